This design comes from an exercise in tuning for small area on the open sky130 flow, not from production work. At most, simulation tests tie the RTL to the original design; equivalence was not proved. Order is by start time. A run may have started before the one above it ended, and the first run may already hold edits. Some runs may be left out. An edit can pass the tests and still lose a function that they never use. For runs 4, 5 and 14, only the layout was checked, not whether the RTL still works. The clock port is modelled as an ideal driver; clocking choices that lean on that would not hold on a real chip. Power figures rest on the tool's default switching activity, not on a simulated workload.

`flow/config.mk`:
```
export PLATFORM = sky130hd
export DESIGN_NAME = top_stopwatch
export DESIGN_NICKNAME = top_stopwatch
export VERILOG_FILES = /design/flow/design.v
export SDC_FILE = /design/flow/constraint.sdc
export NUM_CORES = 4
export LEC_CHECK = 0
export ABC_AREA = 1
export CAP_MARGIN = 20
export CORE_MARGIN = 2
export CORE_UTILIZATION = 40
export SLEW_MARGIN = 20
```
`flow/constraint.sdc`:
```
create_clock -name core_clock -period 10.0 [get_ports {clk}]
set_input_delay 2.0000 -clock core_clock [delete_from_list [all_inputs] [get_ports {clk}]]
set_output_delay 2.0000 -clock core_clock [all_outputs]
set_load 0.01 [all_outputs]
```
`flow/design.v`:
```
module bcd_to_seg7 (
    input wire [3:0] bcd,
    output reg [6:0] seg7   
);
    always @(*) begin
        case (bcd)
            4'd0: seg7 = 7'b1000000;   
            4'd1: seg7 = 7'b1111001;   
            4'd2: seg7 = 7'b0100100;   
            4'd3: seg7 = 7'b0110000;   
            4'd4: seg7 = 7'b0011001;   
            4'd5: seg7 = 7'b0010010;   
            4'd6: seg7 = 7'b0000010;   
            4'd7: seg7 = 7'b1111000;   
            4'd8: seg7 = 7'b0000000;   
            4'd9: seg7 = 7'b0010000;   
            default: seg7 = 7'b1111111;   
        endcase
    end
endmodule
module top_stopwatch (
    input wire clk,
    input wire CLR,
    input wire PAUSE,
    input wire record_btn_raw,
    input wire browse_btn_raw,
    output wire [15:0] DATA,
    output wire [1:0] LED_TEST,
    output wire LED15,
    output wire LED14,
    output wire LED13,
    output wire LED12
);
    wire rst_n = CLR;
    reg [4:0] phase;
    wire tick_cnt  = (phase == 5'd9);
    wire tick_scan = (phase[1:0] == 2'd1);
    always @(posedge clk or negedge rst_n) begin
        if (!rst_n)
            phase <= 5'd0;
        else
            phase <= (phase == 5'd19) ? 5'd0 : phase + 5'd1;
    end
    reg rec_dly, brw_dly;
    wire rec_press = ~record_btn_raw & rec_dly;
    wire brw_press = ~browse_btn_raw & brw_dly;
    always @(posedge clk or negedge rst_n) begin
        if (!rst_n) begin
            rec_dly <= 1'b1;
            brw_dly <= 1'b1;
        end
        else begin
            rec_dly <= record_btn_raw;
            brw_dly <= browse_btn_raw;
        end
    end
    localparam [2:0] LIVE = 3'b010;
    localparam [2:0] ZERO = 3'b101;
    function [2:0] jnext;
        input [2:0] c;
        jnext = {c[1:0], ~c[2]};
    endfunction
    function [2:0] jpos;
        input [2:0] c;
        case (c)
            3'b000: jpos = 3'd0;
            3'b001: jpos = 3'd1;
            3'b011: jpos = 3'd2;
            3'b111: jpos = 3'd3;
            3'b110: jpos = 3'd4;
            3'b100: jpos = 3'd5;
            default: jpos = 3'd0;
        endcase
    endfunction
    reg [2:0] browse;
    reg [2:0] rec_idx;
    reg wrapped;
    wire browsing = (browse != LIVE);
    wire do_record = rec_press & ~browsing;
    always @(posedge clk or negedge rst_n) begin
        if (!rst_n) begin
            browse  <= LIVE;
            rec_idx <= 3'b000;
            wrapped <= 1'b0;
        end
        else begin
            if (browsing) begin
                if (rec_press)
                    browse <= jnext(browse);
                else if (brw_press)
                    browse <= LIVE;
            end
            else begin
                if (rec_press) begin
                    rec_idx <= jnext(rec_idx);
                    if (rec_idx == 3'b100)
                        wrapped <= 1'b1;
                end
                else if (brw_press)
                    browse <= 3'b000;
            end
        end
    end
    reg [6:0] centi;
    reg [5:0] sec;
    reg [5:0] min;
    wire en_c = tick_cnt & PAUSE & ~browsing;
    wire wrap_c = (centi == 7'd99);
    wire wrap_s = (sec == 6'd59);
    wire wrap_m = (min == 6'd59);
    always @(posedge clk or negedge rst_n) begin
        if (!rst_n) begin
            centi <= 7'd0;
            sec <= 6'd0;
            min <= 6'd0;
        end
        else if (en_c) begin
            centi <= wrap_c ? 7'd0 : centi + 7'd1;
            if (wrap_c) begin
                sec <= wrap_s ? 6'd0 : sec + 6'd1;
                if (wrap_s)
                    min <= wrap_m ? 6'd0 : min + 6'd1;
            end
        end
    end
    wire [18:0] live = {min, sec, centi};
    reg [18:0] slot0, slot1, slot2, slot3, slot4, slot5;
    always @(posedge clk) begin
        if (do_record && rec_idx == 3'b000) slot0 <= live;
        if (do_record && rec_idx == 3'b001) slot1 <= live;
        if (do_record && rec_idx == 3'b011) slot2 <= live;
        if (do_record && rec_idx == 3'b111) slot3 <= live;
        if (do_record && rec_idx == 3'b110) slot4 <= live;
        if (do_record && rec_idx == 3'b100) slot5 <= live;
    end
    wire browse_valid = wrapped | (jpos(browse) < jpos(rec_idx));
    reg [2:0] src;
    always @(posedge clk)
        src <= !browsing ? LIVE : (browse_valid ? browse : ZERO);
    reg [18:0] shown;
    always @(*) begin
        case (src)
            3'b000: shown = slot0;
            3'b001: shown = slot1;
            3'b011: shown = slot2;
            3'b111: shown = slot3;
            3'b110: shown = slot4;
            3'b100: shown = slot5;
            LIVE:   shown = live;
            default: shown = 19'd0;
        endcase
    end
    reg [2:0] scan;
    reg [3:0] digit;    
    wire [2:0] next_d = (scan == 3'd6) ? 3'd0 : scan;
    reg [6:0] field;
    always @(*) begin
        case (next_d[2:1])
            2'd0: field = {1'b0, shown[18:13]};
            2'd1: field = {1'b0, shown[12:7]};
            default: field = shown[6:0];
        endcase
    end
    wire [3:0] tens = field / 7'd10;
    wire [3:0] ones = field % 7'd10;
    always @(posedge clk or negedge rst_n) begin
        if (!rst_n) begin
            scan <= 3'd0;
            digit <= 4'd8;
        end
        else if (tick_scan) begin
            scan <= next_d + 3'd1;
            digit <= next_d[0] ? ones : tens;
        end
    end
    reg [7:0] sel;
    always @(*) begin
        case (scan)
            3'd1: sel = 8'b00000010;
            3'd2: sel = 8'b00000001;
            3'd3: sel = 8'b10000000;
            3'd4: sel = 8'b01000000;
            3'd5: sel = 8'b00100000;
            3'd6: sel = 8'b00010000;
            default: sel = 8'b00000000;
        endcase
    end
    wire [6:0] seg;
    bcd_to_seg7 u_seg (.bcd(digit), .seg7(seg));
    assign DATA = {sel, 1'b0, seg};
    assign LED_TEST = {brw_press, rec_press};
    assign LED15 = ~CLR;
    assign LED14 = ~PAUSE;
    assign LED13 = ~record_btn_raw;
    assign LED12 = ~browse_btn_raw;
endmodule
```
`flow/run.sh`:
```
#!/bin/bash
# synth_recipe.tcl (not shown) runs the flow's synth.tcl, then flattens the netlist and writes it again
# the make line also repeats each setting of config.mk as NAME=value (left out here)
make -C /OpenROAD-flow-scripts/flow DESIGN_CONFIG=/design/flow/config.mk WORK_HOME=/design/flow/orfs CLKGATE_MAP_FILE= SYNTH_SCRIPT=/design/flow/synth_recipe.tcl finish
```
==> impl_metrics.json, run 1 <==
{
  "grt_pass1_wl_um": 27600,
  "path_clk_slew_ns": 0.06,
  "hp-class": "reg2reg",
  "pre_cts_ws_ns": 4.76,
  "r2r_cells": 26,
  "ir_worst_vdd_uv": 136,
  "viasPerCell": 5.38,
  "grt_pass1_vias": 5136,
  "post-cts-setup-buffers": 0,
  "insertion_delay_ns": 0.42,
  "cp_max_fo": 4,
  "cts_tree": "built",
  "async_flop_share_pct": 25.5,
  "vias": 5280,
  "reg2reg_to": "digit[3]$_DFFE_PN1N_",
  "initial_core_util_pct": 40.9,
  "power_density_nw_per_um2": 277,
  "rrSetupSlack_ns": 6.21,
  "yosysWarnings": 2,
  "drive_gt1_share_pct": 11.6,
  "crit_chain": "clkdlybuf4s50_1 > inv_1 > nand2_1 > inv_1 > clkdlybuf4s50_1",
  "fin_crit_ns": 5.24,
  "holdBufCountCts": 0,
  "dp_hpwl_um": 11300,
  "grt_antenna_before_repair": 0,
  "ys_ff_latch": 157,
  "min_path_cells": 2,
  "p_leak_nw": 3.22,
  "drv_slew": 0,
  "status": "timing/DRC/antenna clean",
  "grt_start_max_net_pins": 42,
  "total_power_mw": 2.31,
  "tightest_slew_ns": 0.999,
  "fill_cells": 1622,
  "syn_inst": 708,
  "core_area_um2": 18000,
  "drt_pass1_iterations": 7,
  "cts.sinks": 157,
  "cts_resized": 0,
  "max_stage_delay_ns": 0.54,
  "max_slew_margin_pct": 33.3,
  "fin_crit_sh_pct": 52.4,
  "hold_violations": 0,
  "synth.distinct_cells": 51,
  "critPathKind": "in2out",
  "arrival_ns": 3.24,
  "end_kind": "output port",
  "fp.dieH_um": 140,
  "gp_congestion": 0.798,
  "syn_area_um2": 7340,
  "drt_iter0_markers": 437,
  "cts_max_level": 4,
  "cp.required_ns": 8.00,
  "yosysSeqAreaShare_pct": 61.1,
  "routedWlPerCell_um": 17.3,
  "finalWirelength_um": 17000,
  "grt_usage_pct": 18.3,
  "timing.rr.start": "src[2]$_SDFF_PN0_",
  "min_to": "wrapped$_DFFE_PN0P_",
  "crit_slowest_cell": "clkdlybuf4s50_1",
  "antenna_cells": 0,
  "skew_ns": 0.00546,
  "min-delay-start": "wrapped$_DFFE_PN0P_",
  "nets": 759,
  "final.setup.worst_slack_ns": 4.76,
  "core.rowCount": 49,
  "dp.cells": 950,
  "die_area_um2": 19500,
  "clock_path_buffers": 2,
  "tns_ns": 0,
  "ant_nets": 0,
  "ys.flop_type": "edfxtp_1",
  "synth_top_area_share_pct": 46.6,
  "setup_viol": 0,
  "finalNonFillerCells": 982,
  "dieWidth_um": 140,
  "synth_top_area_cell": "edfxtp_1",
  "portBuffers": 23,
  "synth_edf_count": 114,
  "max_cap_viol_count": 0,
  "syn2layout_area_growth_pct": 13.7,
  "syn_avg_cell_area_um2": 10.4,
  "synth_area_leaders": "edfxtp_1, dfrtp_1, nand2_1, inv_1, nor2_1",
  "drc": 0,
  "cts_buffers": 17,
  "gr-total-overflow": 0,
  "root_buffer": "clkbuf_16",
  "rsz0062_at_grt": "false",
  "pin_count": 27,
  "max_freq_ghz": 0.191,
  "startpoint_type": "input pin"
}
cell families after synthesis:
logic type	share of synthesized area (%)
adders and majority gates	2.39
xor gates and xnor gates	0.358
and+or+nand+nor	21.2
AOI/OAI and AO/OA	8.02
buffers and inverters	6.88
other	0.0511
DFF	61.1
flip-flops by register name, indices dropped and copies added, names as in the netlist:
register	flops
slot0	19
slot1	19
slot2	19
slot3	19
slot4	19
slot5	19
centi	7
min	6
sec	6
phase	5
digit	4
browse	3
rec_idx	3
scan	3
src	3
brw_dly	1
rec_dly	1
wrapped	1
metrics by stage:
stage	hold WS (ns)	instance area, µm²	util (%)
2_1_floorplan	0.422	7350	-
3_3_place_gp	0.461	7780	43.3
3_5_place_dp	0.473	7790	43.4
4_1_cts	0.489	8350	46.5
5_1_grt	0.516	8350	46.5
6_report	0.487	8350	46.5
final cells by class:
cell class                      instances  area (µm²)  area share, %
Clock inverter                         10         115           1.38
Multi-Input combinational cell        442        2380           28.5
Tap cell                              229         287           3.43
Timing Repair Buffer                   31         293           3.51
Clock buffer                           22         444           5.32
Sequential cell                       157        4490           53.8
Inverter                               91         344           4.12
report_power, final:
group | total [mW] | internal (mW) | switching, mW
clock network | 0.620 | 0.367 | 0.253
logic | 0.872 | 0.293 | 0.579
registers | 0.819 | 0.759 | 0.0593
total | 2.31 | 1.42 | 0.891
cell usage after synthesis (10+ instances only):
cell,n
ha_1,14
inv_1,81
a221oi_1,10
nor2_1,57
dfrtp_1,36
edfxtp_1,114
nand3_1,31
nand2_1,159
o21ai_0,32
a21oi_1,19
nor3_1,16
nand4_1,32
cells in the final DEF, fill, tap and decap left out, drive strengths merged, types with 9 or more instances in the layout:
| master | count |
|---|---|
| a21oi | 23 |
| a221oi | 10 |
| a22oi | 9 |
| buf | 9 |
| clkbuf | 22 |
| clkdlybuf4s50 | 22 |
| dfrtp | 36 |
| edfxtp | 114 |
| ha | 14 |
| inv | 91 |
| nand2 | 169 |
| nand3 | 37 |
| nand4 | 33 |
| nor2 | 65 |
| nor3 | 17 |
| o21ai | 36 |
per-layer routing:
| metal | part of all wire (%) | up-vias | global-route usage, % |
|---|---|---|---|
| met4 | 1.9 | 0 | 6.01 |
| met3 | 6.2 | 29 | 4.13 |
| li1 | - | 2511 | - |
| met5 | 0 | - | 0 |
| met2 | 48 | 183 | 29.3 |
| met1 | 44 | 2557 | 24.8 |
critical path: cells and delay by family:
family                 cells  cell delay [ns]
buffers and inverters      4             1.15
AND/OR/NAND/NOR            1             0.10
worst max-delay path by stage:
| stage | startpoint | end | slack, ns | depth (start not counted) |
|---|---|---|---|---|
| 3_5_place_dp | record_btn_raw | LED_TEST[0] | 4.76 | 5 |
| 3_3_place_gp | record_btn_raw | LED_TEST[0] | 4.79 | 5 |
| 5_1_grt | record_btn_raw | LED_TEST[0] | 4.68 | 5 |
| 4_1_cts | record_btn_raw | LED_TEST[0] | 4.76 | 5 |
| 2_1_floorplan | record_btn_raw | slot4[0]$_DFFE_PP_ | 5.00 | 7 |
| 6_report | record_btn_raw | LED_TEST[0] | 4.76 | 5 |
==> run 2, diff against run 1 <==
==> flow/flow/run.sh (new file) <==
#!/bin/bash
# Own layout flow: the standard flow (standard.sh), with three changes to how
# the layout is made:
#   * synthesis maps the combinational logic with an area-oriented ABC script
#     (flow/abc_area.script) instead of ORFS's abc_area.script; registers are
#     mapped by the unchanged standard synthesis before ABC runs;
#   * port buffers use sky130_fd_sc_hd__buf_1 (still one buffer per port);
#   * clock tree synthesis inserts no dummy loads.
# Each step's full output goes to a log file of its own in this folder.
set -euo pipefail
W=$(pwd)
rm -rf "$W/scripts_mod"
cp -r "$FLOW_HOME/scripts" "$W/scripts_mod"
cp "$W/flow/abc_area.script" "$W/scripts_mod/abc_area.script"
export SCRIPTS_DIR="$W/scripts_mod"
export BUFFER_PORTS_ARGS="-buffer_cell sky130_fd_sc_hd__buf_1"
export CTS_ARGS="-sink_clustering_enable -repair_clock_nets -dont_use_dummy_load ${CTS_EXTRA:-}"
bash standard.sh synth > "$W/log_synth.txt" 2>&1
bash standard.sh floorplan > "$W/log_floorplan.txt" 2>&1
bash standard.sh place > "$W/log_place.txt" 2>&1
bash standard.sh cts > "$W/log_cts.txt" 2>&1
bash standard.sh route > "$W/log_route.txt" 2>&1
bash standard.sh finish > "$W/log_finish.txt" 2>&1
test -f "$W/out/final.def"
==> flow/flow/abc_area.script (new file) <==
&get -n
&st
&dch -f
&nf -R 1000
&put
topo
==> flow/standard.sh (new file) <==
#!/bin/bash
# synth_recipe.tcl (not shown) runs the flow's synth.tcl, then flattens the netlist and writes it again
# the make line also repeats each setting of config.mk as NAME=value (left out here)
make -C /OpenROAD-flow-scripts/flow DESIGN_CONFIG=/design/flow/config.mk WORK_HOME=/design/flow/orfs CLKGATE_MAP_FILE= SYNTH_SCRIPT=/design/flow/synth_recipe.tcl "${@:-finish}"
removed: flow/run.sh
==> run 2 against run 1 <==
  * Still clean
  * Setup slack better by 0.16 ns
  * Final area down 10%
  * Flip-flop and latch count unchanged
  * Largest cell class unchanged
  * Largest power group is now sequential cells
==> impl_metrics.json, run 2 <==
{
  "status": "timing/DRC/antenna clean",
  "grt_pass1_wl_um": 23600,
  "core_area_um2": 16000,
  "synth_compound_area_share_pct": 14.3,
  "drt_pass1_iterations": 6,
  "drive_gt1_share_pct": 8.62,
  "max_freq_ghz": 0.197,
  "power_density_nw_per_um2": 269,
  "vias": 4292,
  "ys_ff_latch": 157,
  "p_leak_nw": 2.55,
  "tns_ns": 0,
  "skew_ns": 0.0114,
  "finalWirelength_um": 14500,
  "syn_avg_cell_area_um2": 13.3,
  "crit_family": "compound AO/OA/AOI/OAI gates",
  "routedWlPerCell_um": 19.0,
  "fp.dieH_um": 132,
  "rrSetupSlack_ns": 4.92,
  "startpoint_type": "flop",
  "total_power_mw": 2.02,
  "ant_nets": 0,
  "cp_max_fo": 13,
  "synth_top_area_share_pct": 51.9,
  "synth_top_area_cell": "edfxtp_1",
  "portBuffers": 23,
  "post-cts-setup-buffers": 0,
  "critical_path_depth": 23,
  "synth.distinct_cells": 45,
  "crit_buf_inv": 2,
  "synth_fa_ha_area_share_pct": 2.66,
  "cp.required_ns": 10.29,
  "dp_hpwl_um": 9080,
  "final_cell_mix": "edfxtp_1, nand2_1, dfrtp_1",
  "dieWidth_um": 132,
  "synth.area.mux_share_pct": 1.63,
  "cts.sinks": 157,
  "viasPerCell": 5.64,
  "synth.most_common_cell": "edfxtp_1",
  "ys_top_cells_by_count": "edfxtp_1, nand2_1, dfrtp_1",
  "gp_congestion": 0.800,
  "finalNonFillerCells": 761,
  "max_slew_margin_pct": 53.7,
  "cts_max_level": 4,
  "grt_antenna_before_repair": 0,
  "syn_inst": 494,
  "fin_crit_ns": 5.08,
  "path_clk_slew_ns": 0.06,
  "holdBufCountCts": 0,
  "syn2layout_area_growth_pct": 13.8,
  "yosysSeqAreaShare_pct": 68.1,
  "nets": 566,
  "max_stage_delay_ns": 0.56,
  "grt_start_max_net_pins": 42,
  "core.rowCount": 46,
  "cpMostUsedCell": "nand2_1",
  "crit_slowest_cell": "dfrtp_1",
  "ys.flop_type": "edfxtp_1",
  "drc": 0,
  "end_kind": "flop",
  "synth_area_leaders": "edfxtp_1, dfrtp_1, a22oi_1, ha_1, a222oi_1",
  "setup_viol": 0,
  "max_cap_viol_count": 0,
  "grt_pass1_vias": 4350,
  "grt_usage_pct": 17.5,
  "clock_path_buffers": 2,
  "gr-total-overflow": 0,
  "yosysWarnings": 2,
  "synth_edf_count": 114,
  "tightest_slew_ns": 0.689,
  "syn_area_um2": 6590,
  "crit_chain": "clkinv_1 > nand2_1 > nand2_1 > nand2_1 > a31oi_1 > o31a_1 > clkinv_1 > a21o_1 > nor2_1 > a21oi_1 > a21oi_1 > a31oi_1 > xnor2_1 > nand2_1 > a21o_1 > xor2_1 > ha_1 > nor2_1 > nor2_1 > mux2i_1 > nand2_1 > o21ai_0 > mux2_1",
  "fin_crit_sh_pct": 50.8,
  "cts_resized": 0,
  "ir_worst_vdd_uv": 147,
  "hold_violations": 0,
  "layout.cells.most_common": "edfxtp_1",
  "cts_tree": "built",
  "antenna_cells": 0,
  "drv_slew": 0,
  "initial_core_util_pct": 41.2,
  "hp-class": "reg2reg",
  "synthXorXnorAreaFrac_pct": 1.33,
  "insertion_delay_ns": 0.42,
  "drt_iter0_markers": 466,
  "rsz0062_at_grt": "false",
  "synth_top_family_by_area": "compound AO/OA/AOI/OAI gates",
  "dp.cells": 744,
  "arrival_ns": 5.37,
  "async_flop_share_pct": 25.5,
  "pin_count": 27,
  "min_path_cells": 1,
  "root_buffer": "clkbuf_16",
  "critPathKind": "reg2reg",
  "die_area_um2": 17500,
  "yosys.area_share.simple_pct": 10.2,
  "r2r_cells": 23,
  "cts_buffers": 17
}
==> run 2: changes by cell type after synthesis, sizes merged, moves of 13 or more <==
cell / delta
a222oi: +17
a22oi: +18
a31oi: +13
clkinv: +19
inv: -90
nand2: -128
nand3: -18
nand4: -30
nor2: -32
==> run 2: worst paths after layout <==
| check | startpoint | endpoint |
|---|---|---|
| worst max-delay path | scan[0]$_DFFE_PN0N_ | digit[2]$_DFFE_PN0N_ |
| worst min-delay path | phase[0]$_DFF_PN0_ | phase[0]$_DFF_PN0_ |
| worst max register to register | scan[0]$_DFFE_PN0N_ | digit[2]$_DFFE_PN0N_ |
| worst min register to register | phase[0]$_DFF_PN0_ | phase[0]$_DFF_PN0_ |
| max in group asynchronous | CLR | digit[3]$_DFFE_PN1N_ |
| min in group asynchronous | CLR | min[0]$_DFFE_PN0P_ |
==> run 2: cell families (layout without fill, tap and decap cells) <==
family,count (synthesis),in the layout
muxes,10,10
and+or+nand+nor,140,140
adders and majority gates,14,14
other,1,3
AOI/OAI and AO/OA,136,136
buffers and inverters,26,75
DFF,157,157
xor gates and xnor gates,10,10
==> run 2: through the flow <==
stage	util [%]	setup slack, ns	hold slack [ns]	cell area, µm²
2_1_floorplan	-	5.26	0.444	6600
4_1_cts	46.9	4.96	0.504	7500
5_1_grt	46.9	4.43	0.519	7500
6_report	46.9	4.92	0.504	7500
3_3_place_gp	44.2	5.12	0.482	7070
3_5_place_dp	44.2	5.00	0.476	7070
==> run 2: final cells by class <==
class                           count  area (µm²)
Clock buffer                       17         425
Fill cell                        1421        8500
Inverter                           20        75.1
Multi-Input combinational cell    313        2040
Sequential cell                   157        4490
Tap cell                          216         270
Timing Repair Buffer               38         200
==> run 2: routing by layer <==
layer / vias up / wire (µm) / GRT usage, %
met5: - / 0 / 0
li1: 2026 / - / -
met1: 2134 / 6250 / 22.2
met3: 19 / 775 / 4.65
met4: 0 / 204 / 5.68
met2: 113 / 7240 / 29.3
==> run 2: power by group <==
group | internal [mW] | switching, mW
clock network | 0.294 | 0.210
registers | 0.744 | 0.0567
logic | 0.279 | 0.436
==> run 3, diff against run 2 <==
==> flow/run.sh (new file) <==
#!/bin/bash
# synth_recipe.tcl (not shown) runs the flow's synth.tcl, then flattens the netlist and writes it again
# the make line also repeats each setting of config.mk as NAME=value (left out here)
make -C /OpenROAD-flow-scripts/flow DESIGN_CONFIG=/design/flow/config.mk WORK_HOME=/design/flow/orfs CLKGATE_MAP_FILE= SYNTH_SCRIPT=/design/flow/synth_recipe.tcl finish
--- a/flow/config.mk
+++ b/flow/config.mk
@@ -9,4 +9,5 @@
 export CAP_MARGIN = 20
 export CORE_MARGIN = 2
 export CORE_UTILIZATION = 40
+export CTS_BUF_LIST = sky130_fd_sc_hd__clkbuf_2 sky130_fd_sc_hd__clkbuf_4 sky130_fd_sc_hd__clkbuf_8
 export SLEW_MARGIN = 20
removed: flow/flow/run.sh
removed: flow/flow/abc_area.script
removed: flow/standard.sh
==> run 3 against run 2 <==
  * Still clean on timing, DRC and antenna
  * Synthesized area up 11%
  * Global-route usage up 0.71 points
  * Combinational power up 21%
  * Synthesized cell count up 43%
  * Setup slack worse by 0.16 ns
  * Critical path depth down 18
  * Core utilization down 1.3 points
  * Routed wire length up 17%
  * Final cell count up 29%
  * Fmax down 3.0%
  * Clock skew down 0.00084 ns
  * Highest routed layer unchanged
==> impl_metrics.json, run 3 <==
{
  "clock_path_buffers": 2,
  "fp.dieH_um": 140,
  "pin_count": 27,
  "ys_top_cells_by_count": "nand2_1, edfxtp_1, inv_1",
  "hold_violations": 0,
  "p_seq_share_pct": 38.0,
  "gp_congestion": 0.798,
  "cts_resized": 0,
  "critPathKind": "in2out",
  "holdBufCountCts": 0,
  "grt_usage_pct": 18.2,
  "skew_ns": 0.0105,
  "gr-total-overflow": 0,
  "initial_core_util_pct": 40.9,
  "tns_ns": 0,
  "status": "timing/DRC/antenna clean",
  "routedWlPerCell_um": 17.2,
  "power_density_nw_per_um2": 263,
  "syn_inst": 708,
  "synth_top_area_share_pct": 46.6,
  "cp.required_ns": 8.00,
  "synth_area_leaders": "edfxtp_1, dfrtp_1, nand2_1, inv_1, nor2_1",
  "p_clk_share_pct": 21.7,
  "cp_max_fo": 4,
  "synth_edf_count": 114,
  "ys_ff_latch": 157,
  "switching_share_pct": 40.3,
  "crit_chain": "clkdlybuf4s50_1 > inv_1 > nand2_1 > inv_1 > clkdlybuf4s50_1",
  "rsz0062_at_grt": "false",
  "fin_crit_sh_pct": 52.4,
  "yosysWarnings": 2,
  "grt_antenna_before_repair": 0,
  "max_cap_viol_count": 0,
  "cts.sinks": 157,
  "syn_avg_cell_area_um2": 10.4,
  "syn2layout_area_growth_pct": 11.4,
  "crit_family": "buffers and inverters",
  "hp-class": "reg2reg",
  "max_freq_ghz": 0.191,
  "synth.distinct_cells": 51,
  "grt_pass1_vias": 5123,
  "path_clk_slew_ns": 0.08,
  "crit_buf_inv": 4,
  "die_area_um2": 19500,
  "root_buffer": "clkbuf_8",
  "yosysSeqAreaShare_pct": 61.1,
  "synth.most_common_cell": "nand2_1",
  "grt_pass1_wl_um": 27400,
  "p_leak_nw": 3.15,
  "ys.flop_type": "edfxtp_1",
  "layout.cells.most_common": "nand2_1",
  "fin_crit_ns": 5.24,
  "hold_slack_ns": 0.491,
  "viasPerCell": 5.36,
  "final_cell_mix": "nand2_1, edfxtp_1, inv_1",
  "core_area_um2": 18000,
  "max_slew_margin_pct": 34.6,
  "dp_hpwl_um": 11300,
  "cts_buffers": 17,
  "comb_power_share_pct": 40.3,
  "syn_area_um2": 7340,
  "p_sw_uw": 868,
  "vias": 5264,
  "cts_max_level": 4,
  "drv_slew": 0,
  "crit_slowest_cell": "clkdlybuf4s50_1",
  "drt_iter0_markers": 484,
  "final.setup.worst_slack_ns": 4.76,
  "ir_worst_vdd_uv": 131,
  "core.rowCount": 49,
  "cts_tree": "built",
  "tightest_slew_ns": 0.980,
  "grt_start_max_net_pins": 42,
  "startpoint_type": "input pin",
  "end_kind": "output port",
  "dieWidth_um": 140,
  "synth_top_area_cell": "edfxtp_1",
  "drt_pass1_iterations": 5,
  "nets": 759,
  "post-cts-setup-buffers": 0,
  "finalWirelength_um": 16900,
  "drc": 0,
  "setup_viol": 0,
  "drive_gt1_share_pct": 12.2,
  "arrival_ns": 3.24,
  "ant_nets": 0,
  "insertion_delay_ns": 0.45,
  "pre_cts_ws_ns": 4.76,
  "portBuffers": 23,
  "async_flop_share_pct": 25.5,
  "max_stage_delay_ns": 0.54,
  "p_int_mw": 1.29
}
## run 3: layout make-up
cell class	instances	area, µm²
Clock inverter	10	115
Timing Repair Buffer	31	293
Sequential cell	157	4490
Inverter	91	344
Fill cell	1646	9780
Multi-Input combinational cell	442	2380
Tap cell	229	287
Antenna cell	1	2.50
Clock buffer	22	272
## run 3: final timing paths
| kind | slack (ns) | depth (start not counted) | start | endpoint |
|---|---|---|---|---|
| max | 4.76 | 5 | record_btn_raw | LED_TEST[0] |
| max in group asynchronous | 8.00 | 2 | CLR | digit[3]$_DFFE_PN1N_ |
| min in group asynchronous | 1.58 | 2 | CLR | min[3]$_DFFE_PN0P_ |
| max reg2reg | 6.20 | 27 | src[2]$_SDFF_PN0_ | digit[3]$_DFFE_PN1N_ |
| min reg2reg | 0.49 | 2 | wrapped$_DFFE_PN0P_ | wrapped$_DFFE_PN0P_ |
| min | 0.49 | 2 | wrapped$_DFFE_PN0P_ | wrapped$_DFFE_PN0P_ |
## run 3: per-layer routing
layer	GRT usage, %	vias to the layer above	part of all wire (%)
met5	0	-	0
met4	6.59	0	2.0
met3	3.96	29	6.1
met2	28.9	165	48
met1	24.8	2562	44
li1	-	2508	-
## run 3: metrics by stage
stage	util (%)	instance area [µm²]	instances	power (mW)
CTS	45.5	8180	982	2.16
global placement	43.3	7780	949	1.67
global route	45.5	8180	982	2.31
finish	45.5	8180	983	2.15
floorplan	-	7350	710	1.46
detailed placement	43.4	7790	950	1.70
## run 3: cells by family (layout without fill, tap and decap cells)
family	after synthesis	count (layout)	share of synthesized area [%]
buffers and inverters	111	154	6.88
and+or+nand+nor	330	330	21.2
adders and majority gates	14	14	2.39
AOI/OAI and AO/OA	92	92	8.02
other	1	4	0.0511
xor gates and xnor gates	3	3	0.358
DFF	157	157	61.1
## run 3: power groups by stage
stage / clock network [mW] / logic [mW] / registers (mW)
6_report: 0.468 / 0.868 / 0.817
5_1_grt: 0.504 / 0.979 / 0.825
2_1_floorplan: 0 / 0.653 / 0.810
3_5_place_dp: 0 / 0.867 / 0.831
4_1_cts: 0.471 / 0.870 / 0.816
3_3_place_gp: 0 / 0.838 / 0.827
## run 3: worst register-to-register path, delay by kind of cell (launching register included)
family | cells | cell delay (ns)
buf+inv | 4 | 0.57
compound gates | 1 | 0.12
fa+ha+maj | 1 | 0.17
simple gates | 21 | 2.12
flops | 1 | 0.74
==> run 4, diff against run 3 <==
--- a/flow/design.v
+++ b/flow/design.v
@@ -32,14 +32,30 @@
     output wire LED12
 );
     wire rst_n = CLR;
-    reg [4:0] phase;
-    wire tick_cnt  = (phase == 5'd9);
-    wire tick_scan = (phase[1:0] == 2'd1);
-    always @(posedge clk or negedge rst_n) begin
-        if (!rst_n)
-            phase <= 5'd0;
-        else
-            phase <= (phase == 5'd19) ? 5'd0 : phase + 5'd1;
+    reg [1:0] lo;
+    reg [2:0] hi;
+    reg [2:0] hi_next;
+    wire tick_scan = (lo == 2'b01);
+    wire tick_cnt  = tick_scan & (hi == 3'b011);
+    always @(*) begin
+        case (hi)
+            3'b000: hi_next = 3'b001;
+            3'b001: hi_next = 3'b011;
+            3'b011: hi_next = 3'b111;
+            3'b111: hi_next = 3'b110;
+            default: hi_next = 3'b000;
+        endcase
+    end
+    always @(posedge clk or negedge rst_n) begin
+        if (!rst_n) begin
+            lo <= 2'b00;
+            hi <= 3'b000;
+        end
+        else begin
+            lo <= {lo[0], ~lo[1]};
+            if (lo == 2'b10)
+                hi <= hi_next;
+        end
     end
     reg rec_dly, brw_dly;
     wire rec_press = ~record_btn_raw & rec_dly;
@@ -55,35 +71,23 @@
         end
     end
     localparam [2:0] LIVE = 3'b010;
-    localparam [2:0] ZERO = 3'b101;
     function [2:0] jnext;
         input [2:0] c;
         jnext = {c[1:0], ~c[2]};
     endfunction
-    function [2:0] jpos;
-        input [2:0] c;
-        case (c)
-            3'b000: jpos = 3'd0;
-            3'b001: jpos = 3'd1;
-            3'b011: jpos = 3'd2;
-            3'b111: jpos = 3'd3;
-            3'b110: jpos = 3'd4;
-            3'b100: jpos = 3'd5;
-            default: jpos = 3'd0;
-        endcase
-    endfunction
     reg [2:0] browse;
     reg [2:0] rec_idx;
-    reg wrapped;
+    reg clear;
     wire browsing = (browse != LIVE);
     wire do_record = rec_press & ~browsing;
     always @(posedge clk or negedge rst_n) begin
         if (!rst_n) begin
             browse  <= LIVE;
             rec_idx <= 3'b000;
-            wrapped <= 1'b0;
-        end
-        else begin
+            clear   <= 1'b1;
+        end
+        else begin
+            clear <= 1'b0;
             if (browsing) begin
                 if (rec_press)
                     browse <= jnext(browse);
@@ -91,11 +95,8 @@
                     browse <= LIVE;
             end
             else begin
-                if (rec_press) begin
+                if (rec_press)
                     rec_idx <= jnext(rec_idx);
-                    if (rec_idx == 3'b100)
-                        wrapped <= 1'b1;
-                end
                 else if (brw_press)
                     browse <= 3'b000;
             end
@@ -105,38 +106,49 @@
     reg [5:0] sec;
     reg [5:0] min;
     wire en_c = tick_cnt & PAUSE & ~browsing;
-    wire wrap_c = (centi == 7'd99);
-    wire wrap_s = (sec == 6'd59);
-    wire wrap_m = (min == 6'd59);
+    wire wrap_c = en_c & centi[6] & centi[5] & centi[1] & centi[0];
+    wire wrap_s = wrap_c & sec[5] & sec[4] & sec[3] & sec[1] & sec[0];
+    wire wrap_m = wrap_s & min[5] & min[4] & min[3] & min[1] & min[0];
+    wire [6:0] t_c;
+    wire [5:0] t_s, t_m;
+    assign t_c[0] = en_c;
+    assign t_s[0] = wrap_c;
+    assign t_m[0] = wrap_s;
+    genvar gi;
+    generate
+        for (gi = 1; gi < 7; gi = gi + 1) begin : g_c
+            assign t_c[gi] = t_c[gi-1] & centi[gi-1];
+        end
+        for (gi = 1; gi < 6; gi = gi + 1) begin : g_sm
+            assign t_s[gi] = t_s[gi-1] & sec[gi-1];
+            assign t_m[gi] = t_m[gi-1] & min[gi-1];
+        end
+    endgenerate
     always @(posedge clk or negedge rst_n) begin
         if (!rst_n) begin
             centi <= 7'd0;
             sec <= 6'd0;
             min <= 6'd0;
         end
-        else if (en_c) begin
-            centi <= wrap_c ? 7'd0 : centi + 7'd1;
-            if (wrap_c) begin
-                sec <= wrap_s ? 6'd0 : sec + 6'd1;
-                if (wrap_s)
-                    min <= wrap_m ? 6'd0 : min + 6'd1;
-            end
+        else begin
+            centi <= (centi ^ t_c) & ~({7{wrap_c}} & 7'b1100100);
+            sec <= (sec ^ t_s) & ~({6{wrap_s}} & 6'b111100);
+            min <= (min ^ t_m) & ~({6{wrap_m}} & 6'b111100);
         end
     end
     wire [18:0] live = {min, sec, centi};
     reg [18:0] slot0, slot1, slot2, slot3, slot4, slot5;
     always @(posedge clk) begin
-        if (do_record && rec_idx == 3'b000) slot0 <= live;
-        if (do_record && rec_idx == 3'b001) slot1 <= live;
-        if (do_record && rec_idx == 3'b011) slot2 <= live;
-        if (do_record && rec_idx == 3'b111) slot3 <= live;
-        if (do_record && rec_idx == 3'b110) slot4 <= live;
-        if (do_record && rec_idx == 3'b100) slot5 <= live;
-    end
-    wire browse_valid = wrapped | (jpos(browse) < jpos(rec_idx));
+        if (clear || (do_record && rec_idx == 3'b000)) slot0 <= live;
+        if (clear || (do_record && rec_idx == 3'b001)) slot1 <= live;
+        if (clear || (do_record && rec_idx == 3'b011)) slot2 <= live;
+        if (clear || (do_record && rec_idx == 3'b111)) slot3 <= live;
+        if (clear || (do_record && rec_idx == 3'b110)) slot4 <= live;
+        if (clear || (do_record && rec_idx == 3'b100)) slot5 <= live;
+    end
     reg [2:0] src;
     always @(posedge clk)
-        src <= !browsing ? LIVE : (browse_valid ? browse : ZERO);
+        src <= browse;
     reg [18:0] shown;
     always @(*) begin
         case (src)
==> flow/flow/run.sh (new file) <==
#!/bin/bash
# Own layout flow: the standard flow (standard.sh), with three changes to how
# the layout is made:
#   * synthesis maps the combinational logic with an area-oriented ABC script
#     (flow/abc_area.script) instead of ORFS's abc_area.script; registers are
#     mapped by the unchanged standard synthesis before ABC runs;
#   * port buffers use sky130_fd_sc_hd__buf_1 (still one buffer per port);
#   * clock tree synthesis uses clkbuf_8 buffers and inserts no dummy loads.
# Each step's full output goes to a log file of its own in this folder.
set -euo pipefail
W=$(pwd)
rm -rf "$W/scripts_mod"
cp -r "$FLOW_HOME/scripts" "$W/scripts_mod"
cp "$W/flow/abc_area.script" "$W/scripts_mod/abc_area.script"
export SCRIPTS_DIR="$W/scripts_mod"
export BUFFER_PORTS_ARGS="-buffer_cell sky130_fd_sc_hd__buf_1"
export CTS_ARGS="-sink_clustering_enable -repair_clock_nets -dont_use_dummy_load -buf_list sky130_fd_sc_hd__clkbuf_8 -root_buf sky130_fd_sc_hd__clkbuf_8"
bash standard.sh synth > "$W/log_synth.txt" 2>&1
bash standard.sh floorplan > "$W/log_floorplan.txt" 2>&1
bash standard.sh place > "$W/log_place.txt" 2>&1
bash standard.sh cts > "$W/log_cts.txt" 2>&1
bash standard.sh route > "$W/log_route.txt" 2>&1
bash standard.sh finish > "$W/log_finish.txt" 2>&1
test -f "$W/out/final.def"
==> flow/flow/abc_area.script (new file) <==
&get -n
&st
&dch -f
&nf -R 1000
&put
topo
==> flow/standard.sh (new file) <==
#!/bin/bash
# synth_recipe.tcl (not shown) runs the flow's synth.tcl, then flattens the netlist and writes it again
# the make line also repeats each setting of config.mk as NAME=value (left out here)
make -C /OpenROAD-flow-scripts/flow DESIGN_CONFIG=/design/flow/config.mk WORK_HOME=/design/flow/orfs CLKGATE_MAP_FILE= SYNTH_SCRIPT=/design/flow/synth_recipe.tcl "${@:-finish}"
--- a/flow/config.mk
+++ b/flow/config.mk
@@ -9,5 +9,4 @@
 export CAP_MARGIN = 20
 export CORE_MARGIN = 2
 export CORE_UTILIZATION = 40
-export CTS_BUF_LIST = sky130_fd_sc_hd__clkbuf_2 sky130_fd_sc_hd__clkbuf_4 sky130_fd_sc_hd__clkbuf_8
 export SLEW_MARGIN = 20
removed: flow/run.sh
==> run 4 against run 3 <==
  * Still clean
  * Count of clock-buffer cells in the layout down 5
  * Die area fell by 13%
  * Via count shrank 26%
  * Critical path type unchanged
  * Critical endpoint is now LED15
==> impl_metrics.json, run 4 <==
{
  "switching_share_pct": 30.9,
  "ff_latch_area_um2": 4490,
  "end_kind": "output port",
  "fin_crit_sh_pct": 48.3,
  "synth_area_leaders": "edfxtp_1, dfrtp_1, ha_1, a22oi_1, a222oi_1",
  "critPathKind": "in2out",
  "gp_congestion": 0.798,
  "fp.dieH_um": 130,
  "crit_slowest_cell": "buf_4",
  "skew_ns": 0.0201,
  "pre_cts_ws_ns": 5.10,
  "hold_slack_ns": 0.413,
  "yosysSeqAreaShare_pct": 70.4,
  "final_cell_mix": "edfxtp_1, nand2_1, dfrtp_1",
  "synth_top_area_cell": "edfxtp_1",
  "final.setup.worst_slack_ns": 5.17,
  "cts_resized": 0,
  "routedWlPerCell_um": 19.2,
  "cts_max_level": 4,
  "core_area_um2": 15700,
  "max_freq_ghz": 0.207,
  "drc": 0,
  "grt_pass1_wl_um": 21100,
  "max_cap_viol_count": 0,
  "async_flop_share_pct": 25.5,
  "holdBufCountCts": 0,
  "drt_pass1_iterations": 5,
  "setup_viol": 0,
  "comb_power_share_pct": 24.0,
  "clock_path_buffers": 2,
  "synth_edf_count": 114,
  "grt_pass1_vias": 3811,
  "power_density_nw_per_um2": 214,
  "gr-total-overflow": 0,
  "crit_chain": "clkbuf_2 > buf_4 > clkinv_1 > buf_1",
  "arrival_ns": 2.83,
  "grt_usage_pct": 17.2,
  "core.rowCount": 46,
  "dp_hpwl_um": 8060,
  "drive_gt1_share_pct": 7.84,
  "ys.flop_type": "edfxtp_1",
  "tns_ns": 0,
  "startpoint_type": "input pin",
  "tightest_slew_ns": 1.08,
  "yosysWarnings": 2,
  "max_stage_delay_ns": 0.47,
  "cts.sinks": 157,
  "die_area_um2": 17000,
  "pin_count": 27,
  "max_slew_margin_pct": 27.8,
  "portBuffers": 23,
  "p_leak_nw": 2.69,
  "p_sw_uw": 467,
  "cp.required_ns": 8.00,
  "path_clk_slew_ns": 0.07,
  "antenna_cells": 0,
  "insertion_delay_ns": 0.44,
  "fin_crit_ns": 4.83,
  "ir_worst_vdd_uv": 95.7,
  "initial_core_util_pct": 40.6,
  "rsz0062_at_grt": "false",
  "syn_avg_cell_area_um2": 14.6,
  "p_int_mw": 1.04,
  "cts_buffers": 17,
  "ant_nets": 0,
  "grt_antenna_before_repair": 0,
  "cts_tree": "built",
  "syn2layout_area_growth_pct": 10.4,
  "synth.distinct_cells": 42,
  "finalWirelength_um": 13400,
  "syn_inst": 437,
  "grt_start_max_net_pins": 42,
  "layout.cells.most_common": "edfxtp_1",
  "ys_ff_latch": 157,
  "synth_top_area_share_pct": 53.7,
  "viasPerCell": 5.54,
  "ys_top_cells_by_count": "edfxtp_1, nand2_1, dfrtp_1",
  "drt_iter0_markers": 371,
  "cp_max_fo": 41,
  "vias": 3886,
  "total_power_mw": 1.51,
  "dieWidth_um": 130,
  "status": "timing/DRC/antenna clean",
  "hold_violations": 0,
  "drv_slew": 0,
  "root_buffer": "clkbuf_8",
  "hp-class": "reg2reg",
  "p_clk_share_pct": 22.6,
  "syn_area_um2": 6380,
  "multi_input_area_um2": 1820,
  "fill_cells": 1408,
  "nets": 515,
  "p_seq_share_pct": 53.4,
  "post-cts-setup-buffers": 0,
  "synth.most_common_cell": "edfxtp_1"
}
[run 4: through the flow]
step,instances,area [µm²],utilization [%]
after floorplan,440,6390,-
after global placement,684,6810,43.3
after detailed placement,684,6810,43.3
after CTS,701,7040,44.8
after global routing,701,7040,44.8
final,701,7040,44.8
[run 4: worst max-delay path: cells and delay by family]
family	cells	cell delay [ns]
buffers and inverters	4	0.82
[run 4: kinds of logic after synthesis]
logic type,count (synthesis),synth area share [%]
adders and majority gates,23,4.51
other,1,0.0588
DFF,157,70.4
AOI/OAI and AO/OA,116,13.2
buffers and inverters,22,1.59
and+or+nand+nor,102,7.87
xor gates and xnor gates,11,1.51
muxes,5,0.824
[run 4: worst paths after layout]
check | startpoint | end | slack [ns] | cells past startpoint
max | CLR | LED15 | 5.17 | 4
min | lo[0]$_DFF_PN0_ | lo[1]$_DFF_PN0_ | 0.41 | 0
max reg2reg | src[0]$_DFF_P_ | digit[2]$_DFFE_PN0N_ | 5.47 | 22
min reg2reg | lo[0]$_DFF_PN0_ | lo[1]$_DFF_PN0_ | 0.41 | 0
max in group asynchronous | CLR | digit[3]$_DFFE_PN1N_ | 7.97 | 2
min in group asynchronous | CLR | min[2]$_DFF_PN0_ | 1.64 | 2
[run 4: per-layer routing]
| metal | global-route usage [%] | part of all wire (%) | vias up |
|---|---|---|---|
| li1 | - | - | 1805 |
| met5 | 0 | 0 | - |
| met2 | 27.9 | 48 | 114 |
| met1 | 22.9 | 45 | 1953 |
| met4 | 6.39 | 1.5 | 0 |
| met3 | 3.61 | 5.3 | 14 |
[run 4: power by group through the flow]
stage | logic, mW | registers (mW) | clock network (mW)
CTS | 0.365 | 0.807 | 0.349
floorplan | 0.251 | 0.805 | 0
finish | 0.362 | 0.807 | 0.342
global placement | 0.355 | 0.815 | 0
global route | 0.405 | 0.816 | 0.373
detailed placement | 0.363 | 0.820 | 0
[run 4: area by class of cell]
| cell class | count | area share, % |
|---|---|---|
| clock buffers | 17 | 3.32 |
| repair buffers | 34 | 2.42 |
| inverters | 16 | 0.853 |
| multi-input cells | 261 | 25.8 |
| flip-flops and latches | 157 | 63.8 |
| well taps | 216 | 3.84 |
==> run 5, diff against run 4 <==
--- a/flow/config.mk
+++ b/flow/config.mk
@@ -6,7 +6,7 @@
 export NUM_CORES = 4
 export LEC_CHECK = 0
 export ABC_AREA = 1
-export CAP_MARGIN = 20
+export CAP_MARGIN = 0
 export CORE_MARGIN = 2
 export CORE_UTILIZATION = 40
-export SLEW_MARGIN = 20
+export SLEW_MARGIN = 0
==> run 5 against run 4 <==
  * Via count did not move
  * Non-clock buffer count did not move
  * Sequential share of layout area stayed put
  * Critical path type unchanged
==> impl_metrics.json, run 5 <==
{
  "p_leak_nw": 2.69,
  "gp_congestion": 0.798,
  "startpoint_type": "input pin",
  "routedWlPerCell_um": 19.2,
  "synth_top_area_cell": "edfxtp_1",
  "arrival_ns": 2.83,
  "grt_pass1_wl_um": 21100,
  "synth_edf_count": 114,
  "cts_buffers": 17,
  "min_path_cells": 0,
  "cp_max_fo": 41,
  "vias": 3886,
  "yosysWarnings": 2,
  "cts_resized": 0,
  "async_flop_share_pct": 25.5,
  "grt_antenna_before_repair": 0,
  "core.rowCount": 46,
  "max_freq_ghz": 0.207,
  "synth.distinct_cells": 42,
  "portBuffers": 23,
  "syn2layout_area_growth_pct": 10.4,
  "grt_usage_pct": 17.2,
  "end_kind": "output port",
  "initial_core_util_pct": 40.6,
  "post-cts-setup-buffers": 0,
  "synth_top_area_share_pct": 53.7,
  "dp_hpwl_um": 8060,
  "yosysSeqAreaShare_pct": 70.4,
  "r2r_cells": 22,
  "nets": 515,
  "fin_crit_sh_pct": 48.3,
  "ant_nets": 0,
  "die_area_um2": 17000,
  "fp.dieH_um": 130,
  "final_cell_mix": "edfxtp_1, nand2_1, dfrtp_1",
  "tightest_slew_ns": 1.08,
  "gr-total-overflow": 0,
  "path_clk_slew_ns": 0.07,
  "synth.most_common_cell": "edfxtp_1",
  "dieWidth_um": 130,
  "syn_inst": 437,
  "skew_ns": 0.0201,
  "cts.sinks": 157,
  "layout.cells.most_common": "edfxtp_1",
  "synth_area_leaders": "edfxtp_1, dfrtp_1, ha_1, a22oi_1, a222oi_1",
  "insertion_delay_ns": 0.44,
  "root_buffer": "clkbuf_8",
  "tns_ns": 0,
  "hold_violations": 0,
  "grt_start_max_net_pins": 42,
  "drive_gt1_share_pct": 7.84,
  "power_density_nw_per_um2": 214,
  "core_area_um2": 15700,
  "max_cap_viol_count": 0,
  "ys.flop_type": "edfxtp_1",
  "holdBufCountCts": 0,
  "ys_top_cells_by_count": "edfxtp_1, nand2_1, dfrtp_1",
  "drc": 0,
  "finalWirelength_um": 13400,
  "max_slew_margin_pct": 27.8,
  "final_util_pct": 44.8,
  "drv_slew": 0,
  "clock_path_buffers": 2,
  "viasPerCell": 5.54,
  "syn_area_um2": 6380,
  "grt_pass1_vias": 3811,
  "pin_count": 27,
  "status": "timing/DRC/antenna clean",
  "cp.required_ns": 8.00,
  "ys_ff_latch": 157,
  "cts_tree": "built",
  "ir_worst_vdd_uv": 95.7,
  "hp-class": "reg2reg",
  "cts_max_level": 4,
  "fin_crit_ns": 4.83,
  "critPathKind": "in2out",
  "setup_viol": 0,
  "antenna_cells": 0,
  "drt_iter0_markers": 371,
  "drt_pass1_iterations": 5,
  "rsz0062_at_grt": "false",
  "syn_avg_cell_area_um2": 14.6
}
-- run 5: cell counts after synthesis --
No cell type changed its count.
-- run 5: cells by family after synthesis --
group	count (synthesis)	share of synthesized area (%)
flip-flops	157	70.4
AO/OA/AOI/OAI	116	13.2
AND/OR/NAND/NOR	102	7.87
adder cells (fa/ha/maj)	23	4.51
buffers and inverters	22	1.59
XOR/XNOR	11	1.51
multiplexers	5	0.824
other	1	0.0588
-- run 5: area by class of cell --
class / count / area [µm²]
Fill cell: 1408 / 8670
Inverter: 16 / 60.1
Sequential cell: 157 / 4490
Tap cell: 216 / 270
Multi-Input combinational cell: 261 / 1820
Clock buffer: 17 / 234
Timing Repair Buffer: 34 / 170
-- run 5: metrics by stage --
step	power, mW	hold WS (ns)	worst slack, ns	cell area [µm²]	instances
global route	1.59	0.425	5.01	7040	701
finish	1.51	0.413	5.17	7040	701
global placement	1.17	0.397	5.10	6810	684
floorplan	1.06	0.379	5.42	6390	440
detailed placement	1.18	0.396	5.10	6810	684
CTS	1.52	0.413	5.10	7040	701
-- run 5: final timing paths --
check	slack, ns	to	start
max	5.17	LED15	CLR
min	0.41	lo[1]$_DFF_PN0_	lo[0]$_DFF_PN0_
max reg2reg	5.47	digit[2]$_DFFE_PN0N_	src[0]$_DFF_P_
min reg2reg	0.41	lo[1]$_DFF_PN0_	lo[0]$_DFF_PN0_
max in group asynchronous	7.97	digit[3]$_DFFE_PN1N_	CLR
min in group asynchronous	1.64	min[2]$_DFF_PN0_	CLR
-- run 5: worst max-delay path, stage by stage --
cell,delay (ns)
clkbuf_2,0.07
buf_4,0.47
clkinv_1,0.13
buf_1,0.15
-- run 5: report_power, final --
part           internal, mW  switching, mW
Combinational         0.135          0.227
Sequential            0.759         0.0479
Clock                 0.150          0.192
-- run 5: per-layer routing --
metal  vias to the layer above  track usage, %  routed length [µm]
li1                       1805               -                   -
met1                      1953            22.9                6110
met2                       114            27.9                6420
met3                        14            3.61                 715
met4                         0            6.39                 198
met5                         -               0                   0
==> run 6, diff against run 5 <==
--- a/flow/design.v
+++ b/flow/design.v
@@ -76,18 +76,16 @@
         jnext = {c[1:0], ~c[2]};
     endfunction
     reg [2:0] browse;
+    reg [2:0] scan;
     reg [2:0] rec_idx;
-    reg clear;
     wire browsing = (browse != LIVE);
     wire do_record = rec_press & ~browsing;
     always @(posedge clk or negedge rst_n) begin
         if (!rst_n) begin
             browse  <= LIVE;
             rec_idx <= 3'b000;
-            clear   <= 1'b1;
-        end
-        else begin
-            clear <= 1'b0;
+        end
+        else begin
             if (browsing) begin
                 if (rec_press)
                     browse <= jnext(browse);
@@ -137,6 +135,7 @@
         end
     end
     wire [18:0] live = {min, sec, centi};
+    wire clear = (scan == 3'd0);
     reg [18:0] slot0, slot1, slot2, slot3, slot4, slot5;
     always @(posedge clk) begin
         if (clear || (do_record && rec_idx == 3'b000)) slot0 <= live;
@@ -162,7 +161,6 @@
             default: shown = 19'd0;
         endcase
     end
-    reg [2:0] scan;
     reg [3:0] digit;    
     wire [2:0] next_d = (scan == 3'd6) ? 3'd0 : scan;
     reg [6:0] field;
==> run 6 against run 5 <==
  * Flip-flop and latch count decreased by 1
  * First-iteration DRC count decreased by 4.9%
  * Clock power about the same
  * Die area decreased by 0.69%
  * Sequential share of layout area decreased by 0.62 points
  * Worst hold slack got worse by 0.012 ns
  * Combinational power increased by about 20%
  * Critical path type unchanged
  * Largest cell class unchanged
  * Largest power group unchanged
==> impl_metrics.json, run 6 <==
{
  "status": "timing/DRC/antenna clean",
  "core_area_um2": 15300,
  "grt_pass1_wl_um": 21200,
  "p_leak_nw": 2.64,
  "synth.distinct_cells": 41,
  "dp_hpwl_um": 8470,
  "hp-class": "reg2reg",
  "yosysWarnings": 2,
  "cp.required_ns": 8.00,
  "grt_antenna_before_repair": 0,
  "crit_buf_inv": 4,
  "crit_family": "buffers and inverters",
  "drt_pass1_iterations": 6,
  "crit_slowest_cell": "buf_4",
  "p_int_mw": 1.05,
  "dpl_cell_area_um2": 6840,
  "antenna_cells": 0,
  "async_flop_share_pct": 25.0,
  "max_stage_delay_ns": 0.45,
  "arrival_ns": 2.82,
  "fin_crit_sh_pct": 48.2,
  "syn_inst": 435,
  "fill_cells": 1341,
  "final_cell_mix": "edfxtp_1, nand2_1, dfrtp_1",
  "fin_crit_ns": 4.82,
  "root_buffer": "clkbuf_8",
  "final.setup.worst_slack_ns": 5.18,
  "max_freq_ghz": 0.208,
  "ys_ff_latch": 156,
  "drive_gt1_share_pct": 9.67,
  "portBuffers": 23,
  "post-cts-setup-buffers": 0,
  "synth.most_common_cell": "edfxtp_1",
  "max_slew_margin_pct": 53.3,
  "final_cell_area_um2": 7070,
  "grt_start_max_net_pins": 41,
  "tns_ns": 0,
  "total_power_mw": 1.56,
  "holdBufCountCts": 0,
  "ir_worst_vdd_uv": 114,
  "synth_area_leaders": "edfxtp_1, dfrtp_1, ha_1, a22oi_1, a222oi_1",
  "initial_core_util_pct": 41.4,
  "rsz0062_at_grt": "false",
  "hold_violations": 0,
  "core.rowCount": 45,
  "insertion_delay_ns": 0.44,
  "p_sw_uw": 510,
  "max_cap_viol_count": 0,
  "pre_cts_ws_ns": 5.14,
  "crit_chain": "clkbuf_2 > buf_4 > clkinv_1 > buf_1",
  "skew_ns": 0.0214,
  "ys_top_cells_by_count": "edfxtp_1, nand2_1, dfrtp_1",
  "p_clk_share_pct": 21.7,
  "drc": 0,
  "synth_edf_count": 114,
  "cts_max_level": 4,
  "gp_congestion": 0.781,
  "cts_resized": 0,
  "dp.cells": 680,
  "p_seq_share_pct": 50.6,
  "routedWlPerCell_um": 19.7,
  "cts_tree": "built",
  "synth_top_area_cell": "edfxtp_1",
  "syn2layout_area_growth_pct": 11.6,
  "drv_slew": 0,
  "vias": 3864,
  "dieWidth_um": 130,
  "cts_buffers": 17,
  "drt_iter0_markers": 353,
  "critPathKind": "in2out",
  "comb_power_share_pct": 27.7,
  "cts.sinks": 156,
  "nets": 516,
  "cp_max_fo": 40,
  "grt_usage_pct": 17.2,
  "viasPerCell": 5.54,
  "tightest_slew_ns": 0.701,
  "switching_share_pct": 32.6,
  "finalNonFillerCells": 697,
  "gr-total-overflow": 0,
  "ant_nets": 0,
  "end_kind": "output port",
  "final_util_pct": 46.2,
  "yosysSeqAreaShare_pct": 70.5,
  "die_area_um2": 16900,
  "clock_path_buffers": 2,
  "ys.flop_type": "edfxtp_1",
  "pin_count": 27,
  "synth_top_area_share_pct": 54.0,
  "power_density_nw_per_um2": 221,
  "finalWirelength_um": 13700,
  "path_clk_slew_ns": 0.06,
  "syn_avg_cell_area_um2": 14.6,
  "startpoint_type": "input pin",
  "fp.dieH_um": 130,
  "layout.cells.most_common": "edfxtp_1",
  "setup_viol": 0,
  "syn_area_um2": 6330,
  "hold_slack_ns": 0.401,
  "grt_pass1_vias": 3772
}
[run 6: changes by cell type in the layout (fill, tap and decap cells not counted), sizes merged, moves of 3 or more]
cell    before  now
a21o         4    1
and3         2    6
buf         33   37
clkinv      16   12
nand4        3    0
xor2         4    1
a31o         3    0
a22oi       27   30
xnor2        7   10
[run 6: cell type report]
class | instances | area (µm²) | area share (%)
timing repair buffer | 38 | 200 | 2.83
inverter | 12 | 45.0 | 0.637
tap | 211 | 264 | 3.73
sequential | 156 | 4460 | 63.1
multi-input combinational | 263 | 1860 | 26.3
clock buffer | 17 | 234 | 3.31
[run 6: power by group through the flow]
stage / Combinational (mW) / Sequential, mW / Clock, mW
finish: 0.434 / 0.792 / 0.339
global placement: 0.416 / 0.802 / 0
CTS: 0.436 / 0.792 / 0.348
global route: 0.486 / 0.800 / 0.377
detailed placement: 0.435 / 0.805 / 0
floorplan: 0.303 / 0.785 / 0
[run 6: metal layers]
layer / wire, µm / part of all wire (%) / vias to the layer above / GRT usage [%]
met2: 6650 / 49 / 115 / 28.0
met5: 0 / 0 / - / 0
met4: 76 / 0.55 / 0 / 3.80
met3: 716 / 5.2 / 5 / 4.47
li1: - / - / 1817 / -
met1: 6270 / 46 / 1927 / 23.5
[run 6: logic make-up (layout without fill, tap and decap cells)]
| group | after synthesis | count (layout) | synth area share, % |
|---|---|---|---|
| other | 1 | 3 | 0.0592 |
| xor gates and xnor gates | 11 | 11 | 1.52 |
| muxes | 5 | 5 | 0.830 |
| DFF | 156 | 156 | 70.5 |
| adders and majority gates | 23 | 23 | 4.54 |
| buffers and inverters | 18 | 67 | 1.36 |
| AOI/OAI and AO/OA | 115 | 115 | 13.1 |
| and+or+nand+nor | 106 | 106 | 8.12 |
[run 6: final timing paths]
path	startpoint	to	slack, ns	cells after the start
max in group asynchronous	CLR	digit[3]$_DFFE_PN1N_	7.96	2
max	CLR	LED15	5.18	4
min	lo[0]$_DFF_PN0_	lo[1]$_DFF_PN0_	0.40	0
min reg2reg	lo[0]$_DFF_PN0_	lo[1]$_DFF_PN0_	0.40	0
max reg2reg	src[0]$_DFF_P_	digit[2]$_DFFE_PN0N_	5.18	21
min in group asynchronous	CLR	sec[1]$_DFF_PN0_	1.63	2
==> run 7, diff against run 6 <==
--- a/flow/config.mk
+++ b/flow/config.mk
@@ -8,5 +8,6 @@
 export ABC_AREA = 1
 export CAP_MARGIN = 0
 export CORE_MARGIN = 2
-export CORE_UTILIZATION = 40
+export CORE_UTILIZATION = 65
+export PLACE_DENSITY = 0.75
 export SLEW_MARGIN = 0
==> run 7 against run 6 <==
  * Setup slack worse by 0.26 ns
  * Final cell count down 12%
  * Critical endpoint unchanged
  * Count of clock-buffer cells in the layout unchanged
  * Critical path type unchanged
  * Total power down 0.63%
  * Largest cell class unchanged
  * Non-clock buffer count down 4
  * Worst hold slack lost 0.012 ns
  * Clock power is 1% lower
==> impl_metrics.json, run 7 <==
{
  "syn_avg_cell_area_um2": 14.6,
  "grt_usage_pct": 25.8,
  "initial_core_util_pct": 66.0,
  "grt_antenna_before_repair": 0,
  "syn2layout_area_growth_pct": 9.52,
  "hp-class": "reg2reg",
  "layout.cells.most_common": "edfxtp_1",
  "antenna_cells": 0,
  "end_kind": "output port",
  "drv_slew": 0,
  "crit_family": "buffers and inverters",
  "cts_max_level": 4,
  "cts.sinks": 156,
  "dpl_cell_area_um2": 6700,
  "startpoint_type": "input pin",
  "timing.rr.start": "scan[0]$_DFFE_PN0N_",
  "final_cell_mix": "edfxtp_1, nand2_1, dfrtp_1",
  "dp_hpwl_um": 7640,
  "dp.cells": 598,
  "syn_inst": 435,
  "ir_worst_vdd_uv": 158,
  "fin_crit_ns": 5.07,
  "hold_slack_ns": 0.389,
  "setup_viol": 0,
  "synth.most_common_cell": "edfxtp_1",
  "synth_area_leaders": "edfxtp_1, dfrtp_1, ha_1, a22oi_1, a222oi_1",
  "min-delay-start": "lo[0]$_DFF_PN0_",
  "skew_ns": 0.0255,
  "crit_buf_inv": 3,
  "die_area_um2": 10500,
  "crit_slowest_cell": "clkbuf_2",
  "pre_cts_ws_ns": 4.85,
  "min_to": "lo[1]$_DFF_PN0_",
  "final_cell_area_um2": 6940,
  "holdBufCountCts": 0,
  "clock_path_buffers": 2,
  "fin_crit_sh_pct": 50.7,
  "dieWidth_um": 103,
  "cp_max_fo": 40,
  "cts_buffers": 17,
  "tightest_slew_ns": 1.21,
  "cts_tree": "built",
  "cts_resized": 0,
  "max_slew_margin_pct": 19.6,
  "viasPerCell": 6.34,
  "fp.dieH_um": 103,
  "pin_count": 27,
  "status": "timing/DRC/antenna clean",
  "ys_top_cells_by_count": "edfxtp_1, nand2_1, dfrtp_1",
  "cp.required_ns": 8.00,
  "worstSetupStartpoint": "CLR",
  "final_util_pct": 72.3,
  "portBuffers": 23,
  "gp_congestion": 0.839,
  "hold_violations": 0,
  "post-cts-setup-buffers": 0,
  "core_area_um2": 9590,
  "synth_edf_count": 114,
  "finalNonFillerCells": 615,
  "vias": 3900,
  "yosysWarnings": 2,
  "rrSetupSlack_ns": 5.16,
  "synth_top_area_share_pct": 54.0,
  "final.setup.worst_slack_ns": 4.93,
  "ys.flop_type": "edfxtp_1",
  "grt_pass1_wl_um": 19400,
  "max_stage_delay_ns": 0.74,
  "max_cap_viol_count": 0,
  "yosysSeqAreaShare_pct": 70.5,
  "power_density_nw_per_um2": 224,
  "max_freq_ghz": 0.197,
  "arrival_ns": 3.07,
  "drt_iter0_markers": 353,
  "routedWlPerCell_um": 20.3,
  "root_buffer": "clkbuf_8",
  "grt_start_max_net_pins": 41,
  "p_leak_nw": 2.62,
  "ys_ff_latch": 156,
  "crit_chain": "clkbuf_2 > clkinv_1 > buf_1",
  "gr-total-overflow": 0,
  "core.rowCount": 36,
  "min_path_cells": 0,
  "total_power_mw": 1.55,
  "insertion_delay_ns": 0.45,
  "critPathKind": "in2out",
  "synth.distinct_cells": 41,
  "syn_area_um2": 6330,
  "drt_pass1_iterations": 5,
  "r2r_cells": 21,
  "ant_nets": 0,
  "path_clk_slew_ns": 0.06,
  "tns_ns": 0,
  "finalWirelength_um": 12500,
  "grt_pass1_vias": 3678,
  "drc": 0,
  "drive_gt1_share_pct": 8.92,
  "reg2reg_to": "digit[2]$_DFFE_PN0N_",
  "synth_top_area_cell": "edfxtp_1",
  "async_flop_share_pct": 25.0,
  "nets": 512,
  "rsz0062_at_grt": "false"
}
[run 7: changes by cell type in the layout (fill, tap and decap cells not counted)]
cell / change
buf_4: -4
nor3b_2: +1
nor3b_4: -1
[run 7: logic make-up after synthesis]
family | synth area share, %
AND/OR/NAND/NOR | 8.12
multiplexers | 0.830
other | 0.0592
AO/OA/AOI/OAI | 13.1
buffers and inverters | 1.36
XOR/XNOR | 1.52
flip-flops | 70.5
adder cells (fa/ha/maj) | 4.54
[run 7: how the worst max path moves through the flow]
| stage | to | slack (ns) | depth (start not counted) |
|---|---|---|---|
| after floorplan | slot0[0]$_DFFE_PP_ | 5.12 | 5 |
| after global placement | LED15 | 4.88 | 3 |
| after detailed placement | LED15 | 4.85 | 3 |
| after CTS | LED15 | 4.86 | 3 |
| after global routing | LED15 | 4.66 | 3 |
| final | LED15 | 4.93 | 3 |
[run 7: layout make-up]
type | instances | area, µm²
tap | 133 | 166
timing repair buffer | 34 | 170
sequential | 156 | 4460
multi-input combinational | 263 | 1860
clock buffer | 17 | 234
fill | 630 | 2660
inverter | 12 | 45.0
[run 7: power breakdown]
group | total, mW | internal (mW) | switching, mW
combinational | 0.430 | 0.166 | 0.264
clock | 0.334 | 0.150 | 0.184
sequential | 0.790 | 0.737 | 0.0528
total | 1.55 | 1.05 | 0.501
[run 7: worst register-to-register path: stages (launching register included)]
cell and delay (ns):
dfrtp_1 0.63, clkinv_1 0.26, nand2_1 0.13, nand2_1 0.14, nand2_1 0.29, a31oi_1 0.08
o31a_1 0.32, nor2_1 0.11, nor2_1 0.08, xnor2_1 0.31, a21oi_1 0.12, nor2_1 0.34
xnor2_1 0.20, nand2_1 0.12, a21oi_1 0.30, xnor2_1 0.21, ha_1 0.25, nand2_1 0.07
a21oi_1 0.28, mux2i_1 0.25, a21oi_1 0.09, o21ai_0 0.17
[run 7: metal layers]
metal  wire (µm)  GRT usage [%]  part of all wire [%]
met1        5440           37.2                    44
met2        5840           36.9                    47
met3         843           6.78                   6.7
met4         370           13.1                   3.0
met5           0              0                     0
==> run 8, diff against run 7 <==
--- a/flow/flow/run.sh
+++ b/flow/flow/run.sh
@@ -5,7 +5,9 @@
 #     (flow/abc_area.script) instead of ORFS's abc_area.script; registers are
 #     mapped by the unchanged standard synthesis before ABC runs;
 #   * port buffers use sky130_fd_sc_hd__buf_1 (still one buffer per port);
-#   * clock tree synthesis uses clkbuf_8 buffers and inserts no dummy loads.
+#   * clock tree synthesis uses clkbuf_4 leaf buffers under a clkbuf_8 root and
+#     inserts no dummy loads; after it, flow/post_cts.tcl upsizes to clkbuf_8
+#     each leaf buffer whose estimated clock-pin slew is over 100 ps.
 # Each step's full output goes to a log file of its own in this folder.
 set -euo pipefail
 W=$(pwd)
@@ -14,7 +16,8 @@
 cp "$W/flow/abc_area.script" "$W/scripts_mod/abc_area.script"
 export SCRIPTS_DIR="$W/scripts_mod"
 export BUFFER_PORTS_ARGS="-buffer_cell sky130_fd_sc_hd__buf_1"
-export CTS_ARGS="-sink_clustering_enable -repair_clock_nets -dont_use_dummy_load -buf_list sky130_fd_sc_hd__clkbuf_8 -root_buf sky130_fd_sc_hd__clkbuf_8"
+export CTS_ARGS="-sink_clustering_enable -repair_clock_nets -dont_use_dummy_load -buf_list sky130_fd_sc_hd__clkbuf_4 -root_buf sky130_fd_sc_hd__clkbuf_8"
+export POST_CTS_TCL="$W/flow/post_cts.tcl"
 bash standard.sh synth > "$W/log_synth.txt" 2>&1
 bash standard.sh floorplan > "$W/log_floorplan.txt" 2>&1
 bash standard.sh place > "$W/log_place.txt" 2>&1
==> flow/flow/post_cts.tcl (new file) <==
# POST_CTS hook: upsize a clock-tree leaf buffer to clkbuf_8 when the estimated
# slew at any of its register clock pins is over 100 ps, then legalize.
estimate_parasitics -placement
set my_big [[ord::get_db] findMaster sky130_fd_sc_hd__clkbuf_8]
set my_n 0
foreach inst [[ord::get_db_block] getInsts] {
  if {[[$inst getMaster] getName] != "sky130_fd_sc_hd__clkbuf_4"} { continue }
  set onet [[$inst findITerm X] getNet]
  if {$onet == "NULL" || [$onet getSigType] != "CLOCK"} { continue }
  set worst 0.0
  foreach it [$onet getITerms] {
    if {[$it getInst] == $inst} { continue }
    set pin [get_pins [[$it getInst] getName]/[[$it getMTerm] getName]]
    set s [get_property $pin slew_max]
    if {$s > $worst} { set worst $s }
  }
  if {$worst > 0.100} {
    puts "post_cts: [$inst getName] sink slew [format %.3f $worst], upsized to clkbuf_8"
    $inst swapMaster $my_big
    incr my_n
  }
}
puts "post_cts: upsized $my_n clock buffers"
if {$my_n > 0} {
  detailed_placement
  check_placement -verbose
  estimate_parasitics -placement
}
--- a/flow/config.mk
+++ b/flow/config.mk
@@ -8,6 +8,5 @@
 export ABC_AREA = 1
 export CAP_MARGIN = 0
 export CORE_MARGIN = 2
-export CORE_UTILIZATION = 65
-export PLACE_DENSITY = 0.75
+export CORE_UTILIZATION = 40
 export SLEW_MARGIN = 0
==> run 8 against run 7 <==
  * Still clean
  * Routed wire length is 9.3% higher
  * Count of clock-buffer cells in the layout stayed put
  * Combinational power is 0.9% higher
  * Final area is 1.3% higher
  * Critical path depth is 1 higher
  * Critical endpoint unchanged
  * Largest cell class unchanged
==> impl_metrics.json, run 8 <==
{
  "hp-class": "reg2reg",
  "p_seq_share_pct": 51.7,
  "p_clk_share_pct": 19.8,
  "skew_ns": 0.0316,
  "yosysWarnings": 2,
  "drt_iter0_markers": 372,
  "finalWirelength_um": 13600,
  "fp.dieH_um": 130,
  "p_int_mw": 1.02,
  "max_freq_ghz": 0.208,
  "grt_start_max_net_pins": 41,
  "grt_usage_pct": 17.2,
  "final_util_pct": 45.9,
  "core_area_um2": 15300,
  "initial_core_util_pct": 41.4,
  "grt_pass1_wl_um": 21200,
  "insertion_delay_ns": 0.43,
  "cp.required_ns": 8.00,
  "rsz0062_at_grt": "false",
  "layout.cells.most_common": "edfxtp_1",
  "synth_top_area_share_pct": 54.0,
  "ant_nets": 0,
  "grt_pass1_vias": 3752,
  "antenna_cells": 0,
  "ys_top_cells_by_count": "edfxtp_1, nand2_1, dfrtp_1",
  "syn_avg_cell_area_um2": 14.6,
  "switching_share_pct": 33.0,
  "die_area_um2": 16900,
  "p_leak_nw": 2.62,
  "cts_tree": "built",
  "arrival_ns": 2.81,
  "startpoint_type": "input pin",
  "synth.most_common_cell": "edfxtp_1",
  "gp_congestion": 0.781,
  "max_slew_margin_pct": 53.8,
  "drc": 0,
  "async_flop_share_pct": 25.0,
  "syn2layout_area_growth_pct": 10.9,
  "reg2reg_to": "digit[2]$_DFFE_PN0N_",
  "total_power_mw": 1.53,
  "pin_count": 27,
  "hold_violations": 0,
  "routedWlPerCell_um": 19.6,
  "drv_slew": 0,
  "dp_hpwl_um": 8470,
  "end_kind": "output port",
  "final_cell_mix": "edfxtp_1, nand2_1, dfrtp_1",
  "p_sw_uw": 505,
  "syn_inst": 435,
  "gr-total-overflow": 0,
  "synth_top_area_cell": "edfxtp_1",
  "cts.sinks": 156,
  "path_clk_slew_ns": 0.09,
  "fin_crit_sh_pct": 48.1,
  "dieWidth_um": 130,
  "drt_pass1_iterations": 5,
  "fin_crit_ns": 4.81,
  "nets": 516,
  "min_to": "lo[1]$_DFF_PN0_",
  "viasPerCell": 5.52,
  "fill_cells": 1349,
  "rrSetupSlack_ns": 5.19,
  "cp_max_fo": 40,
  "tightest_slew_ns": 0.694,
  "synth_edf_count": 114,
  "timing.rr.start": "scan[0]$_DFFE_PN0N_",
  "status": "timing/DRC/antenna clean",
  "ir_worst_vdd_uv": 114,
  "grt_antenna_before_repair": 0,
  "ys.flop_type": "edfxtp_1",
  "max_cap_viol_count": 0,
  "setup_viol": 0,
  "comb_power_share_pct": 28.4,
  "min_path_cells": 0,
  "min-delay-start": "lo[0]$_DFF_PN0_",
  "core.rowCount": 45,
  "critPathKind": "in2out",
  "synth.distinct_cells": 41,
  "syn_area_um2": 6330,
  "synth_area_leaders": "edfxtp_1, dfrtp_1, ha_1, a22oi_1, a222oi_1",
  "power_density_nw_per_um2": 218,
  "drive_gt1_share_pct": 9.67,
  "ys_ff_latch": 156,
  "tns_ns": 0,
  "portBuffers": 23,
  "r2r_cells": 20,
  "yosysSeqAreaShare_pct": 70.5,
  "vias": 3848
}
[run 8: cell counts after synthesis]
No cell type changed its count.
[run 8: worst max path at each step]
stage	to	startpoint	depth (start not counted)	slack, ns
final	LED15	CLR	4	5.19
after global routing	digit[2]$_DFFE_PN0N_	scan[0]$_DFFE_PN0N_	20	4.69
after detailed placement	LED15	CLR	4	5.14
after global placement	LED15	CLR	4	5.15
after floorplan	slot0[0]$_DFFE_PP_	record_btn_raw	5	5.12
[run 8: final cells by class]
cell class | instances | area, µm² | area share, %
multi-input cells | 263 | 1860 | 26.5
clock buffers | 17 | 190 | 2.71
well taps | 211 | 264 | 3.76
repair buffers | 38 | 200 | 2.85
inverters | 12 | 45.0 | 0.641
flip-flops and latches | 156 | 4460 | 63.5
[run 8: logic make-up (layout without fill, tap and decap cells)]
group | count (synthesis) | after routing | synth area share, %
compound gates | 115 | 115 | 13.1
xor+xnor | 11 | 11 | 1.52
fa+ha+maj | 23 | 23 | 4.54
buf+inv | 18 | 67 | 1.36
flops | 156 | 156 | 70.5
mux | 5 | 5 | 0.830
other cells | 1 | 3 | 0.0592
simple gates | 106 | 106 | 8.12
[run 8: stage by stage]
| stage | hold slack [ns] | setup slack, ns | instance area (µm²) | instances |
|---|---|---|---|---|
| 5_1_grt | 0.437 | 4.69 | 7030 | 697 |
| 3_3_place_gp | 0.382 | 5.15 | 6840 | 680 |
| 3_5_place_dp | 0.389 | 5.14 | 6840 | 680 |
| 2_1_floorplan | 0.366 | 5.12 | 6340 | 437 |
| 6_report | 0.407 | 5.19 | 7030 | 697 |
[run 8: power groups by stage]
| stage | registers (mW) | logic [mW] | clock network, mW |
|---|---|---|---|
| after floorplan | 0.785 | 0.303 | 0 |
| after global placement | 0.802 | 0.416 | 0 |
| after detailed placement | 0.805 | 0.435 | 0 |
| after global routing | 0.800 | 0.486 | 0.343 |
| final | 0.791 | 0.434 | 0.303 |
[run 8: layer usage]
| metal | up-vias | GRT usage (%) | share of wire, % |
|---|---|---|---|
| met1 | 1902 | 23.5 | 45 |
| met2 | 116 | 27.9 | 48 |
| met4 | 0 | 4.36 | 0.78 |
| li1 | 1819 | - | - |
| met5 | - | 0 | 0 |
| met3 | 11 | 3.98 | 5.7 |
[run 8: critical path, cell delays in order]
cell and delay (ns):
clkbuf_2 0.07, buf_4 0.44, clkinv_1 0.12, buf_1 0.15
==> run 9, diff against run 8 <==
--- a/flow/config.mk
+++ b/flow/config.mk
@@ -8,5 +8,6 @@
 export ABC_AREA = 1
 export CAP_MARGIN = 0
 export CORE_MARGIN = 2
-export CORE_UTILIZATION = 40
+export CORE_UTILIZATION = 65
+export PLACE_DENSITY = 0.75
 export SLEW_MARGIN = 0
==> run 9 against run 8 <==
  * Critical path type unchanged
  * Still clean
  * Largest cell class unchanged
  * Total power down 1.8%
  * Clock power down 6%
  * Global-route usage increased by 8.3 points
  * Critical path depth down 1
  * Final area down 2.2%
  * Routed wire length is 9.5% lower
==> impl_metrics.json, run 9 <==
{
  "max_cap_viol_count": 0,
  "max_slew_margin_pct": 20.4,
  "multi_input_area_um2": 1860,
  "final_cell_mix": "edfxtp_1, nand2_1, dfrtp_1",
  "ant_nets": 0,
  "die_area_um2": 10500,
  "cts.sinks": 156,
  "initial_core_util_pct": 66.0,
  "rrSetupSlack_ns": 5.17,
  "fin_crit_ns": 5.07,
  "gp_congestion": 0.839,
  "gr-total-overflow": 0,
  "startpoint_type": "input pin",
  "pre_cts_ws_ns": 4.85,
  "hold_violations": 0,
  "tns_ns": 0,
  "total_power_mw": 1.50,
  "dpl_cell_area_um2": 6700,
  "hp-class": "reg2reg",
  "critPathKind": "in2out",
  "power_density_nw_per_um2": 218,
  "drt_pass1_iterations": 5,
  "cp_max_fo": 40,
  "grt_usage_pct": 25.5,
  "fill_cells": 647,
  "drv_slew": 0,
  "path_clk_slew_ns": 0.10,
  "synth.most_common_cell": "edfxtp_1",
  "synth.distinct_cells": 41,
  "synth_top_area_cell": "edfxtp_1",
  "nets": 512,
  "ff_latch_area_um2": 4460,
  "core.rowCount": 36,
  "p_leak_nw": 2.59,
  "portBuffers": 23,
  "async_flop_share_pct": 25.0,
  "synth_area_leaders": "edfxtp_1, dfrtp_1, ha_1, a22oi_1, a222oi_1",
  "vias": 3875,
  "arrival_ns": 3.07,
  "insertion_delay_ns": 0.42,
  "finalWirelength_um": 12400,
  "viasPerCell": 6.30,
  "final.setup.worst_slack_ns": 4.93,
  "grt_pass1_vias": 3694,
  "yosysWarnings": 2,
  "drc": 0,
  "cp.required_ns": 8.00,
  "synth_top_area_share_pct": 54.0,
  "pin_count": 27,
  "ys_top_cells_by_count": "edfxtp_1, nand2_1, dfrtp_1",
  "drive_gt1_share_pct": 8.92,
  "antenna_cells": 0,
  "rsz0062_at_grt": "false",
  "cts_tree": "built",
  "grt_antenna_before_repair": 0,
  "syn_avg_cell_area_um2": 14.6,
  "ir_worst_vdd_uv": 157,
  "max_freq_ghz": 0.197,
  "core_area_um2": 9590,
  "status": "timing/DRC/antenna clean",
  "skew_ns": 0.0311,
  "ys_ff_latch": 156,
  "crit_chain": "clkbuf_2 > clkinv_1 > buf_1",
  "fin_crit_sh_pct": 50.7,
  "end_kind": "output port",
  "yosysSeqAreaShare_pct": 70.5,
  "dp_hpwl_um": 7640,
  "drt_iter0_markers": 373,
  "grt_pass1_wl_um": 19200,
  "layout.cells.most_common": "edfxtp_1",
  "tightest_slew_ns": 1.19,
  "ys.flop_type": "edfxtp_1",
  "dieWidth_um": 103,
  "routedWlPerCell_um": 20.1,
  "synth_edf_count": 114,
  "crit_slowest_cell": "clkbuf_2",
  "setup_viol": 0,
  "max_stage_delay_ns": 0.74,
  "fp.dieH_um": 103,
  "syn_inst": 435,
  "final_cell_area_um2": 6870,
  "syn_area_um2": 6330,
  "grt_start_max_net_pins": 41,
  "syn2layout_area_growth_pct": 8.53
}
run 9: report_power, final:
part           switching (mW)  leakage [nW]  internal (mW)
clock                   0.175        0.0963          0.109
combinational           0.263         0.871          0.166
sequential             0.0529          1.62          0.737
run 9: path summary, 6_finish.rpt:
kind / from / endpoint / depth (start not counted)
max in group asynchronous: CLR / sec[3]$_DFF_PN0_ / 1
worst max-delay path: CLR / LED15 / 3
min in group asynchronous: CLR / scan[0]$_DFFE_PN0N_ / 1
worst min register to register: lo[0]$_DFF_PN0_ / lo[1]$_DFF_PN0_ / 0
worst min-delay path: lo[0]$_DFF_PN0_ / lo[1]$_DFF_PN0_ / 0
worst max register to register: scan[0]$_DFFE_PN0N_ / digit[2]$_DFFE_PN0N_ / 21
run 9: cells by family (layout without fill, tap and decap cells):
kind of cell | count (synthesis) | count (layout) | synth area share (%)
flops | 156 | 156 | 70.5
fa+ha+maj | 23 | 23 | 4.54
compound gates | 115 | 115 | 13.1
xor+xnor | 11 | 11 | 1.52
simple gates | 106 | 106 | 8.12
buf+inv | 18 | 63 | 1.36
mux | 5 | 5 | 0.830
other cells | 1 | 3 | 0.0592
run 9: cell type report:
class / instances / area share (%)
Timing Repair Buffer: 34 / 2.48
Sequential cell: 156 / 64.9
Multi-Input combinational cell: 263 / 27.0
Clock buffer: 17 / 2.49
Inverter: 12 / 0.655
Tap cell: 133 / 2.42
run 9: critical path, delay by kind of cell:
| kind | cells | cell delay, ns |
|---|---|---|
| buf+inv | 3 | 1.06 |
run 9: metal layers:
layer | global-route usage, % | part of all wire, % | routed length, µm
met1 | 36.6 | 43 | 5250
met2 | 37.3 | 48 | 5940
met3 | 6.58 | 7.5 | 925
met4 | 11.4 | 1.9 | 233
met5 | 0 | 0 | 0
run 9: through the flow:
step                cells  utilization (%)  hold WS, ns
floorplan             437                -        0.366
global placement      598             69.9        0.379
detailed placement    598             69.9        0.389
global route          615             71.6        0.402
finish                615             71.6        0.389
==> run 10, diff against run 9 <==
--- a/flow/flow/run.sh
+++ b/flow/flow/run.sh
@@ -18,6 +18,7 @@
 export BUFFER_PORTS_ARGS="-buffer_cell sky130_fd_sc_hd__buf_1"
 export CTS_ARGS="-sink_clustering_enable -repair_clock_nets -dont_use_dummy_load -buf_list sky130_fd_sc_hd__clkbuf_4 -root_buf sky130_fd_sc_hd__clkbuf_8"
 export POST_CTS_TCL="$W/flow/post_cts.tcl"
+export RECOVER_POWER=100
 bash standard.sh synth > "$W/log_synth.txt" 2>&1
 bash standard.sh floorplan > "$W/log_floorplan.txt" 2>&1
 bash standard.sh place > "$W/log_place.txt" 2>&1
--- a/flow/config.mk
+++ b/flow/config.mk
@@ -8,6 +8,5 @@
 export ABC_AREA = 1
 export CAP_MARGIN = 0
 export CORE_MARGIN = 2
-export CORE_UTILIZATION = 65
-export PLACE_DENSITY = 0.75
+export CORE_UTILIZATION = 40
 export SLEW_MARGIN = 0
==> run 10 against run 9 <==
  * The layout now fails its checks (capacitance limit, slew limit)
  * Total power up 1.5%
  * Sequential power about the same
  * Combinational power about the same
  * Critical path depth up 1
  * Synthesized cell count unchanged
  * Count of clock-buffer cells in the layout unchanged
  * Final cell count up 13%
  * Via count down 0.21%
  * Sequential share of layout area down 0.84 points
  * Largest cell class unchanged
==> impl_metrics.json, run 10 <==
{
  "status": "failed layout checks",
  "so_faults": "capacitance limit, slew limit",
  "reg2reg_to": "digit[2]$_DFFE_PN0N_",
  "pin_count": 27,
  "fin_crit_ns": 6.14,
  "synth_area_leaders": "edfxtp_1, dfrtp_1, ha_1, a22oi_1, a222oi_1",
  "rrSetupSlack_ns": 5.18,
  "tightest_slew_ns": 2.28,
  "ys.flop_type": "edfxtp_1",
  "hp-class": "reg2reg",
  "drv_slew": 51,
  "yosysSeqAreaShare_pct": 70.5,
  "routedWlPerCell_um": 19.7,
  "synthXorXnorAreaFrac_pct": 1.52,
  "grt_antenna_before_repair": 0,
  "async_flop_share_pct": 25.0,
  "max_slew_margin_pct": -51.8,
  "p_clk_share_pct": 20.0,
  "max_freq_ghz": 0.163,
  "startpoint_type": "input pin",
  "core_area_um2": 15300,
  "drc": 0,
  "ys_ff_latch": 156,
  "switching_share_pct": 32.9,
  "cp_max_fo": 40,
  "p_int_mw": 1.02,
  "p_sw_uw": 502,
  "grt_start_max_net_pins": 41,
  "critPathKind": "in2out",
  "tns_ns": 0,
  "drt_pass1_iterations": 5,
  "syn_avg_cell_area_um2": 14.6,
  "fin_crit_sh_pct": 61.4,
  "drt_iter0_markers": 392,
  "rsz0062_at_grt": "false",
  "synth_top_area_cell": "edfxtp_1",
  "ant_nets": 0,
  "synth_top_family_by_area": "compound AO/OA/AOI/OAI gates",
  "synth.most_common_cell": "edfxtp_1",
  "yosysWarnings": 2,
  "ys_top_cells_by_count": "edfxtp_1, nand2_1, dfrtp_1",
  "syn_area_um2": 6330,
  "syn2layout_area_growth_pct": 9.96,
  "yosys.area_share.simple_pct": 8.12,
  "cts_tree": "built",
  "arrival_ns": 4.14,
  "timing.rr.start": "src[0]$_DFF_P_",
  "portBuffers": 23,
  "core.rowCount": 45,
  "dp_hpwl_um": 8470,
  "drive_gt1_share_pct": 6.79,
  "synth_compound_area_share_pct": 13.1,
  "nets": 516,
  "cp-endpoint": "LED15",
  "comb_power_share_pct": 28.3,
  "gr-total-overflow": 0,
  "hold_violations": 0,
  "end_kind": "output port",
  "finalWirelength_um": 13700,
  "grt_pass1_vias": 3752,
  "r2r_cells": 21,
  "fp.dieH_um": 130,
  "setup_viol": 0,
  "synth_edf_count": 114,
  "power_density_nw_per_um2": 219,
  "grt_pass1_wl_um": 21200,
  "max_cap_viol_count": 2,
  "antenna_cells": 0,
  "vias": 3867,
  "synth.distinct_cells": 41,
  "syn_inst": 435,
  "fill_cells": 1365,
  "skew_ns": 0.0311,
  "initial_core_util_pct": 41.4,
  "final_cell_mix": "edfxtp_1, nand2_1, dfrtp_1",
  "synth_top_area_share_pct": 54.0,
  "worstSetupStartpoint": "CLR",
  "path_clk_slew_ns": 0.09,
  "layout.cells.most_common": "edfxtp_1",
  "die_area_um2": 16900,
  "viasPerCell": 5.55,
  "p_seq_share_pct": 51.7,
  "hold_slack_ns": 0.407,
  "dieWidth_um": 130,
  "grt_usage_pct": 17.2,
  "synth_fa_ha_area_share_pct": 4.54,
  "insertion_delay_ns": 0.43,
  "cp.required_ns": 8.00,
  "ir_worst_vdd_uv": 114,
  "synth.area.mux_share_pct": 0.830,
  "gp_congestion": 0.781,
  "cts.sinks": 156,
  "p_leak_nw": 2.57
}
## run 10: per-stage QoR
| step | cell area (µm²) | std cells | setup WS, ns | total power [mW] | utilization (%) |
|---|---|---|---|---|---|
| floorplan | 6340 | 437 | 5.12 | 1.09 | - |
| global placement | 6840 | 680 | 5.15 | 1.22 | 44.6 |
| detailed placement | 6840 | 680 | 5.14 | 1.24 | 44.6 |
| global route | 6960 | 697 | 3.36 | 1.62 | 45.5 |
| finish | 6960 | 697 | 3.86 | 1.52 | 45.5 |
## run 10: cell families after synthesis
logic type | Yosys count
DFF | 156
AOI/OAI and AO/OA | 115
and+or+nand+nor | 106
adders and majority gates | 23
buffers and inverters | 18
xor gates and xnor gates | 11
muxes | 5
other | 1
## run 10: worst min-delay path by stage
stage,start,end,slack (ns),depth (start not counted)
3_3_place_gp,lo[0]$_DFF_PN0_,lo[1]$_DFF_PN0_,0.38,0
2_1_floorplan,lo[0]$_DFF_PN0_,lo[1]$_DFF_PN0_,0.37,0
6_report,lo[0]$_DFF_PN0_,lo[1]$_DFF_PN0_,0.41,0
5_1_grt,lo[0]$_DFF_PN0_,lo[1]$_DFF_PN0_,0.44,0
3_5_place_dp,lo[0]$_DFF_PN0_,lo[1]$_DFF_PN0_,0.39,0
## run 10: routing by layer
layer / global-route usage, % / routed length, µm / up-vias / part of all wire (%)
met3: 3.98 / 608 / 11 / 4.4
met4: 4.36 / 106 / 0 / 0.77
met2: 27.9 / 6580 / 103 / 48
li1: - / - / 1822 / -
met5: 0 / 0 / - / 0
met1: 23.5 / 6420 / 1931 / 47
## run 10: final cells by class
| class | instances | area (µm²) | area share, % |
|---|---|---|---|
| clock buffers | 17 | 190 | 2.73 |
| inverters | 12 | 45.0 | 0.647 |
| multi-input cells | 263 | 1830 | 26.3 |
| flip-flops and latches | 156 | 4460 | 64.1 |
| well taps | 211 | 264 | 3.79 |
| repair buffers | 38 | 170 | 2.44 |
## run 10: critical path, stage by stage
cell	delay, ns
clkbuf_2	0.07
clkbuf_1	1.61
clkinv_1	0.22
buf_1	0.20
## run 10: power by group through the flow
stage               registers, mW  logic (mW)  clock network [mW]
global placement            0.802       0.416                   0
global route                0.797       0.483               0.343
floorplan                   0.785       0.303                   0
detailed placement          0.805       0.435                   0
finish                      0.789       0.431               0.305
==> run 11, diff against run 10 <==
--- a/flow/flow/run.sh
+++ b/flow/flow/run.sh
@@ -18,7 +18,6 @@
 export BUFFER_PORTS_ARGS="-buffer_cell sky130_fd_sc_hd__buf_1"
 export CTS_ARGS="-sink_clustering_enable -repair_clock_nets -dont_use_dummy_load -buf_list sky130_fd_sc_hd__clkbuf_4 -root_buf sky130_fd_sc_hd__clkbuf_8"
 export POST_CTS_TCL="$W/flow/post_cts.tcl"
-export RECOVER_POWER=100
 bash standard.sh synth > "$W/log_synth.txt" 2>&1
 bash standard.sh floorplan > "$W/log_floorplan.txt" 2>&1
 bash standard.sh place > "$W/log_place.txt" 2>&1
--- a/flow/config.mk
+++ b/flow/config.mk
@@ -8,5 +8,6 @@
 export ABC_AREA = 1
 export CAP_MARGIN = 0
 export CORE_MARGIN = 2
-export CORE_UTILIZATION = 40
+export CORE_UTILIZATION = 80
+export PLACE_DENSITY = 0.88
 export SLEW_MARGIN = 0
==> run 11 against run 10 <==
  * Now clean on timing, DRC and antenna
  * Sequential power up 0.8%
  * Non-clock buffer count down 3
  * Synthesized area unchanged
  * Critical path type is now reg2reg
  * Largest power group unchanged
  * Highest routed layer unchanged
==> impl_metrics.json, run 11 <==
{
  "status": "timing/DRC/antenna clean",
  "tightest_slew_ns": 1.16,
  "yosysSeqAreaShare_pct": 70.5,
  "die_area_um2": 8640,
  "p_leak_nw": 2.59,
  "cp_max_fo": 19,
  "synth_area_leaders": "edfxtp_1, dfrtp_1, ha_1, a22oi_1, a222oi_1",
  "dpl_cell_area_um2": 6670,
  "core_area_um2": 7690,
  "drv_slew": 0,
  "cts.sinks": 156,
  "r2r_cells": 21,
  "arrival_ns": 5.21,
  "drt_iter0_markers": 647,
  "routedWlPerCell_um": 24.2,
  "p_sw_uw": 514,
  "grt_pass1_wl_um": 21700,
  "gp_congestion": 0.816,
  "max_freq_ghz": 0.205,
  "grt_start_max_net_pins": 41,
  "grt_antenna_before_repair": 0,
  "hp-class": "reg2reg",
  "grt_usage_pct": 34.9,
  "power_density_nw_per_um2": 223,
  "synth.most_common_cell": "edfxtp_1",
  "async_flop_share_pct": 25.0,
  "gr-total-overflow": 0,
  "drc": 0,
  "path_clk_slew_ns": 0.09,
  "grt_pass1_vias": 4166,
  "antenna_cells": 0,
  "syn_inst": 435,
  "synth_top_area_cell": "edfxtp_1",
  "cts_tree": "built",
  "end_kind": "flop",
  "final_cell_mix": "edfxtp_1, nand2_1, dfrtp_1",
  "dp_hpwl_um": 8460,
  "drt_pass1_iterations": 8,
  "initial_core_util_pct": 82.4,
  "critPathKind": "reg2reg",
  "yosysWarnings": 2,
  "finalWirelength_um": 14100,
  "fin_crit_sh_pct": 48.8,
  "nets": 513,
  "ir_worst_vdd_uv": 167,
  "max_slew_margin_pct": 22.7,
  "startpoint_type": "flop",
  "setup_viol": 0,
  "switching_share_pct": 33.7,
  "ant_nets": 0,
  "min_path_cells": 0,
  "syn_avg_cell_area_um2": 14.6,
  "syn_area_um2": 6330,
  "synth.distinct_cells": 41,
  "core.rowCount": 32,
  "max_cap_viol_count": 0,
  "fin_crit_ns": 4.88,
  "skew_ns": 0.0294,
  "insertion_delay_ns": 0.43,
  "ys_top_cells_by_count": "edfxtp_1, nand2_1, dfrtp_1",
  "viasPerCell": 7.20,
  "syn2layout_area_growth_pct": 8.04,
  "p_seq_share_pct": 52.1,
  "layout.cells.most_common": "edfxtp_1",
  "p_int_mw": 1.01,
  "ys.flop_type": "edfxtp_1",
  "synth_edf_count": 114,
  "final_cell_area_um2": 6840,
  "portBuffers": 23,
  "drive_gt1_share_pct": 9.11,
  "dieWidth_um": 93.0,
  "cp.required_ns": 10.33,
  "pin_count": 27,
  "vias": 4211,
  "synth_top_area_share_pct": 54.0,
  "comb_power_share_pct": 28.9,
  "fill_cells": 312,
  "rsz0062_at_grt": "false",
  "fp.dieH_um": 93.0,
  "tns_ns": 0,
  "p_clk_share_pct": 19.0,
  "ys_ff_latch": 156,
  "hold_violations": 0
}
run 11: cell count changes in the layout (fill, tap and decap cells not counted), sizes merged:
cell	before	now
clkbuf	26	18
buf	29	34
run 11: worst max-delay path, cell delays in order, from the launching register on:
cell	delay [ns]
dfxtp_1	0.49
nor3b_2	0.09
buf_4	0.23
a222oi_1	0.40
nand3_1	0.19
a211oi_1	0.28
a21oi_1	0.09
nor2_1	0.13
nor2_1	0.07
xnor2_1	0.30
a21oi_1	0.12
nor2_1	0.39
xnor2_1	0.23
nand2_1	0.13
a21oi_1	0.31
xnor2_1	0.22
ha_1	0.25
nand2_1	0.07
a21oi_1	0.29
mux2i_1	0.22
a21oi_1	0.08
o21ai_0	0.18
run 11: worst paths after layout:
kind / slack [ns] / end / from
setup / recovery: 5.12 / digit[2]$_DFFE_PN0N_ / src[2]$_DFF_P_
hold / removal: 0.41 / lo[1]$_DFF_PN0_ / lo[0]$_DFF_PN0_
setup reg to reg: 5.12 / digit[2]$_DFFE_PN0N_ / src[2]$_DFF_P_
hold reg to reg: 0.41 / lo[1]$_DFF_PN0_ / lo[0]$_DFF_PN0_
max in group asynchronous: 7.96 / digit[3]$_DFFE_PN1N_ / CLR
min in group asynchronous: 1.63 / centi[3]$_DFF_PN0_ / CLR
run 11: logic make-up (layout without fill, tap and decap cells):
family | count (synthesis) | in the layout | synth area share [%]
adders and majority gates | 23 | 23 | 4.54
other | 1 | 3 | 0.0592
buffers and inverters | 18 | 64 | 1.36
xor gates and xnor gates | 11 | 11 | 1.52
AOI/OAI and AO/OA | 115 | 115 | 13.1
and+or+nand+nor | 106 | 106 | 8.12
muxes | 5 | 5 | 0.830
DFF | 156 | 156 | 70.5
run 11: power by group through the flow:
stage                     Combinational [mW]  Sequential [mW]  Clock (mW)
final                                  0.441            0.795       0.289
after global placement                 0.403            0.799           0
after detailed placement               0.425            0.806           0
after global routing                   0.478            0.801       0.310
after floorplan                        0.303            0.785           0
run 11: stage by stage:
step | cells | hold WS (ns) | util, % | power, mW | setup slack, ns
floorplan | 437 | 0.366 | - | 1.09 | 5.12
global placement | 568 | 0.380 | 86.8 | 1.20 | 5.18
detailed placement | 568 | 0.386 | 86.8 | 1.23 | 5.17
global route | 585 | 0.438 | 89.0 | 1.59 | 4.75
finish | 585 | 0.408 | 89.0 | 1.52 | 5.12
run 11: layer usage:
layer  routed length [µm]  track usage, %  part of all wire, %  vias up
met4                  687            18.5                  4.9        0
met5                    0               0                    0        -
met3                 1660            7.82                   12       79
met2                 6940            55.3                   49      307
met1                 4860            46.2                   34     2014
li1                     -               -                    -     1811
run 11: cell type report:
class / instances / area, µm² / share of cell area, %
Sequential cell: 156 / 4460 / 65.2
Multi-Input combinational cell: 263 / 1860 / 27.1
Timing Repair Buffer: 35 / 178 / 2.60
Clock buffer: 17 / 171 / 2.51
Tap cell: 102 / 128 / 1.87
Inverter: 12 / 45.0 / 0.658
==> run 12, diff against run 11 <==
--- a/flow/flow/run.sh
+++ b/flow/flow/run.sh
@@ -1,5 +1,5 @@
 #!/bin/bash
-# Own layout flow: the standard flow (standard.sh), with three changes to how
+# Own layout flow: the standard flow (standard.sh), with these changes to how
 # the layout is made:
 #   * synthesis maps the combinational logic with an area-oriented ABC script
 #     (flow/abc_area.script) instead of ORFS's abc_area.script; registers are
--- a/flow/config.mk
+++ b/flow/config.mk
@@ -8,6 +8,6 @@
 export ABC_AREA = 1
 export CAP_MARGIN = 0
 export CORE_MARGIN = 2
-export CORE_UTILIZATION = 80
-export PLACE_DENSITY = 0.88
+export CORE_UTILIZATION = 65
+export PLACE_DENSITY = 0.75
 export SLEW_MARGIN = 0
==> run 12 against run 11 <==
  * Largest cell class unchanged
  * Still clean on timing, DRC and antenna
  * Flip-flop and latch count is the same
  * Clock power shrank 2%
  * Critical endpoint is now LED15
  * Sequential power decreased by 0.8%
==> impl_metrics.json, run 12 <==
{
  "timing.rr.start": "scan[0]$_DFFE_PN0N_",
  "syn_avg_cell_area_um2": 14.6,
  "grt_pass1_wl_um": 19200,
  "ant_nets": 0,
  "synth_edf_count": 114,
  "status": "timing/DRC/antenna clean",
  "drt_pass1_iterations": 5,
  "finalWirelength_um": 12400,
  "gp_congestion": 0.839,
  "core_area_um2": 9590,
  "pin_count": 27,
  "synth_top_area_cell": "edfxtp_1",
  "layout.cells.most_common": "edfxtp_1",
  "path_clk_slew_ns": 0.10,
  "synth.most_common_cell": "edfxtp_1",
  "grt_start_max_net_pins": 41,
  "tightest_slew_ns": 1.19,
  "final_cell_mix": "edfxtp_1, nand2_1, dfrtp_1",
  "setup_viol": 0,
  "portBuffers": 23,
  "ys_top_cells_by_count": "edfxtp_1, nand2_1, dfrtp_1",
  "nets": 512,
  "drc": 0,
  "core.rowCount": 36,
  "fp.dieH_um": 103,
  "power_density_nw_per_um2": 218,
  "syn2layout_area_growth_pct": 8.53,
  "grt_usage_pct": 25.5,
  "worstSetupStartpoint": "CLR",
  "switching_share_pct": 32.7,
  "drv_slew": 0,
  "insertion_delay_ns": 0.42,
  "syn_inst": 435,
  "die_area_um2": 10500,
  "max_cap_viol_count": 0,
  "dieWidth_um": 103,
  "synth_top_area_share_pct": 54.0,
  "cts_tree": "built",
  "ys_ff_latch": 156,
  "hp-class": "reg2reg",
  "p_sw_uw": 490,
  "yosysSeqAreaShare_pct": 70.5,
  "synth_area_leaders": "edfxtp_1, dfrtp_1, ha_1, a22oi_1, a222oi_1",
  "ys.flop_type": "edfxtp_1",
  "skew_ns": 0.0311,
  "end_kind": "output port",
  "grt_pass1_vias": 3694,
  "yosysWarnings": 2,
  "p_clk_share_pct": 18.9,
  "hold_violations": 0,
  "critPathKind": "in2out",
  "vias": 3875,
  "comb_power_share_pct": 28.6,
  "drt_iter0_markers": 373,
  "arrival_ns": 3.07,
  "min-delay-start": "lo[0]$_DFF_PN0_",
  "grt_antenna_before_repair": 0,
  "fill_cells": 647,
  "startpoint_type": "input pin",
  "antenna_cells": 0,
  "ff_latch_area_um2": 4460,
  "async_flop_share_pct": 25.0,
  "rsz0062_at_grt": "false",
  "ir_worst_vdd_uv": 157,
  "fin_crit_ns": 5.07,
  "p_leak_nw": 2.59,
  "fin_crit_sh_pct": 50.7,
  "p_seq_share_pct": 52.6,
  "multi_input_area_um2": 1860,
  "viasPerCell": 6.30,
  "max_freq_ghz": 0.197,
  "gr-total-overflow": 0,
  "dp_hpwl_um": 7640,
  "drive_gt1_share_pct": 8.92,
  "cp.required_ns": 8.00,
  "initial_core_util_pct": 66.0,
  "syn_area_um2": 6330,
  "cp_max_fo": 40,
  "total_power_mw": 1.50,
  "p_int_mw": 1.01,
  "tns_ns": 0,
  "synth.distinct_cells": 41,
  "max_slew_margin_pct": 20.4,
  "cts.sinks": 156,
  "routedWlPerCell_um": 20.1
}
==> run 12: changes by cell type in the layout (fill, tap and decap cells not counted), sizes merged <==
cell  delta
buf      -1
==> run 12: routing by layer <==
| layer | vias up | wire length (µm) | track usage (%) |
|---|---|---|---|
| met1 | 1902 | 5250 | 36.6 |
| li1 | 1807 | - | - |
| met4 | 0 | 233 | 11.4 |
| met5 | - | 0 | 0 |
| met2 | 143 | 5940 | 37.3 |
| met3 | 23 | 925 | 6.58 |
==> run 12: power by group through the flow <==
| stage | Clock (mW) | Sequential (mW) | Combinational, mW |
|---|---|---|---|
| global route | 0.309 | 0.797 | 0.480 |
| floorplan | 0 | 0.785 | 0.303 |
| global placement | 0 | 0.799 | 0.407 |
| detailed placement | 0 | 0.802 | 0.425 |
| finish | 0.284 | 0.789 | 0.429 |
==> run 12: logic make-up (layout without fill, tap and decap cells) <==
kind of cell / Yosys count / after routing / synth area share (%)
compound gates: 115 / 115 / 13.1
xor+xnor: 11 / 11 / 1.52
fa+ha+maj: 23 / 23 / 4.54
buf+inv: 18 / 63 / 1.36
flops: 156 / 156 / 70.5
mux: 5 / 5 / 0.830
other cells: 1 / 3 / 0.0592
simple gates: 106 / 106 / 8.12
==> run 12: area by class of cell <==
cell class | instances | share of cell area, %
inverters | 12 | 0.655
well taps | 133 | 2.42
repair buffers | 34 | 2.48
clock buffers | 17 | 2.49
flip-flops and latches | 156 | 64.9
multi-input cells | 263 | 27.0
==> run 12: path summary, 6_finish.rpt <==
| path | end | slack, ns | cells after the start |
|---|---|---|---|
| min in group asynchronous | scan[0]$_DFFE_PN0N_ | 1.73 | 1 |
| max | LED15 | 4.93 | 3 |
| max reg2reg | digit[2]$_DFFE_PN0N_ | 5.17 | 21 |
| min | lo[1]$_DFF_PN0_ | 0.39 | 0 |
| min reg2reg | lo[1]$_DFF_PN0_ | 0.39 | 0 |
| max in group asynchronous | sec[3]$_DFF_PN0_ | 7.61 | 1 |
==> run 12: critical path, stage by stage <==
cell and delay [ns]:
clkbuf_2 0.74, clkinv_1 0.15, buf_1 0.17
==> run 12: per-stage QoR <==
step | std cells | area, µm² | setup WS, ns | hold WS, ns | util, %
2_1_floorplan | 437 | 6340 | 5.12 | 0.366 | -
3_3_place_gp | 598 | 6700 | 4.88 | 0.379 | 69.9
3_5_place_dp | 598 | 6700 | 4.85 | 0.389 | 69.9
5_1_grt | 615 | 6870 | 4.67 | 0.402 | 71.6
6_report | 615 | 6870 | 4.93 | 0.389 | 71.6
==> run 13, diff against run 12 <==
--- a/flow/config.mk
+++ b/flow/config.mk
@@ -9,5 +9,6 @@
 export CAP_MARGIN = 0
 export CORE_MARGIN = 2
 export CORE_UTILIZATION = 65
+export GPL_TIMING_DRIVEN = 0
 export PLACE_DENSITY = 0.75
 export SLEW_MARGIN = 0
==> run 13 against run 12 <==
  * Global-route usage grew 1.8 points
  * Highest routed layer unchanged
  * Synthesized cell count is the same
  * Final cell count grew 1.5%
  * Routed wire length grew 7.7%
  * Worst hold slack gained 0.035 ns
  * Combinational power grew 3%
  * Sequential power grew 0.5%
  * Count of clock-buffer cells in the layout is the same
  * Still clean
  * Critical path depth grew 16
==> impl_metrics.json, run 13 <==
{
  "status": "timing/DRC/antenna clean",
  "rrSetupSlack_ns": 4.86,
  "arrival_ns": 5.49,
  "p_clk_share_pct": 19.5,
  "p_int_mw": 1.03,
  "cp_max_fo": 19,
  "yosysWarnings": 2,
  "dieWidth_um": 103,
  "pre_cts_ws_ns": 4.94,
  "total_power_mw": 1.54,
  "synth_top_area_cell": "edfxtp_1",
  "vias": 4004,
  "ys_ff_latch": 156,
  "cp-endpoint": "digit[2]$_DFFE_PN0N_",
  "synth_area_leaders": "edfxtp_1, dfrtp_1, ha_1, a22oi_1, a222oi_1",
  "ir_worst_vdd_uv": 176,
  "synth.most_common_cell": "edfxtp_1",
  "drt_pass1_iterations": 8,
  "die_area_um2": 10500,
  "synth.area.mux_share_pct": 0.830,
  "crit_chain": "and3b_1 > a22oi_1 > a31oi_1 > o31a_1 > nor2_1 > nor2_1 > xnor2_1 > a21oi_1 > nor2_1 > xnor2_1 > nand2_1 > a21oi_1 > xnor2_1 > ha_1 > nand2_1 > a21oi_1 > mux2i_1 > a21oi_1 > o21ai_0",
  "gp_congestion": 0.755,
  "tightest_slew_ns": 0.951,
  "ys.flop_type": "edfxtp_1",
  "rsz0062_at_grt": "false",
  "fin_crit_sh_pct": 51.4,
  "end_kind": "flop",
  "drt_iter0_markers": 447,
  "drive_gt1_share_pct": 10.6,
  "initial_core_util_pct": 66.0,
  "drc": 0,
  "power_density_nw_per_um2": 218,
  "layout.cells.most_common": "edfxtp_1",
  "portBuffers": 23,
  "path_clk_slew_ns": 0.09,
  "skew_ns": 0.0265,
  "synth_fa_ha_area_share_pct": 4.54,
  "critPathKind": "reg2reg",
  "synth.distinct_cells": 41,
  "viasPerCell": 6.42,
  "cpMostUsedCell": "a21oi_1",
  "p_seq_share_pct": 51.6,
  "yosys.area_share.simple_pct": 8.12,
  "hp-class": "reg2reg",
  "fp.dieH_um": 103,
  "dp.cells": 607,
  "syn_avg_cell_area_um2": 14.6,
  "synth_top_family_by_area": "compound AO/OA/AOI/OAI gates",
  "syn_inst": 435,
  "grt_antenna_before_repair": 0,
  "crit_slowest_cell": "and3b_1",
  "p_leak_nw": 2.66,
  "comb_power_share_pct": 28.9,
  "synthXorXnorAreaFrac_pct": 1.52,
  "max_stage_delay_ns": 0.84,
  "yosysSeqAreaShare_pct": 70.5,
  "p_sw_uw": 504,
  "synth_edf_count": 114,
  "grt_usage_pct": 27.3,
  "synth_compound_area_share_pct": 13.1,
  "core.rowCount": 36,
  "nets": 521,
  "gr-total-overflow": 0,
  "setup_viol": 0,
  "dp_hpwl_um": 8870,
  "max_slew_margin_pct": 36.6,
  "r2r_cells": 19,
  "hold_violations": 0,
  "insertion_delay_ns": 0.43,
  "finalNonFillerCells": 624,
  "final.setup.worst_slack_ns": 4.86,
  "max_cap_viol_count": 0,
  "synth_top_area_share_pct": 54.0,
  "syn_area_um2": 6330,
  "syn2layout_area_growth_pct": 11.1,
  "switching_share_pct": 32.8,
  "async_flop_share_pct": 25.0,
  "pin_count": 27,
  "cts.sinks": 156,
  "max_freq_ghz": 0.195,
  "fin_crit_ns": 5.14,
  "ant_nets": 0,
  "grt_start_max_net_pins": 33,
  "startpoint_type": "flop",
  "cts_tree": "built",
  "ys_top_cells_by_count": "edfxtp_1, nand2_1, dfrtp_1",
  "tns_ns": 0,
  "routedWlPerCell_um": 21.3,
  "antenna_cells": 0,
  "final_util_pct": 73.3,
  "grt_pass1_vias": 3783,
  "final_cell_mix": "edfxtp_1, nand2_1, dfrtp_1",
  "reg2reg_to": "digit[2]$_DFFE_PN0N_",
  "grt_pass1_wl_um": 20300,
  "drv_slew": 0,
  "cp.required_ns": 10.35,
  "finalWirelength_um": 13300,
  "timing.rr.start": "src[2]$_DFF_P_",
  "worstSetupStartpoint": "src[2]$_DFF_P_",
  "core_area_um2": 9590
}
run 13: cell counts after synthesis:
Identical to the previous run, type by type.
run 13: per-stage QoR:
stage	hold WS [ns]	cell area, µm²
after floorplan	0.366	6340
after global placement	0.378	6590
after detailed placement	0.401	6850
after global routing	0.444	7040
final	0.424	7040
run 13: critical path, delay by kind of cell, from the launching register on:
kind                       cells  cell delay (ns)
and+or+nand+nor                6             1.66
DFF                            1             0.49
xor gates and xnor gates       3             0.65
AOI/OAI and AO/OA              8             1.76
adders and majority gates      1             0.24
muxes                          1             0.26
run 13: power by group through the flow:
stage / registers (mW) / clock network, mW / logic (mW)
floorplan: 0.785 / 0 / 0.303
global placement: 0.794 / 0 / 0.395
detailed placement: 0.804 / 0 / 0.440
global route: 0.798 / 0.334 / 0.498
finish: 0.793 / 0.300 / 0.444
run 13: metal layers:
layer / wire, µm / global-route usage [%]
met4: 189 / 10.4
met5: 0 / 0
met2: 6750 / 42.9
met1: 5400 / 37.4
met3: 955 / 7.05
run 13: final cells by class:
cell class                 instances  area, µm²
sequential                       156       4460
fill                             631       2560
multi-input combinational        263       1860
timing repair buffer              37        269
clock buffer                      17        190
tap                              133        166
inverter                          12       45.0
buffer                             6       41.3
run 13: kinds of logic (layout without fill, tap and decap cells):
kind of cell	after synthesis	count (layout)
flip-flops	156	156
AO/OA/AOI/OAI	115	115
AND/OR/NAND/NOR	106	106
adder cells (fa/ha/maj)	23	23
buffers and inverters	18	72
XOR/XNOR	11	11
multiplexers	5	5
other	1	3
run 13: how the worst min path moves through the flow:
stage	startpoint	to	slack [ns]	depth (start not counted)
3_3_place_gp	lo[0]$_DFF_PN0_	lo[1]$_DFF_PN0_	0.38	0
3_5_place_dp	lo[0]$_DFF_PN0_	lo[1]$_DFF_PN0_	0.40	0
2_1_floorplan	lo[0]$_DFF_PN0_	lo[1]$_DFF_PN0_	0.37	0
6_report	lo[0]$_DFF_PN0_	lo[1]$_DFF_PN0_	0.42	0
5_1_grt	lo[0]$_DFF_PN0_	lo[1]$_DFF_PN0_	0.44	0
==> run 14, diff against run 13 <==
--- a/flow/design.v
+++ b/flow/design.v
@@ -135,7 +135,7 @@
         end
     end
     wire [18:0] live = {min, sec, centi};
-    wire clear = (scan == 3'd0);
+    wire clear = (scan == 3'd2);
     reg [18:0] slot0, slot1, slot2, slot3, slot4, slot5;
     always @(posedge clk) begin
         if (clear || (do_record && rec_idx == 3'b000)) slot0 <= live;
@@ -162,10 +162,25 @@
         endcase
     end
     reg [3:0] digit;    
-    wire [2:0] next_d = (scan == 3'd6) ? 3'd0 : scan;
+    reg [2:0] scan_n;
+    reg [1:0] fsel;
+    reg dsel;
+    reg [7:0] sel;
+    always @(*) begin
+        case (scan)
+            3'd2: begin scan_n = 3'd0; fsel = 2'd0; dsel = 1'b0; sel = 8'b00000000; end
+            3'd0: begin scan_n = 3'd1; fsel = 2'd0; dsel = 1'b1; sel = 8'b00000010; end
+            3'd1: begin scan_n = 3'd3; fsel = 2'd1; dsel = 1'b0; sel = 8'b00000001; end
+            3'd3: begin scan_n = 3'd7; fsel = 2'd1; dsel = 1'b1; sel = 8'b10000000; end
+            3'd7: begin scan_n = 3'd6; fsel = 2'd2; dsel = 1'b0; sel = 8'b01000000; end
+            3'd6: begin scan_n = 3'd4; fsel = 2'd2; dsel = 1'b1; sel = 8'b00100000; end
+            3'd4: begin scan_n = 3'd0; fsel = 2'd0; dsel = 1'b0; sel = 8'b00010000; end
+            default: begin scan_n = 3'd0; fsel = 2'd0; dsel = 1'b0; sel = 8'b00000000; end
+        endcase
+    end
     reg [6:0] field;
     always @(*) begin
-        case (next_d[2:1])
+        case (fsel)
             2'd0: field = {1'b0, shown[18:13]};
             2'd1: field = {1'b0, shown[12:7]};
             default: field = shown[6:0];
@@ -175,25 +190,13 @@
     wire [3:0] ones = field % 7'd10;
     always @(posedge clk or negedge rst_n) begin
         if (!rst_n) begin
-            scan <= 3'd0;
+            scan <= 3'd2;
             digit <= 4'd8;
         end
         else if (tick_scan) begin
-            scan <= next_d + 3'd1;
-            digit <= next_d[0] ? ones : tens;
-        end
-    end
-    reg [7:0] sel;
-    always @(*) begin
-        case (scan)
-            3'd1: sel = 8'b00000010;
-            3'd2: sel = 8'b00000001;
-            3'd3: sel = 8'b10000000;
-            3'd4: sel = 8'b01000000;
-            3'd5: sel = 8'b00100000;
-            3'd6: sel = 8'b00010000;
-            default: sel = 8'b00000000;
-        endcase
+            scan <= scan_n;
+            digit <= dsel ? ones : tens;
+        end
     end
     wire [6:0] seg;
     bcd_to_seg7 u_seg (.bcd(digit), .seg7(seg));
--- a/flow/config.mk
+++ b/flow/config.mk
@@ -9,6 +9,5 @@
 export CAP_MARGIN = 0
 export CORE_MARGIN = 2
 export CORE_UTILIZATION = 65
-export GPL_TIMING_DRIVEN = 0
 export PLACE_DENSITY = 0.75
 export SLEW_MARGIN = 0
==> run 14 against run 13 <==
  * Still clean
  * Sequential power decreased by 2.6%
  * Final cell count down 2.2%
  * Combinational power fell by 4%
  * Critical endpoint unchanged
  * Synthesized area shrank 0.36%
  * Sequential share of layout area increased by 1.6 points
  * Critical path type unchanged
  * First-iteration DRC count is 8.7% lower
  * Final area shrank 2.4%
  * Worst hold slack got worse by 0.00069 ns
  * Clock power is 4% lower
  * Count of clock-buffer cells in the layout is the same
  * Setup slack better by 0.15 ns
  * Register-to-register slack improved by 0.15 ns
==> impl_metrics.json, run 14 <==
{
  "gr-total-overflow": 0,
  "hp-class": "reg2reg",
  "min_to": "lo[1]$_DFF_PN0_",
  "reg2reg_to": "digit[2]$_DFFE_PN0N_",
  "arrival_ns": 5.37,
  "crit_slowest_cell": "and3_1",
  "grt_usage_pct": 26.4,
  "final_cell_mix": "edfxtp_1, a22oi_1, dfrtp_1",
  "insertion_delay_ns": 0.43,
  "ant_nets": 0,
  "drv_slew": 0,
  "dr_wl_met3_um": 1080,
  "path_clk_slew_ns": 0.10,
  "r2r_cells": 20,
  "grt_pass1_wl_um": 19900,
  "setup_viol": 0,
  "async_flop_share_pct": 25.0,
  "syn_avg_cell_area_um2": 14.6,
  "synth.distinct_cells": 36,
  "hold_violations": 0,
  "rsz0062_at_grt": "false",
  "rrSetupSlack_ns": 5.01,
  "ys_top_cells_by_count": "edfxtp_1, a22oi_1, dfrtp_1",
  "drt_pass1_iterations": 6,
  "synth.area.mux_share_pct": 1.15,
  "p_leak_nw": 2.62,
  "yosysWarnings": 2,
  "worstSetupStartpoint": "src[0]$_DFF_P_",
  "wl_met1_um": 5270,
  "cts.sinks": 156,
  "drt_iter0_markers": 408,
  "vias": 3894,
  "skew_ns": 0.0341,
  "routedWlPerCell_um": 20.5,
  "crit_chain": "and3_1 > a22oi_1 > a31oi_1 > a21oi_1 > nand2_1 > o21ai_0 > a21oi_1 > xnor2_1 > nor2b_1 > o22a_1 > xnor2_1 > nand2_1 > a21oi_1 > xnor2_1 > ha_1 > a21oi_1 > nor2_1 > mux2i_1 > o21ai_0 > nand2_1",
  "finalWirelength_um": 12500,
  "synth_top_area_cell": "edfxtp_1",
  "total_power_mw": 1.49,
  "synth_top_family_by_area": "compound AO/OA/AOI/OAI gates",
  "fill_cells": 616,
  "fin_crit_ns": 4.99,
  "core.rowCount": 35,
  "synth_area_leaders": "edfxtp_1, dfrtp_1, ha_1, a22oi_1, a222oi_1",
  "max_slew_margin_pct": 22.0,
  "synthXorXnorAreaFrac_pct": 1.39,
  "ff_latch_area_um2": 4470,
  "dr_wl_met2_um": 5970,
  "synth_top_area_share_pct": 54.2,
  "cpMostUsedCell": "a21oi_1",
  "yosys.area_share.simple_pct": 7.28,
  "yosysSeqAreaShare_pct": 70.8,
  "die_area_um2": 10500,
  "max_cap_viol_count": 0,
  "portBuffers": 23,
  "startpoint_type": "flop",
  "layout.cells.most_common": "edfxtp_1",
  "critPathKind": "reg2reg",
  "status": "timing/DRC/antenna clean",
  "min_path_cells": 0,
  "multi_input_area_um2": 1830,
  "dp_hpwl_um": 7640,
  "ys_ff_latch": 156,
  "grt_start_max_net_pins": 41,
  "syn_area_um2": 6310,
  "synth_fa_ha_area_share_pct": 4.36,
  "timing.rr.start": "src[0]$_DFF_P_",
  "max_freq_ghz": 0.200,
  "nets": 510,
  "power_density_nw_per_um2": 216,
  "tightest_slew_ns": 1.17,
  "core_area_um2": 9330,
  "syn_inst": 432,
  "grt_antenna_before_repair": 0,
  "grt_pass1_vias": 3735,
  "fp.dieH_um": 103,
  "min-delay-start": "lo[0]$_DFF_PN0_",
  "pin_count": 27,
  "drive_gt1_share_pct": 9.36,
  "drc": 0,
  "initial_core_util_pct": 67.7,
  "fin_crit_sh_pct": 49.9,
  "dieWidth_um": 103,
  "end_kind": "flop",
  "cts_tree": "built",
  "antenna_cells": 0,
  "tns_ns": 0,
  "synth_compound_area_share_pct": 13.5,
  "cp.required_ns": 10.38,
  "synth.most_common_cell": "edfxtp_1",
  "cp_max_fo": 19,
  "synth_edf_count": 114,
  "ys.flop_type": "edfxtp_1",
  "syn2layout_area_growth_pct": 8.76,
  "ir_worst_vdd_uv": 135,
  "max_stage_delay_ns": 0.87,
  "viasPerCell": 6.38,
  "top_layer_used": "met4",
  "gp_congestion": 0.773
}
-- run 14: cell count changes in the layout (fill, tap and decap cells not counted), sizes merged, moves of 4 or more --
cell	change
a31oi	-4
buf	-9
a22oi	+6
o21ai	+5
nand2	-9
nand3	+6
-- run 14: layer usage --
layer	track usage (%)	vias to the layer above
li1	-	1804
met1	37.8	1899
met2	40.6	172
met3	7.32	19
met4	7.69	0
met5	0	-
-- run 14: kinds of logic after synthesis --
family,after synthesis
xor+xnor,10
compound gates,121
simple gates,95
flops,156
buf+inv,20
mux,7
fa+ha+maj,22
other cells,1
-- run 14: worst max-delay path by stage --
stage / to / slack (ns)
2_1_floorplan: slot0[0]$_DFFE_PP_ / 5.10
3_3_place_gp: LED15 / 5.20
3_5_place_dp: digit[2]$_DFFE_PN0N_ / 5.05
5_1_grt: digit[2]$_DFFE_PN0N_ / 4.69
6_report: digit[2]$_DFFE_PN0N_ / 5.01
-- run 14: worst max-delay path: cells and delay by family, from the launching register on --
family	cells	cell delay, ns
muxes	1	0.21
xor gates and xnor gates	3	0.70
adders and majority gates	1	0.26
DFF	1	0.50
AOI/OAI and AO/OA	9	1.73
and+or+nand+nor	6	1.55
-- run 14: metrics by stage --
stage	utilization, %	setup slack (ns)	instances	hold WS [ns]	cell area (µm²)
final	73.6	5.01	610	0.423	6860
after global routing	73.6	4.69	610	0.438	6860
after detailed placement	71.8	5.05	593	0.403	6690
after global placement	71.8	5.20	593	0.391	6690
after floorplan	-	5.10	434	0.379	6320
-- run 14: cell type report --
cell class | instances | share of cell area (%)
Clock buffer | 17 | 2.50
Timing Repair Buffer | 35 | 2.59
Sequential cell | 156 | 65.1
Inverter | 15 | 0.820
Tap cell | 129 | 2.35
Multi-Input combinational cell | 258 | 26.7
-- run 14: power by group --
part	total, mW	internal [mW]	switching [mW]
sequential	0.772	0.729	0.0423
clock	0.289	0.109	0.180
combinational	0.425	0.167	0.258
==> run 15, diff against run 14 <==
--- a/flow/design.v
+++ b/flow/design.v
@@ -135,7 +135,7 @@
         end
     end
     wire [18:0] live = {min, sec, centi};
-    wire clear = (scan == 3'd2);
+    wire clear = (scan == 3'd0);
     reg [18:0] slot0, slot1, slot2, slot3, slot4, slot5;
     always @(posedge clk) begin
         if (clear || (do_record && rec_idx == 3'b000)) slot0 <= live;
@@ -168,14 +168,14 @@
     reg [7:0] sel;
     always @(*) begin
         case (scan)
-            3'd2: begin scan_n = 3'd0; fsel = 2'd0; dsel = 1'b0; sel = 8'b00000000; end
-            3'd0: begin scan_n = 3'd1; fsel = 2'd0; dsel = 1'b1; sel = 8'b00000010; end
-            3'd1: begin scan_n = 3'd3; fsel = 2'd1; dsel = 1'b0; sel = 8'b00000001; end
-            3'd3: begin scan_n = 3'd7; fsel = 2'd1; dsel = 1'b1; sel = 8'b10000000; end
-            3'd7: begin scan_n = 3'd6; fsel = 2'd2; dsel = 1'b0; sel = 8'b01000000; end
-            3'd6: begin scan_n = 3'd4; fsel = 2'd2; dsel = 1'b1; sel = 8'b00100000; end
-            3'd4: begin scan_n = 3'd0; fsel = 2'd0; dsel = 1'b0; sel = 8'b00010000; end
-            default: begin scan_n = 3'd0; fsel = 2'd0; dsel = 1'b0; sel = 8'b00000000; end
+            3'd0: begin scan_n = 3'd4; fsel = 2'd0; dsel = 1'b0; sel = 8'b00000000; end
+            3'd4: begin scan_n = 3'd6; fsel = 2'd0; dsel = 1'b1; sel = 8'b00000010; end
+            3'd6: begin scan_n = 3'd7; fsel = 2'd1; dsel = 1'b0; sel = 8'b00000001; end
+            3'd7: begin scan_n = 3'd3; fsel = 2'd1; dsel = 1'b1; sel = 8'b10000000; end
+            3'd3: begin scan_n = 3'd1; fsel = 2'd2; dsel = 1'b0; sel = 8'b01000000; end
+            3'd1: begin scan_n = 3'd5; fsel = 2'd2; dsel = 1'b1; sel = 8'b00100000; end
+            3'd5: begin scan_n = 3'd4; fsel = 2'd0; dsel = 1'b0; sel = 8'b00010000; end
+            default: begin scan_n = 3'd4; fsel = 2'd0; dsel = 1'b0; sel = 8'b00000000; end
         endcase
     end
     reg [6:0] field;
@@ -190,7 +190,7 @@
     wire [3:0] ones = field % 7'd10;
     always @(posedge clk or negedge rst_n) begin
         if (!rst_n) begin
-            scan <= 3'd2;
+            scan <= 3'd0;
             digit <= 4'd8;
         end
         else if (tick_scan) begin
==> run 15 against run 14 <==
  * Still clean on timing, DRC and antenna
  * First-iteration DRC count rose by 17%
  * Sequential share of layout area grew 0.15 points
  * Count of clock-buffer cells in the layout is the same
  * Via count rose by 1.5%
  * Core utilization decreased by 0.19 points
  * Clock power increased by 3%
  * Clock skew is 0.0051 ns lower
  * Register-to-register slack lost 0.03 ns
  * Worst hold slack better by 0.0010 ns
  * Die area fell by 0.24%
  * Flip-flop and latch count unchanged
  * Global-route usage is 1.0 points higher
==> impl_metrics.json, run 15 <==
{
  "layout.cells.most_common": "edfxtp_1",
  "core_area_um2": 9330,
  "insertion_delay_ns": 0.43,
  "yosysSeqAreaShare_pct": 70.9,
  "fp.dieH_um": 102,
  "ir_worst_vdd_uv": 145,
  "nets": 509,
  "grt_usage_pct": 27.5,
  "dpl_cell_area_um2": 6660,
  "synth_top_area_share_pct": 54.4,
  "ys.flop_type": "edfxtp_1",
  "fill_cells": 611,
  "max_cap_viol_count": 0,
  "drive_gt1_share_pct": 8.96,
  "grt_pass1_vias": 3856,
  "vias": 3953,
  "fin_crit_sh_pct": 50.3,
  "ys_top_cells_by_count": "edfxtp_1, nand2_1, dfrtp_1",
  "tns_ns": 0,
  "drt_pass1_iterations": 6,
  "hp-class": "reg2reg",
  "p_leak_nw": 2.45,
  "antenna_cells": 0,
  "power_density_nw_per_um2": 221,
  "synth_area_leaders": "edfxtp_1, dfrtp_1, ha_1, a22oi_1, a222oi_1",
  "drc": 0,
  "min_path_cells": 0,
  "cp.required_ns": 10.28,
  "die_area_um2": 10500,
  "synth.distinct_cells": 36,
  "viasPerCell": 6.49,
  "dr_wl_met3_um": 1180,
  "drv_slew": 0,
  "final_cell_area_um2": 6850,
  "yosysWarnings": 2,
  "r2r_cells": 23,
  "pin_count": 27,
  "cts.sinks": 156,
  "max_slew_margin_pct": 22.0,
  "dieWidth_um": 102,
  "status": "timing/DRC/antenna clean",
  "synth.most_common_cell": "edfxtp_1",
  "syn_avg_cell_area_um2": 14.6,
  "critPathKind": "reg2reg",
  "syn2layout_area_growth_pct": 8.77,
  "initial_core_util_pct": 67.5,
  "grt_antenna_before_repair": 0,
  "grt_pass1_wl_um": 20700,
  "drt_iter0_markers": 476,
  "dr_wl_met2_um": 6550,
  "core.rowCount": 35,
  "synth_edf_count": 114,
  "cts_tree": "built",
  "arrival_ns": 5.31,
  "fin_crit_ns": 5.03,
  "gp_congestion": 0.786,
  "setup_viol": 0,
  "tightest_slew_ns": 1.17,
  "cp_max_fo": 9,
  "syn_area_um2": 6290,
  "skew_ns": 0.0290,
  "ant_nets": 0,
  "gr-total-overflow": 0,
  "portBuffers": 23,
  "startpoint_type": "flop",
  "grt_start_max_net_pins": 41,
  "end_kind": "flop",
  "ys_ff_latch": 156,
  "async_flop_share_pct": 25.0,
  "top_layer_used": "met4",
  "path_clk_slew_ns": 0.08,
  "routedWlPerCell_um": 21.8,
  "syn_inst": 432,
  "max_freq_ghz": 0.199,
  "final_cell_mix": "edfxtp_1, nand2_1, dfrtp_1",
  "rsz0062_at_grt": "false",
  "finalWirelength_um": 13300,
  "synth_top_area_cell": "edfxtp_1",
  "hold_violations": 0,
  "wl_met1_um": 5380,
  "dp_hpwl_um": 8100
}
## run 15: final timing paths
kind                                        from              endpoint  slack [ns]
setup / recovery             scan[0]$_DFFE_PN0N_  digit[1]$_DFFE_PN0N_        4.97
hold / removal             browse[1]$_DFFE_PN1P_        src[1]$_DFF_P_        0.42
setup reg to reg             scan[0]$_DFFE_PN0N_  digit[1]$_DFFE_PN0N_        4.97
hold reg to reg            browse[1]$_DFFE_PN1P_        src[1]$_DFF_P_        0.42
max in group asynchronous                    CLR  digit[3]$_DFFE_PN1N_        7.97
min in group asynchronous                    CLR      sec[4]$_DFF_PN0_        1.62
## run 15: cell type report
type / count / area, µm² / area share (%)
multi-input cells: 262 / 1830 / 26.7
repair buffers: 34 / 170 / 2.49
clock buffers: 17 / 184 / 2.69
inverters: 11 / 41.3 / 0.603
flip-flops and latches: 156 / 4460 / 65.2
well taps: 129 / 161 / 2.36
## run 15: report_power, final
| group | internal [mW] | switching [mW] | total (mW) | leakage, nW |
|---|---|---|---|---|
| combinational | 0.164 | 0.267 | 0.432 | 0.847 |
| clock | 0.117 | 0.182 | 0.299 | 0.102 |
| sequential | 0.733 | 0.0497 | 0.782 | 1.50 |
| total | 1.01 | 0.499 | 1.51 | 2.45 |
## run 15: per-layer routing
layer  vias up  global-route usage (%)
met4         0                    9.95
met3        15                    5.81
met2       193                    43.4
met5         -                       0
li1       1806                       -
met1      1939                    38.5
## run 15: logic make-up (layout without fill, tap and decap cells)
| kind of cell | Yosys count | in the layout | synth area share, % |
|---|---|---|---|
| mux | 5 | 5 | 0.815 |
| simple gates | 104 | 104 | 7.95 |
| fa+ha+maj | 22 | 22 | 4.37 |
| buf+inv | 16 | 62 | 1.25 |
| compound gates | 119 | 119 | 13.4 |
| other cells | 1 | 3 | 0.0596 |
| flops | 156 | 156 | 70.9 |
| xor+xnor | 9 | 9 | 1.25 |
## run 15: critical path: stages, from the launching register on
cell     delay [ns]
dfrtp_1        0.46
nor2b_1        0.18
nor2b_1        0.16
nor2_1         0.30
nand2_1        0.25
a31oi_1        0.22
nor3_1         0.07
a31oi_1        0.30
nor2_1         0.07
nor2_1         0.19
xnor2_1        0.23
a21oi_1        0.12
nor2_1         0.31
xnor2_1        0.18
and2_0         0.24
o21ai_0        0.34
xor2_1         0.27
ha_1           0.24
a21oi_1        0.07
nor2_1         0.25
xnor2_1        0.17
nor2_1         0.05
a21oi_1        0.13
o21ai_0        0.08
## run 15: through the flow
step	cells	hold WS (ns)	setup WS, ns	total power [mW]	util (%)
3_5_place_dp	592	0.401	5.03	1.22	71.4
6_report	609	0.424	4.97	1.51	73.4
2_1_floorplan	434	0.379	5.10	1.08	-
5_1_grt	609	0.431	4.48	1.60	73.4
3_3_place_gp	592	0.393	5.17	1.20	71.4
==> run 16, diff against run 15 <==
--- a/flow/flow/run.sh
+++ b/flow/flow/run.sh
@@ -7,7 +7,7 @@
 #   * port buffers use sky130_fd_sc_hd__buf_1 (still one buffer per port);
 #   * clock tree synthesis uses clkbuf_4 leaf buffers under a clkbuf_8 root and
 #     inserts no dummy loads; after it, flow/post_cts.tcl upsizes to clkbuf_8
-#     each leaf buffer whose estimated clock-pin slew is over 100 ps.
+#     each leaf buffer whose estimated clock-pin slew is over 110 ps.
 # Each step's full output goes to a log file of its own in this folder.
 set -euo pipefail
 W=$(pwd)
@@ -18,6 +18,7 @@
 export BUFFER_PORTS_ARGS="-buffer_cell sky130_fd_sc_hd__buf_1"
 export CTS_ARGS="-sink_clustering_enable -repair_clock_nets -dont_use_dummy_load -buf_list sky130_fd_sc_hd__clkbuf_4 -root_buf sky130_fd_sc_hd__clkbuf_8"
 export POST_CTS_TCL="$W/flow/post_cts.tcl"
+export REMOVE_ABC_BUFFERS=1
 bash standard.sh synth > "$W/log_synth.txt" 2>&1
 bash standard.sh floorplan > "$W/log_floorplan.txt" 2>&1
 bash standard.sh place > "$W/log_place.txt" 2>&1
--- a/flow/flow/post_cts.tcl
+++ b/flow/flow/post_cts.tcl
@@ -14,7 +14,7 @@
     set s [get_property $pin slew_max]
     if {$s > $worst} { set worst $s }
   }
-  if {$worst > 0.100} {
+  if {$worst > 0.110} {
     puts "post_cts: [$inst getName] sink slew [format %.3f $worst], upsized to clkbuf_8"
     $inst swapMaster $my_big
     incr my_n
--- a/flow/config.mk
+++ b/flow/config.mk
@@ -9,5 +9,6 @@
 export CAP_MARGIN = 0
 export CORE_MARGIN = 2
 export CORE_UTILIZATION = 65
+export GPL_TIMING_DRIVEN = 0
 export PLACE_DENSITY = 0.75
 export SLEW_MARGIN = 0
==> run 16 against run 15 <==
  * Still clean
  * Die area is the same
  * Synthesized area is the same
  * Fmax shrank 8.6%
  * Sequential power is essentially flat
==> impl_metrics.json, run 16 <==
{
  "fin_crit_sh_pct": 55.0,
  "cts.sinks": 156,
  "p_seq_share_pct": 52.3,
  "core.rowCount": 35,
  "drt_pass1_iterations": 5,
  "die_area_um2": 10500,
  "p_clk_share_pct": 17.8,
  "initial_core_util_pct": 67.5,
  "cpMostUsedCell": "nor2_1",
  "fin_crit_ns": 5.50,
  "status": "timing/DRC/antenna clean",
  "vias": 3909,
  "fill_cells": 620,
  "reg2reg_to": "digit[1]$_DFFE_PN0N_",
  "ant_nets": 0,
  "routedWlPerCell_um": 20.5,
  "cts_tree": "built",
  "syn2layout_area_growth_pct": 10.3,
  "rrSetupSlack_ns": 4.50,
  "tightest_slew_ns": 0.964,
  "dp_hpwl_um": 8880,
  "insertion_delay_ns": 0.41,
  "final_cell_mix": "edfxtp_1, nand2_1, dfrtp_1",
  "syn_avg_cell_area_um2": 14.6,
  "p_sw_uw": 492,
  "dieWidth_um": 102,
  "p_leak_nw": 2.48,
  "min_to": "src[1]$_DFF_P_",
  "grt_pass1_vias": 3776,
  "synth_top_area_cell": "edfxtp_1",
  "gr-total-overflow": 0,
  "async_flop_share_pct": 25.0,
  "startpoint_type": "flop",
  "layout.cells.most_common": "edfxtp_1",
  "cp.required_ns": 10.29,
  "pre_cts_ws_ns": 4.53,
  "ys.flop_type": "edfxtp_1",
  "final.setup.worst_slack_ns": 4.50,
  "syn_area_um2": 6290,
  "crit_chain": "nor3b_2 > buf_6 > a222oi_1 > a31oi_1 > nor3_1 > a31oi_1 > nor2_1 > nor2_1 > xnor2_1 > a21oi_1 > nor2_1 > xnor2_1 > and2_0 > o21ai_0 > xor2_1 > ha_1 > a21oi_1 > nor2_1 > xnor2_1 > nor2_1 > a21oi_1 > o21ai_0",
  "power_density_nw_per_um2": 216,
  "synth_edf_count": 114,
  "path_clk_slew_ns": 0.11,
  "switching_share_pct": 32.9,
  "portBuffers": 23,
  "grt_antenna_before_repair": 0,
  "antenna_cells": 0,
  "yosysSeqAreaShare_pct": 70.9,
  "ir_worst_vdd_uv": 133,
  "tns_ns": 0,
  "grt_start_max_net_pins": 30,
  "min-delay-start": "browse[1]$_DFFE_PN1P_",
  "grt_usage_pct": 26.5,
  "max_stage_delay_ns": 0.79,
  "synth.most_common_cell": "edfxtp_1",
  "gp_congestion": 0.764,
  "arrival_ns": 5.79,
  "crit_slowest_cell": "nor3b_2",
  "pin_count": 27,
  "drt_iter0_markers": 411,
  "end_kind": "flop",
  "grt_pass1_wl_um": 19900,
  "synth_area_leaders": "edfxtp_1, dfrtp_1, ha_1, a22oi_1, a222oi_1",
  "drive_gt1_share_pct": 10.1,
  "rsz0062_at_grt": "false",
  "dpl_cell_area_um2": 6790,
  "drv_slew": 0,
  "yosysWarnings": 2,
  "comb_power_share_pct": 29.9,
  "final_util_pct": 74.4,
  "timing.rr.start": "src[0]$_DFF_P_",
  "hold_violations": 0,
  "final_cell_area_um2": 6940,
  "critPathKind": "reg2reg",
  "setup_viol": 0,
  "cp_max_fo": 10,
  "skew_ns": 0.0310,
  "ys_top_cells_by_count": "edfxtp_1, nand2_1, dfrtp_1",
  "synth_top_area_share_pct": 54.4,
  "ys_ff_latch": 156,
  "core_area_um2": 9330,
  "p_int_mw": 1.00,
  "drc": 0,
  "min_path_cells": 0,
  "viasPerCell": 6.38,
  "synth.distinct_cells": 36,
  "max_cap_viol_count": 0,
  "max_freq_ghz": 0.182,
  "syn_inst": 432,
  "max_slew_margin_pct": 35.7,
  "r2r_cells": 22,
  "fp.dieH_um": 102,
  "finalWirelength_um": 12600,
  "nets": 513,
  "hp-class": "reg2reg",
  "total_power_mw": 1.50
}
run 16: final cells by class:
type / count / area, µm² / share of cell area (%)
clock buffer: 17 / 153 / 2.20
timing repair buffer: 38 / 293 / 4.22
tap: 129 / 161 / 2.32
inverter: 11 / 41.3 / 0.595
sequential: 156 / 4460 / 64.3
multi-input combinational: 262 / 1830 / 26.4
run 16: worst max path at each step:
stage | from | endpoint | slack [ns] | depth (start not counted)
2_1_floorplan | record_btn_raw | slot0[0]$_DFFE_PP_ | 5.07 | 5
3_3_place_gp | record_btn_raw | slot0[16]$_DFFE_PP_ | 3.08 | 6
3_5_place_dp | src[0]$_DFF_P_ | digit[1]$_DFFE_PN0N_ | 4.53 | 22
5_1_grt | src[0]$_DFF_P_ | digit[1]$_DFFE_PN0N_ | 3.99 | 22
6_report | src[0]$_DFF_P_ | digit[1]$_DFFE_PN0N_ | 4.50 | 22
run 16: cell families (layout without fill, tap and decap cells):
family	Yosys count	in the layout	synth area share, %
AO/OA/AOI/OAI	119	119	13.4
XOR/XNOR	9	9	1.25
adder cells (fa/ha/maj)	22	22	4.37
buffers and inverters	16	66	1.25
flip-flops	156	156	70.9
multiplexers	5	5	0.815
other	1	3	0.0596
AND/OR/NAND/NOR	104	104	7.95
run 16: power groups by stage:
stage / Sequential (mW) / Combinational, mW / Clock (mW)
final: 0.783 / 0.448 / 0.266
after global routing: 0.790 / 0.498 / 0.298
after detailed placement: 0.797 / 0.445 / 0
after global placement: 0.787 / 0.394 / 0
after floorplan: 0.779 / 0.303 / 0
run 16: per-stage QoR:
stage / hold WS (ns) / std cells
detailed placement: 0.409 / 596
floorplan: 0.379 / 429
global route: 0.443 / 613
global placement: 0.393 / 581
finish: 0.432 / 613
run 16: critical path, delay by kind of cell, from the launching register on:
family,cells,cell delay [ns]
simple gates,8,2.03
compound gates,8,1.50
xor+xnor,4,0.88
flops,1,0.48
buf+inv,1,0.26
fa+ha+maj,1,0.25
run 16: per-layer routing:
metal  GRT usage (%)  vias up  wire length (µm)
met5               0        -                 0
met4            7.59        0               107
met3            6.77       13               652
met2            43.7      141              6530
met1            35.5     1943              5290
li1                -     1812                 -
==> run 17, diff against run 16 <==
--- a/flow/flow/run.sh
+++ b/flow/flow/run.sh
@@ -18,7 +18,6 @@
 export BUFFER_PORTS_ARGS="-buffer_cell sky130_fd_sc_hd__buf_1"
 export CTS_ARGS="-sink_clustering_enable -repair_clock_nets -dont_use_dummy_load -buf_list sky130_fd_sc_hd__clkbuf_4 -root_buf sky130_fd_sc_hd__clkbuf_8"
 export POST_CTS_TCL="$W/flow/post_cts.tcl"
-export REMOVE_ABC_BUFFERS=1
 bash standard.sh synth > "$W/log_synth.txt" 2>&1
 bash standard.sh floorplan > "$W/log_floorplan.txt" 2>&1
 bash standard.sh place > "$W/log_place.txt" 2>&1
--- a/flow/config.mk
+++ b/flow/config.mk
@@ -9,6 +9,5 @@
 export CAP_MARGIN = 0
 export CORE_MARGIN = 2
 export CORE_UTILIZATION = 65
-export GPL_TIMING_DRIVEN = 0
 export PLACE_DENSITY = 0.75
 export SLEW_MARGIN = 0
==> run 17 against run 16 <==
  * Sequential power barely moved
  * Still clean on timing, DRC and antenna
  * Critical path depth is 1 higher
  * Highest routed layer unchanged
  * Register-to-register slack improved by 0.48 ns
  * Final area decreased by 1.7%
  * Via count is 1.3% higher
  * Largest power group unchanged
  * Critical endpoint unchanged
==> impl_metrics.json, run 17 <==
{
  "switching_share_pct": 33.3,
  "syn_inst": 432,
  "tightest_slew_ns": 1.18,
  "final_cell_area_um2": 6820,
  "rsz0062_at_grt": "false",
  "cp_max_fo": 9,
  "status": "timing/DRC/antenna clean",
  "startpoint_type": "flop",
  "hold_violations": 0,
  "syn_avg_cell_area_um2": 14.6,
  "p_leak_nw": 2.43,
  "insertion_delay_ns": 0.42,
  "tns_ns": 0,
  "grt_start_max_net_pins": 41,
  "dpl_cell_area_um2": 6660,
  "layout.cells.most_common": "edfxtp_1",
  "p_seq_share_pct": 52.3,
  "max_cap_viol_count": 0,
  "ys.flop_type": "edfxtp_1",
  "synth_top_family_by_area": "compound AO/OA/AOI/OAI gates",
  "max_freq_ghz": 0.199,
  "viasPerCell": 6.50,
  "synth.area.mux_share_pct": 0.815,
  "synthXorXnorAreaFrac_pct": 1.25,
  "fp.dieH_um": 102,
  "async_flop_share_pct": 25.0,
  "ys_top_cells_by_count": "edfxtp_1, nand2_1, dfrtp_1",
  "pin_count": 27,
  "cts_tree": "built",
  "core_area_um2": 9330,
  "comb_power_share_pct": 28.9,
  "gp_congestion": 0.786,
  "total_power_mw": 1.49,
  "drc": 0,
  "grt_pass1_vias": 3860,
  "power_density_nw_per_um2": 219,
  "hold_slack_ns": 0.429,
  "dieWidth_um": 102,
  "synth_fa_ha_area_share_pct": 4.37,
  "ant_nets": 0,
  "core.rowCount": 35,
  "hp-class": "reg2reg",
  "grt_antenna_before_repair": 0,
  "finalWirelength_um": 13300,
  "synth.distinct_cells": 36,
  "critPathKind": "reg2reg",
  "yosysSeqAreaShare_pct": 70.9,
  "ir_worst_vdd_uv": 151,
  "yosys.area_share.simple_pct": 7.95,
  "dp.cells": 592,
  "grt_usage_pct": 27.6,
  "drt_pass1_iterations": 6,
  "p_sw_uw": 497,
  "synth_area_leaders": "edfxtp_1, dfrtp_1, ha_1, a22oi_1, a222oi_1",
  "antenna_cells": 0,
  "dp_hpwl_um": 8100,
  "fin_crit_sh_pct": 50.2,
  "synth_compound_area_share_pct": 13.4,
  "portBuffers": 23,
  "initial_core_util_pct": 67.5,
  "nets": 509,
  "cp.required_ns": 10.31,
  "final_cell_mix": "edfxtp_1, nand2_1, dfrtp_1",
  "routedWlPerCell_um": 21.8,
  "grt_pass1_wl_um": 20700,
  "end_kind": "flop",
  "setup_viol": 0,
  "synth_top_area_cell": "edfxtp_1",
  "path_clk_slew_ns": 0.11,
  "cts.sinks": 156,
  "drv_slew": 0,
  "syn_area_um2": 6290,
  "p_int_uw": 997,
  "ys_ff_latch": 156,
  "gr-total-overflow": 0,
  "vias": 3961,
  "arrival_ns": 5.33,
  "max_slew_margin_pct": 21.1,
  "synth_edf_count": 114,
  "drive_gt1_share_pct": 8.96,
  "syn2layout_area_growth_pct": 8.37,
  "die_area_um2": 10500,
  "drt_iter0_markers": 482,
  "finalNonFillerCells": 609,
  "skew_ns": 0.0328,
  "yosysWarnings": 2,
  "synth.most_common_cell": "edfxtp_1",
  "fin_crit_ns": 5.02,
  "p_clk_share_pct": 18.8,
  "synth_top_area_share_pct": 54.4
}
[run 17: cell type report]
type	instances	area, µm²
Tap cell	129	161
Clock buffer	17	159
Multi-Input combinational cell	262	1830
Timing Repair Buffer	34	170
Sequential cell	156	4460
Inverter	11	41.3
Fill cell	614	2510
[run 17: stage by stage]
stage / utilization, % / setup slack (ns)
after floorplan: - / 5.10
after global placement: 71.4 / 5.17
after detailed placement: 71.4 / 5.03
after global routing: 73.1 / 4.52
final: 73.1 / 4.98
[run 17: worst paths after layout]
kind                                       startpoint              endpoint  slack (ns)  cells past startpoint
worst max-delay path              scan[0]$_DFFE_PN0N_  digit[1]$_DFFE_PN0N_        4.98                     23
min in group asynchronous                         CLR      min[1]$_DFF_PN0_        1.62                      2
worst min-delay path            browse[1]$_DFFE_PN1P_        src[1]$_DFF_P_        0.43                      0
max in group asynchronous                         CLR     hi[2]$_DFFE_PN0N_        7.98                      2
worst max register to register    scan[0]$_DFFE_PN0N_  digit[1]$_DFFE_PN0N_        4.98                     23
worst min register to register  browse[1]$_DFFE_PN1P_        src[1]$_DFF_P_        0.43                      0
[run 17: critical path, stage by stage (launching register included)]
cell and delay [ns]:
dfrtp_1 0.46, nor2b_1 0.18, nor2b_1 0.16, nor2_1 0.31
nand2_1 0.25, a31oi_1 0.23, nor3_1 0.07, a31oi_1 0.30
nor2_1 0.07, nor2_1 0.19, xnor2_1 0.23, a21oi_1 0.12
nor2_1 0.32, xnor2_1 0.18, and2_0 0.24, o21ai_0 0.35
xor2_1 0.27, ha_1 0.24, a21oi_1 0.07, nor2_1 0.25
xnor2_1 0.17, nor2_1 0.05, a21oi_1 0.13, o21ai_0 0.08
[run 17: kinds of logic after synthesis]
group                      Yosys count
buffers and inverters               16
AOI/OAI and AO/OA                  119
xor gates and xnor gates             9
muxes                                5
DFF                                156
other                                1
and+or+nand+nor                    104
adders and majority gates           22
[run 17: power groups by stage]
stage / clock network (mW) / registers [mW] / logic (mW)
after global placement: 0 / 0.793 / 0.408
after global routing: 0.305 / 0.790 / 0.482
after detailed placement: 0 / 0.796 / 0.426
final: 0.281 / 0.781 / 0.431
after floorplan: 0 / 0.779 / 0.304
[run 17: metal layers]
layer,routed length [µm],track usage [%],vias to the layer above
li1,-,-,1804
met1,5320,38.3,1957
met2,6610,43.4,184
met3,1180,6.43,16
met4,153,9.95,0
met5,0,0,-
==> run 18, diff against run 17 <==
--- a/flow/flow/post_cts.tcl
+++ b/flow/flow/post_cts.tcl
@@ -1,5 +1,5 @@
 # POST_CTS hook: upsize a clock-tree leaf buffer to clkbuf_8 when the estimated
-# slew at any of its register clock pins is over 100 ps, then legalize.
+# slew at any of its register clock pins is over 110 ps, then legalize.
 estimate_parasitics -placement
 set my_big [[ord::get_db] findMaster sky130_fd_sc_hd__clkbuf_8]
 set my_n 0
==> run 18 against run 17 <==
  * Largest power group unchanged
  * Clock power is essentially flat
  * Synthesized area did not move
  * Clock skew is the same
==> impl_metrics.json, run 18 <==
{
  "path_clk_slew_ns": 0.11,
  "viasPerCell": 6.50,
  "synth.area.mux_share_pct": 0.815,
  "max_cap_viol_count": 0,
  "cts.sinks": 156,
  "max_freq_ghz": 0.199,
  "tns_ns": 0,
  "cp.required_ns": 10.31,
  "drt_pass1_iterations": 6,
  "arrival_ns": 5.33,
  "synth_top_family_by_area": "compound AO/OA/AOI/OAI gates",
  "final_util_pct": 73.1,
  "p_int_uw": 997,
  "tightest_slew_ns": 1.18,
  "ys_top_cells_by_count": "edfxtp_1, nand2_1, dfrtp_1",
  "min_path_cells": 0,
  "synth_area_leaders": "edfxtp_1, dfrtp_1, ha_1, a22oi_1, a222oi_1",
  "max_stage_delay_ns": 0.46,
  "nets": 509,
  "routedWlPerCell_um": 21.8,
  "ys.flop_type": "edfxtp_1",
  "drv_slew": 0,
  "p_clk_share_pct": 18.8,
  "hold_slack_ns": 0.429,
  "syn_inst": 432,
  "grt_usage_pct": 27.6,
  "synth_top_area_share_pct": 54.4,
  "ys_ff_latch": 156,
  "power_density_nw_per_um2": 219,
  "syn_area_um2": 6290,
  "synthXorXnorAreaFrac_pct": 1.25,
  "critical_path_depth": 23,
  "final_cell_area_um2": 6820,
  "critPathKind": "reg2reg",
  "dieWidth_um": 102,
  "async_flop_share_pct": 25.0,
  "grt_start_max_net_pins": 41,
  "hp-class": "reg2reg",
  "layout.cells.most_common": "edfxtp_1",
  "switching_share_pct": 33.3,
  "finalWirelength_um": 13300,
  "skew_ns": 0.0328,
  "crit_chain": "nor2b_1 > nor2b_1 > nor2_1 > nand2_1 > a31oi_1 > nor3_1 > a31oi_1 > nor2_1 > nor2_1 > xnor2_1 > a21oi_1 > nor2_1 > xnor2_1 > and2_0 > o21ai_0 > xor2_1 > ha_1 > a21oi_1 > nor2_1 > xnor2_1 > nor2_1 > a21oi_1 > o21ai_0",
  "drive_gt1_share_pct": 8.96,
  "crit_buf_inv": 0,
  "crit_family": "simple AND/OR/NAND/NOR gates",
  "synth_edf_count": 114,
  "status": "timing/DRC/antenna clean",
  "fin_crit_ns": 5.02,
  "synth.most_common_cell": "edfxtp_1",
  "core_area_um2": 9330,
  "crit_slowest_cell": "dfrtp_1",
  "max_slew_margin_pct": 21.1,
  "yosysWarnings": 2,
  "insertion_delay_ns": 0.42,
  "drt_iter0_markers": 482,
  "comb_power_share_pct": 28.9,
  "hold_violations": 0,
  "end_kind": "flop",
  "pin_count": 27,
  "dpl_cell_area_um2": 6660,
  "fp.dieH_um": 102,
  "ant_nets": 0,
  "ir_worst_vdd_uv": 151,
  "fin_crit_sh_pct": 50.2,
  "drc": 0,
  "grt_antenna_before_repair": 0,
  "gr-total-overflow": 0,
  "p_sw_uw": 497,
  "final_cell_mix": "edfxtp_1, nand2_1, dfrtp_1",
  "p_seq_share_pct": 52.3,
  "p_leak_nw": 2.43,
  "core.rowCount": 35,
  "antenna_cells": 0,
  "portBuffers": 23,
  "yosys.area_share.simple_pct": 7.95,
  "setup_viol": 0,
  "die_area_um2": 10500,
  "synth.distinct_cells": 36,
  "grt_pass1_wl_um": 20700,
  "yosysSeqAreaShare_pct": 70.9,
  "initial_core_util_pct": 67.5,
  "rsz0062_at_grt": "false",
  "synth_compound_area_share_pct": 13.4,
  "synth_fa_ha_area_share_pct": 4.37,
  "synth_top_area_cell": "edfxtp_1",
  "dp_hpwl_um": 8100,
  "startpoint_type": "flop",
  "gp_congestion": 0.786,
  "r2r_cells": 23,
  "vias": 3961,
  "grt_pass1_vias": 3860,
  "cts_tree": "built",
  "cpMostUsedCell": "nor2_1",
  "syn_avg_cell_area_um2": 14.6,
  "syn2layout_area_growth_pct": 8.37,
  "cp_max_fo": 9
}
==> run 18: cell counts in the layout (fill, tap and decap cells not counted) <==
Identical to the previous run, type by type.
==> run 18: power by group through the flow <==
stage	logic (mW)	clock network (mW)	registers (mW)
global placement	0.408	0	0.793
global route	0.482	0.305	0.790
finish	0.431	0.281	0.781
detailed placement	0.426	0	0.796
floorplan	0.304	0	0.779
==> run 18: kinds of logic (layout without fill, tap and decap cells) <==
logic type                 Yosys count  in the layout
other                                1              3
and+or+nand+nor                    104            104
DFF                                156            156
AOI/OAI and AO/OA                  119            119
xor gates and xnor gates             9              9
buffers and inverters               16             62
muxes                                5              5
adders and majority gates           22             22
==> run 18: path summary, 6_finish.rpt <==
check / end / start / slack [ns]
min in group asynchronous: min[1]$_DFF_PN0_ / CLR / 1.62
worst max register to register: digit[1]$_DFFE_PN0N_ / scan[0]$_DFFE_PN0N_ / 4.98
max in group asynchronous: hi[2]$_DFFE_PN0N_ / CLR / 7.98
worst min-delay path: src[1]$_DFF_P_ / browse[1]$_DFFE_PN1P_ / 0.43
worst min register to register: src[1]$_DFF_P_ / browse[1]$_DFFE_PN1P_ / 0.43
worst max-delay path: digit[1]$_DFFE_PN0N_ / scan[0]$_DFFE_PN0N_ / 4.98
==> run 18: area by class of cell <==
| class | count | area [µm²] |
|---|---|---|
| Fill cell | 614 | 2510 |
| Inverter | 11 | 41.3 |
| Clock buffer | 17 | 159 |
| Multi-Input combinational cell | 262 | 1830 |
| Timing Repair Buffer | 34 | 170 |
| Sequential cell | 156 | 4460 |
| Tap cell | 129 | 161 |
==> run 18: per-layer routing <==
layer  share of wire, %  GRT usage (%)  up-vias
met5                  0              0        -
met4                1.2           9.95        0
met3                8.9           6.43       16
met2                 50           43.4      184
met1                 40           38.3     1957
li1                   -              -     1804
==> run 18: stage by stage <==
step	std cells	total power, mW	setup slack, ns
after floorplan	434	1.08	5.10
after global placement	592	1.20	5.17
after detailed placement	592	1.22	5.03
after global routing	609	1.58	4.52
final	609	1.49	4.98
==> run 19, diff against run 18 <==
--- a/flow/flow/run.sh
+++ b/flow/flow/run.sh
@@ -18,6 +18,7 @@
 export BUFFER_PORTS_ARGS="-buffer_cell sky130_fd_sc_hd__buf_1"
 export CTS_ARGS="-sink_clustering_enable -repair_clock_nets -dont_use_dummy_load -buf_list sky130_fd_sc_hd__clkbuf_4 -root_buf sky130_fd_sc_hd__clkbuf_8"
 export POST_CTS_TCL="$W/flow/post_cts.tcl"
+export GPL_KEEP_OVERFLOW=0
 bash standard.sh synth > "$W/log_synth.txt" 2>&1
 bash standard.sh floorplan > "$W/log_floorplan.txt" 2>&1
 bash standard.sh place > "$W/log_place.txt" 2>&1
==> run 19 against run 18 <==
  * Flip-flop and latch count stayed put
  * Clock power down 3%
  * Final cell count grew 0.33%
  * First-iteration DRC count shrank 13%
  * Fmax shrank 6.1%
  * Sequential share of layout area down 0.85 points
  * Critical path type unchanged
  * Core utilization grew 0.97 points
  * Routed wire length shrank 2.7%
  * Still clean
  * Synthesized cell count unchanged
  * Final area increased by 1.3%
  * Synthesized area did not move
  * Die area stayed put
==> impl_metrics.json, run 19 <==
{
  "final_cell_area_um2": 6910,
  "routedWlPerCell_um": 21.1,
  "rsz0062_at_grt": "false",
  "finalWirelength_um": 12900,
  "hold_slack_ns": 0.426,
  "cts_tree": "built",
  "synth.distinct_cells": 36,
  "cp_max_fo": 19,
  "layout.cells.most_common": "edfxtp_1",
  "antenna_cells": 0,
  "max_slew_margin_pct": 32.2,
  "tightest_slew_ns": 1.02,
  "ys_ff_latch": 156,
  "hp-class": "reg2reg",
  "critPathKind": "reg2reg",
  "power_density_nw_per_um2": 216,
  "syn_area_um2": 6290,
  "gr-total-overflow": 0,
  "viasPerCell": 6.56,
  "setup_viol": 0,
  "max_cap_viol_count": 0,
  "grt_start_max_net_pins": 41,
  "drc": 0,
  "drive_gt1_share_pct": 9.75,
  "grt_pass1_vias": 3783,
  "fp.dieH_um": 102,
  "dieWidth_um": 102,
  "max_freq_ghz": 0.187,
  "async_flop_share_pct": 25.0,
  "grt_antenna_before_repair": 0,
  "vias": 4010,
  "yosysWarnings": 2,
  "core.rowCount": 35,
  "cts.sinks": 156,
  "ant_nets": 0,
  "synth.most_common_cell": "edfxtp_1",
  "hold_violations": 0,
  "syn_inst": 432,
  "nets": 511,
  "fin_crit_sh_pct": 53.4,
  "drt_iter0_markers": 420,
  "synth_area_leaders": "edfxtp_1, dfrtp_1, ha_1, a22oi_1, a222oi_1",
  "yosysSeqAreaShare_pct": 70.9,
  "grt_usage_pct": 26.5,
  "ys.flop_type": "edfxtp_1",
  "tns_ns": 0,
  "total_power_mw": 1.49,
  "synth_top_area_cell": "edfxtp_1",
  "final_cell_mix": "edfxtp_1, nand2_1, dfrtp_1",
  "synth_edf_count": 114,
  "ys_top_cells_by_count": "edfxtp_1, nand2_1, dfrtp_1",
  "ir_worst_vdd_uv": 164,
  "gp_congestion": 0.790,
  "end_kind": "flop",
  "syn2layout_area_growth_pct": 9.80,
  "grt_pass1_wl_um": 20000,
  "drv_slew": 0,
  "synth_top_area_share_pct": 54.4,
  "insertion_delay_ns": 0.41,
  "path_clk_slew_ns": 0.11,
  "die_area_um2": 10500,
  "skew_ns": 0.0311,
  "portBuffers": 23,
  "cp.required_ns": 10.29,
  "pin_count": 27,
  "startpoint_type": "flop",
  "arrival_ns": 5.63,
  "syn_avg_cell_area_um2": 14.6,
  "core_area_um2": 9330,
  "fill_cells": 588,
  "dpl_cell_area_um2": 6760,
  "fin_crit_ns": 5.34,
  "p_leak_nw": 2.46,
  "dp_hpwl_um": 8770,
  "status": "timing/DRC/antenna clean",
  "drt_pass1_iterations": 5,
  "initial_core_util_pct": 67.5
}
==> run 19: kinds of logic after synthesis <==
family                     synth area share [%]
and+or+nand+nor                            7.95
muxes                                     0.815
adders and majority gates                  4.37
buffers and inverters                      1.25
AOI/OAI and AO/OA                          13.4
DFF                                        70.9
xor gates and xnor gates                   1.25
other                                    0.0596
==> run 19: per-stage QoR <==
step / util (%) / cells / worst slack, ns
after global placement: 69.8 / 581 / 3.47
after detailed placement: 72.5 / 594 / 4.79
after global routing: 74.1 / 611 / 4.17
after floorplan: - / 434 / 5.10
final: 74.1 / 611 / 4.66
==> run 19: path summary, 6_finish.rpt <==
check | to | depth (start not counted) | from | slack (ns)
worst max-delay path | digit[1]$_DFFE_PN0N_ | 22 | src[0]$_DFF_P_ | 4.66
worst min-delay path | src[1]$_DFF_P_ | 0 | browse[1]$_DFFE_PN1P_ | 0.43
worst max register to register | digit[1]$_DFFE_PN0N_ | 22 | src[0]$_DFF_P_ | 4.66
worst min register to register | src[1]$_DFF_P_ | 0 | browse[1]$_DFFE_PN1P_ | 0.43
max in group asynchronous | hi[2]$_DFFE_PN0N_ | 1 | CLR | 7.69
min in group asynchronous | min[4]$_DFF_PN0_ | 1 | CLR | 1.70
==> run 19: area by class of cell <==
class / instances / area, µm² / area share, %
clock buffer: 17 / 153 / 2.21
inverter: 11 / 41.3 / 0.597
multi-input combinational: 262 / 1830 / 26.5
sequential: 156 / 4460 / 64.6
tap: 129 / 161 / 2.34
timing repair buffer: 36 / 262 / 3.78
==> run 19: where the power goes <==
group	internal (mW)	switching (mW)	total, mW
Clock	0.0964	0.176	0.272
Sequential	0.732	0.0511	0.783
Combinational	0.171	0.266	0.438
Total	1.00	0.493	1.49
==> run 19: worst max-delay path: stages, from the launching register on <==
cell and delay [ns]:
dfxtp_1 0.49, nand2_1 0.12, nor2_2 0.75, a222oi_1 0.28, a31oi_1 0.21, nor3_1 0.07
a31oi_1 0.32, nor2_1 0.07, nor2_1 0.21, xnor2_1 0.25, a21oi_1 0.12, nor2_1 0.35
xnor2_1 0.15, and2_0 0.22, o21ai_0 0.39, xor2_1 0.26, ha_1 0.24, a21oi_1 0.07
nor2_1 0.22, xnor2_1 0.16, nor2_1 0.06, a21oi_1 0.13, o21ai_0 0.08
==> run 19: per-layer routing <==
metal | share of wire [%] | GRT usage, %
met5 | 0 | 0
met2 | 49 | 42.3
met4 | 2.2 | 9.03
met1 | 40 | 35.9
met3 | 8.0 | 7.18
==> run 20, diff against run 19 <==
--- a/flow/flow/run.sh
+++ b/flow/flow/run.sh
@@ -18,7 +18,7 @@
 export BUFFER_PORTS_ARGS="-buffer_cell sky130_fd_sc_hd__buf_1"
 export CTS_ARGS="-sink_clustering_enable -repair_clock_nets -dont_use_dummy_load -buf_list sky130_fd_sc_hd__clkbuf_4 -root_buf sky130_fd_sc_hd__clkbuf_8"
 export POST_CTS_TCL="$W/flow/post_cts.tcl"
-export GPL_KEEP_OVERFLOW=0
+export GPL_KEEP_OVERFLOW=0.3
 bash standard.sh synth > "$W/log_synth.txt" 2>&1
 bash standard.sh floorplan > "$W/log_floorplan.txt" 2>&1
 bash standard.sh place > "$W/log_place.txt" 2>&1
==> run 20 against run 19 <==
  * Worst hold slack worse by 0.013 ns
  * Count of clock-buffer cells in the layout unchanged
  * Sequential share of layout area up 0.87 points
  * Critical path depth up 1
  * Critical path type unchanged
  * Largest power group unchanged
  * Highest routed layer unchanged
==> impl_metrics.json, run 20 <==
{
  "total_power_mw": 1.48,
  "cts.sinks": 156,
  "drt_iter0_markers": 417,
  "crit_slowest_cell": "dfrtp_1",
  "syn_avg_cell_area_um2": 14.6,
  "syn_inst": 432,
  "hp-class": "reg2reg",
  "gr-usage-met2_pct": 42.6,
  "drt_pass1_iterations": 7,
  "grt_pass1_vias": 3876,
  "final.setup.worst_slack_ns": 4.84,
  "end_kind": "flop",
  "antenna_cells": 0,
  "gr-usage-met1_pct": 35.7,
  "ys.flop_type": "edfxtp_1",
  "tightest_slew_ns": 1.25,
  "drc": 0,
  "grt_start_max_net_pins": 41,
  "initial_core_util_pct": 67.5,
  "hold_violations": 0,
  "vias": 3944,
  "arrival_ns": 5.45,
  "drive_gt1_share_pct": 9.38,
  "final_cell_mix": "edfxtp_1, nand2_1, dfrtp_1",
  "synth_top_area_share_pct": 54.4,
  "synth.most_common_cell": "edfxtp_1",
  "max_freq_ghz": 0.194,
  "synth.distinct_cells": 36,
  "synth_top_area_cell": "edfxtp_1",
  "layout.cells.most_common": "edfxtp_1",
  "cpMostUsedCell": "nor2_1",
  "core_area_um2": 9330,
  "grt_antenna_before_repair": 0,
  "fp.dieH_um": 102,
  "grtUsageMet3_pct": 6.77,
  "startpoint_type": "flop",
  "crit_buf_inv": 0,
  "ff_latch_area_um2": 4460,
  "portBuffers": 23,
  "async_flop_share_pct": 25.0,
  "pin_count": 27,
  "p_leak_nw": 2.43,
  "fill_cells": 632,
  "cts_tree": "built",
  "core.rowCount": 35,
  "routedWlPerCell_um": 21.1,
  "viasPerCell": 6.48,
  "synth_edf_count": 114,
  "insertion_delay_ns": 0.42,
  "yosysWarnings": 2,
  "grt_usage_pct": 26.9,
  "syn2layout_area_growth_pct": 8.35,
  "fin_crit_sh_pct": 51.6,
  "yosysSeqAreaShare_pct": 70.9,
  "tns_ns": 0,
  "synth_area_leaders": "edfxtp_1, dfrtp_1, ha_1, a22oi_1, a222oi_1",
  "drv_slew": 0,
  "fin_crit_ns": 5.16,
  "grt_pass1_wl_um": 20100,
  "nets": 509,
  "finalNonFillerCells": 609,
  "max_stage_delay_ns": 0.46,
  "finalWirelength_um": 12900,
  "cp_max_fo": 9,
  "path_clk_slew_ns": 0.10,
  "skew_ns": 0.0441,
  "setup_viol": 0,
  "ys_ff_latch": 156,
  "multi_input_area_um2": 1830,
  "cp.required_ns": 10.29,
  "gp_congestion": 0.817,
  "dp_hpwl_um": 8000,
  "dp.cells": 592,
  "busiest_layer": "met2",
  "ys_top_cells_by_count": "edfxtp_1, nand2_1, dfrtp_1",
  "ir_worst_vdd_uv": 142,
  "rsz0062_at_grt": "false",
  "ant_nets": 0,
  "rrSetupSlack_ns": 4.84,
  "critPathKind": "reg2reg",
  "crit_chain": "nor2b_1 > nor2b_1 > nor2_1 > nand2_1 > a31oi_1 > nor3_1 > a31oi_1 > nor2_1 > nor2_1 > xnor2_1 > a21oi_1 > nor2_1 > xnor2_1 > and2_0 > o21ai_0 > xor2_1 > ha_1 > a21oi_1 > nor2_1 > xnor2_1 > nor2_1 > a21oi_1 > o21ai_0",
  "dieWidth_um": 102,
  "syn_area_um2": 6290,
  "crit_family": "simple AND/OR/NAND/NOR gates",
  "gr-total-overflow": 0,
  "die_area_um2": 10500,
  "pre_cts_ws_ns": 4.92,
  "power_density_nw_per_um2": 218,
  "max_slew_margin_pct": 16.8,
  "status": "timing/DRC/antenna clean",
  "max_cap_viol_count": 0
}
run 20: cell counts after synthesis:
Identical to the previous run, type by type.
run 20: worst reg2reg max path: stages, from the launching register on:
cell and delay (ns):
dfrtp_1 0.46, nor2b_1 0.20, nor2b_1 0.17, nor2_1 0.33, nand2_1 0.28, a31oi_1 0.25
nor3_1 0.07, a31oi_1 0.30, nor2_1 0.07, nor2_1 0.23, xnor2_1 0.25, a21oi_1 0.13
nor2_1 0.33, xnor2_1 0.15, and2_0 0.21, o21ai_0 0.38, xor2_1 0.27, ha_1 0.25
a21oi_1 0.08, nor2_1 0.23, xnor2_1 0.16, nor2_1 0.06, a21oi_1 0.14, o21ai_0 0.09
run 20: through the flow:
stage | hold slack (ns) | util (%) | cell area (µm²)
finish | 0.413 | 73.1 | 6820
global placement | 0.392 | 71.5 | 6670
detailed placement | 0.395 | 71.5 | 6670
floorplan | 0.379 | - | 6300
global route | 0.431 | 73.1 | 6820
run 20: path summary, 6_finish.rpt:
path / startpoint / endpoint / depth (start not counted)
hold / removal: lo[0]$_DFF_PN0_ / lo[1]$_DFF_PN0_ / 0
setup / recovery: scan[0]$_DFFE_PN0N_ / digit[1]$_DFFE_PN0N_ / 23
hold reg to reg: lo[0]$_DFF_PN0_ / lo[1]$_DFF_PN0_ / 0
min in group asynchronous: CLR / min[0]$_DFF_PN0_ / 2
setup reg to reg: scan[0]$_DFFE_PN0N_ / digit[1]$_DFFE_PN0N_ / 23
max in group asynchronous: CLR / rec_dly$_DFF_PN1_ / 2
run 20: cells by family after synthesis:
| group | Yosys count | synth area share (%) |
|---|---|---|
| flops | 156 | 70.9 |
| compound gates | 119 | 13.4 |
| simple gates | 104 | 7.95 |
| fa+ha+maj | 22 | 4.37 |
| buf+inv | 16 | 1.25 |
| xor+xnor | 9 | 1.25 |
| mux | 5 | 0.815 |
| other cells | 1 | 0.0596 |
run 20: power breakdown:
part	internal [mW]	leakage (nW)	total (mW)	switching (mW)
registers	0.732	1.50	0.781	0.0486
logic	0.165	0.846	0.433	0.268
clock network	0.0963	0.0886	0.271	0.175
total	0.994	2.43	1.48	0.491
run 20: layer usage:
layer | vias to the layer above | routed length, µm
met3 | 34 | 1140
met1 | 1889 | 5020
met4 | 0 | 368
li1 | 1806 | -
met5 | - | 0
met2 | 215 | 6350
run 20: area by class of cell:
type / instances / share of cell area [%]
sequential: 156 / 65.5
multi-input combinational: 262 / 26.8
timing repair buffer: 34 / 2.49
clock buffer: 17 / 2.24
tap: 129 / 2.37
inverter: 11 / 0.605
==> run 21, diff against run 20 <==
--- a/flow/flow/run.sh
+++ b/flow/flow/run.sh
@@ -5,6 +5,8 @@
 #     (flow/abc_area.script) instead of ORFS's abc_area.script; registers are
 #     mapped by the unchanged standard synthesis before ABC runs;
 #   * port buffers use sky130_fd_sc_hd__buf_1 (still one buffer per port);
+#   * before clock tree synthesis, flow/pre_cts.tcl downsizes logic cells and
+#     repair buffers that the placement's repair made bigger than needed;
 #   * clock tree synthesis uses clkbuf_4 leaf buffers under a clkbuf_8 root and
 #     inserts no dummy loads; after it, flow/post_cts.tcl upsizes to clkbuf_8
 #     each leaf buffer whose estimated clock-pin slew is over 110 ps.
@@ -17,8 +19,8 @@
 export SCRIPTS_DIR="$W/scripts_mod"
 export BUFFER_PORTS_ARGS="-buffer_cell sky130_fd_sc_hd__buf_1"
 export CTS_ARGS="-sink_clustering_enable -repair_clock_nets -dont_use_dummy_load -buf_list sky130_fd_sc_hd__clkbuf_4 -root_buf sky130_fd_sc_hd__clkbuf_8"
+export PRE_CTS_TCL="$W/flow/pre_cts.tcl"
 export POST_CTS_TCL="$W/flow/post_cts.tcl"
-export GPL_KEEP_OVERFLOW=0.3
 bash standard.sh synth > "$W/log_synth.txt" 2>&1
 bash standard.sh floorplan > "$W/log_floorplan.txt" 2>&1
 bash standard.sh place > "$W/log_place.txt" 2>&1
==> flow/flow/pre_cts.tcl (new file) <==
# PRE_CTS hook: downsize logic cells and repair buffers (not registers, clock
# cells or tie cells) to the smallest drive strength that keeps their output
# slew under 80% of the library limit and adds no max-slew or max-capacitance
# violation anywhere (placement parasitics).
proc my_viol_count {} {
  return [expr {[sta::max_slew_violation_count] + [sta::max_capacitance_violation_count]}]
}
proc my_out_ok {inst} {
  foreach it [$inst getITerms] {
    if {![$it isOutputSignal]} { continue }
    set pin [get_pins [$inst getName]/[[$it getMTerm] getName]]
    set slew [get_property $pin slew_max]
    if {$slew > 1.2} { return 0 }
  }
  return 1
}
estimate_parasitics -placement
set base [my_viol_count]
puts "down: violations before $base"
set saved 0.0
set db [ord::get_db]
foreach inst [[ord::get_db_block] getInsts] {
  set m [$inst getMaster]
  set mn [$m getName]
  if {[$m getType] != "CORE"} { continue }
  if {![regexp {^(sky130_fd_sc_hd__[a-z0-9]+)_([0-9]+)$} $mn -> fam drv]} { continue }
  if {[string match "*df*" $fam] || [string match "*clk*" $fam] || [string match "*conb*" $fam]} { continue }
  if {$drv <= 1} { continue }
  foreach d {0 1 2 4} {
    if {$d >= $drv} { break }
    set cand [$db findMaster ${fam}_$d]
    if {$cand == "NULL"} { continue }
    set a0 [expr {[$m getWidth]*[$m getHeight]}]
    $inst swapMaster $cand
    estimate_parasitics -placement
    if {[my_viol_count] <= $base && [my_out_ok $inst]} {
      set saved [expr {$saved + ($a0 - [$cand getWidth]*[$cand getHeight])/1e6}]
      puts "down: [$inst getName] $mn -> ${fam}_$d"
      break
    } else {
      $inst swapMaster $m
    }
  }
}
estimate_parasitics -placement
puts "down: saved $saved um2, violations after [my_viol_count]"
==> run 21 against run 20 <==
  * Sequential power about the same
  * Clock power up 3%
  * Still clean
  * Combinational power decreased by 3%
  * Critical path type unchanged
  * Final area shrank 0.99%
  * Register-to-register slack got worse by 0.29 ns
  * Fmax decreased by 5.4%
  * Worst hold slack better by 0.017 ns
  * Largest power group unchanged
  * Non-clock buffer count unchanged
==> impl_metrics.json, run 21 <==
{
  "grtUsageMet3_pct": 6.57,
  "die_area_um2": 10500,
  "gr-usage-met1_pct": 38.2,
  "syn_area_um2": 6290,
  "ys_top_cells_by_count": "edfxtp_1, nand2_1, dfrtp_1",
  "routedWlPerCell_um": 21.8,
  "antenna_cells": 0,
  "crit_family": "compound AO/OA/AOI/OAI gates",
  "status": "timing/DRC/antenna clean",
  "crit_buf_inv": 1,
  "synth_top_area_cell": "edfxtp_1",
  "crit_chain": "nand2_1 > nor2_1 > buf_1 > a222oi_1 > a31oi_1 > nor3_1 > a31oi_1 > nor2_1 > nor2_1 > xnor2_1 > a21oi_1 > nor2_1 > xnor2_1 > and2_0 > o21ai_0 > xor2_1 > ha_1 > a21oi_1 > nor2_1 > xnor2_1 > nor2_1 > a21oi_1 > o21ai_0",
  "portBuffers": 23,
  "rsz0062_at_grt": "false",
  "grt_antenna_before_repair": 0,
  "r2r_cells": 23,
  "ys_ff_latch": 156,
  "finalWirelength_um": 13300,
  "rrSetupSlack_ns": 4.55,
  "grt_pass1_vias": 3864,
  "busiest_layer": "met2",
  "final_cell_mix": "edfxtp_1, nand2_1, dfrtp_1",
  "drv_slew": 0,
  "vias": 3918,
  "synth.most_common_cell": "edfxtp_1",
  "ir_worst_vdd_uv": 142,
  "hp-class": "reg2reg",
  "cp_max_fo": 19,
  "gr-total-overflow": 0,
  "yosysSeqAreaShare_pct": 70.9,
  "synth.distinct_cells": 36,
  "synth_top_area_share_pct": 54.4,
  "fp.dieH_um": 102,
  "core_area_um2": 9330,
  "reg2reg_to": "digit[1]$_DFFE_PN0N_",
  "path_clk_slew_ns": 0.11,
  "timing.rr.start": "src[1]$_DFF_P_",
  "max_cap_viol_count": 0,
  "arrival_ns": 5.76,
  "grt_pass1_wl_um": 20600,
  "dieWidth_um": 102,
  "async_flop_share_pct": 25.0,
  "max_freq_ghz": 0.183,
  "total_power_mw": 1.48,
  "insertion_delay_ns": 0.42,
  "gr-usage-met2_pct": 43.3,
  "hold_violations": 0,
  "skew_ns": 0.0313,
  "dp_hpwl_um": 8100,
  "max_slew_margin_pct": 21.4,
  "drt_pass1_iterations": 6,
  "ant_nets": 0,
  "end_kind": "flop",
  "drt_iter0_markers": 495,
  "yosysWarnings": 2,
  "cts_tree": "built",
  "nets": 509,
  "cts.sinks": 156,
  "syn_inst": 432,
  "gp_congestion": 0.786,
  "tightest_slew_ns": 1.18,
  "drc": 0,
  "fin_crit_ns": 5.45,
  "ys.flop_type": "edfxtp_1",
  "drive_gt1_share_pct": 6.46,
  "setup_viol": 0,
  "power_density_nw_per_um2": 219,
  "tns_ns": 0,
  "pin_count": 27,
  "layout.cells.most_common": "edfxtp_1",
  "synth_area_leaders": "edfxtp_1, dfrtp_1, ha_1, a22oi_1, a222oi_1",
  "startpoint_type": "flop",
  "min_to": "src[1]$_DFF_P_",
  "syn_avg_cell_area_um2": 14.6,
  "initial_core_util_pct": 67.5,
  "critPathKind": "reg2reg",
  "cp.required_ns": 10.31,
  "p_leak_nw": 2.40,
  "min_path_cells": 0,
  "grt_usage_pct": 27.5,
  "fin_crit_sh_pct": 54.5,
  "core.rowCount": 35,
  "critical_path_depth": 23,
  "grt_start_max_net_pins": 41,
  "synth_edf_count": 114,
  "crit_slowest_cell": "buf_1",
  "viasPerCell": 6.43,
  "cpMostUsedCell": "nor2_1",
  "syn2layout_area_growth_pct": 7.27,
  "min-delay-start": "browse[1]$_DFFE_PN1P_",
  "max_stage_delay_ns": 0.84
}
## run 21: cell types whose count changed in the layout (fill, tap and decap cells not counted), moves of 3 or more
cell,delta
buf_4,-11
buf_2,+6
buf_1,+5
nor3b_1,+3
nor3b_2,-3
## run 21: logic make-up (layout without fill, tap and decap cells)
kind of cell / count (synthesis) / in the layout / share of synthesized area, %
flops: 156 / 156 / 70.9
compound gates: 119 / 119 / 13.4
simple gates: 104 / 104 / 7.95
fa+ha+maj: 22 / 22 / 4.37
buf+inv: 16 / 62 / 1.25
xor+xnor: 9 / 9 / 1.25
mux: 5 / 5 / 0.815
other cells: 1 / 3 / 0.0596
## run 21: layer usage
metal / vias up / routed length [µm]
met5: - / 0
met4: 0 / 172
met3: 18 / 1220
met2: 205 / 6540
met1: 1896 / 5360
li1: 1799 / -
## run 21: per-stage QoR
| step | instance area [µm²] | hold slack [ns] | instances | util (%) | setup WS, ns |
|---|---|---|---|---|---|
| global route | 6750 | 0.431 | 609 | 72.4 | 3.98 |
| detailed placement | 6660 | 0.401 | 592 | 71.4 | 5.03 |
| floorplan | 6300 | 0.379 | 434 | - | 5.10 |
| global placement | 6660 | 0.393 | 592 | 71.4 | 5.17 |
| finish | 6750 | 0.430 | 609 | 72.4 | 4.55 |
## run 21: worst max-delay path by stage
stage / start / end / slack, ns
after floorplan: src[1]$_DFF_P_ / digit[1]$_DFFE_PN0N_ / 5.10
after global placement: CLR / LED15 / 5.17
after detailed placement: scan[0]$_DFFE_PN0N_ / digit[1]$_DFFE_PN0N_ / 5.03
after global routing: src[1]$_DFF_P_ / digit[1]$_DFFE_PN0N_ / 3.98
final: src[1]$_DFF_P_ / digit[1]$_DFFE_PN0N_ / 4.55
## run 21: power breakdown
group	internal (mW)	leakage [nW]	switching, mW
logic	0.156	0.808	0.265
clock network	0.100	0.0912	0.180
registers	0.732	1.50	0.0467
## run 21: cell type report
| type | count | area, µm² |
|---|---|---|
| flip-flops and latches | 156 | 4460 |
| fillers | 631 | 2570 |
| multi-input cells | 262 | 1790 |
| well taps | 129 | 161 |
| clock buffers | 17 | 159 |
| repair buffers | 34 | 136 |
| inverters | 11 | 41.3 |
==> run 22, diff against run 21 <==
--- a/flow/flow/run.sh
+++ b/flow/flow/run.sh
@@ -5,6 +5,8 @@
 #     (flow/abc_area.script) instead of ORFS's abc_area.script; registers are
 #     mapped by the unchanged standard synthesis before ABC runs;
 #   * port buffers use sky130_fd_sc_hd__buf_1 (still one buffer per port);
+#   * one tie cell drives all constant outputs' port buffers (no tie fanout
+#     repair);
 #   * before clock tree synthesis, flow/pre_cts.tcl downsizes logic cells and
 #     repair buffers that the placement's repair made bigger than needed;
 #   * clock tree synthesis uses clkbuf_4 leaf buffers under a clkbuf_8 root and
@@ -19,6 +21,7 @@
 export SCRIPTS_DIR="$W/scripts_mod"
 export BUFFER_PORTS_ARGS="-buffer_cell sky130_fd_sc_hd__buf_1"
 export CTS_ARGS="-sink_clustering_enable -repair_clock_nets -dont_use_dummy_load -buf_list sky130_fd_sc_hd__clkbuf_4 -root_buf sky130_fd_sc_hd__clkbuf_8"
+export SKIP_REPAIR_TIE_FANOUT=1
 export PRE_CTS_TCL="$W/flow/pre_cts.tcl"
 export POST_CTS_TCL="$W/flow/post_cts.tcl"
 bash standard.sh synth > "$W/log_synth.txt" 2>&1
==> run 22 against run 21 <==
  * Flip-flop and latch count stayed put
  * Synthesized cell count unchanged
  * Setup slack lost 0.022 ns
  * Synthesized area unchanged
  * Final cell count decreased by 0.33%
  * Via count decreased by 0.43%
  * Die area stayed put
  * Worst hold slack worse by 0.014 ns
  * Sequential share of layout area rose by 0.12 points
  * Register-to-register slack worse by 0.02 ns
  * Critical path depth shrank 1
  * Critical endpoint unchanged
  * Largest power group unchanged
==> impl_metrics.json, run 22 <==
{
  "synth_top_area_share_pct": 54.4,
  "dp_hpwl_um": 8150,
  "syn_avg_cell_area_um2": 14.6,
  "end_kind": "flop",
  "setup_viol": 0,
  "fin_crit_sh_pct": 54.7,
  "path_clk_slew_ns": 0.11,
  "pin_count": 27,
  "ys_ff_latch": 156,
  "core.rowCount": 35,
  "initial_core_util_pct": 67.5,
  "ys.flop_type": "edfxtp_1",
  "drc": 0,
  "grt_usage_pct": 27.1,
  "drv_slew": 0,
  "rrSetupSlack_ns": 4.53,
  "drive_gt1_share_pct": 5.65,
  "max_freq_ghz": 0.183,
  "routedWlPerCell_um": 21.2,
  "pre_cts_ws_ns": 5.00,
  "rsz0062_at_grt": "false",
  "core_area_um2": 9330,
  "antenna_cells": 0,
  "synth_edf_count": 114,
  "p_leak_nw": 2.37,
  "synth_top_area_cell": "edfxtp_1",
  "syn_inst": 432,
  "status": "timing/DRC/antenna clean",
  "cp.required_ns": 10.31,
  "viasPerCell": 6.43,
  "cts.sinks": 156,
  "final.setup.worst_slack_ns": 4.53,
  "tns_ns": 0,
  "startpoint_type": "flop",
  "drt_pass1_iterations": 5,
  "synth.distinct_cells": 36,
  "fp.dieH_um": 102,
  "gp_congestion": 0.774,
  "yosysWarnings": 2,
  "yosysSeqAreaShare_pct": 70.9,
  "layout.cells.most_common": "edfxtp_1",
  "ant_nets": 0,
  "portBuffers": 23,
  "grt_start_max_net_pins": 41,
  "hold_slack_ns": 0.416,
  "timing.rr.start": "src[0]$_DFF_P_",
  "fin_crit_ns": 5.47,
  "ys_top_cells_by_count": "edfxtp_1, nand2_1, dfrtp_1",
  "async_flop_share_pct": 25.0,
  "synth_area_leaders": "edfxtp_1, dfrtp_1, ha_1, a22oi_1, a222oi_1",
  "finalWirelength_um": 12900,
  "arrival_ns": 5.78,
  "synth.most_common_cell": "edfxtp_1",
  "max_cap_viol_count": 0,
  "tightest_slew_ns": 1.17,
  "cp_max_fo": 19,
  "hold_violations": 0,
  "syn_area_um2": 6290,
  "gr-total-overflow": 0,
  "ir_worst_vdd_uv": 135,
  "fill_cells": 656,
  "die_area_um2": 10500,
  "skew_ns": 0.0406,
  "worstSetupStartpoint": "src[0]$_DFF_P_",
  "vias": 3901,
  "final_cell_mix": "edfxtp_1, nand2_1, dfrtp_1",
  "grt_pass1_wl_um": 20500,
  "syn2layout_area_growth_pct": 7.08,
  "hp-class": "reg2reg",
  "max_slew_margin_pct": 22.2,
  "insertion_delay_ns": 0.42,
  "critPathKind": "reg2reg",
  "cts_tree": "built",
  "grt_pass1_vias": 3800,
  "power_density_nw_per_um2": 219,
  "drt_iter0_markers": 435,
  "dieWidth_um": 102,
  "grt_antenna_before_repair": 1,
  "nets": 507,
  "min-delay-start": "lo[0]$_DFF_PN0_"
}
-- run 22: layout make-up --
class	instances	area (µm²)	area share [%]
Sequential cell	156	4460	66.2
Tap cell	129	161	2.39
Inverter	11	41.3	0.613
Clock buffer	17	159	2.36
Multi-Input combinational cell	260	1780	26.5
Timing Repair Buffer	34	131	1.95
-- run 22: final timing paths --
check	to	depth (start not counted)
worst max-delay path	digit[1]$_DFFE_PN0N_	22
worst min-delay path	lo[1]$_DFF_PN0_	0
worst max register to register	digit[1]$_DFFE_PN0N_	22
worst min register to register	lo[1]$_DFF_PN0_	0
max in group asynchronous	centi[3]$_DFF_PN0_	2
min in group asynchronous	min[5]$_DFF_PN0_	2
-- run 22: worst max-delay path, stage by stage (launching register included) --
cell and delay (ns):
dfxtp_1 0.43, nor3b_1 0.22, buf_1 0.81, a222oi_1 0.24
a31oi_1 0.26, nor3_1 0.06, a31oi_1 0.27, nor2_1 0.07
nor2_1 0.23, xnor2_1 0.25, a21oi_1 0.12, nor2_1 0.33
xnor2_1 0.15, and2_0 0.22, o21ai_0 0.42, xor2_1 0.28
ha_1 0.25, a21oi_1 0.09, nor2_1 0.22, xnor2_1 0.16
nor2_1 0.05, a21oi_1 0.15, o21ai_0 0.09
-- run 22: per-stage QoR --
step | instances | util, % | power [mW] | instance area, µm²
5_1_grt | 607 | 72.3 | 1.56 | 6740
3_3_place_gp | 590 | 71.3 | 1.20 | 6660
2_1_floorplan | 432 | - | 1.08 | 6290
3_5_place_dp | 590 | 71.3 | 1.22 | 6660
6_report | 607 | 72.3 | 1.47 | 6740
-- run 22: logic make-up (layout without fill, tap and decap cells) --
| kind of cell | count (synthesis) | count (layout) | share of synthesized area (%) |
|---|---|---|---|
| multiplexers | 5 | 5 | 0.815 |
| buffers and inverters | 16 | 62 | 1.25 |
| AND/OR/NAND/NOR | 104 | 104 | 7.95 |
| flip-flops | 156 | 156 | 70.9 |
| AO/OA/AOI/OAI | 119 | 119 | 13.4 |
| adder cells (fa/ha/maj) | 22 | 22 | 4.37 |
| other | 1 | 1 | 0.0596 |
| XOR/XNOR | 9 | 9 | 1.25 |
-- run 22: power by group --
part	internal (mW)	leakage (nW)	switching (mW)
Sequential	0.733	1.50	0.0472
Combinational	0.157	0.783	0.263
Clock	0.100	0.0912	0.175
Total	0.989	2.37	0.485
-- run 22: routing by layer --
| metal | share of wire [%] | GRT usage, % | vias up |
|---|---|---|---|
| met5 | 0 | 0 | - |
| met4 | 2.0 | 8.72 | 0 |
| met3 | 8.7 | 5.68 | 25 |
| met2 | 50 | 44.3 | 183 |
| met1 | 39 | 37.1 | 1886 |
| li1 | - | - | 1807 |
==> run 23, diff against run 22 <==
--- a/flow/config.mk
+++ b/flow/config.mk
@@ -8,6 +8,6 @@
 export ABC_AREA = 1
 export CAP_MARGIN = 0
 export CORE_MARGIN = 2
-export CORE_UTILIZATION = 65
-export PLACE_DENSITY = 0.75
+export CORE_UTILIZATION = 55
+export PLACE_DENSITY = 0.65
 export SLEW_MARGIN = 0
==> run 23 against run 22 <==
  * Largest power group unchanged
  * Total power is 0.50% lower
  * Worst hold slack better by 0.0063 ns
  * Global-route usage decreased by 4.2 points
  * Sequential share of layout area shrank 0.086 points
  * Still clean on timing, DRC and antenna
  * Critical endpoint unchanged
  * Clock skew down 0.010 ns
==> impl_metrics.json, run 23 <==
{
  "fill_cells": 932,
  "routedWlPerCell_um": 21.6,
  "synth_edf_count": 114,
  "p_leak_nw": 2.37,
  "rsz0062_at_grt": "false",
  "hp-class": "reg2reg",
  "ir_worst_vdd_uv": 160,
  "multi_input_area_um2": 1780,
  "dp.cells": 605,
  "p_sw_uw": 487,
  "max_freq_ghz": 0.184,
  "fin_crit_sh_pct": 54.3,
  "cts_tree": "built",
  "p_seq_share_pct": 53.1,
  "p_int_uw": 980,
  "dpl_cell_area_um2": 6680,
  "drt_iter0_markers": 380,
  "cp_max_fo": 19,
  "max_cap_viol_count": 0,
  "ff_latch_area_um2": 4460,
  "synth_area_leaders": "edfxtp_1, dfrtp_1, ha_1, a22oi_1, a222oi_1",
  "drive_gt1_share_pct": 5.64,
  "skew_ns": 0.0303,
  "gr-total-overflow": 0,
  "core_area_um2": 11300,
  "cts.sinks": 156,
  "synth_top_area_cell": "edfxtp_1",
  "finalWirelength_um": 13400,
  "crit_family": "compound AO/OA/AOI/OAI gates",
  "synth.distinct_cells": 36,
  "final_cell_mix": "edfxtp_1, nand2_1, dfrtp_1",
  "max_slew_margin_pct": 20.1,
  "finalNonFillerCells": 622,
  "grt_pass1_wl_um": 21000,
  "antenna_cells": 0,
  "die_area_um2": 12300,
  "final.setup.worst_slack_ns": 4.57,
  "tightest_slew_ns": 1.20,
  "cp.required_ns": 10.29,
  "crit_slowest_cell": "buf_1",
  "end_kind": "flop",
  "syn_inst": 432,
  "drt_pass1_iterations": 5,
  "viasPerCell": 6.27,
  "drc": 0,
  "gp_congestion": 0.809,
  "critPathKind": "reg2reg",
  "status": "timing/DRC/antenna clean",
  "grt_start_max_net_pins": 41,
  "syn2layout_area_growth_pct": 7.22,
  "fp.dieH_um": 111,
  "async_flop_share_pct": 25.0,
  "yosysSeqAreaShare_pct": 70.9,
  "ys_ff_latch": 156,
  "crit_chain": "nand2_1 > nor2_1 > buf_1 > a222oi_1 > a31oi_1 > nor3_1 > a31oi_1 > nor2_1 > nor2_1 > xnor2_1 > a21oi_1 > nor2_1 > xnor2_1 > and2_0 > o21ai_0 > xor2_1 > ha_1 > a21oi_1 > nor2_1 > xnor2_1 > nor2_1 > a21oi_1 > o21ai_0",
  "initial_core_util_pct": 55.8,
  "setup_viol": 0,
  "ys_top_cells_by_count": "edfxtp_1, nand2_1, dfrtp_1",
  "comb_power_share_pct": 28.4,
  "synth.most_common_cell": "edfxtp_1",
  "nets": 508,
  "layout.cells.most_common": "edfxtp_1",
  "crit_buf_inv": 1,
  "power_density_nw_per_um2": 217,
  "synth_top_area_share_pct": 54.4,
  "tns_ns": 0,
  "switching_share_pct": 33.2,
  "ant_nets": 0,
  "grt_usage_pct": 22.9,
  "cpMostUsedCell": "nor2_1",
  "syn_area_um2": 6290,
  "path_clk_slew_ns": 0.10,
  "arrival_ns": 5.73,
  "syn_avg_cell_area_um2": 14.6,
  "vias": 3901,
  "startpoint_type": "flop",
  "dieWidth_um": 111,
  "drv_slew": 0,
  "yosysWarnings": 2,
  "final_cell_area_um2": 6750,
  "grt_pass1_vias": 3913,
  "ys.flop_type": "edfxtp_1",
  "dp_hpwl_um": 8490,
  "fin_crit_ns": 5.43,
  "core.rowCount": 39,
  "pin_count": 27,
  "pre_cts_ws_ns": 4.99,
  "max_stage_delay_ns": 0.85,
  "hold_violations": 0,
  "portBuffers": 23,
  "grt_antenna_before_repair": 0,
  "insertion_delay_ns": 0.43,
  "p_clk_share_pct": 18.5
}
## run 23: cell families (layout without fill, tap and decap cells)
kind of cell,count (synthesis),after routing,synth area share (%)
and+or+nand+nor,104,104,7.95
buffers and inverters,16,63,1.25
DFF,156,156,70.9
other,1,1,0.0596
muxes,5,5,0.815
xor gates and xnor gates,9,9,1.25
AOI/OAI and AO/OA,119,119,13.4
adders and majority gates,22,22,4.37
## run 23: worst reg2reg max path, stage by stage, from the launching register on
cell and delay, ns:
dfxtp_1 0.43, nand2_1 0.07, nor2_1 0.08, buf_1 0.85
a222oi_1 0.28, a31oi_1 0.33, nor3_1 0.09, a31oi_1 0.22
nor2_1 0.08, nor2_1 0.20, xnor2_1 0.23, a21oi_1 0.11
nor2_1 0.32, xnor2_1 0.14, and2_0 0.22, o21ai_0 0.34
xor2_1 0.29, ha_1 0.25, a21oi_1 0.08, nor2_1 0.25
xnor2_1 0.17, nor2_1 0.06, a21oi_1 0.14, o21ai_0 0.09
## run 23: final timing paths
kind	cells after the start	endpoint	slack, ns	start
min reg2reg	0	src[0]$_DFF_P_	0.42	browse[0]$_DFFE_PN0P_
max reg2reg	23	digit[1]$_DFFE_PN0N_	4.57	src[0]$_DFF_P_
min	0	src[0]$_DFF_P_	0.42	browse[0]$_DFFE_PN0P_
max in group asynchronous	2	centi[1]$_DFF_PN0_	7.60	CLR
max	23	digit[1]$_DFFE_PN0N_	4.57	src[0]$_DFF_P_
min in group asynchronous	2	min[5]$_DFF_PN0_	1.79	CLR
## run 23: final cells by class
class                           count  area share, %
Timing Repair Buffer               35           2.00
Clock buffer                       17           2.17
Inverter                           11          0.612
Multi-Input combinational cell    260           26.4
Sequential cell                   156           66.1
Tap cell                          143           2.65
## run 23: power by group through the flow
| stage | sequential [mW] | clock, mW | combinational [mW] |
|---|---|---|---|
| after floorplan | 0.779 | 0 | 0.304 |
| after global placement | 0.793 | 0 | 0.409 |
| after detailed placement | 0.796 | 0 | 0.423 |
| after global routing | 0.786 | 0.304 | 0.468 |
| final | 0.779 | 0.272 | 0.417 |
## run 23: per-layer routing
metal	track usage, %	part of all wire [%]
met5	0	0
met4	8.83	1.8
met3	5.36	5.9
met2	36.0	48
met1	31.4	44
## run 23: metrics by stage
stage	hold slack, ns	total power, mW	utilization (%)
after floorplan	0.379	1.08	-
after global placement	0.392	1.20	59.3
after detailed placement	0.400	1.22	59.3
after global routing	0.442	1.56	59.9
final	0.422	1.47	59.9
==> run 24, diff against run 23 <==
--- a/flow/config.mk
+++ b/flow/config.mk
@@ -8,6 +8,6 @@
 export ABC_AREA = 1
 export CAP_MARGIN = 0
 export CORE_MARGIN = 2
-export CORE_UTILIZATION = 55
-export PLACE_DENSITY = 0.65
+export CORE_UTILIZATION = 72
+export PLACE_DENSITY = 0.82
 export SLEW_MARGIN = 0
==> run 24 against run 23 <==
  * Still clean on timing, DRC and antenna
  * Sequential share of layout area increased by 0.38 points
  * Register-to-register slack got worse by 0.24 ns
  * Sequential power about the same
  * Total power increased by 0.66%
  * Count of clock-buffer cells in the layout unchanged
  * Combinational power increased by 2%
  * Synthesized cell count unchanged
  * Non-clock buffer count decreased by 1
  * Flip-flop and latch count unchanged
  * Global-route usage increased by 7.2 points
  * Core utilization increased by 18 points
  * Die area decreased by 23%
  * Highest routed layer unchanged
==> impl_metrics.json, run 24 <==
{
  "cts_tree": "built",
  "drc": 0,
  "antenna_cells": 0,
  "ant_nets": 0,
  "grt_start_max_net_pins": 41,
  "syn_avg_cell_area_um2": 14.6,
  "timing.rr.start": "src[1]$_DFF_P_",
  "grt_pass1_wl_um": 21200,
  "finalNonFillerCells": 586,
  "cts.sinks": 156,
  "syn2layout_area_growth_pct": 6.60,
  "skew_ns": 0.0252,
  "grt_usage_pct": 30.1,
  "drt_iter0_markers": 355,
  "core_area_um2": 8590,
  "synth_top_area_share_pct": 54.4,
  "syn_area_um2": 6290,
  "path_clk_slew_ns": 0.10,
  "dieWidth_um": 97.5,
  "portBuffers": 23,
  "synth.distinct_cells": 36,
  "fp.dieH_um": 97.5,
  "drt_pass1_iterations": 10,
  "yosysSeqAreaShare_pct": 70.9,
  "core.rowCount": 34,
  "fin_crit_ns": 5.67,
  "drv_slew": 0,
  "ys_top_cells_by_count": "edfxtp_1, nand2_1, dfrtp_1",
  "die_area_um2": 9510,
  "p_leak_nw": 2.38,
  "tns_ns": 0,
  "fin_crit_sh_pct": 56.7,
  "arrival_ns": 5.93,
  "end_kind": "flop",
  "max_stage_delay_ns": 0.90,
  "setup_viol": 0,
  "syn_inst": 432,
  "gr-total-overflow": 0,
  "gp_congestion": 0.827,
  "reg2reg_to": "digit[1]$_DFFE_PN0N_",
  "crit_chain": "nor3b_1 > buf_1 > a22oi_1 > a31oi_1 > nor3_1 > a31oi_1 > nor2_1 > nor2_1 > xnor2_1 > a21oi_1 > nor2_1 > xnor2_1 > and2_0 > o21ai_0 > xor2_1 > ha_1 > a21oi_1 > nor2_1 > xnor2_1 > nor2_1 > a21oi_1 > o21ai_0",
  "status": "timing/DRC/antenna clean",
  "synth_area_leaders": "edfxtp_1, dfrtp_1, ha_1, a22oi_1, a222oi_1",
  "hold_violations": 0,
  "critPathKind": "reg2reg",
  "max_slew_margin_pct": 18.6,
  "min-delay-start": "lo[0]$_DFF_PN0_",
  "vias": 3988,
  "layout.cells.most_common": "edfxtp_1",
  "tightest_slew_ns": 1.22,
  "finalWirelength_um": 13300,
  "routedWlPerCell_um": 22.8,
  "r2r_cells": 22,
  "ir_worst_vdd_uv": 152,
  "synth_edf_count": 114,
  "worstSetupStartpoint": "src[1]$_DFF_P_",
  "synth.most_common_cell": "edfxtp_1",
  "dp.cells": 569,
  "min_path_cells": 0,
  "grt_pass1_vias": 3948,
  "hp-class": "reg2reg",
  "rrSetupSlack_ns": 4.33,
  "cp.required_ns": 10.25,
  "cpMostUsedCell": "nor2_1",
  "startpoint_type": "flop",
  "power_density_nw_per_um2": 220,
  "ys.flop_type": "edfxtp_1",
  "max_freq_ghz": 0.176,
  "insertion_delay_ns": 0.42,
  "max_cap_viol_count": 0,
  "initial_core_util_pct": 73.3,
  "dp_hpwl_um": 8370,
  "rsz0062_at_grt": "false",
  "yosysWarnings": 2,
  "viasPerCell": 6.81,
  "grt_antenna_before_repair": 0,
  "drive_gt1_share_pct": 6.07,
  "final_cell_mix": "edfxtp_1, nand2_1, dfrtp_1",
  "ys_ff_latch": 156,
  "cp_max_fo": 19,
  "crit_slowest_cell": "buf_1",
  "synth_top_area_cell": "edfxtp_1",
  "pin_count": 27,
  "final_util_pct": 78.1,
  "async_flop_share_pct": 25.0,
  "nets": 507,
  "min_to": "lo[1]$_DFF_PN0_"
}
## run 24: cell families (layout without fill, tap and decap cells)
logic type	count (synthesis)	in the layout	synth area share, %
compound gates	119	119	13.4
xor+xnor	9	9	1.25
fa+ha+maj	22	22	4.37
buf+inv	16	62	1.25
flops	156	156	70.9
mux	5	5	0.815
other cells	1	1	0.0596
simple gates	104	104	7.95
## run 24: stage by stage
stage | setup WS (ns) | hold slack [ns] | area (µm²) | power, mW
after floorplan | 5.10 | 0.379 | 6290 | 1.08
after global placement | 5.18 | 0.392 | 6630 | 1.20
after detailed placement | 4.89 | 0.404 | 6630 | 1.23
after global routing | 3.88 | 0.441 | 6710 | 1.56
final | 4.33 | 0.424 | 6710 | 1.48
## run 24: worst max-delay path: cells and delay by family (launching register included)
kind                     cells  cell delay (ns)
flip-flops                   1             0.42
adder cells (fa/ha/maj)      1             0.25
XOR/XNOR                     4             0.86
buffers and inverters        1             0.90
AO/OA/AOI/OAI                8             1.65
AND/OR/NAND/NOR              8             1.45
## run 24: how the worst max path moves through the flow
stage                           end  slack, ns  cells past startpoint
2_1_floorplan  digit[1]$_DFFE_PN0N_       5.10                     21
3_3_place_gp                  LED15       5.18                      4
3_5_place_dp   digit[1]$_DFFE_PN0N_       4.89                     23
5_1_grt        digit[1]$_DFFE_PN0N_       3.88                     22
6_report       digit[1]$_DFFE_PN0N_       4.33                     22
## run 24: metal layers
metal | routed length [µm] | GRT usage (%) | vias up
li1 | - | - | 1797
met1 | 5050 | 40.7 | 1948
met2 | 6670 | 48.2 | 205
met3 | 1230 | 6.98 | 38
met4 | 395 | 12.2 | 0
met5 | 0 | 0 | -
## run 24: report_power, final
part | internal, mW | total [mW] | switching [mW]
combinational | 0.157 | 0.426 | 0.269
clock | 0.0962 | 0.269 | 0.172
sequential | 0.733 | 0.782 | 0.0499
total | 0.986 | 1.48 | 0.491
## run 24: final cells by class
class,instances,area [µm²]
Clock buffer,17,153
Fill cell,524,1880
Inverter,11,41.3
Multi-Input combinational cell,260,1780
Sequential cell,156,4460
Tap cell,108,135
Timing Repair Buffer,34,134

==> afterwards: timing with drivers on the ports <==
The flow's constraints put no driver on any port. The routed layouts listed below were extracted and timed again, unchanged, in two steps.
Step 1: set_driving_cell puts a clkbuf_16 on clk and a buf_2 on each other input, an assumption about the parent block.
Step 2, shift: input delay + t, output delay - t, t = (earliest + latest rising clock arrival at the registers) / 2. This alone moves slack from input paths to output paths.
a / b / c = ideal / step 1 / step 2; a / b = the first two.
run | shift t [ns] | setup WS [ns] | clock arrival spread, ns | slew at the worst register clock pin (ns) | worst slew at a driven data input, ns
run 1 | 0.454 | 4.756 / 4.726 / 4.726 | 0.005 / 0.005 | 0.06 / 0.06 | 0.04
run 2 | 0.453 | 4.916 / 4.916 / 4.916 | 0.012 / 0.013 | 0.06 / 0.06 | 0.03
run 3 | 0.485 | 4.758 / 4.728 / 4.728 | 0.010 / 0.011 | 0.08 / 0.08 | 0.04
run 4 | 0.472 | 5.166 / 5.142 / 5.142 | 0.021 / 0.021 | 0.08 / 0.08 | 0.03
run 5 | 0.472 | 5.166 / 5.142 / 5.142 | 0.021 / 0.021 | 0.08 / 0.08 | 0.03
run 6 | 0.463 | 5.182 / 5.158 / 5.158 | 0.022 / 0.021 | 0.08 / 0.08 | 0.03
run 7 | 0.470 | 4.927 / 4.905 / 4.905 | 0.025 / 0.025 | 0.08 / 0.08 | 0.03
run 8 | 0.451 | 5.189 / 5.165 / 5.165 | 0.032 / 0.032 | 0.10 / 0.10 | 0.03
run 9 | 0.440 | 4.926 / 4.904 / 4.904 | 0.032 / 0.032 | 0.10 / 0.10 | 0.03
run 10 | 0.453 | 3.863 / 3.840 / 3.840 | 0.032 / 0.032 | 0.09 / 0.09 | 0.03
run 11 | 0.444 | 5.120 / 5.120 / 5.120 | 0.030 / 0.029 | 0.10 / 0.10 | 0.03
run 12 | 0.440 | 4.926 / 4.904 / 4.904 | 0.032 / 0.032 | 0.10 / 0.10 | 0.03
run 13 | 0.451 | 4.861 / 4.861 / 4.861 | 0.027 / 0.028 | 0.09 / 0.09 | 0.03
run 14 | 0.442 | 5.007 / 5.007 / 5.007 | 0.034 / 0.034 | 0.10 / 0.10 | 0.03
run 15 | 0.453 | 4.973 / 4.973 / 4.973 | 0.029 / 0.029 | 0.10 / 0.10 | 0.03
run 16 | 0.421 | 4.501 / 4.501 / 4.501 | 0.031 / 0.031 | 0.11 / 0.11 | 0.03
run 17 | 0.444 | 4.983 / 4.983 / 4.983 | 0.034 / 0.034 | 0.11 / 0.11 | 0.03
run 18 | 0.444 | 4.983 / 4.983 / 4.983 | 0.034 / 0.034 | 0.11 / 0.11 | 0.03
run 19 | 0.425 | 4.657 / 4.656 / 4.656 | 0.036 / 0.036 | 0.11 / 0.11 | 0.03
run 20 | 0.431 | 4.842 / 4.842 / 4.842 | 0.044 / 0.045 | 0.12 / 0.12 | 0.03
run 21 | 0.443 | 4.549 / 4.549 / 4.549 | 0.033 / 0.033 | 0.11 / 0.11 | 0.03
run 22 | 0.437 | 4.527 / 4.527 / 4.527 | 0.041 / 0.040 | 0.11 / 0.11 | 0.03
run 23 | 0.445 | 4.565 / 4.565 / 4.565 | 0.031 / 0.031 | 0.11 / 0.11 | 0.03
run 24 | 0.439 | 4.326 / 4.326 / 4.326 | 0.025 / 0.025 | 0.10 / 0.10 | 0.04
